This design comes from an exercise in tuning for small area on the open sky130 flow, not from production work. At most, simulation tests tie the RTL to the original design; equivalence was not proved. Runs are listed by start time; runs that overlapped did not see each other's results, and the first one shown may already differ from the original design. The series may have gaps, and a smaller design here may also do less where the tests do not look. For run 1, only the layout was checked, not whether the RTL still works.

$ cat flow/run.sh
#!/bin/bash
# synth_recipe.tcl (not shown) runs the flow's synth.tcl, then flattens the netlist and writes it again
# the make line also repeats each setting of config.mk as NAME=value (left out here)
make -C /OpenROAD-flow-scripts/flow DESIGN_CONFIG=/design/flow/config.mk WORK_HOME=/design/flow/orfs CLKGATE_MAP_FILE= SYNTH_SCRIPT=/design/flow/synth_recipe.tcl finish
$ cat flow/config.mk
export PLATFORM = sky130hd
export DESIGN_NAME = y_huff
export DESIGN_NICKNAME = y_huff
export VERILOG_FILES = /design/flow/design.v
export SDC_FILE = /design/flow/constraint.sdc
export NUM_CORES = 4
export LEC_CHECK = 0
export CAP_MARGIN = 20
export CORE_MARGIN = 2
export CORE_UTILIZATION = 40
export SLEW_MARGIN = 20
$ cat flow/constraint.sdc
create_clock -name core_clock -period 10.0 [get_ports {clk}]
set_input_delay 2.0000 -clock core_clock [delete_from_list [all_inputs] [get_ports {clk}]]
set_output_delay 2.0000 -clock core_clock [all_outputs]
set_load 0.01 [all_outputs]
$ cat flow/design.v
module y_huff(clk, rst, enable,
Y11, Y12, Y13, Y14, Y15, Y16, Y17, Y18, Y21, Y22, Y23, Y24, Y25, Y26, Y27, Y28,
Y31, Y32, Y33, Y34, Y35, Y36, Y37, Y38, Y41, Y42, Y43, Y44, Y45, Y46, Y47, Y48,
Y51, Y52, Y53, Y54, Y55, Y56, Y57, Y58, Y61, Y62, Y63, Y64, Y65, Y66, Y67, Y68,
Y71, Y72, Y73, Y74, Y75, Y76, Y77, Y78, Y81, Y82, Y83, Y84, Y85, Y86, Y87, Y88,
JPEG_bitstream, data_ready, output_reg_count, end_of_block_output,
 end_of_block_empty);
input		clk;
input		rst;
input		enable;
input  [10:0]  Y11, Y12, Y13, Y14, Y15, Y16, Y17, Y18, Y21, Y22, Y23, Y24;
input  [10:0]  Y25, Y26, Y27, Y28, Y31, Y32, Y33, Y34, Y35, Y36, Y37, Y38;
input  [10:0]  Y41, Y42, Y43, Y44, Y45, Y46, Y47, Y48, Y51, Y52, Y53, Y54;
input  [10:0]  Y55, Y56, Y57, Y58, Y61, Y62, Y63, Y64, Y65, Y66, Y67, Y68;
input  [10:0]  Y71, Y72, Y73, Y74, Y75, Y76, Y77, Y78, Y81, Y82, Y83, Y84;
input  [10:0]  Y85, Y86, Y87, Y88;
output	[31:0]	JPEG_bitstream;
output	data_ready;
output	[4:0] output_reg_count;
output	end_of_block_output;
output		end_of_block_empty;
reg		[7:0] block_counter;
reg		[11:0]  Y11_amp, Y11_1_pos, Y11_1_neg, Y11_diff;
reg		[11:0]  Y11_previous, Y11_1;
reg		[10:0]  Y12_amp, Y12_pos, Y12_neg;
reg		[10:0]  Y21_pos, Y21_neg, Y31_pos, Y31_neg, Y22_pos, Y22_neg;
reg		[10:0]  Y13_pos, Y13_neg, Y14_pos, Y14_neg, Y15_pos, Y15_neg;
reg		[10:0]  Y16_pos, Y16_neg, Y17_pos, Y17_neg, Y18_pos, Y18_neg;
reg		[10:0]  Y23_pos, Y23_neg, Y24_pos, Y24_neg, Y25_pos, Y25_neg;
reg		[10:0]  Y26_pos, Y26_neg, Y27_pos, Y27_neg, Y28_pos, Y28_neg;
reg		[10:0]  Y32_pos, Y32_neg;
reg		[10:0]  Y33_pos, Y33_neg, Y34_pos, Y34_neg, Y35_pos, Y35_neg;
reg		[10:0]  Y36_pos, Y36_neg, Y37_pos, Y37_neg, Y38_pos, Y38_neg;
reg		[10:0]  Y41_pos, Y41_neg, Y42_pos, Y42_neg;
reg		[10:0]  Y43_pos, Y43_neg, Y44_pos, Y44_neg, Y45_pos, Y45_neg;
reg		[10:0]  Y46_pos, Y46_neg, Y47_pos, Y47_neg, Y48_pos, Y48_neg;
reg		[10:0]  Y51_pos, Y51_neg, Y52_pos, Y52_neg;
reg		[10:0]  Y53_pos, Y53_neg, Y54_pos, Y54_neg, Y55_pos, Y55_neg;
reg		[10:0]  Y56_pos, Y56_neg, Y57_pos, Y57_neg, Y58_pos, Y58_neg;
reg		[10:0]  Y61_pos, Y61_neg, Y62_pos, Y62_neg;
reg		[10:0]  Y63_pos, Y63_neg, Y64_pos, Y64_neg, Y65_pos, Y65_neg;
reg		[10:0]  Y66_pos, Y66_neg, Y67_pos, Y67_neg, Y68_pos, Y68_neg;
reg		[10:0]  Y71_pos, Y71_neg, Y72_pos, Y72_neg;
reg		[10:0]  Y73_pos, Y73_neg, Y74_pos, Y74_neg, Y75_pos, Y75_neg;
reg		[10:0]  Y76_pos, Y76_neg, Y77_pos, Y77_neg, Y78_pos, Y78_neg;
reg		[10:0]  Y81_pos, Y81_neg, Y82_pos, Y82_neg;
reg		[10:0]  Y83_pos, Y83_neg, Y84_pos, Y84_neg, Y85_pos, Y85_neg;
reg		[10:0]  Y86_pos, Y86_neg, Y87_pos, Y87_neg, Y88_pos, Y88_neg;
reg		[3:0]	Y11_bits_pos, Y11_bits_neg, Y11_bits, Y11_bits_1;
reg		[3:0]	Y12_bits_pos, Y12_bits_neg, Y12_bits, Y12_bits_1; 
reg		[3:0]	Y12_bits_2, Y12_bits_3;
reg		Y11_msb, Y12_msb, Y12_msb_1, data_ready;
reg		enable_1, enable_2, enable_3, enable_4, enable_5, enable_6;
reg		enable_7, enable_8, enable_9, enable_10, enable_11, enable_12;
reg		enable_13, enable_module, enable_latch_7, enable_latch_8;
reg		Y12_et_zero, rollover, rollover_1, rollover_2, rollover_3;
reg		rollover_4, rollover_5, rollover_6, rollover_7;
reg		Y21_et_zero, Y21_msb, Y31_et_zero, Y31_msb;
reg		Y22_et_zero, Y22_msb, Y13_et_zero, Y13_msb;
reg		Y14_et_zero, Y14_msb, Y15_et_zero, Y15_msb;
reg		Y16_et_zero, Y16_msb, Y17_et_zero, Y17_msb;
reg		Y18_et_zero, Y18_msb;
reg		Y23_et_zero, Y23_msb, Y24_et_zero, Y24_msb;
reg		Y25_et_zero, Y25_msb, Y26_et_zero, Y26_msb;
reg		Y27_et_zero, Y27_msb, Y28_et_zero, Y28_msb;
reg		Y32_et_zero, Y32_msb, Y33_et_zero, Y33_msb;
reg		Y34_et_zero, Y34_msb, Y35_et_zero, Y35_msb;
reg		Y36_et_zero, Y36_msb, Y37_et_zero, Y37_msb;
reg		Y38_et_zero, Y38_msb;
reg		Y41_et_zero, Y41_msb, Y42_et_zero, Y42_msb;
reg		Y43_et_zero, Y43_msb, Y44_et_zero, Y44_msb;
reg		Y45_et_zero, Y45_msb, Y46_et_zero, Y46_msb;
reg		Y47_et_zero, Y47_msb, Y48_et_zero, Y48_msb;
reg		Y51_et_zero, Y51_msb, Y52_et_zero, Y52_msb;
reg		Y53_et_zero, Y53_msb, Y54_et_zero, Y54_msb;
reg		Y55_et_zero, Y55_msb, Y56_et_zero, Y56_msb;
reg		Y57_et_zero, Y57_msb, Y58_et_zero, Y58_msb;
reg		Y61_et_zero, Y61_msb, Y62_et_zero, Y62_msb;
reg		Y63_et_zero, Y63_msb, Y64_et_zero, Y64_msb;
reg		Y65_et_zero, Y65_msb, Y66_et_zero, Y66_msb;
reg		Y67_et_zero, Y67_msb, Y68_et_zero, Y68_msb;
reg		Y71_et_zero, Y71_msb, Y72_et_zero, Y72_msb;
reg		Y73_et_zero, Y73_msb, Y74_et_zero, Y74_msb;
reg		Y75_et_zero, Y75_msb, Y76_et_zero, Y76_msb;
reg		Y77_et_zero, Y77_msb, Y78_et_zero, Y78_msb;
reg		Y81_et_zero, Y81_msb, Y82_et_zero, Y82_msb;
reg		Y83_et_zero, Y83_msb, Y84_et_zero, Y84_msb;
reg		Y85_et_zero, Y85_msb, Y86_et_zero, Y86_msb;
reg		Y87_et_zero, Y87_msb, Y88_et_zero, Y88_msb;
reg 	Y12_et_zero_1, Y12_et_zero_2, Y12_et_zero_3, Y12_et_zero_4, Y12_et_zero_5;
reg		[10:0] Y_DC [11:0];
reg 	[3:0] Y_DC_code_length [11:0];
reg		[15:0] Y_AC [161:0];
reg 	[4:0] Y_AC_code_length [161:0];
reg 	[7:0] Y_AC_run_code [250:0];
reg		[10:0] Y11_Huff, Y11_Huff_1, Y11_Huff_2;
reg		[15:0] Y12_Huff, Y12_Huff_1, Y12_Huff_2;
reg		[3:0] Y11_Huff_count, Y11_Huff_shift, Y11_Huff_shift_1, Y11_amp_shift, Y12_amp_shift;
reg		[3:0] Y12_Huff_shift, Y12_Huff_shift_1, zero_run_length, zrl_1, zrl_2, zrl_3;
reg		[4:0] Y12_Huff_count, Y12_Huff_count_1;
reg		[4:0] output_reg_count, Y11_output_count, old_orc_1, old_orc_2;
reg		[4:0] old_orc_3, old_orc_4, old_orc_5, old_orc_6, Y12_oc_1;
reg		[4:0] orc_3, orc_4, orc_5, orc_6, orc_7, orc_8;
reg		[4:0] Y12_output_count;
reg 	[4:0] Y12_edge, Y12_edge_1, Y12_edge_2, Y12_edge_3, Y12_edge_4;
reg		[31:0]	JPEG_bitstream, JPEG_bs, JPEG_bs_1, JPEG_bs_2, JPEG_bs_3, JPEG_bs_4, JPEG_bs_5;
reg		[31:0]	JPEG_Y12_bs, JPEG_Y12_bs_1, JPEG_Y12_bs_2, JPEG_Y12_bs_3, JPEG_Y12_bs_4;
reg		[31:0]	JPEG_ro_bs, JPEG_ro_bs_1, JPEG_ro_bs_2, JPEG_ro_bs_3, JPEG_ro_bs_4;
reg		[21:0]	Y11_JPEG_LSBs_3;
reg		[10:0]	Y11_JPEG_LSBs, Y11_JPEG_LSBs_1, Y11_JPEG_LSBs_2;
reg		[9:0]	Y12_JPEG_LSBs, Y12_JPEG_LSBs_1, Y12_JPEG_LSBs_2, Y12_JPEG_LSBs_3;
reg		[25:0]	Y11_JPEG_bits, Y11_JPEG_bits_1, Y12_JPEG_bits, Y12_JPEG_LSBs_4;	  
reg		[7:0]	Y12_code_entry;
reg		third_8_all_0s, fourth_8_all_0s, fifth_8_all_0s, sixth_8_all_0s, seventh_8_all_0s;
reg		eighth_8_all_0s, end_of_block, code_15_0, zrl_et_15, end_of_block_output;
reg		end_of_block_empty;
wire	[7:0]	code_index = { zrl_2, Y12_bits };
always @(posedge clk)
begin
	if (rst) begin
		third_8_all_0s <= 0; fourth_8_all_0s <= 0;
		fifth_8_all_0s <= 0; sixth_8_all_0s <= 0; seventh_8_all_0s <= 0;
		eighth_8_all_0s <= 0;
		end
	else if (enable_1) begin
		third_8_all_0s <= Y25_et_zero & Y34_et_zero & Y43_et_zero & Y52_et_zero
					  & Y61_et_zero & Y71_et_zero & Y62_et_zero & Y53_et_zero;
		fourth_8_all_0s <= Y44_et_zero & Y35_et_zero & Y26_et_zero & Y17_et_zero
					  & Y18_et_zero & Y27_et_zero & Y36_et_zero & Y45_et_zero;
		fifth_8_all_0s <= Y54_et_zero & Y63_et_zero & Y72_et_zero & Y81_et_zero
					  & Y82_et_zero & Y73_et_zero & Y64_et_zero & Y55_et_zero;
		sixth_8_all_0s <= Y46_et_zero & Y37_et_zero & Y28_et_zero & Y38_et_zero
					  & Y47_et_zero & Y56_et_zero & Y65_et_zero & Y74_et_zero;
		seventh_8_all_0s <= Y83_et_zero & Y84_et_zero & Y75_et_zero & Y66_et_zero
					  & Y57_et_zero & Y48_et_zero & Y58_et_zero & Y67_et_zero;
		eighth_8_all_0s <= Y76_et_zero & Y85_et_zero & Y86_et_zero & Y77_et_zero
					  & Y68_et_zero & Y78_et_zero & Y87_et_zero & Y88_et_zero;						  			  
		end
end	 
always @(posedge clk)
begin
	if (rst) 
		end_of_block <= 0;
	else if (enable)
		end_of_block <= 0;
	else if (enable_module & block_counter < 32)
		end_of_block <= third_8_all_0s & fourth_8_all_0s & fifth_8_all_0s
					& sixth_8_all_0s & seventh_8_all_0s & eighth_8_all_0s;
	else if (enable_module & block_counter < 48)
		end_of_block <= fifth_8_all_0s & sixth_8_all_0s & seventh_8_all_0s 
					& eighth_8_all_0s;
	else if (enable_module & block_counter <= 64)
		end_of_block <= seventh_8_all_0s & eighth_8_all_0s;
	else if (enable_module & block_counter > 64)
		end_of_block <= 1;
end	 
always @(posedge clk)
begin
	if (rst) begin
		block_counter <= 0;
		end
	else if (enable) begin
		block_counter <= 0;
		end	
	else if (enable_module && block_counter != 8'd255) begin
		block_counter <= block_counter + 1;
		end
end	 
always @(posedge clk)
begin
	if (rst) begin
		output_reg_count <= 0;
		end
	else if (end_of_block_output) begin
		output_reg_count <= 0;
		end
	else if (enable_6) begin
		output_reg_count <= output_reg_count + Y11_output_count;
		end	
	else if (enable_latch_7) begin
		output_reg_count <= output_reg_count + Y12_oc_1;
		end
end	 
always @(posedge clk)
begin
	if (rst) begin
		old_orc_1 <= 0;
		end
	else if (end_of_block_output) begin
		old_orc_1 <= 0;
		end
	else if (enable_module) begin
		old_orc_1 <= output_reg_count;
		end
end
always @(posedge clk)
begin
	if (rst) begin
		rollover <= 0; rollover_1 <= 0; rollover_2 <= 0;
		rollover_3 <= 0; rollover_4 <= 0; rollover_5 <= 0;
		rollover_6 <= 0; rollover_7 <= 0;
		old_orc_2 <= 0; 
		orc_3 <= 0; orc_4 <= 0; orc_5 <= 0; orc_6 <= 0; 
		orc_7 <= 0; orc_8 <= 0; data_ready <= 0;
		end_of_block_output <= 0; end_of_block_empty <= 0;
		end
	else if (enable_module) begin
		rollover <= (old_orc_1 > output_reg_count); 
		rollover_1 <= rollover;
		rollover_2 <= rollover_1;
		rollover_3 <= rollover_2;
		rollover_4 <= rollover_3;
		rollover_5 <= rollover_4;
		rollover_6 <= rollover_5;
		rollover_7 <= rollover_6;
		old_orc_2 <= old_orc_1;
		orc_3 <= old_orc_2;
		orc_4 <= orc_3; orc_5 <= orc_4;
		orc_6 <= orc_5; orc_7 <= orc_6;
		orc_8 <= orc_7;
		data_ready <= rollover_6 | block_counter == 77;
		end_of_block_output <= block_counter == 77;
		end_of_block_empty <= rollover_7 & block_counter == 77 & output_reg_count == 0;
		end
end	 
always @(posedge clk)
begin
	if (rst) begin
		JPEG_bs_5 <= 0; 
		end
	else if (enable_module) begin 
		JPEG_bs_5[31] <= (rollover_6 & orc_7 > 0) ? JPEG_ro_bs_4[31] : JPEG_bs_4[31];
		JPEG_bs_5[30] <= (rollover_6 & orc_7 > 1) ? JPEG_ro_bs_4[30] : JPEG_bs_4[30];
		JPEG_bs_5[29] <= (rollover_6 & orc_7 > 2) ? JPEG_ro_bs_4[29] : JPEG_bs_4[29];
		JPEG_bs_5[28] <= (rollover_6 & orc_7 > 3) ? JPEG_ro_bs_4[28] : JPEG_bs_4[28];
		JPEG_bs_5[27] <= (rollover_6 & orc_7 > 4) ? JPEG_ro_bs_4[27] : JPEG_bs_4[27];
		JPEG_bs_5[26] <= (rollover_6 & orc_7 > 5) ? JPEG_ro_bs_4[26] : JPEG_bs_4[26];
		JPEG_bs_5[25] <= (rollover_6 & orc_7 > 6) ? JPEG_ro_bs_4[25] : JPEG_bs_4[25];
		JPEG_bs_5[24] <= (rollover_6 & orc_7 > 7) ? JPEG_ro_bs_4[24] : JPEG_bs_4[24];
		JPEG_bs_5[23] <= (rollover_6 & orc_7 > 8) ? JPEG_ro_bs_4[23] : JPEG_bs_4[23];
		JPEG_bs_5[22] <= (rollover_6 & orc_7 > 9) ? JPEG_ro_bs_4[22] : JPEG_bs_4[22];
		JPEG_bs_5[21] <= (rollover_6 & orc_7 > 10) ? JPEG_ro_bs_4[21] : JPEG_bs_4[21];
		JPEG_bs_5[20] <= (rollover_6 & orc_7 > 11) ? JPEG_ro_bs_4[20] : JPEG_bs_4[20];
		JPEG_bs_5[19] <= (rollover_6 & orc_7 > 12) ? JPEG_ro_bs_4[19] : JPEG_bs_4[19];
		JPEG_bs_5[18] <= (rollover_6 & orc_7 > 13) ? JPEG_ro_bs_4[18] : JPEG_bs_4[18];
		JPEG_bs_5[17] <= (rollover_6 & orc_7 > 14) ? JPEG_ro_bs_4[17] : JPEG_bs_4[17];
		JPEG_bs_5[16] <= (rollover_6 & orc_7 > 15) ? JPEG_ro_bs_4[16] : JPEG_bs_4[16];
		JPEG_bs_5[15] <= (rollover_6 & orc_7 > 16) ? JPEG_ro_bs_4[15] : JPEG_bs_4[15];
		JPEG_bs_5[14] <= (rollover_6 & orc_7 > 17) ? JPEG_ro_bs_4[14] : JPEG_bs_4[14];
		JPEG_bs_5[13] <= (rollover_6 & orc_7 > 18) ? JPEG_ro_bs_4[13] : JPEG_bs_4[13];
		JPEG_bs_5[12] <= (rollover_6 & orc_7 > 19) ? JPEG_ro_bs_4[12] : JPEG_bs_4[12];
		JPEG_bs_5[11] <= (rollover_6 & orc_7 > 20) ? JPEG_ro_bs_4[11] : JPEG_bs_4[11];
		JPEG_bs_5[10] <= (rollover_6 & orc_7 > 21) ? JPEG_ro_bs_4[10] : JPEG_bs_4[10];
		JPEG_bs_5[9] <= (rollover_6 & orc_7 > 22) ? JPEG_ro_bs_4[9] : JPEG_bs_4[9];
		JPEG_bs_5[8] <= (rollover_6 & orc_7 > 23) ? JPEG_ro_bs_4[8] : JPEG_bs_4[8];
		JPEG_bs_5[7] <= (rollover_6 & orc_7 > 24) ? JPEG_ro_bs_4[7] : JPEG_bs_4[7];
		JPEG_bs_5[6] <= (rollover_6 & orc_7 > 25) ? JPEG_ro_bs_4[6] : JPEG_bs_4[6];
		JPEG_bs_5[5] <= (rollover_6 & orc_7 > 26) ? JPEG_ro_bs_4[5] : JPEG_bs_4[5];
		JPEG_bs_5[4] <= (rollover_6 & orc_7 > 27) ? JPEG_ro_bs_4[4] : JPEG_bs_4[4];
		JPEG_bs_5[3] <= (rollover_6 & orc_7 > 28) ? JPEG_ro_bs_4[3] : JPEG_bs_4[3];
		JPEG_bs_5[2] <= (rollover_6 & orc_7 > 29) ? JPEG_ro_bs_4[2] : JPEG_bs_4[2];
		JPEG_bs_5[1] <= (rollover_6 & orc_7 > 30) ? JPEG_ro_bs_4[1] : JPEG_bs_4[1];
		JPEG_bs_5[0] <= JPEG_bs_4[0];
		end
end	
always @(posedge clk)
begin
	if (rst) begin
		JPEG_bs_4 <= 0; JPEG_ro_bs_4 <= 0;
		end
	else if (enable_module) begin 
		JPEG_bs_4 <= (old_orc_6 == 1) ? JPEG_bs_3 >> 1 : JPEG_bs_3;
		JPEG_ro_bs_4 <= (Y12_edge_4 <= 1) ? JPEG_ro_bs_3 << 1 : JPEG_ro_bs_3;
		end
end	
always @(posedge clk)
begin
	if (rst) begin
		JPEG_bs_3 <= 0; old_orc_6 <= 0; JPEG_ro_bs_3 <= 0;
		Y12_edge_4 <= 0; 
		end
	else if (enable_module) begin 
		JPEG_bs_3 <= (old_orc_5 >= 2) ? JPEG_bs_2 >> 2 : JPEG_bs_2;
		old_orc_6 <= (old_orc_5 >= 2) ? old_orc_5 - 2 : old_orc_5;
		JPEG_ro_bs_3 <= (Y12_edge_3 <= 2) ? JPEG_ro_bs_2 << 2 : JPEG_ro_bs_2;
		Y12_edge_4 <= (Y12_edge_3 <= 2) ? Y12_edge_3 : Y12_edge_3 - 2;
		end
end	
always @(posedge clk)
begin
	if (rst) begin
		JPEG_bs_2 <= 0; old_orc_5 <= 0; JPEG_ro_bs_2 <= 0;
		Y12_edge_3 <= 0; 
		end
	else if (enable_module) begin 
		JPEG_bs_2 <= (old_orc_4 >= 4) ? JPEG_bs_1 >> 4 : JPEG_bs_1;
		old_orc_5 <= (old_orc_4 >= 4) ? old_orc_4 - 4 : old_orc_4;
		JPEG_ro_bs_2 <= (Y12_edge_2 <= 4) ? JPEG_ro_bs_1 << 4 : JPEG_ro_bs_1;
		Y12_edge_3 <= (Y12_edge_2 <= 4) ? Y12_edge_2 : Y12_edge_2 - 4;
		end
end	
always @(posedge clk)
begin
	if (rst) begin
		JPEG_bs_1 <= 0; old_orc_4 <= 0; JPEG_ro_bs_1 <= 0; 
		Y12_edge_2 <= 0; 
		end
	else if (enable_module) begin 
		JPEG_bs_1 <= (old_orc_3 >= 8) ? JPEG_bs >> 8 : JPEG_bs;
		old_orc_4 <= (old_orc_3 >= 8) ? old_orc_3 - 8 : old_orc_3;
		JPEG_ro_bs_1 <= (Y12_edge_1 <= 8) ? JPEG_ro_bs << 8 : JPEG_ro_bs;
		Y12_edge_2 <= (Y12_edge_1 <= 8) ? Y12_edge_1 : Y12_edge_1 - 8;
		end
end	
always @(posedge clk)
begin
	if (rst) begin
		JPEG_bs <= 0; old_orc_3 <= 0; JPEG_ro_bs <= 0;
		Y12_edge_1 <= 0; Y11_JPEG_bits_1 <= 0;
		end
	else if (enable_module) begin 
		JPEG_bs <= (old_orc_2 >= 16) ? Y11_JPEG_bits >> 10 : Y11_JPEG_bits << 6;
		old_orc_3 <= (old_orc_2 >= 16) ? old_orc_2 - 16 : old_orc_2;
		JPEG_ro_bs <= (Y12_edge <= 16) ? Y11_JPEG_bits_1 << 16 : Y11_JPEG_bits_1;
		Y12_edge_1 <= (Y12_edge <= 16) ? Y12_edge : Y12_edge - 16;
		Y11_JPEG_bits_1 <= Y11_JPEG_bits;
		end
end	
always @(posedge clk)
begin
	if (rst) begin
		Y12_JPEG_bits <= 0; Y12_edge <= 0;
		end
	else if (enable_module) begin 
		Y12_JPEG_bits[25] <= (Y12_Huff_shift_1 >= 16) ? Y12_JPEG_LSBs_4[25] : Y12_Huff_2[15];
		Y12_JPEG_bits[24] <= (Y12_Huff_shift_1 >= 15) ? Y12_JPEG_LSBs_4[24] : Y12_Huff_2[14];
		Y12_JPEG_bits[23] <= (Y12_Huff_shift_1 >= 14) ? Y12_JPEG_LSBs_4[23] : Y12_Huff_2[13];
		Y12_JPEG_bits[22] <= (Y12_Huff_shift_1 >= 13) ? Y12_JPEG_LSBs_4[22] : Y12_Huff_2[12];
		Y12_JPEG_bits[21] <= (Y12_Huff_shift_1 >= 12) ? Y12_JPEG_LSBs_4[21] : Y12_Huff_2[11];
		Y12_JPEG_bits[20] <= (Y12_Huff_shift_1 >= 11) ? Y12_JPEG_LSBs_4[20] : Y12_Huff_2[10];
		Y12_JPEG_bits[19] <= (Y12_Huff_shift_1 >= 10) ? Y12_JPEG_LSBs_4[19] : Y12_Huff_2[9];
		Y12_JPEG_bits[18] <= (Y12_Huff_shift_1 >= 9) ? Y12_JPEG_LSBs_4[18] : Y12_Huff_2[8];
		Y12_JPEG_bits[17] <= (Y12_Huff_shift_1 >= 8) ? Y12_JPEG_LSBs_4[17] : Y12_Huff_2[7];
		Y12_JPEG_bits[16] <= (Y12_Huff_shift_1 >= 7) ? Y12_JPEG_LSBs_4[16] : Y12_Huff_2[6];
		Y12_JPEG_bits[15] <= (Y12_Huff_shift_1 >= 6) ? Y12_JPEG_LSBs_4[15] : Y12_Huff_2[5];
		Y12_JPEG_bits[14] <= (Y12_Huff_shift_1 >= 5) ? Y12_JPEG_LSBs_4[14] : Y12_Huff_2[4];
		Y12_JPEG_bits[13] <= (Y12_Huff_shift_1 >= 4) ? Y12_JPEG_LSBs_4[13] : Y12_Huff_2[3];
		Y12_JPEG_bits[12] <= (Y12_Huff_shift_1 >= 3) ? Y12_JPEG_LSBs_4[12] : Y12_Huff_2[2];
		Y12_JPEG_bits[11] <= (Y12_Huff_shift_1 >= 2) ? Y12_JPEG_LSBs_4[11] : Y12_Huff_2[1];
		Y12_JPEG_bits[10] <= (Y12_Huff_shift_1 >= 1) ? Y12_JPEG_LSBs_4[10] : Y12_Huff_2[0];
		Y12_JPEG_bits[9:0] <= Y12_JPEG_LSBs_4[9:0];
		Y12_edge <= old_orc_2 + 26;  
		end
end	
always @(posedge clk)
begin
	if (rst) begin
		Y11_JPEG_bits <= 0; 
		end
	else if (enable_7) begin 
		Y11_JPEG_bits[25] <= (Y11_Huff_shift_1 >= 11) ? Y11_JPEG_LSBs_3[21] : Y11_Huff_2[10];
		Y11_JPEG_bits[24] <= (Y11_Huff_shift_1 >= 10) ? Y11_JPEG_LSBs_3[20] : Y11_Huff_2[9];
		Y11_JPEG_bits[23] <= (Y11_Huff_shift_1 >= 9) ? Y11_JPEG_LSBs_3[19] : Y11_Huff_2[8];
		Y11_JPEG_bits[22] <= (Y11_Huff_shift_1 >= 8) ? Y11_JPEG_LSBs_3[18] : Y11_Huff_2[7];
		Y11_JPEG_bits[21] <= (Y11_Huff_shift_1 >= 7) ? Y11_JPEG_LSBs_3[17] : Y11_Huff_2[6];
		Y11_JPEG_bits[20] <= (Y11_Huff_shift_1 >= 6) ? Y11_JPEG_LSBs_3[16] : Y11_Huff_2[5];
		Y11_JPEG_bits[19] <= (Y11_Huff_shift_1 >= 5) ? Y11_JPEG_LSBs_3[15] : Y11_Huff_2[4];
		Y11_JPEG_bits[18] <= (Y11_Huff_shift_1 >= 4) ? Y11_JPEG_LSBs_3[14] : Y11_Huff_2[3];
		Y11_JPEG_bits[17] <= (Y11_Huff_shift_1 >= 3) ? Y11_JPEG_LSBs_3[13] : Y11_Huff_2[2];
		Y11_JPEG_bits[16] <= (Y11_Huff_shift_1 >= 2) ? Y11_JPEG_LSBs_3[12] : Y11_Huff_2[1];
		Y11_JPEG_bits[15] <= (Y11_Huff_shift_1 >= 1) ? Y11_JPEG_LSBs_3[11] : Y11_Huff_2[0];
		Y11_JPEG_bits[14:4] <= Y11_JPEG_LSBs_3[10:0];
		end
	else if (enable_latch_8) begin
		Y11_JPEG_bits <= Y12_JPEG_bits;
		end
end	
always @(posedge clk)
begin
	if (rst) begin
		Y12_oc_1 <= 0; Y12_JPEG_LSBs_4 <= 0;
		Y12_Huff_2 <= 0; Y12_Huff_shift_1 <= 0;
		end
	else if (enable_module) begin 
		Y12_oc_1 <= (Y12_et_zero_5 & !code_15_0 & block_counter != 67) ? 0 : 
			Y12_bits_3 + Y12_Huff_count_1;
		Y12_JPEG_LSBs_4 <= Y12_JPEG_LSBs_3 << Y12_Huff_shift;
		Y12_Huff_2 <= Y12_Huff_1;
		Y12_Huff_shift_1 <= Y12_Huff_shift;
		end
end
always @(posedge clk)
begin
	if (rst) begin
		Y11_JPEG_LSBs_3 <= 0; Y11_Huff_2 <= 0; 
		Y11_Huff_shift_1 <= 0; 
		end
	else if (enable_6) begin 
		Y11_JPEG_LSBs_3 <= Y11_JPEG_LSBs_2 << Y11_Huff_shift;
		Y11_Huff_2 <= Y11_Huff_1;
		Y11_Huff_shift_1 <= Y11_Huff_shift;
		end
end	
always @(posedge clk)
begin
	if (rst) begin
		Y12_Huff_shift <= 0;
		Y12_Huff_1 <= 0; Y12_JPEG_LSBs_3 <= 0; Y12_bits_3 <= 0;
		Y12_Huff_count_1 <= 0; Y12_et_zero_5 <= 0; code_15_0 <= 0;
		end
	else if (enable_module) begin 
		Y12_Huff_shift <= 16 - Y12_Huff_count;
		Y12_Huff_1 <= Y12_Huff;
		Y12_JPEG_LSBs_3 <= Y12_JPEG_LSBs_2;
		Y12_bits_3 <= Y12_bits_2;
		Y12_Huff_count_1 <= Y12_Huff_count;
		Y12_et_zero_5 <= Y12_et_zero_4;
		code_15_0 <= zrl_et_15 & !end_of_block;
		end
end	
always @(posedge clk)
begin
	if (rst) begin
		Y11_output_count <= 0; Y11_JPEG_LSBs_2 <= 0; Y11_Huff_shift <= 0;
		Y11_Huff_1 <= 0;
		end
	else if (enable_5) begin 
		Y11_output_count <= Y11_bits_1 + Y11_Huff_count;
		Y11_JPEG_LSBs_2 <= Y11_JPEG_LSBs_1 << Y11_amp_shift;
		Y11_Huff_shift <= 11 - Y11_Huff_count;
		Y11_Huff_1 <= Y11_Huff;
		end
end	
always @(posedge clk)
begin
	if (rst) begin
		Y12_JPEG_LSBs_2 <= 0;
		Y12_Huff <= 0; Y12_Huff_count <= 0; Y12_bits_2 <= 0;
		Y12_et_zero_4 <= 0; zrl_et_15 <= 0; zrl_3 <= 0;
		end
	else if (enable_module) begin
		Y12_JPEG_LSBs_2 <= Y12_JPEG_LSBs_1 << Y12_amp_shift;
		Y12_Huff <= Y_AC[Y12_code_entry];
		Y12_Huff_count <= Y_AC_code_length[Y12_code_entry];
		Y12_bits_2 <= Y12_bits_1;
		Y12_et_zero_4 <= Y12_et_zero_3;
		zrl_et_15 <= zrl_3 == 15;
		zrl_3 <= zrl_2;
		end
end	
always @(posedge clk)
begin
	if (rst) begin
		Y11_Huff <= 0; Y11_Huff_count <= 0; Y11_amp_shift <= 0;
		Y11_JPEG_LSBs_1 <= 0; Y11_bits_1 <= 0; 
		end
	else if (enable_4) begin
		Y11_Huff[10:0] <= Y_DC[Y11_bits];
		Y11_Huff_count <= Y_DC_code_length[Y11_bits];
		Y11_amp_shift <= 11 - Y11_bits;
		Y11_JPEG_LSBs_1 <= Y11_JPEG_LSBs;
		Y11_bits_1 <= Y11_bits;
		end
end	
always @(posedge clk)
begin
	if (rst) begin
		Y12_code_entry <= 0; Y12_JPEG_LSBs_1 <= 0; Y12_amp_shift <= 0; 
		Y12_bits_1 <= 0; Y12_et_zero_3 <= 0; zrl_2 <= 0;
		end
	else if (enable_module) begin
		Y12_code_entry <= Y_AC_run_code[code_index];
		Y12_JPEG_LSBs_1 <= Y12_JPEG_LSBs;
		Y12_amp_shift <= 10 - Y12_bits;
		Y12_bits_1 <= Y12_bits;
		Y12_et_zero_3 <= Y12_et_zero_2;
		zrl_2 <= zrl_1;
		end
end	
always @(posedge clk)
begin
	if (rst) begin
		Y11_bits <= 0; Y11_JPEG_LSBs <= 0; 
		end
	else if (enable_3) begin
		Y11_bits <= Y11_msb ? Y11_bits_neg : Y11_bits_pos;
		Y11_JPEG_LSBs <= Y11_amp[10:0];  
		end
end	
always @(posedge clk)
begin
	if (rst) begin
		Y12_bits <= 0; Y12_JPEG_LSBs <= 0; zrl_1 <= 0;
		Y12_et_zero_2 <= 0;
		end
	else if (enable_module) begin 
		Y12_bits <= Y12_msb_1 ? Y12_bits_neg : Y12_bits_pos;
		Y12_JPEG_LSBs <= Y12_amp[9:0];  
		zrl_1 <= block_counter == 62 & Y12_et_zero ? 0 : zero_run_length;
		Y12_et_zero_2 <= Y12_et_zero_1;
		end
end	
always @(posedge clk)
begin
	if (rst) begin
		Y11_amp <= 0;
		end
	else if (enable_2) begin 
		Y11_amp <= Y11_msb ? Y11_1_neg : Y11_1_pos;
		end
end	
always @(posedge clk)
begin
	if (rst) 
		zero_run_length <= 0; 
	else if (enable)
		zero_run_length <= 0; 
	else if (enable_module) 
		zero_run_length <= Y12_et_zero ? zero_run_length + 1: 0;
end	 
always @(posedge clk)
begin
	if (rst) begin
		Y12_amp <= 0;  
		Y12_et_zero_1 <= 0; Y12_msb_1 <= 0;
		end
	else if (enable_module) begin
		Y12_amp <= Y12_msb ? Y12_neg : Y12_pos;
		Y12_et_zero_1 <= Y12_et_zero;
		Y12_msb_1 <= Y12_msb;
		end
end	 
always @(posedge clk)
begin
	if (rst) begin
		Y11_1_pos <= 0; Y11_1_neg <= 0; Y11_msb <= 0;
		Y11_previous <= 0; 
		end
	else if (enable_1) begin
		Y11_1_pos <= Y11_diff;
		Y11_1_neg <= Y11_diff - 1;
		Y11_msb <= Y11_diff[11];
		Y11_previous <= Y11_1;
		end
end	 
always @(posedge clk)
begin
	if (rst) begin 
		Y12_pos <= 0; Y12_neg <= 0; Y12_msb <= 0; Y12_et_zero <= 0; 
		Y13_pos <= 0; Y13_neg <= 0; Y13_msb <= 0; Y13_et_zero <= 0;
		Y14_pos <= 0; Y14_neg <= 0; Y14_msb <= 0; Y14_et_zero <= 0; 
		Y15_pos <= 0; Y15_neg <= 0; Y15_msb <= 0; Y15_et_zero <= 0;
		Y16_pos <= 0; Y16_neg <= 0; Y16_msb <= 0; Y16_et_zero <= 0; 
		Y17_pos <= 0; Y17_neg <= 0; Y17_msb <= 0; Y17_et_zero <= 0;
		Y18_pos <= 0; Y18_neg <= 0; Y18_msb <= 0; Y18_et_zero <= 0; 
		Y21_pos <= 0; Y21_neg <= 0; Y21_msb <= 0; Y21_et_zero <= 0;
		Y22_pos <= 0; Y22_neg <= 0; Y22_msb <= 0; Y22_et_zero <= 0; 
		Y23_pos <= 0; Y23_neg <= 0; Y23_msb <= 0; Y23_et_zero <= 0;
		Y24_pos <= 0; Y24_neg <= 0; Y24_msb <= 0; Y24_et_zero <= 0; 
		Y25_pos <= 0; Y25_neg <= 0; Y25_msb <= 0; Y25_et_zero <= 0;
		Y26_pos <= 0; Y26_neg <= 0; Y26_msb <= 0; Y26_et_zero <= 0; 
		Y27_pos <= 0; Y27_neg <= 0; Y27_msb <= 0; Y27_et_zero <= 0;
		Y28_pos <= 0; Y28_neg <= 0; Y28_msb <= 0; Y28_et_zero <= 0; 
		Y31_pos <= 0; Y31_neg <= 0; Y31_msb <= 0; Y31_et_zero <= 0;  
		Y32_pos <= 0; Y32_neg <= 0; Y32_msb <= 0; Y32_et_zero <= 0; 
		Y33_pos <= 0; Y33_neg <= 0; Y33_msb <= 0; Y33_et_zero <= 0;
		Y34_pos <= 0; Y34_neg <= 0; Y34_msb <= 0; Y34_et_zero <= 0; 
		Y35_pos <= 0; Y35_neg <= 0; Y35_msb <= 0; Y35_et_zero <= 0;
		Y36_pos <= 0; Y36_neg <= 0; Y36_msb <= 0; Y36_et_zero <= 0; 
		Y37_pos <= 0; Y37_neg <= 0; Y37_msb <= 0; Y37_et_zero <= 0;
		Y38_pos <= 0; Y38_neg <= 0; Y38_msb <= 0; Y38_et_zero <= 0;
		Y41_pos <= 0; Y41_neg <= 0; Y41_msb <= 0; Y41_et_zero <= 0;  
		Y42_pos <= 0; Y42_neg <= 0; Y42_msb <= 0; Y42_et_zero <= 0; 
		Y43_pos <= 0; Y43_neg <= 0; Y43_msb <= 0; Y43_et_zero <= 0;
		Y44_pos <= 0; Y44_neg <= 0; Y44_msb <= 0; Y44_et_zero <= 0; 
		Y45_pos <= 0; Y45_neg <= 0; Y45_msb <= 0; Y45_et_zero <= 0;
		Y46_pos <= 0; Y46_neg <= 0; Y46_msb <= 0; Y46_et_zero <= 0; 
		Y47_pos <= 0; Y47_neg <= 0; Y47_msb <= 0; Y47_et_zero <= 0;
		Y48_pos <= 0; Y48_neg <= 0; Y48_msb <= 0; Y48_et_zero <= 0;
		Y51_pos <= 0; Y51_neg <= 0; Y51_msb <= 0; Y51_et_zero <= 0;  
		Y52_pos <= 0; Y52_neg <= 0; Y52_msb <= 0; Y52_et_zero <= 0; 
		Y53_pos <= 0; Y53_neg <= 0; Y53_msb <= 0; Y53_et_zero <= 0;
		Y54_pos <= 0; Y54_neg <= 0; Y54_msb <= 0; Y54_et_zero <= 0; 
		Y55_pos <= 0; Y55_neg <= 0; Y55_msb <= 0; Y55_et_zero <= 0;
		Y56_pos <= 0; Y56_neg <= 0; Y56_msb <= 0; Y56_et_zero <= 0; 
		Y57_pos <= 0; Y57_neg <= 0; Y57_msb <= 0; Y57_et_zero <= 0;
		Y58_pos <= 0; Y58_neg <= 0; Y58_msb <= 0; Y58_et_zero <= 0;
		Y61_pos <= 0; Y61_neg <= 0; Y61_msb <= 0; Y61_et_zero <= 0;  
		Y62_pos <= 0; Y62_neg <= 0; Y62_msb <= 0; Y62_et_zero <= 0; 
		Y63_pos <= 0; Y63_neg <= 0; Y63_msb <= 0; Y63_et_zero <= 0;
		Y64_pos <= 0; Y64_neg <= 0; Y64_msb <= 0; Y64_et_zero <= 0; 
		Y65_pos <= 0; Y65_neg <= 0; Y65_msb <= 0; Y65_et_zero <= 0;
		Y66_pos <= 0; Y66_neg <= 0; Y66_msb <= 0; Y66_et_zero <= 0; 
		Y67_pos <= 0; Y67_neg <= 0; Y67_msb <= 0; Y67_et_zero <= 0;
		Y68_pos <= 0; Y68_neg <= 0; Y68_msb <= 0; Y68_et_zero <= 0;
		Y71_pos <= 0; Y71_neg <= 0; Y71_msb <= 0; Y71_et_zero <= 0;  
		Y72_pos <= 0; Y72_neg <= 0; Y72_msb <= 0; Y72_et_zero <= 0; 
		Y73_pos <= 0; Y73_neg <= 0; Y73_msb <= 0; Y73_et_zero <= 0;
		Y74_pos <= 0; Y74_neg <= 0; Y74_msb <= 0; Y74_et_zero <= 0; 
		Y75_pos <= 0; Y75_neg <= 0; Y75_msb <= 0; Y75_et_zero <= 0;
		Y76_pos <= 0; Y76_neg <= 0; Y76_msb <= 0; Y76_et_zero <= 0; 
		Y77_pos <= 0; Y77_neg <= 0; Y77_msb <= 0; Y77_et_zero <= 0;
		Y78_pos <= 0; Y78_neg <= 0; Y78_msb <= 0; Y78_et_zero <= 0;
		Y81_pos <= 0; Y81_neg <= 0; Y81_msb <= 0; Y81_et_zero <= 0;  
		Y82_pos <= 0; Y82_neg <= 0; Y82_msb <= 0; Y82_et_zero <= 0; 
		Y83_pos <= 0; Y83_neg <= 0; Y83_msb <= 0; Y83_et_zero <= 0;
		Y84_pos <= 0; Y84_neg <= 0; Y84_msb <= 0; Y84_et_zero <= 0; 
		Y85_pos <= 0; Y85_neg <= 0; Y85_msb <= 0; Y85_et_zero <= 0;
		Y86_pos <= 0; Y86_neg <= 0; Y86_msb <= 0; Y86_et_zero <= 0; 
		Y87_pos <= 0; Y87_neg <= 0; Y87_msb <= 0; Y87_et_zero <= 0;
		Y88_pos <= 0; Y88_neg <= 0; Y88_msb <= 0; Y88_et_zero <= 0; 
		end
	else if (enable) begin 
		Y12_pos <= Y12;	   
		Y12_neg <= Y12 - 1;
		Y12_msb <= Y12[10];
		Y12_et_zero <= !(|Y12);
		Y13_pos <= Y13;	   
		Y13_neg <= Y13 - 1;
		Y13_msb <= Y13[10];
		Y13_et_zero <= !(|Y13);
		Y14_pos <= Y14;	   
		Y14_neg <= Y14 - 1;
		Y14_msb <= Y14[10];
		Y14_et_zero <= !(|Y14);
		Y15_pos <= Y15;	   
		Y15_neg <= Y15 - 1;
		Y15_msb <= Y15[10];
		Y15_et_zero <= !(|Y15);
		Y16_pos <= Y16;	   
		Y16_neg <= Y16 - 1;
		Y16_msb <= Y16[10];
		Y16_et_zero <= !(|Y16);
		Y17_pos <= Y17;	   
		Y17_neg <= Y17 - 1;
		Y17_msb <= Y17[10];
		Y17_et_zero <= !(|Y17);
		Y18_pos <= Y18;	   
		Y18_neg <= Y18 - 1;
		Y18_msb <= Y18[10];
		Y18_et_zero <= !(|Y18);
		Y21_pos <= Y21;	   
		Y21_neg <= Y21 - 1;
		Y21_msb <= Y21[10];
		Y21_et_zero <= !(|Y21);
		Y22_pos <= Y22;	   
		Y22_neg <= Y22 - 1;
		Y22_msb <= Y22[10];
		Y22_et_zero <= !(|Y22);
		Y23_pos <= Y23;	   
		Y23_neg <= Y23 - 1;
		Y23_msb <= Y23[10];
		Y23_et_zero <= !(|Y23);
		Y24_pos <= Y24;	   
		Y24_neg <= Y24 - 1;
		Y24_msb <= Y24[10];
		Y24_et_zero <= !(|Y24);
		Y25_pos <= Y25;	   
		Y25_neg <= Y25 - 1;
		Y25_msb <= Y25[10];
		Y25_et_zero <= !(|Y25);
		Y26_pos <= Y26;	   
		Y26_neg <= Y26 - 1;
		Y26_msb <= Y26[10];
		Y26_et_zero <= !(|Y26);
		Y27_pos <= Y27;	   
		Y27_neg <= Y27 - 1;
		Y27_msb <= Y27[10];
		Y27_et_zero <= !(|Y27);
		Y28_pos <= Y28;	   
		Y28_neg <= Y28 - 1;
		Y28_msb <= Y28[10];
		Y28_et_zero <= !(|Y28);
		Y31_pos <= Y31;	   
		Y31_neg <= Y31 - 1;
		Y31_msb <= Y31[10];
		Y31_et_zero <= !(|Y31);
		Y32_pos <= Y32;	   
		Y32_neg <= Y32 - 1;
		Y32_msb <= Y32[10];
		Y32_et_zero <= !(|Y32);
		Y33_pos <= Y33;	   
		Y33_neg <= Y33 - 1;
		Y33_msb <= Y33[10];
		Y33_et_zero <= !(|Y33);
		Y34_pos <= Y34;	   
		Y34_neg <= Y34 - 1;
		Y34_msb <= Y34[10];
		Y34_et_zero <= !(|Y34);
		Y35_pos <= Y35;	   
		Y35_neg <= Y35 - 1;
		Y35_msb <= Y35[10];
		Y35_et_zero <= !(|Y35);
		Y36_pos <= Y36;	   
		Y36_neg <= Y36 - 1;
		Y36_msb <= Y36[10];
		Y36_et_zero <= !(|Y36);
		Y37_pos <= Y37;	   
		Y37_neg <= Y37 - 1;
		Y37_msb <= Y37[10];
		Y37_et_zero <= !(|Y37);
		Y38_pos <= Y38;	   
		Y38_neg <= Y38 - 1;
		Y38_msb <= Y38[10];
		Y38_et_zero <= !(|Y38);
		Y41_pos <= Y41;	   
		Y41_neg <= Y41 - 1;
		Y41_msb <= Y41[10];
		Y41_et_zero <= !(|Y41);
		Y42_pos <= Y42;	   
		Y42_neg <= Y42 - 1;
		Y42_msb <= Y42[10];
		Y42_et_zero <= !(|Y42);
		Y43_pos <= Y43;	   
		Y43_neg <= Y43 - 1;
		Y43_msb <= Y43[10];
		Y43_et_zero <= !(|Y43);
		Y44_pos <= Y44;	   
		Y44_neg <= Y44 - 1;
		Y44_msb <= Y44[10];
		Y44_et_zero <= !(|Y44);
		Y45_pos <= Y45;	   
		Y45_neg <= Y45 - 1;
		Y45_msb <= Y45[10];
		Y45_et_zero <= !(|Y45);
		Y46_pos <= Y46;	   
		Y46_neg <= Y46 - 1;
		Y46_msb <= Y46[10];
		Y46_et_zero <= !(|Y46);
		Y47_pos <= Y47;	   
		Y47_neg <= Y47 - 1;
		Y47_msb <= Y47[10];
		Y47_et_zero <= !(|Y47);
		Y48_pos <= Y48;	   
		Y48_neg <= Y48 - 1;
		Y48_msb <= Y48[10];
		Y48_et_zero <= !(|Y48);
		Y51_pos <= Y51;	   
		Y51_neg <= Y51 - 1;
		Y51_msb <= Y51[10];
		Y51_et_zero <= !(|Y51);
		Y52_pos <= Y52;	   
		Y52_neg <= Y52 - 1;
		Y52_msb <= Y52[10];
		Y52_et_zero <= !(|Y52);
		Y53_pos <= Y53;	   
		Y53_neg <= Y53 - 1;
		Y53_msb <= Y53[10];
		Y53_et_zero <= !(|Y53);
		Y54_pos <= Y54;	   
		Y54_neg <= Y54 - 1;
		Y54_msb <= Y54[10];
		Y54_et_zero <= !(|Y54);
		Y55_pos <= Y55;	   
		Y55_neg <= Y55 - 1;
		Y55_msb <= Y55[10];
		Y55_et_zero <= !(|Y55);
		Y56_pos <= Y56;	   
		Y56_neg <= Y56 - 1;
		Y56_msb <= Y56[10];
		Y56_et_zero <= !(|Y56);
		Y57_pos <= Y57;	   
		Y57_neg <= Y57 - 1;
		Y57_msb <= Y57[10];
		Y57_et_zero <= !(|Y57);
		Y58_pos <= Y58;	   
		Y58_neg <= Y58 - 1;
		Y58_msb <= Y58[10];
		Y58_et_zero <= !(|Y58);
		Y61_pos <= Y61;	   
		Y61_neg <= Y61 - 1;
		Y61_msb <= Y61[10];
		Y61_et_zero <= !(|Y61);
		Y62_pos <= Y62;	   
		Y62_neg <= Y62 - 1;
		Y62_msb <= Y62[10];
		Y62_et_zero <= !(|Y62);
		Y63_pos <= Y63;	   
		Y63_neg <= Y63 - 1;
		Y63_msb <= Y63[10];
		Y63_et_zero <= !(|Y63);
		Y64_pos <= Y64;	   
		Y64_neg <= Y64 - 1;
		Y64_msb <= Y64[10];
		Y64_et_zero <= !(|Y64);
		Y65_pos <= Y65;	   
		Y65_neg <= Y65 - 1;
		Y65_msb <= Y65[10];
		Y65_et_zero <= !(|Y65);
		Y66_pos <= Y66;	   
		Y66_neg <= Y66 - 1;
		Y66_msb <= Y66[10];
		Y66_et_zero <= !(|Y66);
		Y67_pos <= Y67;	   
		Y67_neg <= Y67 - 1;
		Y67_msb <= Y67[10];
		Y67_et_zero <= !(|Y67);
		Y68_pos <= Y68;	   
		Y68_neg <= Y68 - 1;
		Y68_msb <= Y68[10];
		Y68_et_zero <= !(|Y68);
		Y71_pos <= Y71;	   
		Y71_neg <= Y71 - 1;
		Y71_msb <= Y71[10];
		Y71_et_zero <= !(|Y71);
		Y72_pos <= Y72;	   
		Y72_neg <= Y72 - 1;
		Y72_msb <= Y72[10];
		Y72_et_zero <= !(|Y72);
		Y73_pos <= Y73;	   
		Y73_neg <= Y73 - 1;
		Y73_msb <= Y73[10];
		Y73_et_zero <= !(|Y73);
		Y74_pos <= Y74;	   
		Y74_neg <= Y74 - 1;
		Y74_msb <= Y74[10];
		Y74_et_zero <= !(|Y74);
		Y75_pos <= Y75;	   
		Y75_neg <= Y75 - 1;
		Y75_msb <= Y75[10];
		Y75_et_zero <= !(|Y75);
		Y76_pos <= Y76;	   
		Y76_neg <= Y76 - 1;
		Y76_msb <= Y76[10];
		Y76_et_zero <= !(|Y76);
		Y77_pos <= Y77;	   
		Y77_neg <= Y77 - 1;
		Y77_msb <= Y77[10];
		Y77_et_zero <= !(|Y77);
		Y78_pos <= Y78;	   
		Y78_neg <= Y78 - 1;
		Y78_msb <= Y78[10];
		Y78_et_zero <= !(|Y78);
		Y81_pos <= Y81;	   
		Y81_neg <= Y81 - 1;
		Y81_msb <= Y81[10];
		Y81_et_zero <= !(|Y81);
		Y82_pos <= Y82;	   
		Y82_neg <= Y82 - 1;
		Y82_msb <= Y82[10];
		Y82_et_zero <= !(|Y82);
		Y83_pos <= Y83;	   
		Y83_neg <= Y83 - 1;
		Y83_msb <= Y83[10];
		Y83_et_zero <= !(|Y83);
		Y84_pos <= Y84;	   
		Y84_neg <= Y84 - 1;
		Y84_msb <= Y84[10];
		Y84_et_zero <= !(|Y84);
		Y85_pos <= Y85;	   
		Y85_neg <= Y85 - 1;
		Y85_msb <= Y85[10];
		Y85_et_zero <= !(|Y85);
		Y86_pos <= Y86;	   
		Y86_neg <= Y86 - 1;
		Y86_msb <= Y86[10];
		Y86_et_zero <= !(|Y86);
		Y87_pos <= Y87;	   
		Y87_neg <= Y87 - 1;
		Y87_msb <= Y87[10];
		Y87_et_zero <= !(|Y87);
		Y88_pos <= Y88;	   
		Y88_neg <= Y88 - 1;
		Y88_msb <= Y88[10];
		Y88_et_zero <= !(|Y88);
		end
	else if (enable_module) begin 
		Y12_pos <= Y21_pos;	   
		Y12_neg <= Y21_neg;
		Y12_msb <= Y21_msb;
		Y12_et_zero <= Y21_et_zero;
		Y21_pos <= Y31_pos;	   
		Y21_neg <= Y31_neg;
		Y21_msb <= Y31_msb;
		Y21_et_zero <= Y31_et_zero;
		Y31_pos <= Y22_pos;	   
		Y31_neg <= Y22_neg;
		Y31_msb <= Y22_msb;
		Y31_et_zero <= Y22_et_zero;
		Y22_pos <= Y13_pos;	   
		Y22_neg <= Y13_neg;
		Y22_msb <= Y13_msb;
		Y22_et_zero <= Y13_et_zero;
		Y13_pos <= Y14_pos;	   
		Y13_neg <= Y14_neg;
		Y13_msb <= Y14_msb;
		Y13_et_zero <= Y14_et_zero;
		Y14_pos <= Y23_pos;	   
		Y14_neg <= Y23_neg;
		Y14_msb <= Y23_msb;
		Y14_et_zero <= Y23_et_zero;
		Y23_pos <= Y32_pos;	   
		Y23_neg <= Y32_neg;
		Y23_msb <= Y32_msb;
		Y23_et_zero <= Y32_et_zero;
		Y32_pos <= Y41_pos;	   
		Y32_neg <= Y41_neg;
		Y32_msb <= Y41_msb;
		Y32_et_zero <= Y41_et_zero;
		Y41_pos <= Y51_pos;	   
		Y41_neg <= Y51_neg;
		Y41_msb <= Y51_msb;
		Y41_et_zero <= Y51_et_zero;
		Y51_pos <= Y42_pos;	   
		Y51_neg <= Y42_neg;
		Y51_msb <= Y42_msb;
		Y51_et_zero <= Y42_et_zero;
		Y42_pos <= Y33_pos;	   
		Y42_neg <= Y33_neg;
		Y42_msb <= Y33_msb;
		Y42_et_zero <= Y33_et_zero;
		Y33_pos <= Y24_pos;	   
		Y33_neg <= Y24_neg;
		Y33_msb <= Y24_msb;
		Y33_et_zero <= Y24_et_zero;
		Y24_pos <= Y15_pos;	   
		Y24_neg <= Y15_neg;
		Y24_msb <= Y15_msb;
		Y24_et_zero <= Y15_et_zero;
		Y15_pos <= Y16_pos;	   
		Y15_neg <= Y16_neg;
		Y15_msb <= Y16_msb;
		Y15_et_zero <= Y16_et_zero;
		Y16_pos <= Y25_pos;	   
		Y16_neg <= Y25_neg;
		Y16_msb <= Y25_msb;
		Y16_et_zero <= Y25_et_zero;
		Y25_pos <= Y34_pos;	   
		Y25_neg <= Y34_neg;
		Y25_msb <= Y34_msb;
		Y25_et_zero <= Y34_et_zero;
		Y34_pos <= Y43_pos;	   
		Y34_neg <= Y43_neg;
		Y34_msb <= Y43_msb;
		Y34_et_zero <= Y43_et_zero;
		Y43_pos <= Y52_pos;	   
		Y43_neg <= Y52_neg;
		Y43_msb <= Y52_msb;
		Y43_et_zero <= Y52_et_zero;
		Y52_pos <= Y61_pos;	   
		Y52_neg <= Y61_neg;
		Y52_msb <= Y61_msb;
		Y52_et_zero <= Y61_et_zero;
		Y61_pos <= Y71_pos;	   
		Y61_neg <= Y71_neg;
		Y61_msb <= Y71_msb;
		Y61_et_zero <= Y71_et_zero;
		Y71_pos <= Y62_pos;	   
		Y71_neg <= Y62_neg;
		Y71_msb <= Y62_msb;
		Y71_et_zero <= Y62_et_zero;
		Y62_pos <= Y53_pos;	   
		Y62_neg <= Y53_neg;
		Y62_msb <= Y53_msb;
		Y62_et_zero <= Y53_et_zero;
		Y53_pos <= Y44_pos;	   
		Y53_neg <= Y44_neg;
		Y53_msb <= Y44_msb;
		Y53_et_zero <= Y44_et_zero;
		Y44_pos <= Y35_pos;	   
		Y44_neg <= Y35_neg;
		Y44_msb <= Y35_msb;
		Y44_et_zero <= Y35_et_zero;
		Y35_pos <= Y26_pos;	   
		Y35_neg <= Y26_neg;
		Y35_msb <= Y26_msb;
		Y35_et_zero <= Y26_et_zero;
		Y26_pos <= Y17_pos;	   
		Y26_neg <= Y17_neg;
		Y26_msb <= Y17_msb;
		Y26_et_zero <= Y17_et_zero;
		Y17_pos <= Y18_pos;	   
		Y17_neg <= Y18_neg;
		Y17_msb <= Y18_msb;
		Y17_et_zero <= Y18_et_zero;
		Y18_pos <= Y27_pos;	   
		Y18_neg <= Y27_neg;
		Y18_msb <= Y27_msb;
		Y18_et_zero <= Y27_et_zero;
		Y27_pos <= Y36_pos;	   
		Y27_neg <= Y36_neg;
		Y27_msb <= Y36_msb;
		Y27_et_zero <= Y36_et_zero;
		Y36_pos <= Y45_pos;	   
		Y36_neg <= Y45_neg;
		Y36_msb <= Y45_msb;
		Y36_et_zero <= Y45_et_zero;
		Y45_pos <= Y54_pos;	   
		Y45_neg <= Y54_neg;
		Y45_msb <= Y54_msb;
		Y45_et_zero <= Y54_et_zero;
		Y54_pos <= Y63_pos;	   
		Y54_neg <= Y63_neg;
		Y54_msb <= Y63_msb;
		Y54_et_zero <= Y63_et_zero;
		Y63_pos <= Y72_pos;	   
		Y63_neg <= Y72_neg;
		Y63_msb <= Y72_msb;
		Y63_et_zero <= Y72_et_zero;
		Y72_pos <= Y81_pos;	   
		Y72_neg <= Y81_neg;
		Y72_msb <= Y81_msb;
		Y72_et_zero <= Y81_et_zero;
		Y81_pos <= Y82_pos;	   
		Y81_neg <= Y82_neg;
		Y81_msb <= Y82_msb;
		Y81_et_zero <= Y82_et_zero;
		Y82_pos <= Y73_pos;	   
		Y82_neg <= Y73_neg;
		Y82_msb <= Y73_msb;
		Y82_et_zero <= Y73_et_zero;
		Y73_pos <= Y64_pos;	   
		Y73_neg <= Y64_neg;
		Y73_msb <= Y64_msb;
		Y73_et_zero <= Y64_et_zero;
		Y64_pos <= Y55_pos;	   
		Y64_neg <= Y55_neg;
		Y64_msb <= Y55_msb;
		Y64_et_zero <= Y55_et_zero;
		Y55_pos <= Y46_pos;	   
		Y55_neg <= Y46_neg;
		Y55_msb <= Y46_msb;
		Y55_et_zero <= Y46_et_zero;
		Y46_pos <= Y37_pos;	   
		Y46_neg <= Y37_neg;
		Y46_msb <= Y37_msb;
		Y46_et_zero <= Y37_et_zero;
		Y37_pos <= Y28_pos;	   
		Y37_neg <= Y28_neg;
		Y37_msb <= Y28_msb;
		Y37_et_zero <= Y28_et_zero;
		Y28_pos <= Y38_pos;	   
		Y28_neg <= Y38_neg;
		Y28_msb <= Y38_msb;
		Y28_et_zero <= Y38_et_zero;
		Y38_pos <= Y47_pos;	   
		Y38_neg <= Y47_neg;
		Y38_msb <= Y47_msb;
		Y38_et_zero <= Y47_et_zero;
		Y47_pos <= Y56_pos;	   
		Y47_neg <= Y56_neg;
		Y47_msb <= Y56_msb;
		Y47_et_zero <= Y56_et_zero;
		Y56_pos <= Y65_pos;	   
		Y56_neg <= Y65_neg;
		Y56_msb <= Y65_msb;
		Y56_et_zero <= Y65_et_zero;
		Y65_pos <= Y74_pos;	   
		Y65_neg <= Y74_neg;
		Y65_msb <= Y74_msb;
		Y65_et_zero <= Y74_et_zero;
		Y74_pos <= Y83_pos;	   
		Y74_neg <= Y83_neg;
		Y74_msb <= Y83_msb;
		Y74_et_zero <= Y83_et_zero;
		Y83_pos <= Y84_pos;	   
		Y83_neg <= Y84_neg;
		Y83_msb <= Y84_msb;
		Y83_et_zero <= Y84_et_zero;
		Y84_pos <= Y75_pos;	   
		Y84_neg <= Y75_neg;
		Y84_msb <= Y75_msb;
		Y84_et_zero <= Y75_et_zero;
		Y75_pos <= Y66_pos;	   
		Y75_neg <= Y66_neg;
		Y75_msb <= Y66_msb;
		Y75_et_zero <= Y66_et_zero;
		Y66_pos <= Y57_pos;	   
		Y66_neg <= Y57_neg;
		Y66_msb <= Y57_msb;
		Y66_et_zero <= Y57_et_zero;
		Y57_pos <= Y48_pos;	   
		Y57_neg <= Y48_neg;
		Y57_msb <= Y48_msb;
		Y57_et_zero <= Y48_et_zero;
		Y48_pos <= Y58_pos;	   
		Y48_neg <= Y58_neg;
		Y48_msb <= Y58_msb;
		Y48_et_zero <= Y58_et_zero;
		Y58_pos <= Y67_pos;	   
		Y58_neg <= Y67_neg;
		Y58_msb <= Y67_msb;
		Y58_et_zero <= Y67_et_zero;
		Y67_pos <= Y76_pos;	   
		Y67_neg <= Y76_neg;
		Y67_msb <= Y76_msb;
		Y67_et_zero <= Y76_et_zero;
		Y76_pos <= Y85_pos;	   
		Y76_neg <= Y85_neg;
		Y76_msb <= Y85_msb;
		Y76_et_zero <= Y85_et_zero;
		Y85_pos <= Y86_pos;	   
		Y85_neg <= Y86_neg;
		Y85_msb <= Y86_msb;
		Y85_et_zero <= Y86_et_zero;
		Y86_pos <= Y77_pos;	   
		Y86_neg <= Y77_neg;
		Y86_msb <= Y77_msb;
		Y86_et_zero <= Y77_et_zero;
		Y77_pos <= Y68_pos;	   
		Y77_neg <= Y68_neg;
		Y77_msb <= Y68_msb;
		Y77_et_zero <= Y68_et_zero;
		Y68_pos <= Y78_pos;	   
		Y68_neg <= Y78_neg;
		Y68_msb <= Y78_msb;
		Y68_et_zero <= Y78_et_zero;
		Y78_pos <= Y87_pos;	   
		Y78_neg <= Y87_neg;
		Y78_msb <= Y87_msb;
		Y78_et_zero <= Y87_et_zero;
		Y87_pos <= Y88_pos;	   
		Y87_neg <= Y88_neg;
		Y87_msb <= Y88_msb;
		Y87_et_zero <= Y88_et_zero;
		Y88_pos <= 0;	   
		Y88_neg <= 0;
		Y88_msb <= 0;
		Y88_et_zero <= 1;
		end
end	 
always @(posedge clk)
begin
	if (rst) begin 
		Y11_diff <= 0; Y11_1 <= 0; 
		end
	else if (enable) begin  
		Y11_diff <= {Y11[10], Y11} - Y11_previous;
		Y11_1 <= Y11[10] ? { 1'b1, Y11 } : { 1'b0, Y11 };
		end
end	 
always @(posedge clk)
begin
	if (rst) 
		Y11_bits_pos <= 0;
	else if (Y11_1_pos[10] == 1) 
		Y11_bits_pos <= 11;	
	else if (Y11_1_pos[9] == 1) 
		Y11_bits_pos <= 10;
	else if (Y11_1_pos[8] == 1) 
		Y11_bits_pos <= 9;
	else if (Y11_1_pos[7] == 1) 
		Y11_bits_pos <= 8;
	else if (Y11_1_pos[6] == 1) 
		Y11_bits_pos <= 7;
	else if (Y11_1_pos[5] == 1) 
		Y11_bits_pos <= 6;
	else if (Y11_1_pos[4] == 1) 
		Y11_bits_pos <= 5;
	else if (Y11_1_pos[3] == 1) 
		Y11_bits_pos <= 4;
	else if (Y11_1_pos[2] == 1) 
		Y11_bits_pos <= 3;
	else if (Y11_1_pos[1] == 1) 
		Y11_bits_pos <= 2;
	else if (Y11_1_pos[0] == 1) 
		Y11_bits_pos <= 1;
	else 
	 	Y11_bits_pos <= 0;
end
always @(posedge clk)
begin
	if (rst) 
		Y11_bits_neg <= 0;
	else if (Y11_1_neg[10] == 0) 
		Y11_bits_neg <= 11;	
	else if (Y11_1_neg[9] == 0) 
		Y11_bits_neg <= 10;  
	else if (Y11_1_neg[8] == 0) 
		Y11_bits_neg <= 9;   
	else if (Y11_1_neg[7] == 0) 
		Y11_bits_neg <= 8;   
	else if (Y11_1_neg[6] == 0) 
		Y11_bits_neg <= 7;   
	else if (Y11_1_neg[5] == 0) 
		Y11_bits_neg <= 6;   
	else if (Y11_1_neg[4] == 0) 
		Y11_bits_neg <= 5;   
	else if (Y11_1_neg[3] == 0) 
		Y11_bits_neg <= 4;   
	else if (Y11_1_neg[2] == 0) 
		Y11_bits_neg <= 3;   
	else if (Y11_1_neg[1] == 0) 
		Y11_bits_neg <= 2;   
	else if (Y11_1_neg[0] == 0) 
		Y11_bits_neg <= 1;
	else 
	 	Y11_bits_neg <= 0;
end
always @(posedge clk)
begin
	if (rst) 
		Y12_bits_pos <= 0;
	else if (Y12_pos[9] == 1) 
		Y12_bits_pos <= 10;
	else if (Y12_pos[8] == 1) 
		Y12_bits_pos <= 9;
	else if (Y12_pos[7] == 1) 
		Y12_bits_pos <= 8;
	else if (Y12_pos[6] == 1) 
		Y12_bits_pos <= 7;
	else if (Y12_pos[5] == 1) 
		Y12_bits_pos <= 6;
	else if (Y12_pos[4] == 1) 
		Y12_bits_pos <= 5;
	else if (Y12_pos[3] == 1) 
		Y12_bits_pos <= 4;
	else if (Y12_pos[2] == 1) 
		Y12_bits_pos <= 3;
	else if (Y12_pos[1] == 1) 
		Y12_bits_pos <= 2;
	else if (Y12_pos[0] == 1) 
		Y12_bits_pos <= 1;
	else 
	 	Y12_bits_pos <= 0;
end
always @(posedge clk)
begin
	if (rst) 
		Y12_bits_neg <= 0;
	else if (Y12_neg[9] == 0) 
		Y12_bits_neg <= 10;  
	else if (Y12_neg[8] == 0) 
		Y12_bits_neg <= 9;   
	else if (Y12_neg[7] == 0) 
		Y12_bits_neg <= 8;   
	else if (Y12_neg[6] == 0) 
		Y12_bits_neg <= 7;   
	else if (Y12_neg[5] == 0) 
		Y12_bits_neg <= 6;   
	else if (Y12_neg[4] == 0) 
		Y12_bits_neg <= 5;   
	else if (Y12_neg[3] == 0) 
		Y12_bits_neg <= 4;   
	else if (Y12_neg[2] == 0) 
		Y12_bits_neg <= 3;   
	else if (Y12_neg[1] == 0) 
		Y12_bits_neg <= 2;   
	else if (Y12_neg[0] == 0) 
		Y12_bits_neg <= 1;
	else 
	 	Y12_bits_neg <= 0;
end
always @(posedge clk)
begin
	if (rst) begin
		enable_module <= 0; 
		end
	else if (enable) begin
		enable_module <= 1; 
		end
end	 
always @(posedge clk)
begin
	if (rst) begin
		enable_latch_7 <= 0; 
		end
	else if (block_counter == 68)  begin
		enable_latch_7 <= 0; 
		end
	else if (enable_6) begin
		enable_latch_7 <= 1; 
		end
end	
always @(posedge clk)
begin
	if (rst) begin
		enable_latch_8 <= 0; 
		end
	else if (enable_7) begin
		enable_latch_8 <= 1; 
		end
end	
always @(posedge clk)
begin
	if (rst) begin
		enable_1 <= 0; enable_2 <= 0; enable_3 <= 0;
		enable_4 <= 0; enable_5 <= 0; enable_6 <= 0;
		enable_7 <= 0; enable_8 <= 0; enable_9 <= 0;
		enable_10 <= 0; enable_11 <= 0; enable_12 <= 0;
		enable_13 <= 0;
		end
	else begin
		enable_1 <= enable; enable_2 <= enable_1; enable_3 <= enable_2;
		enable_4 <= enable_3; enable_5 <= enable_4; enable_6 <= enable_5;
		enable_7 <= enable_6; enable_8 <= enable_7; enable_9 <= enable_8;
		enable_10 <= enable_9; enable_11 <= enable_10; enable_12 <= enable_11;
		enable_13 <= enable_12;
		end
end	 
always @(posedge clk)
begin
	Y_DC_code_length[0] <= 2;
Y_DC_code_length[1] <= 2;
Y_DC_code_length[2] <= 2;
Y_DC_code_length[3] <= 3;
Y_DC_code_length[4] <= 4;
Y_DC_code_length[5] <= 5;
Y_DC_code_length[6] <= 6;
Y_DC_code_length[7] <= 7;
Y_DC_code_length[8] <= 8;
Y_DC_code_length[9] <= 9;
Y_DC_code_length[10] <= 10;
Y_DC_code_length[11] <= 11;
Y_DC[0] <= 11'b00000000000;
Y_DC[1] <= 11'b01000000000;
Y_DC[2] <= 11'b10000000000;
Y_DC[3] <= 11'b11000000000;
Y_DC[4] <= 11'b11100000000;
Y_DC[5] <= 11'b11110000000;
Y_DC[6] <= 11'b11111000000;
Y_DC[7] <= 11'b11111100000;
Y_DC[8] <= 11'b11111110000;
Y_DC[9] <= 11'b11111111000;
Y_DC[10] <= 11'b11111111100;
Y_DC[11] <= 11'b11111111110;
Y_AC_code_length[0] <= 2;
Y_AC_code_length[1] <= 2;
Y_AC_code_length[2] <= 3;
Y_AC_code_length[3] <= 4;
Y_AC_code_length[4] <= 4;
Y_AC_code_length[5] <= 4;
Y_AC_code_length[6] <= 5;
Y_AC_code_length[7] <= 5;
Y_AC_code_length[8] <= 5;
Y_AC_code_length[9] <= 6;
Y_AC_code_length[10] <= 6;
Y_AC_code_length[11] <= 7;
Y_AC_code_length[12] <= 7;
Y_AC_code_length[13] <= 7;
Y_AC_code_length[14] <= 7;
Y_AC_code_length[15] <= 8;
Y_AC_code_length[16] <= 8;
Y_AC_code_length[17] <= 8;
Y_AC_code_length[18] <= 9;
Y_AC_code_length[19] <= 9;
Y_AC_code_length[20] <= 9;
Y_AC_code_length[21] <= 9;
Y_AC_code_length[22] <= 9;
Y_AC_code_length[23] <= 10;
Y_AC_code_length[24] <= 10;
Y_AC_code_length[25] <= 10;
Y_AC_code_length[26] <= 10;
Y_AC_code_length[27] <= 10;
Y_AC_code_length[28] <= 11;
Y_AC_code_length[29] <= 11;
Y_AC_code_length[30] <= 11;
Y_AC_code_length[31] <= 11;
Y_AC_code_length[32] <= 12;
Y_AC_code_length[33] <= 12;
Y_AC_code_length[34] <= 12;
Y_AC_code_length[35] <= 12;
Y_AC_code_length[36] <= 15;
Y_AC_code_length[37] <= 16;
Y_AC_code_length[38] <= 16;
Y_AC_code_length[39] <= 16;
Y_AC_code_length[40] <= 16;
Y_AC_code_length[41] <= 16;
Y_AC_code_length[42] <= 16;
Y_AC_code_length[43] <= 16;
Y_AC_code_length[44] <= 16;
Y_AC_code_length[45] <= 16;
Y_AC_code_length[46] <= 16;
Y_AC_code_length[47] <= 16;
Y_AC_code_length[48] <= 16;
Y_AC_code_length[49] <= 16;
Y_AC_code_length[50] <= 16;
Y_AC_code_length[51] <= 16;
Y_AC_code_length[52] <= 16;
Y_AC_code_length[53] <= 16;
Y_AC_code_length[54] <= 16;
Y_AC_code_length[55] <= 16;
Y_AC_code_length[56] <= 16;
Y_AC_code_length[57] <= 16;
Y_AC_code_length[58] <= 16;
Y_AC_code_length[59] <= 16;
Y_AC_code_length[60] <= 16;
Y_AC_code_length[61] <= 16;
Y_AC_code_length[62] <= 16;
Y_AC_code_length[63] <= 16;
Y_AC_code_length[64] <= 16;
Y_AC_code_length[65] <= 16;
Y_AC_code_length[66] <= 16;
Y_AC_code_length[67] <= 16;
Y_AC_code_length[68] <= 16;
Y_AC_code_length[69] <= 16;
Y_AC_code_length[70] <= 16;
Y_AC_code_length[71] <= 16;
Y_AC_code_length[72] <= 16;
Y_AC_code_length[73] <= 16;
Y_AC_code_length[74] <= 16;
Y_AC_code_length[75] <= 16;
Y_AC_code_length[76] <= 16;
Y_AC_code_length[77] <= 16;
Y_AC_code_length[78] <= 16;
Y_AC_code_length[79] <= 16;
Y_AC_code_length[80] <= 16;
Y_AC_code_length[81] <= 16;
Y_AC_code_length[82] <= 16;
Y_AC_code_length[83] <= 16;
Y_AC_code_length[84] <= 16;
Y_AC_code_length[85] <= 16;
Y_AC_code_length[86] <= 16;
Y_AC_code_length[87] <= 16;
Y_AC_code_length[88] <= 16;
Y_AC_code_length[89] <= 16;
Y_AC_code_length[90] <= 16;
Y_AC_code_length[91] <= 16;
Y_AC_code_length[92] <= 16;
Y_AC_code_length[93] <= 16;
Y_AC_code_length[94] <= 16;
Y_AC_code_length[95] <= 16;
Y_AC_code_length[96] <= 16;
Y_AC_code_length[97] <= 16;
Y_AC_code_length[98] <= 16;
Y_AC_code_length[99] <= 16;
Y_AC_code_length[100] <= 16;
Y_AC_code_length[101] <= 16;
Y_AC_code_length[102] <= 16;
Y_AC_code_length[103] <= 16;
Y_AC_code_length[104] <= 16;
Y_AC_code_length[105] <= 16;
Y_AC_code_length[106] <= 16;
Y_AC_code_length[107] <= 16;
Y_AC_code_length[108] <= 16;
Y_AC_code_length[109] <= 16;
Y_AC_code_length[110] <= 16;
Y_AC_code_length[111] <= 16;
Y_AC_code_length[112] <= 16;
Y_AC_code_length[113] <= 16;
Y_AC_code_length[114] <= 16;
Y_AC_code_length[115] <= 16;
Y_AC_code_length[116] <= 16;
Y_AC_code_length[117] <= 16;
Y_AC_code_length[118] <= 16;
Y_AC_code_length[119] <= 16;
Y_AC_code_length[120] <= 16;
Y_AC_code_length[121] <= 16;
Y_AC_code_length[122] <= 16;
Y_AC_code_length[123] <= 16;
Y_AC_code_length[124] <= 16;
Y_AC_code_length[125] <= 16;
Y_AC_code_length[126] <= 16;
Y_AC_code_length[127] <= 16;
Y_AC_code_length[128] <= 16;
Y_AC_code_length[129] <= 16;
Y_AC_code_length[130] <= 16;
Y_AC_code_length[131] <= 16;
Y_AC_code_length[132] <= 16;
Y_AC_code_length[133] <= 16;
Y_AC_code_length[134] <= 16;
Y_AC_code_length[135] <= 16;
Y_AC_code_length[136] <= 16;
Y_AC_code_length[137] <= 16;
Y_AC_code_length[138] <= 16;
Y_AC_code_length[139] <= 16;
Y_AC_code_length[140] <= 16;
Y_AC_code_length[141] <= 16;
Y_AC_code_length[142] <= 16;
Y_AC_code_length[143] <= 16;
Y_AC_code_length[144] <= 16;
Y_AC_code_length[145] <= 16;
Y_AC_code_length[146] <= 16;
Y_AC_code_length[147] <= 16;
Y_AC_code_length[148] <= 16;
Y_AC_code_length[149] <= 16;
Y_AC_code_length[150] <= 16;
Y_AC_code_length[151] <= 16;
Y_AC_code_length[152] <= 16;
Y_AC_code_length[153] <= 16;
Y_AC_code_length[154] <= 16;
Y_AC_code_length[155] <= 16;
Y_AC_code_length[156] <= 16;
Y_AC_code_length[157] <= 16;
Y_AC_code_length[158] <= 16;
Y_AC_code_length[159] <= 16;
Y_AC_code_length[160] <= 16;
Y_AC_code_length[161] <= 16;
Y_AC[0] <= 16'b0000000000000000;
Y_AC[1] <= 16'b0100000000000000;
Y_AC[2] <= 16'b1000000000000000;
Y_AC[3] <= 16'b1010000000000000;
Y_AC[4] <= 16'b1011000000000000;
Y_AC[5] <= 16'b1100000000000000;
Y_AC[6] <= 16'b1101000000000000;
Y_AC[7] <= 16'b1101100000000000;
Y_AC[8] <= 16'b1110000000000000;
Y_AC[9] <= 16'b1110100000000000;
Y_AC[10] <= 16'b1110110000000000;
Y_AC[11] <= 16'b1111000000000000;
Y_AC[12] <= 16'b1111001000000000;
Y_AC[13] <= 16'b1111010000000000;
Y_AC[14] <= 16'b1111011000000000;
Y_AC[15] <= 16'b1111100000000000;
Y_AC[16] <= 16'b1111100100000000;
Y_AC[17] <= 16'b1111101000000000;
Y_AC[18] <= 16'b1111101100000000;
Y_AC[19] <= 16'b1111101110000000;
Y_AC[20] <= 16'b1111110000000000;
Y_AC[21] <= 16'b1111110010000000;
Y_AC[22] <= 16'b1111110100000000;
Y_AC[23] <= 16'b1111110110000000;
Y_AC[24] <= 16'b1111110111000000;
Y_AC[25] <= 16'b1111111000000000;
Y_AC[26] <= 16'b1111111001000000;
Y_AC[27] <= 16'b1111111010000000;
Y_AC[28] <= 16'b1111111011000000;
Y_AC[29] <= 16'b1111111011100000;
Y_AC[30] <= 16'b1111111100000000;
Y_AC[31] <= 16'b1111111100100000;
Y_AC[32] <= 16'b1111111101000000;
Y_AC[33] <= 16'b1111111101010000;
Y_AC[34] <= 16'b1111111101100000;
Y_AC[35] <= 16'b1111111101110000;
Y_AC[36] <= 16'b1111111110000000;
Y_AC[37] <= 16'b1111111110000010;
Y_AC[38] <= 16'b1111111110000011;
Y_AC[39] <= 16'b1111111110000100;
Y_AC[40] <= 16'b1111111110000101;
Y_AC[41] <= 16'b1111111110000110;
Y_AC[42] <= 16'b1111111110000111;
Y_AC[43] <= 16'b1111111110001000;
Y_AC[44] <= 16'b1111111110001001;
Y_AC[45] <= 16'b1111111110001010;
Y_AC[46] <= 16'b1111111110001011;
Y_AC[47] <= 16'b1111111110001100;
Y_AC[48] <= 16'b1111111110001101;
Y_AC[49] <= 16'b1111111110001110;
Y_AC[50] <= 16'b1111111110001111;
Y_AC[51] <= 16'b1111111110010000;
Y_AC[52] <= 16'b1111111110010001;
Y_AC[53] <= 16'b1111111110010010;
Y_AC[54] <= 16'b1111111110010011;
Y_AC[55] <= 16'b1111111110010100;
Y_AC[56] <= 16'b1111111110010101;
Y_AC[57] <= 16'b1111111110010110;
Y_AC[58] <= 16'b1111111110010111;
Y_AC[59] <= 16'b1111111110011000;
Y_AC[60] <= 16'b1111111110011001;
Y_AC[61] <= 16'b1111111110011010;
Y_AC[62] <= 16'b1111111110011011;
Y_AC[63] <= 16'b1111111110011100;
Y_AC[64] <= 16'b1111111110011101;
Y_AC[65] <= 16'b1111111110011110;
Y_AC[66] <= 16'b1111111110011111;
Y_AC[67] <= 16'b1111111110100000;
Y_AC[68] <= 16'b1111111110100001;
Y_AC[69] <= 16'b1111111110100010;
Y_AC[70] <= 16'b1111111110100011;
Y_AC[71] <= 16'b1111111110100100;
Y_AC[72] <= 16'b1111111110100101;
Y_AC[73] <= 16'b1111111110100110;
Y_AC[74] <= 16'b1111111110100111;
Y_AC[75] <= 16'b1111111110101000;
Y_AC[76] <= 16'b1111111110101001;
Y_AC[77] <= 16'b1111111110101010;
Y_AC[78] <= 16'b1111111110101011;
Y_AC[79] <= 16'b1111111110101100;
Y_AC[80] <= 16'b1111111110101101;
Y_AC[81] <= 16'b1111111110101110;
Y_AC[82] <= 16'b1111111110101111;
Y_AC[83] <= 16'b1111111110110000;
Y_AC[84] <= 16'b1111111110110001;
Y_AC[85] <= 16'b1111111110110010;
Y_AC[86] <= 16'b1111111110110011;
Y_AC[87] <= 16'b1111111110110100;
Y_AC[88] <= 16'b1111111110110101;
Y_AC[89] <= 16'b1111111110110110;
Y_AC[90] <= 16'b1111111110110111;
Y_AC[91] <= 16'b1111111110111000;
Y_AC[92] <= 16'b1111111110111001;
Y_AC[93] <= 16'b1111111110111010;
Y_AC[94] <= 16'b1111111110111011;
Y_AC[95] <= 16'b1111111110111100;
Y_AC[96] <= 16'b1111111110111101;
Y_AC[97] <= 16'b1111111110111110;
Y_AC[98] <= 16'b1111111110111111;
Y_AC[99] <= 16'b1111111111000000;
Y_AC[100] <= 16'b1111111111000001;
Y_AC[101] <= 16'b1111111111000010;
Y_AC[102] <= 16'b1111111111000011;
Y_AC[103] <= 16'b1111111111000100;
Y_AC[104] <= 16'b1111111111000101;
Y_AC[105] <= 16'b1111111111000110;
Y_AC[106] <= 16'b1111111111000111;
Y_AC[107] <= 16'b1111111111001000;
Y_AC[108] <= 16'b1111111111001001;
Y_AC[109] <= 16'b1111111111001010;
Y_AC[110] <= 16'b1111111111001011;
Y_AC[111] <= 16'b1111111111001100;
Y_AC[112] <= 16'b1111111111001101;
Y_AC[113] <= 16'b1111111111001110;
Y_AC[114] <= 16'b1111111111001111;
Y_AC[115] <= 16'b1111111111010000;
Y_AC[116] <= 16'b1111111111010001;
Y_AC[117] <= 16'b1111111111010010;
Y_AC[118] <= 16'b1111111111010011;
Y_AC[119] <= 16'b1111111111010100;
Y_AC[120] <= 16'b1111111111010101;
Y_AC[121] <= 16'b1111111111010110;
Y_AC[122] <= 16'b1111111111010111;
Y_AC[123] <= 16'b1111111111011000;
Y_AC[124] <= 16'b1111111111011001;
Y_AC[125] <= 16'b1111111111011010;
Y_AC[126] <= 16'b1111111111011011;
Y_AC[127] <= 16'b1111111111011100;
Y_AC[128] <= 16'b1111111111011101;
Y_AC[129] <= 16'b1111111111011110;
Y_AC[130] <= 16'b1111111111011111;
Y_AC[131] <= 16'b1111111111100000;
Y_AC[132] <= 16'b1111111111100001;
Y_AC[133] <= 16'b1111111111100010;
Y_AC[134] <= 16'b1111111111100011;
Y_AC[135] <= 16'b1111111111100100;
Y_AC[136] <= 16'b1111111111100101;
Y_AC[137] <= 16'b1111111111100110;
Y_AC[138] <= 16'b1111111111100111;
Y_AC[139] <= 16'b1111111111101000;
Y_AC[140] <= 16'b1111111111101001;
Y_AC[141] <= 16'b1111111111101010;
Y_AC[142] <= 16'b1111111111101011;
Y_AC[143] <= 16'b1111111111101100;
Y_AC[144] <= 16'b1111111111101101;
Y_AC[145] <= 16'b1111111111101110;
Y_AC[146] <= 16'b1111111111101111;
Y_AC[147] <= 16'b1111111111110000;
Y_AC[148] <= 16'b1111111111110001;
Y_AC[149] <= 16'b1111111111110010;
Y_AC[150] <= 16'b1111111111110011;
Y_AC[151] <= 16'b1111111111110100;
Y_AC[152] <= 16'b1111111111110101;
Y_AC[153] <= 16'b1111111111110110;
Y_AC[154] <= 16'b1111111111110111;
Y_AC[155] <= 16'b1111111111111000;
Y_AC[156] <= 16'b1111111111111001;
Y_AC[157] <= 16'b1111111111111010;
Y_AC[158] <= 16'b1111111111111011;
Y_AC[159] <= 16'b1111111111111100;
Y_AC[160] <= 16'b1111111111111101;
Y_AC[161] <= 16'b1111111111111110;
Y_AC_run_code[1] <= 0;
Y_AC_run_code[2] <= 1;
Y_AC_run_code[3] <= 2;
Y_AC_run_code[0] <= 3;
Y_AC_run_code[4] <= 4;
Y_AC_run_code[17] <= 5;
Y_AC_run_code[5] <= 6;
Y_AC_run_code[18] <= 7;
Y_AC_run_code[33] <= 8;
Y_AC_run_code[49] <= 9;
Y_AC_run_code[65] <= 10;
Y_AC_run_code[6] <= 11;
Y_AC_run_code[19] <= 12;
Y_AC_run_code[81] <= 13;
Y_AC_run_code[97] <= 14;
Y_AC_run_code[7] <= 15;
Y_AC_run_code[34] <= 16;
Y_AC_run_code[113] <= 17;
Y_AC_run_code[20] <= 18;
Y_AC_run_code[50] <= 19;
Y_AC_run_code[129] <= 20;
Y_AC_run_code[145] <= 21;
Y_AC_run_code[161] <= 22;
Y_AC_run_code[8] <= 23;
Y_AC_run_code[35] <= 24;
Y_AC_run_code[66] <= 25;
Y_AC_run_code[177] <= 26;
Y_AC_run_code[193] <= 27;
Y_AC_run_code[21] <= 28;
Y_AC_run_code[82] <= 29;
Y_AC_run_code[209] <= 30;
Y_AC_run_code[240] <= 31;
Y_AC_run_code[36] <= 32;
Y_AC_run_code[51] <= 33;
Y_AC_run_code[98] <= 34;
Y_AC_run_code[114] <= 35;
Y_AC_run_code[130] <= 36;
Y_AC_run_code[9] <= 37;
Y_AC_run_code[10] <= 38;
Y_AC_run_code[22] <= 39;
Y_AC_run_code[23] <= 40;
Y_AC_run_code[24] <= 41;
Y_AC_run_code[25] <= 42;
Y_AC_run_code[26] <= 43;
Y_AC_run_code[37] <= 44;
Y_AC_run_code[38] <= 45;
Y_AC_run_code[39] <= 46;
Y_AC_run_code[40] <= 47;
Y_AC_run_code[41] <= 48;
Y_AC_run_code[42] <= 49;
Y_AC_run_code[52] <= 50;
Y_AC_run_code[53] <= 51;
Y_AC_run_code[54] <= 52;
Y_AC_run_code[55] <= 53;
Y_AC_run_code[56] <= 54;
Y_AC_run_code[57] <= 55;
Y_AC_run_code[58] <= 56;
Y_AC_run_code[67] <= 57;
Y_AC_run_code[68] <= 58;
Y_AC_run_code[69] <= 59;
Y_AC_run_code[70] <= 60;
Y_AC_run_code[71] <= 61;
Y_AC_run_code[72] <= 62;
Y_AC_run_code[73] <= 63;
Y_AC_run_code[74] <= 64;
Y_AC_run_code[83] <= 65;
Y_AC_run_code[84] <= 66;
Y_AC_run_code[85] <= 67;
Y_AC_run_code[86] <= 68;
Y_AC_run_code[87] <= 69;
Y_AC_run_code[88] <= 70;
Y_AC_run_code[89] <= 71;
Y_AC_run_code[90] <= 72;
Y_AC_run_code[99] <= 73;
Y_AC_run_code[100] <= 74;
Y_AC_run_code[101] <= 75;
Y_AC_run_code[102] <= 76;
Y_AC_run_code[103] <= 77;
Y_AC_run_code[104] <= 78;
Y_AC_run_code[105] <= 79;
Y_AC_run_code[106] <= 80;
Y_AC_run_code[115] <= 81;
Y_AC_run_code[116] <= 82;
Y_AC_run_code[117] <= 83;
Y_AC_run_code[118] <= 84;
Y_AC_run_code[119] <= 85;
Y_AC_run_code[120] <= 86;
Y_AC_run_code[121] <= 87;
Y_AC_run_code[122] <= 88;
Y_AC_run_code[131] <= 89;
Y_AC_run_code[132] <= 90;
Y_AC_run_code[133] <= 91;
Y_AC_run_code[134] <= 92;
Y_AC_run_code[135] <= 93;
Y_AC_run_code[136] <= 94;
Y_AC_run_code[137] <= 95;
Y_AC_run_code[138] <= 96;
Y_AC_run_code[146] <= 97;
Y_AC_run_code[147] <= 98;
Y_AC_run_code[148] <= 99;
Y_AC_run_code[149] <= 100;
Y_AC_run_code[150] <= 101;
Y_AC_run_code[151] <= 102;
Y_AC_run_code[152] <= 103;
Y_AC_run_code[153] <= 104;
Y_AC_run_code[154] <= 105;
Y_AC_run_code[162] <= 106;
Y_AC_run_code[163] <= 107;
Y_AC_run_code[164] <= 108;
Y_AC_run_code[165] <= 109;
Y_AC_run_code[166] <= 110;
Y_AC_run_code[167] <= 111;
Y_AC_run_code[168] <= 112;
Y_AC_run_code[169] <= 113;
Y_AC_run_code[170] <= 114;
Y_AC_run_code[178] <= 115;
Y_AC_run_code[179] <= 116;
Y_AC_run_code[180] <= 117;
Y_AC_run_code[181] <= 118;
Y_AC_run_code[182] <= 119;
Y_AC_run_code[183] <= 120;
Y_AC_run_code[184] <= 121;
Y_AC_run_code[185] <= 122;
Y_AC_run_code[186] <= 123;
Y_AC_run_code[194] <= 124;
Y_AC_run_code[195] <= 125;
Y_AC_run_code[196] <= 126;
Y_AC_run_code[197] <= 127;
Y_AC_run_code[198] <= 128;
Y_AC_run_code[199] <= 129;
Y_AC_run_code[200] <= 130;
Y_AC_run_code[201] <= 131;
Y_AC_run_code[202] <= 132;
Y_AC_run_code[210] <= 133;
Y_AC_run_code[211] <= 134;
Y_AC_run_code[212] <= 135;
Y_AC_run_code[213] <= 136;
Y_AC_run_code[214] <= 137;
Y_AC_run_code[215] <= 138;
Y_AC_run_code[216] <= 139;
Y_AC_run_code[217] <= 140;
Y_AC_run_code[218] <= 141;
Y_AC_run_code[225] <= 142;
Y_AC_run_code[226] <= 143;
Y_AC_run_code[227] <= 144;
Y_AC_run_code[228] <= 145;
Y_AC_run_code[229] <= 146;
Y_AC_run_code[230] <= 147;
Y_AC_run_code[231] <= 148;
Y_AC_run_code[232] <= 149;
Y_AC_run_code[233] <= 150;
Y_AC_run_code[234] <= 151;
Y_AC_run_code[241] <= 152;
Y_AC_run_code[242] <= 153;
Y_AC_run_code[243] <= 154;
Y_AC_run_code[244] <= 155;
Y_AC_run_code[245] <= 156;
Y_AC_run_code[246] <= 157;
Y_AC_run_code[247] <= 158;
Y_AC_run_code[248] <= 159;
Y_AC_run_code[249] <= 160;
Y_AC_run_code[250] <= 161;
	Y_AC_run_code[16] <= 0;
	Y_AC_run_code[32] <= 0;
	Y_AC_run_code[48] <= 0;
	Y_AC_run_code[64] <= 0;
	Y_AC_run_code[80] <= 0;
	Y_AC_run_code[96] <= 0;
	Y_AC_run_code[112] <= 0;
	Y_AC_run_code[128] <= 0;
	Y_AC_run_code[144] <= 0;
	Y_AC_run_code[160] <= 0;
	Y_AC_run_code[176] <= 0;
	Y_AC_run_code[192] <= 0;
	Y_AC_run_code[208] <= 0;
	Y_AC_run_code[224] <= 0;
end	
always @(posedge clk)
begin
	if (rst) 
		JPEG_bitstream[31] <= 0;
	else if (enable_module && rollover_7) 
		JPEG_bitstream[31] <= JPEG_bs_5[31];
	else if (enable_module && orc_8 == 0) 
		JPEG_bitstream[31] <= JPEG_bs_5[31];
end
always @(posedge clk)
begin
	if (rst) 
		JPEG_bitstream[30] <= 0;
	else if (enable_module && rollover_7) 
		JPEG_bitstream[30] <= JPEG_bs_5[30];
	else if (enable_module && orc_8 <= 1) 
		JPEG_bitstream[30] <= JPEG_bs_5[30];
end
always @(posedge clk)
begin
	if (rst) 
		JPEG_bitstream[29] <= 0;
	else if (enable_module && rollover_7)
		JPEG_bitstream[29] <= JPEG_bs_5[29];
	else if (enable_module && orc_8 <= 2) 
		JPEG_bitstream[29] <= JPEG_bs_5[29];
end
always @(posedge clk)
begin
	if (rst) 
		JPEG_bitstream[28] <= 0;
	else if (enable_module && rollover_7)
		JPEG_bitstream[28] <= JPEG_bs_5[28];
	else if (enable_module && orc_8 <= 3) 
		JPEG_bitstream[28] <= JPEG_bs_5[28];
end
always @(posedge clk)
begin
	if (rst) 
		JPEG_bitstream[27] <= 0;
	else if (enable_module && rollover_7)
		JPEG_bitstream[27] <= JPEG_bs_5[27];
	else if (enable_module && orc_8 <= 4) 
		JPEG_bitstream[27] <= JPEG_bs_5[27];
end
always @(posedge clk)
begin
	if (rst) 
		JPEG_bitstream[26] <= 0;
	else if (enable_module && rollover_7)
		JPEG_bitstream[26] <= JPEG_bs_5[26];
	else if (enable_module && orc_8 <= 5) 
		JPEG_bitstream[26] <= JPEG_bs_5[26];
end
always @(posedge clk)
begin
	if (rst) 
		JPEG_bitstream[25] <= 0;
	else if (enable_module && rollover_7)
		JPEG_bitstream[25] <= JPEG_bs_5[25];
	else if (enable_module && orc_8 <= 6) 
		JPEG_bitstream[25] <= JPEG_bs_5[25];
end
always @(posedge clk)
begin
	if (rst) 
		JPEG_bitstream[24] <= 0;
	else if (enable_module && rollover_7)
		JPEG_bitstream[24] <= JPEG_bs_5[24];
	else if (enable_module && orc_8 <= 7) 
		JPEG_bitstream[24] <= JPEG_bs_5[24];
end
always @(posedge clk)
begin
	if (rst) 
		JPEG_bitstream[23] <= 0;
	else if (enable_module && rollover_7)
		JPEG_bitstream[23] <= JPEG_bs_5[23];
	else if (enable_module && orc_8 <= 8) 
		JPEG_bitstream[23] <= JPEG_bs_5[23];
end
always @(posedge clk)
begin
	if (rst) 
		JPEG_bitstream[22] <= 0;
	else if (enable_module && rollover_7)
		JPEG_bitstream[22] <= JPEG_bs_5[22];
	else if (enable_module && orc_8 <= 9) 
		JPEG_bitstream[22] <= JPEG_bs_5[22];
end
always @(posedge clk)
begin
	if (rst) 
		JPEG_bitstream[21] <= 0;
	else if (enable_module && rollover_7)
		JPEG_bitstream[21] <= JPEG_bs_5[21];
	else if (enable_module && orc_8 <= 10) 
		JPEG_bitstream[21] <= JPEG_bs_5[21];
end
always @(posedge clk)
begin
	if (rst) 
		JPEG_bitstream[20] <= 0;
	else if (enable_module && rollover_7)
		JPEG_bitstream[20] <= JPEG_bs_5[20];
	else if (enable_module && orc_8 <= 11) 
		JPEG_bitstream[20] <= JPEG_bs_5[20];
end
always @(posedge clk)
begin
	if (rst) 
		JPEG_bitstream[19] <= 0;
	else if (enable_module && rollover_7)
		JPEG_bitstream[19] <= JPEG_bs_5[19];
	else if (enable_module && orc_8 <= 12) 
		JPEG_bitstream[19] <= JPEG_bs_5[19];
end
always @(posedge clk)
begin
	if (rst) 
		JPEG_bitstream[18] <= 0;
	else if (enable_module && rollover_7)
		JPEG_bitstream[18] <= JPEG_bs_5[18];
	else if (enable_module && orc_8 <= 13) 
		JPEG_bitstream[18] <= JPEG_bs_5[18];
end
always @(posedge clk)
begin
	if (rst) 
		JPEG_bitstream[17] <= 0;
	else if (enable_module && rollover_7)
		JPEG_bitstream[17] <= JPEG_bs_5[17];
	else if (enable_module && orc_8 <= 14) 
		JPEG_bitstream[17] <= JPEG_bs_5[17];
end
always @(posedge clk)
begin
	if (rst) 
		JPEG_bitstream[16] <= 0;
	else if (enable_module && rollover_7)
		JPEG_bitstream[16] <= JPEG_bs_5[16];
	else if (enable_module && orc_8 <= 15) 
		JPEG_bitstream[16] <= JPEG_bs_5[16];
end
always @(posedge clk)
begin
	if (rst) 
		JPEG_bitstream[15] <= 0;
	else if (enable_module && rollover_7)
		JPEG_bitstream[15] <= JPEG_bs_5[15];
	else if (enable_module && orc_8 <= 16) 
		JPEG_bitstream[15] <= JPEG_bs_5[15];
end
always @(posedge clk)
begin
	if (rst) 
		JPEG_bitstream[14] <= 0;
	else if (enable_module && rollover_7)
		JPEG_bitstream[14] <= JPEG_bs_5[14];
	else if (enable_module && orc_8 <= 17) 
		JPEG_bitstream[14] <= JPEG_bs_5[14];
end
always @(posedge clk)
begin
	if (rst) 
		JPEG_bitstream[13] <= 0;
	else if (enable_module && rollover_7)
		JPEG_bitstream[13] <= JPEG_bs_5[13];
	else if (enable_module && orc_8 <= 18) 
		JPEG_bitstream[13] <= JPEG_bs_5[13];
end
always @(posedge clk)
begin
	if (rst) 
		JPEG_bitstream[12] <= 0;
	else if (enable_module && rollover_7)
		JPEG_bitstream[12] <= JPEG_bs_5[12];
	else if (enable_module && orc_8 <= 19) 
		JPEG_bitstream[12] <= JPEG_bs_5[12];
end
always @(posedge clk)
begin
	if (rst) 
		JPEG_bitstream[11] <= 0;
	else if (enable_module && rollover_7)
		JPEG_bitstream[11] <= JPEG_bs_5[11];
	else if (enable_module && orc_8 <= 20) 
		JPEG_bitstream[11] <= JPEG_bs_5[11];
end
always @(posedge clk)
begin
	if (rst) 
		JPEG_bitstream[10] <= 0;
	else if (enable_module && rollover_7)
		JPEG_bitstream[10] <= JPEG_bs_5[10];
	else if (enable_module && orc_8 <= 21) 
		JPEG_bitstream[10] <= JPEG_bs_5[10];
end
always @(posedge clk)
begin
	if (rst) 
		JPEG_bitstream[9] <= 0;
	else if (enable_module && rollover_7)
		JPEG_bitstream[9] <= JPEG_bs_5[9];
	else if (enable_module && orc_8 <= 22) 
		JPEG_bitstream[9] <= JPEG_bs_5[9];
end
always @(posedge clk)
begin
	if (rst) 
		JPEG_bitstream[8] <= 0;
	else if (enable_module && rollover_7)
		JPEG_bitstream[8] <= JPEG_bs_5[8];
	else if (enable_module && orc_8 <= 23) 
		JPEG_bitstream[8] <= JPEG_bs_5[8];
end
always @(posedge clk)
begin
	if (rst) 
		JPEG_bitstream[7] <= 0;
	else if (enable_module && rollover_7)
		JPEG_bitstream[7] <= JPEG_bs_5[7];
	else if (enable_module && orc_8 <= 24) 
		JPEG_bitstream[7] <= JPEG_bs_5[7];
end
always @(posedge clk)
begin
	if (rst) 
		JPEG_bitstream[6] <= 0;
	else if (enable_module && rollover_7)
		JPEG_bitstream[6] <= JPEG_bs_5[6];
	else if (enable_module && orc_8 <= 25) 
		JPEG_bitstream[6] <= JPEG_bs_5[6];
end
always @(posedge clk)
begin
	if (rst) 
		JPEG_bitstream[5] <= 0;
	else if (enable_module && rollover_7)
		JPEG_bitstream[5] <= JPEG_bs_5[5];
	else if (enable_module && orc_8 <= 26) 
		JPEG_bitstream[5] <= JPEG_bs_5[5];
end
always @(posedge clk)
begin
	if (rst) 
		JPEG_bitstream[4] <= 0;
	else if (enable_module && rollover_7)
		JPEG_bitstream[4] <= JPEG_bs_5[4];
	else if (enable_module && orc_8 <= 27) 
		JPEG_bitstream[4] <= JPEG_bs_5[4];
end
always @(posedge clk)
begin
	if (rst) 
		JPEG_bitstream[3] <= 0;
	else if (enable_module && rollover_7)
		JPEG_bitstream[3] <= JPEG_bs_5[3];
	else if (enable_module && orc_8 <= 28) 
		JPEG_bitstream[3] <= JPEG_bs_5[3];
end
always @(posedge clk)
begin
	if (rst) 
		JPEG_bitstream[2] <= 0;
	else if (enable_module && rollover_7)
		JPEG_bitstream[2] <= JPEG_bs_5[2];
	else if (enable_module && orc_8 <= 29) 
		JPEG_bitstream[2] <= JPEG_bs_5[2];
end
always @(posedge clk)
begin
	if (rst) 
		JPEG_bitstream[1] <= 0;
	else if (enable_module && rollover_7)
		JPEG_bitstream[1] <= JPEG_bs_5[1];
	else if (enable_module && orc_8 <= 30) 
		JPEG_bitstream[1] <= JPEG_bs_5[1];
end
always @(posedge clk)
begin
	if (rst) 
		JPEG_bitstream[0] <= 0;
	else if (enable_module && rollover_7)
		JPEG_bitstream[0] <= JPEG_bs_5[0];
	else if (enable_module && orc_8 <= 31) 
		JPEG_bitstream[0] <= JPEG_bs_5[0];
end
endmodule
==> out/qor.csv, run 1 <==
stage,metric,value,unit
cells_and_area,"commonest non-fill, non-tap cells in the layout","nor2_1, dfxtp_1, a211oi_1",
floorplan,starting density of the core,40.1,%
timing,fmax,0.220,GHz
cells_and_area,Syn-to-layout area delta,16.0,%
routing,Vias,97510,
clock_tree,clk slew on worst S/H paths,0.06,ns
placed_design,post-DP HPWL,287000,µm
setup_path,WP data arrival,5.27,ns
logic_synthesis,Ys Warns,606,
logic_synthesis,syn_area_per_cell,8.58,µm²
routing,routed len/inst,23.1,µm
setup_path,crit path max-delay cell type,buf_4,
logic_synthesis,syn nets,14122,
timing,final worst slack,5.46,ns
grt,vias in the first global route,89907,
routing,"antenna viol nets, final",0,
timing,final hold violations,0,
routing,DR iter-0 viols,9754,
placed_design,GPL Wtd Cong,1.01,
flow_run,Max Cap Viol,0,
clock_tree,clk root buf,clkbuf_16,
clock_tree,Max Buffers Root-to-Sink,4,
timing,relative slew slack,10.6,%
setup_path,"Req. time, crit path",10.73,ns
logic_synthesis,cells after synthesis,13296,
routing,Vias/cell,5.60,
setup_path,Setup CP Type,input port to flop,
logic_synthesis,Cell variety after synth,95,
logic_synthesis,Synth area leaders,"dfxtp_1, mux2i_1, a211oi_1, nor2_1, nor2b_1",
floorplan,total die area,290000,µm²
setup_path,critical path peak fanout,239,
placed_design,Port Buf Inserts,746,
timing,share of the clock period used by the worst path,45.4,%
logic_synthesis,#FFs+latches synth,2350,
logic_synthesis,post-synth top area share,41.2,%
placed_design,Setup WS pre-CTS,4.75,ns
floorplan,core box area,284000,µm²
floorplan,io pins,747,
clock_tree,Num CTS Buffers,273,
clock_tree,Skew-Pair Late Insertion Delay,0.93,ns
routing,# DRC,0,
cells_and_area,storage element area,47100,µm²
cells_and_area,nets,14152,
routing,DRT Wirelength,402000,µm
timing,clock skew,0.101,ns
routing,Detailed Routing Iterations Pass 1,8,
setup_path,Worst setup EP type,flop,
cells_and_area,layout cell share with drive strength beyond 1,4.65,%
grt,initial antenna violation count,167,
worst_hold_path,worst min-delay path class,flop to flop,
floorplan,DIE WIDTH,538,µm
clock_tree,"Hold-fix buffers, CTS",0,
timing,post-layout min period,4.54,ns
timing,Total Neg Setup Slack,0,ns
status,status,timing/DRC/antenna clean,
timing,Worst Tran Pin Value,1.32,ns
grt,largest net degree at the start of global routing,267,
floorplan,chip height,538,µm
setup_path,Startpoint Class,input port,
setup_path,CP Cell Sequence,buf_16 > buf_4 > buf_12 > buf_12 > nor2_1 > a21oi_1 > nor2_1,
timing,final slew viol count,0,
setup_path,CP max stage delay,0.77,ns
logic_synthesis,number of enable flip-flop cells after synthesis,0,
logic_synthesis,Post-synth ARST share,0,%
clock_tree,CTS H-tree lvls,5,
logic_synthesis,post-synthesis cell area,114000,µm²
clock_tree,TritonCTS clock tree,done,
cells_and_area,Filler cells,27755,
clock_tree,clock tree sinks,2350,
logic_synthesis,largest area contributor in the netlist,dfxtp_1,
cells_and_area,"commonest non-fill, non-tap cell in the layout",nor2_1,
cells_and_area,Final Core Density,46.5,%
timing,RSZ-0062 raised after global routing,false,
setup_path,largest delay contributor family on the critical path,buffers and inverters,
timing,final setup fails,0,
grt,"Remaining Overflow, GRT",0,
clock_tree,CTS resizes,0,
floorplan,# rows,196,
clock_tree,Post-CTS Setup Bufs,0,
cells_and_area,Multi-input gate area,61800,µm²
grt,global-route wire length before repair,592000,µm
logic_synthesis,register area share after synthesis,41.2,%
setup_path,Buf/Inv on CP,4,
grt,Tot GR Track Use,26.6,%
logic_synthesis,"Primary FF master, synth",dfxtp_1,
-- final cells by class --
class / count / share of cell area (%)
antenna: 107 / 0.202
sequential: 2350 / 35.5
tap: 3762 / 3.56
multi-input combinational: 9587 / 46.7
inverter: 262 / 0.750
timing repair buffer: 852 / 6.50
clock inverter: 62 / 0.513
clock buffer: 425 / 6.25
-- path summary, 6_finish.rpt --
kind | start | to | slack [ns] | cells after the start
max reg2reg | enable_module | Y15_et_zero | 5.78 | 7
min reg2reg | Y11_JPEG_LSBs_3[8] | Y11_JPEG_bits[12] | 0.41 | 2
max | enable | Y16_pos[4] | 5.46 | 7
min | Y11_JPEG_LSBs_3[8] | Y11_JPEG_bits[12] | 0.41 | 2
-- per-layer routing --
| metal | global-route usage (%) | up-vias | part of all wire [%] |
|---|---|---|---|
| li1 | - | 47674 | - |
| met1 | 35.0 | 46183 | 43 |
| met2 | 42.3 | 2884 | 46 |
| met3 | 4.10 | 721 | 6.0 |
| met4 | 13.2 | 48 | 4.7 |
| met5 | 0 | - | 0.086 |
-- per-stage QoR --
stage | std cells | area (µm²) | hold WS (ns)
global placement | 16811 | 123000 | 0.447
floorplan | 13296 | 114000 | 0.425
detailed placement | 16812 | 123000 | 0.449
global route | 17388 | 132000 | 0.470
CTS | 17299 | 132000 | 0.416
finish | 17407 | 132000 | 0.414
-- tightest hold or removal path, cell delays in order, from the launching register on --
cell and delay, ns:
dfxtp_1 0.34, a21oi_1 0.06, nor2_1 0.07
-- synth_stat cells, types with 9 or more instances --
library cell,n
o211ai_1,13
clkbuf_1,882
ha_1,115
nor2_1,2357
nor2b_1,685
o22a_1,9
a22o_1,51
a31oi_1,35
or4_1,78
a311oi_1,132
o221ai_1,10
o31ai_1,12
nand2b_1,32
mux2_2,39
xnor2_1,289
a21o_1,16
or3_1,33
a41oi_1,31
and2_1,15
buf_1,45
and3_1,12
nand4_1,20
xor2_1,219
nand3b_1,23
o21ai_0,231
nand3_1,117
a211oi_1,1677
inv_1,258
nand2_1,569
o22ai_1,43
dfxtp_1,2350
nor3_1,261
nor4_1,96
nor3b_1,15
buf_2,166
a221oi_1,15
a22oi_1,39
nor4b_1,53
a21oi_1,775
or2_2,19
mux2i_1,1335
-- registers in the layout (all words and copies together) (netlist names), 32 cells and up --
register        count
JPEG_bs_1          32
JPEG_ro_bs         32
JPEG_bitstream     32
JPEG_bs_2          32
JPEG_bs            32
JPEG_bs_5          32
JPEG_bs_4          32
JPEG_ro_bs_1       32
JPEG_ro_bs_2       32
JPEG_ro_bs_3       32
JPEG_bs_3          32
-- cell families (layout without fill, tap and decap cells) --
family | count (synthesis) | count (layout) | synth area share (%)
compound gates | 3171 | 3171 | 19.0
mux | 1380 | 1380 | 12.2
buf+inv | 1359 | 1601 | 4.68
xor+xnor | 508 | 508 | 3.90
other cells | 0 | 107 | 0
flops | 2350 | 2350 | 41.2
simple gates | 4409 | 4409 | 17.7
fa+ha+maj | 119 | 119 | 1.33
Power of run 1 is not shown: the default activity estimate is doubtful for this run.
==> inputs of run 2 (changes only) <==
==> flow/design.v (replaced) <==
module y_huff(clk, rst, enable,
Y11, Y12, Y13, Y14, Y15, Y16, Y17, Y18, Y21, Y22, Y23, Y24, Y25, Y26, Y27, Y28,
Y31, Y32, Y33, Y34, Y35, Y36, Y37, Y38, Y41, Y42, Y43, Y44, Y45, Y46, Y47, Y48,
Y51, Y52, Y53, Y54, Y55, Y56, Y57, Y58, Y61, Y62, Y63, Y64, Y65, Y66, Y67, Y68,
Y71, Y72, Y73, Y74, Y75, Y76, Y77, Y78, Y81, Y82, Y83, Y84, Y85, Y86, Y87, Y88,
JPEG_bitstream, data_ready, output_reg_count, end_of_block_output,
 end_of_block_empty);
input		clk;
input		rst;
input		enable;
input  [10:0]  Y11, Y12, Y13, Y14, Y15, Y16, Y17, Y18, Y21, Y22, Y23, Y24;
input  [10:0]  Y25, Y26, Y27, Y28, Y31, Y32, Y33, Y34, Y35, Y36, Y37, Y38;
input  [10:0]  Y41, Y42, Y43, Y44, Y45, Y46, Y47, Y48, Y51, Y52, Y53, Y54;
input  [10:0]  Y55, Y56, Y57, Y58, Y61, Y62, Y63, Y64, Y65, Y66, Y67, Y68;
input  [10:0]  Y71, Y72, Y73, Y74, Y75, Y76, Y77, Y78, Y81, Y82, Y83, Y84;
input  [10:0]  Y85, Y86, Y87, Y88;
output	[31:0]	JPEG_bitstream;
output	data_ready;
output	[4:0] output_reg_count;
output	end_of_block_output;
output		end_of_block_empty;
wire ld = enable & ~rst;
wire [11*64-1:0] yin = {Y88, Y87, Y78, Y68, Y77, Y86, Y85, Y76, Y67, Y58, Y48, Y57, Y66, Y75, Y84, Y83, Y74, Y65, Y56, Y47, Y38, Y28, Y37, Y46, Y55, Y64, Y73, Y82, Y81, Y72, Y63, Y54, Y45, Y36, Y27, Y18, Y17, Y26, Y35, Y44, Y53, Y62, Y71, Y61, Y52, Y43, Y34, Y25, Y16, Y15, Y24, Y33, Y42, Y51, Y41, Y32, Y23, Y14, Y13, Y22, Y31, Y21, Y12, Y11};
reg  [11*77-1:0] ch;
always @(posedge clk) begin
	ch[11*13-1:0] <= ch[11*14-1:11];
	ch[11*77-1:11*13] <= (yin & {704{ld}}) | ({11'd0, ch[11*77-1:11*14]} & {704{~rst}});
end
wire [10:0] head = ch[10:0];
reg [6:0] bc;
always @(posedge clk) begin
	if (rst) bc <= 7'd127;
	else if (enable) bc <= 7'd0;
	else if (bc != 7'd127) bc <= bc + 7'd1;
end
wire is_dc  = bc == 7'd13;                  
wire is_ac  = bc >= 7'd14 && bc <= 7'd76;   
wire is_63  = bc == 7'd76;
wire is_64  = bc == 7'd77;
wire det1 = |ch[11*29 +: 11];
wire det2 = |ch[11*48 +: 11];
reg nz_a, nz_b, nz_c;
always @(posedge clk) begin
	if (ld) begin
		nz_a <= 1'b0; nz_b <= 1'b0; nz_c <= 1'b0;
	end else if (bc <= 7'd28) begin
		nz_a <= nz_a | det1 | det2;
		nz_b <= nz_b | det2 | (det1 & (bc >= 7'd16));
		nz_c <= nz_c | (det2 & (bc >= 7'd13));
	end
end
wire eobf = (bc <= 7'd42) ? ~nz_a : (bc <= 7'd58) ? ~nz_b : (bc <= 7'd75) ? ~nz_c : 1'b1;
reg [10:0] prev;    
always @(posedge clk) begin
	if (rst) prev <= 11'd0;
	else if (is_dc) prev <= head;
end
wire [11:0] val  = {head[10], head} - ({prev[10], prev} & {12{is_dc}});
wire        neg  = val[11];
wire [11:0] amp  = val - {11'd0, neg};
wire [10:0] mag  = amp[10:0] ^ {11{neg}};
reg  [3:0]  size;
integer k;
always @* begin
	size = 4'd0;
	for (k = 0; k < 11; k = k + 1)
		if (mag[k]) size = k + 1;
end
wire ez = head == 11'd0;
reg [3:0] zr;       
always @(posedge clk) zr <= (is_dc | ~ez) ? 4'd0 : zr + 4'd1;
wire [3:0] run = (is_63 & ez) ? 4'd0 : zr;
reg [20:0] hc;      
always @* begin
	casez ({is_dc, run, size})
      9'b0_0000_0000: hc = {5'd4, 16'b1010000000000000};
      9'b0_0000_0001: hc = {5'd2, 16'b0000000000000000};
      9'b0_0000_0010: hc = {5'd2, 16'b0100000000000000};
      9'b0_0000_0011: hc = {5'd3, 16'b1000000000000000};
      9'b0_0000_0100: hc = {5'd4, 16'b1011000000000000};
      9'b0_0000_0101: hc = {5'd5, 16'b1101000000000000};
      9'b0_0000_0110: hc = {5'd7, 16'b1111000000000000};
      9'b0_0000_0111: hc = {5'd8, 16'b1111100000000000};
      9'b0_0000_1000: hc = {5'd10, 16'b1111110110000000};
      9'b0_0000_1001: hc = {5'd16, 16'b1111111110000010};
      9'b0_0000_1010: hc = {5'd16, 16'b1111111110000011};
      9'b0_0001_0000: hc = {5'd2, 16'b0000000000000000};
      9'b0_0001_0001: hc = {5'd4, 16'b1100000000000000};
      9'b0_0001_0010: hc = {5'd5, 16'b1101100000000000};
      9'b0_0001_0011: hc = {5'd7, 16'b1111001000000000};
      9'b0_0001_0100: hc = {5'd9, 16'b1111101100000000};
      9'b0_0001_0101: hc = {5'd11, 16'b1111111011000000};
      9'b0_0001_0110: hc = {5'd16, 16'b1111111110000100};
      9'b0_0001_0111: hc = {5'd16, 16'b1111111110000101};
      9'b0_0001_1000: hc = {5'd16, 16'b1111111110000110};
      9'b0_0001_1001: hc = {5'd16, 16'b1111111110000111};
      9'b0_0001_1010: hc = {5'd16, 16'b1111111110001000};
      9'b0_0010_0000: hc = {5'd2, 16'b0000000000000000};
      9'b0_0010_0001: hc = {5'd5, 16'b1110000000000000};
      9'b0_0010_0010: hc = {5'd8, 16'b1111100100000000};
      9'b0_0010_0011: hc = {5'd10, 16'b1111110111000000};
      9'b0_0010_0100: hc = {5'd12, 16'b1111111101000000};
      9'b0_0010_0101: hc = {5'd16, 16'b1111111110001001};
      9'b0_0010_0110: hc = {5'd16, 16'b1111111110001010};
      9'b0_0010_0111: hc = {5'd16, 16'b1111111110001011};
      9'b0_0010_1000: hc = {5'd16, 16'b1111111110001100};
      9'b0_0010_1001: hc = {5'd16, 16'b1111111110001101};
      9'b0_0010_1010: hc = {5'd16, 16'b1111111110001110};
      9'b0_0011_0000: hc = {5'd2, 16'b0000000000000000};
      9'b0_0011_0001: hc = {5'd6, 16'b1110100000000000};
      9'b0_0011_0010: hc = {5'd9, 16'b1111101110000000};
      9'b0_0011_0011: hc = {5'd12, 16'b1111111101010000};
      9'b0_0011_0100: hc = {5'd16, 16'b1111111110001111};
      9'b0_0011_0101: hc = {5'd16, 16'b1111111110010000};
      9'b0_0011_0110: hc = {5'd16, 16'b1111111110010001};
      9'b0_0011_0111: hc = {5'd16, 16'b1111111110010010};
      9'b0_0011_1000: hc = {5'd16, 16'b1111111110010011};
      9'b0_0011_1001: hc = {5'd16, 16'b1111111110010100};
      9'b0_0011_1010: hc = {5'd16, 16'b1111111110010101};
      9'b0_0100_0000: hc = {5'd2, 16'b0000000000000000};
      9'b0_0100_0001: hc = {5'd6, 16'b1110110000000000};
      9'b0_0100_0010: hc = {5'd10, 16'b1111111000000000};
      9'b0_0100_0011: hc = {5'd16, 16'b1111111110010110};
      9'b0_0100_0100: hc = {5'd16, 16'b1111111110010111};
      9'b0_0100_0101: hc = {5'd16, 16'b1111111110011000};
      9'b0_0100_0110: hc = {5'd16, 16'b1111111110011001};
      9'b0_0100_0111: hc = {5'd16, 16'b1111111110011010};
      9'b0_0100_1000: hc = {5'd16, 16'b1111111110011011};
      9'b0_0100_1001: hc = {5'd16, 16'b1111111110011100};
      9'b0_0100_1010: hc = {5'd16, 16'b1111111110011101};
      9'b0_0101_0000: hc = {5'd2, 16'b0000000000000000};
      9'b0_0101_0001: hc = {5'd7, 16'b1111010000000000};
      9'b0_0101_0010: hc = {5'd11, 16'b1111111011100000};
      9'b0_0101_0011: hc = {5'd16, 16'b1111111110011110};
      9'b0_0101_0100: hc = {5'd16, 16'b1111111110011111};
      9'b0_0101_0101: hc = {5'd16, 16'b1111111110100000};
      9'b0_0101_0110: hc = {5'd16, 16'b1111111110100001};
      9'b0_0101_0111: hc = {5'd16, 16'b1111111110100010};
      9'b0_0101_1000: hc = {5'd16, 16'b1111111110100011};
      9'b0_0101_1001: hc = {5'd16, 16'b1111111110100100};
      9'b0_0101_1010: hc = {5'd16, 16'b1111111110100101};
      9'b0_0110_0000: hc = {5'd2, 16'b0000000000000000};
      9'b0_0110_0001: hc = {5'd7, 16'b1111011000000000};
      9'b0_0110_0010: hc = {5'd12, 16'b1111111101100000};
      9'b0_0110_0011: hc = {5'd16, 16'b1111111110100110};
      9'b0_0110_0100: hc = {5'd16, 16'b1111111110100111};
      9'b0_0110_0101: hc = {5'd16, 16'b1111111110101000};
      9'b0_0110_0110: hc = {5'd16, 16'b1111111110101001};
      9'b0_0110_0111: hc = {5'd16, 16'b1111111110101010};
      9'b0_0110_1000: hc = {5'd16, 16'b1111111110101011};
      9'b0_0110_1001: hc = {5'd16, 16'b1111111110101100};
      9'b0_0110_1010: hc = {5'd16, 16'b1111111110101101};
      9'b0_0111_0000: hc = {5'd2, 16'b0000000000000000};
      9'b0_0111_0001: hc = {5'd8, 16'b1111101000000000};
      9'b0_0111_0010: hc = {5'd12, 16'b1111111101110000};
      9'b0_0111_0011: hc = {5'd16, 16'b1111111110101110};
      9'b0_0111_0100: hc = {5'd16, 16'b1111111110101111};
      9'b0_0111_0101: hc = {5'd16, 16'b1111111110110000};
      9'b0_0111_0110: hc = {5'd16, 16'b1111111110110001};
      9'b0_0111_0111: hc = {5'd16, 16'b1111111110110010};
      9'b0_0111_1000: hc = {5'd16, 16'b1111111110110011};
      9'b0_0111_1001: hc = {5'd16, 16'b1111111110110100};
      9'b0_0111_1010: hc = {5'd16, 16'b1111111110110101};
      9'b0_1000_0000: hc = {5'd2, 16'b0000000000000000};
      9'b0_1000_0001: hc = {5'd9, 16'b1111110000000000};
      9'b0_1000_0010: hc = {5'd15, 16'b1111111110000000};
      9'b0_1000_0011: hc = {5'd16, 16'b1111111110110110};
      9'b0_1000_0100: hc = {5'd16, 16'b1111111110110111};
      9'b0_1000_0101: hc = {5'd16, 16'b1111111110111000};
      9'b0_1000_0110: hc = {5'd16, 16'b1111111110111001};
      9'b0_1000_0111: hc = {5'd16, 16'b1111111110111010};
      9'b0_1000_1000: hc = {5'd16, 16'b1111111110111011};
      9'b0_1000_1001: hc = {5'd16, 16'b1111111110111100};
      9'b0_1000_1010: hc = {5'd16, 16'b1111111110111101};
      9'b0_1001_0000: hc = {5'd2, 16'b0000000000000000};
      9'b0_1001_0001: hc = {5'd9, 16'b1111110010000000};
      9'b0_1001_0010: hc = {5'd16, 16'b1111111110111110};
      9'b0_1001_0011: hc = {5'd16, 16'b1111111110111111};
      9'b0_1001_0100: hc = {5'd16, 16'b1111111111000000};
      9'b0_1001_0101: hc = {5'd16, 16'b1111111111000001};
      9'b0_1001_0110: hc = {5'd16, 16'b1111111111000010};
      9'b0_1001_0111: hc = {5'd16, 16'b1111111111000011};
      9'b0_1001_1000: hc = {5'd16, 16'b1111111111000100};
      9'b0_1001_1001: hc = {5'd16, 16'b1111111111000101};
      9'b0_1001_1010: hc = {5'd16, 16'b1111111111000110};
      9'b0_1010_0000: hc = {5'd2, 16'b0000000000000000};
      9'b0_1010_0001: hc = {5'd9, 16'b1111110100000000};
      9'b0_1010_0010: hc = {5'd16, 16'b1111111111000111};
      9'b0_1010_0011: hc = {5'd16, 16'b1111111111001000};
      9'b0_1010_0100: hc = {5'd16, 16'b1111111111001001};
      9'b0_1010_0101: hc = {5'd16, 16'b1111111111001010};
      9'b0_1010_0110: hc = {5'd16, 16'b1111111111001011};
      9'b0_1010_0111: hc = {5'd16, 16'b1111111111001100};
      9'b0_1010_1000: hc = {5'd16, 16'b1111111111001101};
      9'b0_1010_1001: hc = {5'd16, 16'b1111111111001110};
      9'b0_1010_1010: hc = {5'd16, 16'b1111111111001111};
      9'b0_1011_0000: hc = {5'd2, 16'b0000000000000000};
      9'b0_1011_0001: hc = {5'd10, 16'b1111111001000000};
      9'b0_1011_0010: hc = {5'd16, 16'b1111111111010000};
      9'b0_1011_0011: hc = {5'd16, 16'b1111111111010001};
      9'b0_1011_0100: hc = {5'd16, 16'b1111111111010010};
      9'b0_1011_0101: hc = {5'd16, 16'b1111111111010011};
      9'b0_1011_0110: hc = {5'd16, 16'b1111111111010100};
      9'b0_1011_0111: hc = {5'd16, 16'b1111111111010101};
      9'b0_1011_1000: hc = {5'd16, 16'b1111111111010110};
      9'b0_1011_1001: hc = {5'd16, 16'b1111111111010111};
      9'b0_1011_1010: hc = {5'd16, 16'b1111111111011000};
      9'b0_1100_0000: hc = {5'd2, 16'b0000000000000000};
      9'b0_1100_0001: hc = {5'd10, 16'b1111111010000000};
      9'b0_1100_0010: hc = {5'd16, 16'b1111111111011001};
      9'b0_1100_0011: hc = {5'd16, 16'b1111111111011010};
      9'b0_1100_0100: hc = {5'd16, 16'b1111111111011011};
      9'b0_1100_0101: hc = {5'd16, 16'b1111111111011100};
      9'b0_1100_0110: hc = {5'd16, 16'b1111111111011101};
      9'b0_1100_0111: hc = {5'd16, 16'b1111111111011110};
      9'b0_1100_1000: hc = {5'd16, 16'b1111111111011111};
      9'b0_1100_1001: hc = {5'd16, 16'b1111111111100000};
      9'b0_1100_1010: hc = {5'd16, 16'b1111111111100001};
      9'b0_1101_0000: hc = {5'd2, 16'b0000000000000000};
      9'b0_1101_0001: hc = {5'd11, 16'b1111111100000000};
      9'b0_1101_0010: hc = {5'd16, 16'b1111111111100010};
      9'b0_1101_0011: hc = {5'd16, 16'b1111111111100011};
      9'b0_1101_0100: hc = {5'd16, 16'b1111111111100100};
      9'b0_1101_0101: hc = {5'd16, 16'b1111111111100101};
      9'b0_1101_0110: hc = {5'd16, 16'b1111111111100110};
      9'b0_1101_0111: hc = {5'd16, 16'b1111111111100111};
      9'b0_1101_1000: hc = {5'd16, 16'b1111111111101000};
      9'b0_1101_1001: hc = {5'd16, 16'b1111111111101001};
      9'b0_1101_1010: hc = {5'd16, 16'b1111111111101010};
      9'b0_1110_0000: hc = {5'd2, 16'b0000000000000000};
      9'b0_1110_0001: hc = {5'd16, 16'b1111111111101011};
      9'b0_1110_0010: hc = {5'd16, 16'b1111111111101100};
      9'b0_1110_0011: hc = {5'd16, 16'b1111111111101101};
      9'b0_1110_0100: hc = {5'd16, 16'b1111111111101110};
      9'b0_1110_0101: hc = {5'd16, 16'b1111111111101111};
      9'b0_1110_0110: hc = {5'd16, 16'b1111111111110000};
      9'b0_1110_0111: hc = {5'd16, 16'b1111111111110001};
      9'b0_1110_1000: hc = {5'd16, 16'b1111111111110010};
      9'b0_1110_1001: hc = {5'd16, 16'b1111111111110011};
      9'b0_1110_1010: hc = {5'd16, 16'b1111111111110100};
      9'b0_1111_0000: hc = {5'd11, 16'b1111111100100000};
      9'b0_1111_0001: hc = {5'd16, 16'b1111111111110101};
      9'b0_1111_0010: hc = {5'd16, 16'b1111111111110110};
      9'b0_1111_0011: hc = {5'd16, 16'b1111111111110111};
      9'b0_1111_0100: hc = {5'd16, 16'b1111111111111000};
      9'b0_1111_0101: hc = {5'd16, 16'b1111111111111001};
      9'b0_1111_0110: hc = {5'd16, 16'b1111111111111010};
      9'b0_1111_0111: hc = {5'd16, 16'b1111111111111011};
      9'b0_1111_1000: hc = {5'd16, 16'b1111111111111100};
      9'b0_1111_1001: hc = {5'd16, 16'b1111111111111101};
      9'b0_1111_1010: hc = {5'd16, 16'b1111111111111110};
      9'b1_????_0000: hc = {5'd2, 16'b0000000000000000};
      9'b1_????_0001: hc = {5'd2, 16'b0100000000000000};
      9'b1_????_0010: hc = {5'd2, 16'b1000000000000000};
      9'b1_????_0011: hc = {5'd3, 16'b1100000000000000};
      9'b1_????_0100: hc = {5'd4, 16'b1110000000000000};
      9'b1_????_0101: hc = {5'd5, 16'b1111000000000000};
      9'b1_????_0110: hc = {5'd6, 16'b1111100000000000};
      9'b1_????_0111: hc = {5'd7, 16'b1111110000000000};
      9'b1_????_1000: hc = {5'd8, 16'b1111111000000000};
      9'b1_????_1001: hc = {5'd9, 16'b1111111100000000};
      9'b1_????_1010: hc = {5'd10, 16'b1111111110000000};
      9'b1_????_1011: hc = {5'd11, 16'b1111111111000000};
      default: hc = 21'd0;
	endcase
end
wire [4:0]  hlen = hc[20:16];
wire [15:0] code = hc[15:0];
wire emit = is_dc | (is_ac & (~ez | ((zr == 4'd15) & ~eobf) | is_63));
wire [4:0] nbits = emit ? ({1'b0, size} + hlen) : 5'd0;
wire [10:0] ampl  = amp[10:0] << (4'd11 - size);
wire [25:0] field = {code, 10'd0} | ({ampl, 15'd0} >> hlen);
reg  [4:0]  pos;        
reg  [31:0] word;       
reg  [31:7] ovf;        
reg         wrapped;    
reg         eob_out;
wire [4:0]  p    = is_dc ? 5'd0 : pos;
wire [5:0]  sum  = {1'b0, p} + {1'b0, nbits};
wire [63:0] rot2 = {field, 6'd0, field, 6'd0} >> p;
wire [31:0] rot  = rot2[31:0];
wire [31:0] keep = 32'hffffffff << (6'd32 - {1'b0, p});
wire [31:0] old  = {wrapped ? ovf : word[31:7], word[6:0]};
always @(posedge clk) begin
	pos  <= sum[4:0];
	word <= (old & keep) | (rot & ~keep);
	ovf  <= rot[31:7];
	wrapped <= ~rst & (is_dc | is_ac) & sum[5];
	eob_out <= ~rst & is_64;
end
assign JPEG_bitstream = word;
assign data_ready = wrapped | eob_out;
assign output_reg_count = pos;
assign end_of_block_output = eob_out;
assign end_of_block_empty = eob_out & (pos == 5'd0);
endmodule
==> run 2 against run 1 <==
Compared with the run above: area after synthesis fell by 68%; critical path depth grew 28; largest cell class is now flip-flops and latches; die area is 68% lower; final cell count down 65%; global-route usage increased by 4.4 points; sequential cell count decreased by 1414; first-iteration DRC count decreased by 65%; via count decreased by 65%; final area down 63%.
==> out/qor.csv, run 2 <==
stage,metric,value,unit
logic_synthesis,"top cells by count, synth","dfxtp_1, nor2_1, a21oi_1, clkbuf_1, nand2_1",
flow_run,Max Cap Viol,0,
logic_synthesis,#FFs+latches synth,936,
setup_path,CP max stage delay,0.50,ns
cells_and_area,Largest Register,ch,
timing,final slew viol count,0,
grt,"Remaining Overflow, GRT",0,
floorplan,DIE WIDTH,305,µm
setup_path,critical path peak fanout,25,
logic_synthesis,largest area contributor in the netlist,dfxtp_1,
cells_and_area,storage element area,19100,µm²
logic_synthesis,number of enable flip-flop cells after synthesis,32,
setup_path,Reg2Reg Setup Slack,0.59,ns
cells_and_area,Largest register FFs,847,
routing,DR iter-0 viols,3462,
floorplan,chip height,305,µm
floorplan,starting density of the core,40.3,%
placed_design,GPL Wtd Cong,0.980,
logic_synthesis,"Primary FF master, synth",dfxtp_1,
routing,Detailed Routing Iterations Pass 1,5,
logic_synthesis,Post-synth ARST share,0,%
timing,Total Neg Setup Slack,0,ns
cells_and_area,Multi-input gate area,16100,µm²
cells_and_area,"commonest non-fill, non-tap cell in the layout",dfxtp_1,
logic_synthesis,syn_area_per_cell,8.73,µm²
logic_synthesis,post-synth top area share,49.8,%
logic_synthesis,register area share after synthesis,52.5,%
logic_synthesis,Ys Warns,1,
setup_path,Setup CP Type,flop to flop,
grt,initial antenna violation count,53,
grt,Tot GR Track Use,31.0,%
clock_tree,clk root buf,clkbuf_16,
logic_synthesis,post-synthesis cell area,36300,µm²
routing,# DRC,0,
logic_synthesis,"count leader, synth",dfxtp_1,
clock_tree,"Hold-fix buffers, CTS",0,
timing,worst hold margin,0.301,ns
routing,Vias/cell,5.55,
cells_and_area,Syn-to-layout area delta,33.8,%
setup_path,Worst setup EP type,flop,
routing,Vias,33927,
grt,vias in the first global route,32491,
timing,final hold violations,0,
floorplan,total die area,93200,µm²
status,status,timing/DRC/antenna clean,
cells_and_area,Largest regs,"ch: 847 flops, ovf: 25 flops, prev: 11 flops",
floorplan,# rows,110,
cells_and_area,"commonest non-fill, non-tap cells in the layout","dfxtp_1, nor2_1, a21oi_1",
setup_path,WP data arrival,9.88,ns
cells_and_area,nets,5576,
placed_design,post-DP HPWL,113000,µm
timing,Worst Tran Pin Value,1.17,ns
setup_path,Startpoint Class,flop,
grt,largest net degree at the start of global routing,177,
clock_tree,Max Buffers Root-to-Sink,3,
clock_tree,clock tree sinks,936,
grt,global-route wire length before repair,217000,µm
placed_design,Port Buf Inserts,746,
floorplan,io pins,747,
routing,DRT Wirelength,149000,µm
timing,share of the clock period used by the worst path,94.1,%
worst_hold_path,worst min-delay path class,flop to flop,
clock_tree,Num CTS Buffers,98,
routing,routed len/inst,24.5,µm
timing,RSZ-0062 raised after global routing,false,
cells_and_area,layout cell share with drive strength beyond 1,7.70,%
timing,fmax,0.106,GHz
timing,final setup fails,0,
timing,post-layout min period,9.41,ns
clock_tree,clk slew on worst S/H paths,0.06,ns
setup_path,"Req. time, crit path",10.47,ns
clock_tree,Skew-Pair Late Insertion Delay,0.68,ns
floorplan,core box area,90000,µm²
routing,"antenna viol nets, final",0,
logic_synthesis,Cell variety after synth,123,
timing,relative slew slack,21.4,%
clock_tree,CTS H-tree lvls,3,
setup_path,crit path max-delay cell type,or3_4,
logic_synthesis,cells after synthesis,4159,
cells_and_area,Filler cells,8386,
logic_synthesis,Synth area leaders,"dfxtp_1, a21oi_1, nor2_1, edfxtp_1, clkbuf_1",
timing,clock skew,0.0483,ns
clock_tree,TritonCTS clock tree,done,
logic_synthesis,syn nets,4902,
run 2: cell count changes in the layout (fill, tap and decap cells not counted), sizes merged, moves of 210 or more:
cell    change
nand2     -360
dfxtp    -1446
mux2i    -1298
nor2     -1502
nor2b     -679
xor2      -210
xnor2     -272
inv       -233
a211oi   -1615
clkbuf    -287
run 2: layer usage:
layer | track usage [%] | vias up | wire length [µm]
li1 | - | 16080 | -
met1 | 40.7 | 16113 | 64000
met2 | 49.9 | 1399 | 68500
met3 | 8.57 | 275 | 12800
met4 | 8.61 | 60 | 3800
met5 | 0 | - | 391
run 2: worst max-delay path: cells and delay by family, from the launching register on:
| family | cells | cell delay (ns) |
|---|---|---|
| compound gates | 10 | 2.06 |
| fa+ha+maj | 3 | 0.74 |
| buf+inv | 4 | 0.76 |
| flops | 1 | 0.43 |
| mux | 2 | 0.74 |
| simple gates | 16 | 4.41 |
run 2: path summary, 6_finish.rpt:
path,startpoint,cells after the start,end
min reg2reg,ch[85],0,ch[74]
max,bc[4],35,flop
min,ch[85],0,ch[74]
max reg2reg,bc[4],35,flop
run 2: cell type report:
cell class	instances	area share [%]
antenna	23	0.118
clock buffer	138	5.79
clock inverter	38	1.25
inverter	38	0.294
multi-input combinational	2912	33.2
sequential	936	39.2
tap	1176	3.03
timing repair buffer	847	17.1
run 2: cells by family after synthesis:
logic type / Yosys count / share of synthesized area [%]
simple gates: 1443 / 17.6
compound gates: 1346 / 22.6
flops: 936 / 52.5
buf+inv: 311 / 3.45
mux: 59 / 1.79
fa+ha+maj: 37 / 1.33
xor+xnor: 27 / 0.710
run 2: what timing repair did:
action                                  CTS  global route
hold endpoints to repair                  0             0
endpoints found under the setup margin    0            57
gates resized for setup                   0            21
buffers inserted                          0             3
run 2: stage by stage:
stage | util (%) | worst slack, ns | std cells | area, µm²
5_1_grt | 53.9 | 0.00293 | 6098 | 48600
3_3_place_gp | 50.0 | 0.348 | 5905 | 45000
6_report | 54.0 | 0.593 | 6108 | 48600
4_1_cts | 53.8 | 0.143 | 6081 | 48400
3_5_place_dp | 50.0 | 0.248 | 5905 | 45000
2_1_floorplan | - | 0.625 | 4159 | 36300
Power of run 2 is not shown: the default activity estimate is doubtful for this run.
==> inputs of run 3 (changes only) <==
==> flow/flow/run.sh (new file) <==
#!/bin/bash
# Own layout flow: the standard flow (standard.sh, unchanged synthesis,
# floorplan, power grid, placement and routing) with two knobs changed:
#  - port buffers are sky130_fd_sc_hd__buf_1 instead of the default pick,
#  - the clock tree is built from clkbuf_4 cells without dummy loads.
# The full make output goes to standard_flow.log in this folder; ORFS's
# per-step logs stay under orfs/logs/.
set -euo pipefail
bash standard.sh \
  "BUFFER_PORTS_ARGS=-buffer_cell sky130_fd_sc_hd__buf_1" \
  "CTS_ARGS=-sink_clustering_enable -repair_clock_nets -dont_use_dummy_load -buf_list sky130_fd_sc_hd__clkbuf_4" \
  finish > standard_flow.log 2>&1
==> flow/standard.sh (new file) <==
#!/bin/bash
# synth_recipe.tcl (not shown) runs the flow's synth.tcl, then flattens the netlist and writes it again
# the make line also repeats each setting of config.mk as NAME=value (left out here)
make -C /OpenROAD-flow-scripts/flow DESIGN_CONFIG=/design/flow/config.mk WORK_HOME=/design/flow/orfs CLKGATE_MAP_FILE= SYNTH_SCRIPT=/design/flow/synth_recipe.tcl "${@:-finish}"
removed: flow/run.sh
==> run 3 against run 2 <==
Compared with the run above: final area fell by 13%; clock skew rose by 0.071 ns; still clean on timing, DRC and antenna; maximum frequency up 0.95%; clock-buffer cell count increased by 90; area after synthesis unchanged; final cell count rose by 1.0%.
==> out/qor.csv, run 3 <==
stage,metric,value,unit
status,status,timing/DRC/antenna clean,
timing,final slew viol count,0,
timing,post-layout min period,9.32,ns
flow_run,Max Cap Viol,0,
clock_tree,Max Buffers Root-to-Sink,3,
setup_path,Worst setup EP type,flop,
floorplan,starting density of the core,40.3,%
timing,clock skew,0.119,ns
logic_synthesis,post-synth top area share,49.8,%
clock_tree,Num CTS Buffers,228,
floorplan,DIE WIDTH,305,µm
timing,final setup fails,0,
routing,Vias/cell,5.60,
cells_and_area,Largest register FFs,847,
setup_path,Startpoint Class,flop,
cells_and_area,layout cell share with drive strength beyond 1,8.87,%
timing,share of the clock period used by the worst path,93.2,%
setup_path,crit path max-delay cell type,nor2_1,
logic_synthesis,#FFs+latches synth,936,
logic_synthesis,Synth Area in Adders,1.33,%
clock_tree,clock tree sinks,936,
clock_tree,clk slew on worst S/H paths,0.07,ns
logic_synthesis,post-synthesis compound-gate area fraction,22.6,%
grt,"Remaining Overflow, GRT",0,
floorplan,total die area,93200,µm²
worst_hold_path,worst min-delay path class,flop to flop,
routing,DRT Wirelength,145000,µm
floorplan,chip height,305,µm
setup_path,CP dominant cell by count,ha_1,
routing,Detailed Routing Iterations Pass 1,6,
timing,fmax,0.107,GHz
placed_design,Port Buf Inserts,746,
cells_and_area,"commonest non-fill, non-tap cell in the layout",dfxtp_1,
logic_synthesis,register area share after synthesis,52.5,%
logic_synthesis,syn nets,4902,
logic_synthesis,Cell variety after synth,123,
grt,initial antenna violation count,42,
setup_path,Setup CP Type,flop to flop,
cells_and_area,Multi-input gate area,16000,µm²
floorplan,core box area,90000,µm²
logic_synthesis,largest area contributor in the netlist,dfxtp_1,
timing,final hold violations,0,
clock_tree,TritonCTS clock tree,done,
grt,Tot GR Track Use,30.0,%
cells_and_area,Syn-to-layout area delta,16.0,%
grt,largest net degree at the start of global routing,191,
floorplan,# rows,110,
routing,DR iter-0 viols,3841,
setup_path,CP max stage delay,0.47,ns
logic_synthesis,post-synthesis cell area,36300,µm²
logic_synthesis,"Primary FF master, synth",dfxtp_1,
logic_synthesis,"count leader, synth",dfxtp_1,
placed_design,GPL Wtd Cong,0.969,
cells_and_area,"commonest non-fill, non-tap cells in the layout","dfxtp_1, nor2_1, a21oi_1",
cells_and_area,nets,5706,
logic_synthesis,cells after synthesis,4159,
cells_and_area,Filler cells,9162,
logic_synthesis,syn_area_per_cell,8.73,µm²
setup_path,largest delay contributor family on the critical path,simple AND/OR/NAND/NOR gates,
cells_and_area,Largest Register,ch,
logic_synthesis,largest family of logic cells by synthesized area,compound AO/OA/AOI/OAI gates,
logic_synthesis,"area fraction in and, or, nand and nor cells after synthesis",17.6,%
routing,Vias,34541,
logic_synthesis,number of enable flip-flop cells after synthesis,32,
cells_and_area,storage element area,19100,µm²
setup_path,critical path peak fanout,24,
logic_synthesis,Ys Warns,1,
routing,"antenna viol nets, final",0,
routing,# DRC,0,
logic_synthesis,mux cell area share after synthesis,1.79,%
floorplan,io pins,747,
clock_tree,Skew-Pair Late Insertion Delay,1.11,ns
routing,routed len/inst,23.5,µm
grt,vias in the first global route,33230,
logic_synthesis,Synth area leaders,"dfxtp_1, a21oi_1, nor2_1, edfxtp_1, clkbuf_1",
cells_and_area,Largest regs,"ch: 847 flops, ovf: 25 flops, prev: 11 flops",
clock_tree,clk root buf,clkbuf_4,
logic_synthesis,Post-synth ARST share,0,%
timing,Total Neg Setup Slack,0,ns
timing,RSZ-0062 raised after global routing,false,
clock_tree,CTS H-tree lvls,4,
grt,global-route wire length before repair,211000,µm
logic_synthesis,XOR/XNOR Fraction of Synth Area,0.710,%
placed_design,post-DP HPWL,108000,µm
setup_path,Buf/Inv on CP,2,
logic_synthesis,"top cells by count, synth","dfxtp_1, nor2_1, a21oi_1, clkbuf_1, nand2_1",
timing,relative slew slack,21.3,%
setup_path,WP data arrival,10.16,ns
setup_path,"Req. time, crit path",10.84,ns
timing,Worst Tran Pin Value,1.18,ns
[run 3: cell types whose count changed in the layout (fill, tap and decap cells not counted), sizes merged]
cell / delta
inv: -1
bufinv: -13
diode: +11
clkinv: -20
clkbuf: +92
clkdlybuf4s50: -744
buf: +742
clkinvlp: -4
[run 3: kinds of logic after synthesis]
group           Yosys count
compound gates         1346
xor+xnor                 27
fa+ha+maj                37
buf+inv                 311
flops                   936
mux                      59
simple gates           1443
[run 3: final timing paths]
kind / to / from / slack [ns] / cells after the start
setup / recovery: flop / bc[4] / 0.68 / 32
hold / removal: ch[80] / ch[91] / 0.25 / 0
setup reg to reg: flop / bc[4] / 0.68 / 32
hold reg to reg: ch[80] / ch[91] / 0.25 / 0
[run 3: cell type report]
| cell class | instances | area share (%) |
|---|---|---|
| Multi-Input combinational cell | 2912 | 38.1 |
| Tap cell | 1176 | 3.49 |
| Inverter | 38 | 0.339 |
| Clock buffer | 228 | 4.06 |
| Sequential cell | 936 | 45.2 |
| Antenna cell | 34 | 0.202 |
| Timing Repair Buffer | 847 | 8.58 |
[run 3: metrics by stage]
stage | hold slack, ns | cell area [µm²] | instances | utilization (%) | setup WS (ns)
global route | 0.246 | 42100 | 6161 | 46.8 | 0.0312
detailed placement | 0.312 | 40300 | 5906 | 44.8 | 0.483
finish | 0.250 | 42100 | 6171 | 46.8 | 0.682
global placement | 0.310 | 40300 | 5906 | 44.8 | 0.435
floorplan | 0.310 | 36300 | 4159 | - | 0.625
CTS | 0.248 | 42000 | 6134 | 46.7 | 0.396
[run 3: timing repair]
item,in CTS,in global routing
setup buffers,0,3
setup endpoints to repair,0,57
endpoints found under the hold margin,0,0
hold buffers,0,0
resized for setup,0,8
[run 3: metal layers]
layer / track usage (%) / vias up / wire (µm)
met5: 0 / - / 200
met4: 11.3 / 32 / 4590
met3: 9.39 / 316 / 13400
met2: 47.3 / 1593 / 65800
met1: 38.6 / 16233 / 61000
li1: - / 16367 / -
Power of run 3 is not shown: the default activity estimate is doubtful for this run.
==> inputs of run 4 (changes only) <==
==> flow/design.v (replaced) <==
module y_huff(clk, rst, enable,
Y11, Y12, Y13, Y14, Y15, Y16, Y17, Y18, Y21, Y22, Y23, Y24, Y25, Y26, Y27, Y28,
Y31, Y32, Y33, Y34, Y35, Y36, Y37, Y38, Y41, Y42, Y43, Y44, Y45, Y46, Y47, Y48,
Y51, Y52, Y53, Y54, Y55, Y56, Y57, Y58, Y61, Y62, Y63, Y64, Y65, Y66, Y67, Y68,
Y71, Y72, Y73, Y74, Y75, Y76, Y77, Y78, Y81, Y82, Y83, Y84, Y85, Y86, Y87, Y88,
JPEG_bitstream, data_ready, output_reg_count, end_of_block_output,
 end_of_block_empty);
input		clk;
input		rst;
input		enable;
input  [10:0]  Y11, Y12, Y13, Y14, Y15, Y16, Y17, Y18, Y21, Y22, Y23, Y24;
input  [10:0]  Y25, Y26, Y27, Y28, Y31, Y32, Y33, Y34, Y35, Y36, Y37, Y38;
input  [10:0]  Y41, Y42, Y43, Y44, Y45, Y46, Y47, Y48, Y51, Y52, Y53, Y54;
input  [10:0]  Y55, Y56, Y57, Y58, Y61, Y62, Y63, Y64, Y65, Y66, Y67, Y68;
input  [10:0]  Y71, Y72, Y73, Y74, Y75, Y76, Y77, Y78, Y81, Y82, Y83, Y84;
input  [10:0]  Y85, Y86, Y87, Y88;
output	[31:0]	JPEG_bitstream;
output	data_ready;
output	[4:0] output_reg_count;
output	end_of_block_output;
output		end_of_block_empty;
wire ld = enable & ~rst;
wire [11*64-1:0] yin = {Y88, Y87, Y78, Y68, Y77, Y86, Y85, Y76, Y67, Y58, Y48, Y57, Y66, Y75, Y84, Y83, Y74, Y65, Y56, Y47, Y38, Y28, Y37, Y46, Y55, Y64, Y73, Y82, Y81, Y72, Y63, Y54, Y45, Y36, Y27, Y18, Y17, Y26, Y35, Y44, Y53, Y62, Y71, Y61, Y52, Y43, Y34, Y25, Y16, Y15, Y24, Y33, Y42, Y51, Y41, Y32, Y23, Y14, Y13, Y22, Y31, Y21, Y12, Y11};
reg  [11*77-1:0] ch;
always @(posedge clk) begin
	ch[11*13-1:0] <= ch[11*14-1:11];
	ch[11*77-1:11*13] <= (yin & {704{ld}}) | ({11'd0, ch[11*77-1:11*14]} & {704{~rst}});
end
wire [10:0] head = ch[10:0];
reg [6:0] bc;
always @(posedge clk) begin
	if (rst) bc <= 7'd127;
	else if (enable) bc <= 7'd0;
	else if (bc != 7'd127) bc <= bc + 7'd1;
end
wire is_dc  = bc == 7'd13;                  
wire is_ac  = bc >= 7'd14 && bc <= 7'd76;   
wire is_63  = bc == 7'd76;
wire is_64  = bc == 7'd77;
wire det1 = |ch[11*29 +: 11];
wire det2 = |ch[11*48 +: 11];
reg nz_a, nz_b, nz_c;
always @(posedge clk) begin
	if (ld) begin
		nz_a <= 1'b0; nz_b <= 1'b0; nz_c <= 1'b0;
	end else if (bc <= 7'd28) begin
		nz_a <= nz_a | det1 | det2;
		nz_b <= nz_b | det2 | (det1 & (bc >= 7'd16));
		nz_c <= nz_c | (det2 & (bc >= 7'd13));
	end
end
wire eobf = (bc <= 7'd42) ? ~nz_a : (bc <= 7'd58) ? ~nz_b : (bc <= 7'd75) ? ~nz_c : 1'b1;
reg [10:0] prev;    
always @(posedge clk) begin
	if (rst) prev <= 11'd0;
	else if (is_dc) prev <= head;
end
wire [11:0] val  = {head[10], head} - ({prev[10], prev} & {12{is_dc}});
wire        neg  = val[11];
wire [11:0] amp  = val - {11'd0, neg};
wire [10:0] mag  = amp[10:0] ^ {11{neg}};
reg  [3:0]  size;
integer k;
always @* begin
	size = 4'd0;
	for (k = 0; k < 11; k = k + 1)
		if (mag[k]) size = k + 1;
end
wire ez = head == 11'd0;
reg [3:0] zr;       
always @(posedge clk) zr <= (is_dc | ~ez) ? 4'd0 : zr + 4'd1;
wire [3:0] run = (is_63 & ez) ? 4'd0 : zr;
reg [20:0] hc;      
always @* begin
	casez ({is_dc, run, size})
      9'b0_0000_0000: hc = {5'd4, 16'b1010000000000000};
      9'b0_0000_0001: hc = {5'd2, 16'b0000000000000000};
      9'b0_0000_0010: hc = {5'd2, 16'b0100000000000000};
      9'b0_0000_0011: hc = {5'd3, 16'b1000000000000000};
      9'b0_0000_0100: hc = {5'd4, 16'b1011000000000000};
      9'b0_0000_0101: hc = {5'd5, 16'b1101000000000000};
      9'b0_0000_0110: hc = {5'd7, 16'b1111000000000000};
      9'b0_0000_0111: hc = {5'd8, 16'b1111100000000000};
      9'b0_0000_1000: hc = {5'd10, 16'b1111110110000000};
      9'b0_0001_0000: hc = {5'd2, 16'b0000000000000000};
      9'b0_0001_0001: hc = {5'd4, 16'b1100000000000000};
      9'b0_0001_0010: hc = {5'd5, 16'b1101100000000000};
      9'b0_0001_0011: hc = {5'd7, 16'b1111001000000000};
      9'b0_0001_0100: hc = {5'd9, 16'b1111101100000000};
      9'b0_0001_0101: hc = {5'd11, 16'b1111111011000000};
      9'b0_0010_0000: hc = {5'd2, 16'b0000000000000000};
      9'b0_0010_0001: hc = {5'd5, 16'b1110000000000000};
      9'b0_0010_0010: hc = {5'd8, 16'b1111100100000000};
      9'b0_0010_0011: hc = {5'd10, 16'b1111110111000000};
      9'b0_0010_0100: hc = {5'd12, 16'b1111111101000000};
      9'b0_0011_0000: hc = {5'd2, 16'b0000000000000000};
      9'b0_0011_0001: hc = {5'd6, 16'b1110100000000000};
      9'b0_0011_0010: hc = {5'd9, 16'b1111101110000000};
      9'b0_0011_0011: hc = {5'd12, 16'b1111111101010000};
      9'b0_0100_0000: hc = {5'd2, 16'b0000000000000000};
      9'b0_0100_0001: hc = {5'd6, 16'b1110110000000000};
      9'b0_0100_0010: hc = {5'd10, 16'b1111111000000000};
      9'b0_0101_0000: hc = {5'd2, 16'b0000000000000000};
      9'b0_0101_0001: hc = {5'd7, 16'b1111010000000000};
      9'b0_0101_0010: hc = {5'd11, 16'b1111111011100000};
      9'b0_0110_0000: hc = {5'd2, 16'b0000000000000000};
      9'b0_0110_0001: hc = {5'd7, 16'b1111011000000000};
      9'b0_0110_0010: hc = {5'd12, 16'b1111111101100000};
      9'b0_0111_0000: hc = {5'd2, 16'b0000000000000000};
      9'b0_0111_0001: hc = {5'd8, 16'b1111101000000000};
      9'b0_0111_0010: hc = {5'd12, 16'b1111111101110000};
      9'b0_1000_0000: hc = {5'd2, 16'b0000000000000000};
      9'b0_1000_0001: hc = {5'd9, 16'b1111110000000000};
      9'b0_1000_0010: hc = {5'd15, 16'b1111111110000000};
      9'b0_1001_0000: hc = {5'd2, 16'b0000000000000000};
      9'b0_1001_0001: hc = {5'd9, 16'b1111110010000000};
      9'b0_1010_0000: hc = {5'd2, 16'b0000000000000000};
      9'b0_1010_0001: hc = {5'd9, 16'b1111110100000000};
      9'b0_1011_0000: hc = {5'd2, 16'b0000000000000000};
      9'b0_1011_0001: hc = {5'd10, 16'b1111111001000000};
      9'b0_1100_0000: hc = {5'd2, 16'b0000000000000000};
      9'b0_1100_0001: hc = {5'd10, 16'b1111111010000000};
      9'b0_1101_0000: hc = {5'd2, 16'b0000000000000000};
      9'b0_1101_0001: hc = {5'd11, 16'b1111111100000000};
      9'b0_1110_0000: hc = {5'd2, 16'b0000000000000000};
      9'b0_1111_0000: hc = {5'd11, 16'b1111111100100000};
      9'b1_????_0000: hc = {5'd2, 16'b0000000000000000};
      9'b1_????_0001: hc = {5'd2, 16'b0100000000000000};
      9'b1_????_0010: hc = {5'd2, 16'b1000000000000000};
      9'b1_????_0011: hc = {5'd3, 16'b1100000000000000};
      9'b1_????_0100: hc = {5'd4, 16'b1110000000000000};
      9'b1_????_0101: hc = {5'd5, 16'b1111000000000000};
      9'b1_????_0110: hc = {5'd6, 16'b1111100000000000};
      9'b1_????_0111: hc = {5'd7, 16'b1111110000000000};
      9'b1_????_1000: hc = {5'd8, 16'b1111111000000000};
      9'b1_????_1001: hc = {5'd9, 16'b1111111100000000};
      9'b1_????_1010: hc = {5'd10, 16'b1111111110000000};
      9'b1_????_1011: hc = {5'd11, 16'b1111111111000000};
      default: hc = 21'd0;
	endcase
end
reg [6:0] tb;
reg [3:0] fl;
always @* begin
	case (run)
      4'd0: begin tb = 7'd121; fl = 4'd9; end
      4'd1: begin tb = 7'd126; fl = 4'd6; end
      4'd2: begin tb = 7'd4; fl = 4'd5; end
      4'd3: begin tb = 7'd11; fl = 4'd4; end
      4'd4: begin tb = 7'd19; fl = 4'd3; end
      4'd5: begin tb = 7'd27; fl = 4'd3; end
      4'd6: begin tb = 7'd35; fl = 4'd3; end
      4'd7: begin tb = 7'd43; fl = 4'd3; end
      4'd8: begin tb = 7'd51; fl = 4'd3; end
      4'd9: begin tb = 7'd60; fl = 4'd2; end
      4'd10: begin tb = 7'd69; fl = 4'd2; end
      4'd11: begin tb = 7'd78; fl = 4'd2; end
      4'd12: begin tb = 7'd87; fl = 4'd2; end
      4'd13: begin tb = 7'd96; fl = 4'd2; end
      4'd14: begin tb = 7'd106; fl = 4'd1; end
      4'd15: begin tb = 7'd116; fl = 4'd1; end
	endcase
end
wire        aclong = ~is_dc & (size >= fl);
wire [6:0]  lcode  = tb + {3'd0, size};
wire [20:0] hcx    = aclong ? {5'd16, 9'h1ff, lcode} : hc;
wire [4:0]  hlen = hcx[20:16];
wire [15:0] code = hcx[15:0];
wire emit = is_dc | (is_ac & (~ez | ((zr == 4'd15) & ~eobf) | is_63));
reg  [4:0]  pos;        
reg  [31:0] word;       
reg  [31:7] ovf;        
reg         wrapped;    
reg         eob_out;
wire [4:0]  p    = is_dc ? 5'd0 : pos;
wire [5:0]  sum  = {1'b0, p} + {1'b0, hlen} + {2'b0, size};    
wire [10:0] ampm = amp[10:0] & ~(11'h7ff << size);
wire [63:0] rc2  = {code, 16'd0, code, 16'd0} >> p;
wire [63:0] ra2  = {21'd0, ampm, 21'd0, ampm} >> sum[4:0];
wire [31:0] rot  = rc2[31:0] | ra2[31:0];
wire [31:0] keep = 32'hffffffff << (6'd32 - {1'b0, p});
wire [31:0] old  = {wrapped ? ovf : word[31:7], word[6:0]};
always @(posedge clk) begin
	if (emit) pos <= sum[4:0];
	word <= (old & keep) | (rot & ~keep);
	ovf  <= rot[31:7];
	wrapped <= ~rst & emit & sum[5];
	eob_out <= ~rst & is_64;
end
assign JPEG_bitstream = word;
assign data_ready = wrapped | eob_out;
assign output_reg_count = pos;
assign end_of_block_output = eob_out;
assign end_of_block_empty = eob_out & (pos == 5'd0);
endmodule
--- a/flow/config.mk
+++ b/flow/config.mk
@@ -7,5 +7,6 @@
 export LEC_CHECK = 0
+export ABC_AREA = 1
 export CAP_MARGIN = 20
 export CORE_MARGIN = 2
-export CORE_UTILIZATION = 40
+export CORE_UTILIZATION = 55
 export SLEW_MARGIN = 20
==> run 4 against run 3 <==
Compared with the run above: non-clock buffer count down 76; synthesized cell count fell by 2.4%; final cell count shrank 8.4%; sequential share of layout area up 4.4 points; die area is 32% lower; first-iteration DRC count shrank 18%; maximum frequency increased by 2.8%; clock-buffer cell count down 7; clock skew grew 0.0013 ns; area after synthesis down 7.7%; sequential cell count is the same; critical path type unchanged.
==> out/qor.csv, run 4 <==
stage,metric,value,unit
routing,"antenna viol nets, final",0,
logic_synthesis,Ys Warns,1,
clock_tree,Num CTS Buffers,221,
clock_tree,clk slew on worst S/H paths,0.07,ns
cells_and_area,Largest Register,ch,
floorplan,DIE WIDTH,251,µm
floorplan,# rows,90,
setup_path,RR Startpoint,bc[1],
cells_and_area,Largest regs,"ch: 847 flops, ovf: 25 flops, prev: 11 flops",
routing,DR iter-0 viols,3164,
setup_path,Buf/Inv on CP,8,
timing,final worst slack,0.937,ns
cells_and_area,Filler cells,5574,
placed_design,Post-Place Cells,5404,
logic_synthesis,largest area contributor in the netlist,dfxtp_1,
timing,clock skew,0.121,ns
flow_run,Max Cap Viol,0,
clock_tree,CTS resizes,0,
floorplan,total die area,62900,µm²
setup_path,worst setup path startpoint,bc[1],
clock_tree,Post-CTS Setup Bufs,0,
placed_design,Setup WS pre-CTS,1.13,ns
cells_and_area,"commonest non-fill, non-tap cell in the layout",dfxtp_1,
logic_synthesis,post-synthesis cell area,33500,µm²
grt,largest net degree at the start of global routing,224,
placed_design,GPL Wtd Cong,0.972,
timing,final hold violations,0,
floorplan,chip height,251,µm
worst_hold_path,worst hold stages,0,
setup_path,CP dominant cell by count,nand2_1,
clock_tree,TritonCTS clock tree,done,
grt,"Remaining Overflow, GRT",0,
routing,DRT Wirelength,118000,µm
setup_path,CP max stage delay,0.62,ns
logic_synthesis,Cell variety after synth,57,
timing,share of the clock period used by the worst path,90.6,%
worst_hold_path,worst min-delay path class,flop to flop,
setup_path,WP data arrival,9.74,ns
cells_and_area,Largest register FFs,847,
setup_path,Worst setup EP type,flop,
cells_and_area,layout cell share with drive strength beyond 1,7.02,%
routing,routed len/inst,20.8,µm
timing,final slew viol count,0,
setup_path,crit path max-delay cell type,fa_1,
grt,vias in the first global route,28780,
logic_synthesis,syn_area_per_cell,8.25,µm²
clock_tree,Max Buffers Root-to-Sink,3,
logic_synthesis,Post-synth ARST share,0,%
worst_hold_path,startpoint of the worst hold path,ch[45],
logic_synthesis,post-synth top area share,53.7,%
cells_and_area,"commonest non-fill, non-tap cells in the layout","dfxtp_1, nor2_1, buf_1",
clock_tree,"Hold-fix buffers, CTS",0,
timing,relative slew slack,26.1,%
logic_synthesis,#FFs+latches synth,936,
logic_synthesis,"Primary FF master, synth",dfxtp_1,
setup_path,Reg2Reg Setup Slack,0.94,ns
routing,Vias,30547,
logic_synthesis,number of enable flip-flop cells after synthesis,37,
logic_synthesis,"top cells by count, synth","dfxtp_1, nor2_1, a21oi_1, nand2_1, nand3_1",
timing,Worst Tran Pin Value,1.11,ns
cells_and_area,Final Core Density,63.8,%
floorplan,core box area,60200,µm²
routing,# DRC,0,
timing,post-layout min period,9.06,ns
floorplan,io pins,747,
logic_synthesis,register area share after synthesis,57.0,%
grt,Tot GR Track Use,36.5,%
logic_synthesis,cells after synthesis,4060,
routing,Detailed Routing Iterations Pass 1,6,
placed_design,Port Buf Inserts,746,
setup_path,Startpoint Class,flop,
setup_path,critical path peak fanout,35,
clock_tree,Skew-Pair Late Insertion Delay,1.02,ns
logic_synthesis,syn nets,4818,
cells_and_area,non-filler instance count after layout,5653,
clock_tree,CTS H-tree lvls,4,
placed_design,post-DP HPWL,88900,µm
timing,RSZ-0062 raised after global routing,false,
timing,Total Neg Setup Slack,0,ns
grt,initial antenna violation count,30,
setup_path,"Req. time, crit path",10.67,ns
status,status,timing/DRC/antenna clean,
cells_and_area,Syn-to-layout area delta,14.8,%
setup_path,largest delay contributor family on the critical path,simple AND/OR/NAND/NOR gates,
floorplan,starting density of the core,55.6,%
setup_path,reg2reg path depth,50,
setup_path,Setup CP Type,flop to flop,
cells_and_area,nets,5603,
routing,Vias/cell,5.40,
clock_tree,clk root buf,clkbuf_4,
setup_path,Levels on crit path,50,
clock_tree,clock tree sinks,936,
grt,global-route wire length before repair,172000,µm
timing,fmax,0.110,GHz
logic_synthesis,"count leader, synth",dfxtp_1,
timing,final setup fails,0,
logic_synthesis,Synth area leaders,"dfxtp_1, a21oi_1, nor2_1, nand2_1, nand3_1",
run 4: cell count changes in the layout (fill, tap and decap cells not counted), sizes merged, moves of 63 or more:
cell    change
nor3       -67
a211oi     -63
nand2     +317
buf        -76
nand3     +157
a21oi     -106
inv       +183
run 4: kinds of logic (layout without fill, tap and decap cells):
kind of cell / count (synthesis) / count (layout) / synth area share, %
buffers and inverters: 431 / 1214 / 4.96
XOR/XNOR: 6 / 6 / 0.157
AO/OA/AOI/OAI: 878 / 878 / 13.5
multiplexers: 3 / 3 / 0.0896
AND/OR/NAND/NOR: 1755 / 1755 / 22.2
other: 0 / 28 / 0
flip-flops: 936 / 936 / 57.0
adder cells (fa/ha/maj): 51 / 51 / 2.06
run 4: layer usage:
layer | wire length, µm | vias up | track usage (%)
li1 | - | 14879 | -
met1 | 49200 | 13986 | 48.0
met2 | 52900 | 1450 | 56.2
met3 | 11800 | 218 | 11.0
met4 | 3660 | 14 | 15.1
met5 | 92 | - | 0
run 4: final timing paths:
| check | end |
|---|---|
| hold / removal | ch[34] |
| setup reg to reg | flop |
| hold reg to reg | ch[34] |
| setup / recovery | flop |
run 4: through the flow:
stage,area (µm²),hold slack [ns]
finish,38500,0.237
global route,38400,0.221
CTS,38400,0.198
detailed placement,36700,0.312
global placement,36700,0.310
floorplan,33500,0.310
run 4: layout make-up:
| cell class | instances | area [µm²] | share of cell area (%) |
|---|---|---|---|
| diodes | 28 | 70.1 | 0.182 |
| clock buffers | 221 | 1660 | 4.31 |
| inverters | 222 | 836 | 2.17 |
| multi-input cells | 2693 | 12700 | 33.2 |
| flip-flops and latches | 936 | 19100 | 49.7 |
| well taps | 782 | 978 | 2.54 |
| repair buffers | 771 | 3060 | 7.95 |
Power of run 4 is not shown: the default activity estimate is doubtful for this run.
==> run 5: too many edits to list; what changed since run 4 <==
flow/design.v: 195 -> 7891 lines; modules unchanged: 0
  y_huff: edited, 195 -> 7891 lines, shown in part
==> module y_huff as of run 5, first 75 of 7891 lines <==
module y_huff(clk, rst, enable, Y11, Y12, Y13, Y14, Y15, Y16, Y17, Y18, Y21, Y22, Y23, Y24, Y25, Y26, Y27, Y28, Y31, Y32
, Y33, Y34, Y35, Y36, Y37, Y38, Y41, Y42, Y43, Y44, Y45, Y46, Y47, Y48, Y51, Y52, Y53, Y54, Y55, Y56, Y57
, Y58, Y61, Y62, Y63, Y64, Y65, Y66, Y67, Y68, Y71, Y72, Y73, Y74, Y75, Y76, Y77, Y78, Y81, Y82, Y83, Y84
, Y85, Y86, Y87, Y88, JPEG_bitstream, data_ready, output_reg_count, end_of_block_output, end_of_block_empty);
  input clk;
  wire clk;
  input rst;
  wire rst;
  input enable;
  wire enable;
  input [10:0] Y11;
  wire [10:0] Y11;
  input [10:0] Y12;
  wire [10:0] Y12;
  input [10:0] Y13;
  wire [10:0] Y13;
  input [10:0] Y14;
  wire [10:0] Y14;
  input [10:0] Y15;
  wire [10:0] Y15;
  input [10:0] Y16;
  wire [10:0] Y16;
  input [10:0] Y17;
  wire [10:0] Y17;
  input [10:0] Y18;
  wire [10:0] Y18;
  input [10:0] Y21;
  wire [10:0] Y21;
  input [10:0] Y22;
  wire [10:0] Y22;
  input [10:0] Y23;
  wire [10:0] Y23;
  input [10:0] Y24;
  wire [10:0] Y24;
  input [10:0] Y25;
  wire [10:0] Y25;
  input [10:0] Y26;
  wire [10:0] Y26;
  input [10:0] Y27;
  wire [10:0] Y27;
  input [10:0] Y28;
  wire [10:0] Y28;
  input [10:0] Y31;
  wire [10:0] Y31;
  input [10:0] Y32;
  wire [10:0] Y32;
  input [10:0] Y33;
  wire [10:0] Y33;
  input [10:0] Y34;
  wire [10:0] Y34;
  input [10:0] Y35;
  wire [10:0] Y35;
  input [10:0] Y36;
  wire [10:0] Y36;
  input [10:0] Y37;
  wire [10:0] Y37;
  input [10:0] Y38;
  wire [10:0] Y38;
  input [10:0] Y41;
  wire [10:0] Y41;
  input [10:0] Y42;
  wire [10:0] Y42;
  input [10:0] Y43;
  wire [10:0] Y43;
  input [10:0] Y44;
  wire [10:0] Y44;
  input [10:0] Y45;
  wire [10:0] Y45;
  input [10:0] Y46;
  wire [10:0] Y46;
  input [10:0] Y47;
  wire [10:0] Y47;
  input [10:0] Y48;
  wire [10:0] Y48;
  input [10:0] Y51;
==> run 5 against run 4 <==
Compared with the run above: die area decreased by 9.0%; non-clock buffer count decreased by 1; final cell count decreased by 19%; via count decreased by 12%; area after synthesis decreased by 9.1%; hold slack improved by 0.0061 ns; critical path depth decreased by 3; critical path type unchanged.
==> out/qor.csv, run 5 <==
stage,metric,value,unit
status,status,timing/DRC/antenna clean,
routing,Vias/cell,5.92,
timing,RSZ-0062 raised after global routing,false,
placed_design,Port Buf Inserts,746,
timing,fmax,0.117,GHz
logic_synthesis,Synth area leaders,"dfxtp_1, o22ai_1, nand2_1, edfxtp_1, nand3_1",
routing,routed len/inst,24.5,µm
timing,share of the clock period used by the worst path,85.2,%
floorplan,DIE WIDTH,239,µm
routing,DRT Wirelength,112000,µm
floorplan,starting density of the core,55.5,%
setup_path,Worst setup EP type,flop,
clock_tree,Post-CTS Setup Bufs,0,
clock_tree,Num CTS Buffers,215,
timing,final setup fails,0,
timing,relative slew slack,17.7,%
logic_synthesis,"top cells by count, synth","dfxtp_1, o22ai_1, nand2_1, inv_1, clkbuf_1",
logic_synthesis,Ys Warns,1,
clock_tree,Max Buffers Root-to-Sink,3,
logic_synthesis,post-synth top area share,60.0,%
grt,"Remaining Overflow, GRT",0,
clock_tree,Skew-Pair Late Insertion Delay,1.08,ns
clock_tree,CTS H-tree lvls,4,
clock_tree,clock tree sinks,941,
floorplan,total die area,57300,µm²
timing,Total Neg Setup Slack,0,ns
floorplan,core box area,54900,µm²
timing,post-layout min period,8.52,ns
routing,"antenna viol nets, final",0,
cells_and_area,layout cell share with drive strength beyond 1,8.10,%
logic_synthesis,largest area contributor in the netlist,dfxtp_1,
placed_design,GPL Wtd Cong,1.00,
worst_hold_path,worst min-delay path class,flop to flop,
logic_synthesis,Cell variety after synth,59,
routing,Detailed Routing Iterations Pass 1,6,
clock_tree,CTS resizes,0,
clock_tree,clk slew on worst S/H paths,0.06,ns
cells_and_area,Largest register FFs,847,
grt,largest net degree at the start of global routing,235,
cells_and_area,Largest regs,"ch: 847 flops, word: 32 flops, ovf: 25 flops",
logic_synthesis,post-synthesis cell area,30400,µm²
cells_and_area,Multi-input gate area,9830,µm²
grt,Tot GR Track Use,38.0,%
floorplan,chip height,239,µm
setup_path,CP max stage delay,0.47,ns
cells_and_area,Largest Register,ch,
logic_synthesis,Post-synth ARST share,0,%
routing,Vias,27029,
grt,global-route wire length before repair,158000,µm
cells_and_area,Filler cells,4679,
logic_synthesis,syn_area_per_cell,9.96,µm²
logic_synthesis,cells after synthesis,3057,
timing,clock skew,0.110,ns
logic_synthesis,#FFs+latches synth,941,
flow_run,Max Cap Viol,0,
cells_and_area,storage element area,19100,µm²
setup_path,CP dominant cell by count,nand2_1,
logic_synthesis,"Primary FF master, synth",dfxtp_1,
timing,final slew viol count,0,
timing,final hold violations,0,
routing,DR iter-0 viols,3091,
logic_synthesis,number of enable flip-flop cells after synthesis,29,
clock_tree,clk root buf,clkbuf_4,
grt,vias in the first global route,25781,
cells_and_area,Final Core Density,64.2,%
routing,# DRC,0,
clock_tree,"Hold-fix buffers, CTS",0,
setup_path,Startpoint Class,flop,
cells_and_area,Syn-to-layout area delta,15.8,%
cells_and_area,"commonest non-fill, non-tap cell in the layout",dfxtp_1,
timing,Worst Tran Pin Value,1.24,ns
placed_design,post-DP HPWL,84300,µm
logic_synthesis,"count leader, synth",dfxtp_1,
clock_tree,TritonCTS clock tree,done,
setup_path,WP data arrival,9.43,ns
setup_path,crit path max-delay cell type,fa_1,
logic_synthesis,register area share after synthesis,62.8,%
cells_and_area,"commonest non-fill, non-tap cells in the layout","dfxtp_1, buf_1, o22ai_1",
setup_path,critical path peak fanout,11,
floorplan,# rows,86,
cells_and_area,nets,4611,
grt,initial antenna violation count,31,
setup_path,Setup CP Type,flop to flop,
setup_path,"Req. time, crit path",10.91,ns
floorplan,io pins,747,
logic_synthesis,syn nets,3815,
[run 5: cell count changes in the layout (fill, tap and decap cells not counted), moves of 8 or more]
cell,before,now
diode_2,28,12
dfxtp_1,899,912
nand3_1,229,147
clkbuf_4,223,215
xor2_1,3,16
o22ai_1,3,699
o21ai_0,84,96
nor2_1,880,142
edfxtp_1,37,29
a21oi_1,726,40
nand3_2,13,5
nand4_1,39,26
nand2_1,497,342
inv_1,204,182
[run 5: logic make-up after synthesis]
group | Yosys count | synth area share [%]
adders and majority gates | 51 | 2.17
xor gates and xnor gates | 21 | 0.649
buffers and inverters | 389 | 4.88
DFF | 941 | 62.8
and+or+nand+nor | 751 | 11.1
muxes | 2 | 0.0658
AOI/OAI and AO/OA | 902 | 18.3
[run 5: worst max-delay path, delay by kind of cell (launching register included)]
family | cells | cell delay [ns]
AOI/OAI and AO/OA | 8 | 1.25
buffers and inverters | 9 | 1.47
DFF | 1 | 0.38
xor gates and xnor gates | 1 | 0.28
and+or+nand+nor | 21 | 2.88
adders and majority gates | 8 | 2.18
[run 5: worst paths after layout]
| path | cells after the start | to | from | slack, ns |
|---|---|---|---|---|
| setup / recovery | 47 | word[6] | bc[0] | 1.48 |
| hold / removal | 0 | ch[71] | ch[82] | 0.24 |
| setup reg to reg | 47 | word[6] | bc[0] | 1.48 |
| hold reg to reg | 0 | ch[71] | ch[82] | 0.24 |
[run 5: per-stage QoR]
step	std cells	cell area [µm²]	hold slack [ns]	worst slack, ns
after floorplan	3057	30400	0.310	2.91
after global placement	4340	33600	0.310	1.84
after detailed placement	4340	33600	0.312	1.70
after CTS	4555	35200	0.229	1.70
after global routing	4564	35200	0.230	0.913
final	4567	35300	0.243	1.48
[run 5: area by class of cell]
cell class / instances / area share (%)
Sequential cell: 941 / 54.3
Multi-Input combinational cell: 1727 / 27.9
Timing Repair Buffer: 770 / 8.53
Clock buffer: 215 / 4.58
Tap cell: 704 / 2.50
Inverter: 198 / 2.16
Antenna cell: 12 / 0.0852
[run 5: routing by layer]
metal  vias to the layer above  GRT usage, %  routed length [µm]
met5                         -             0                  69
met2                      1581          54.4               47600
met1                     12714          54.2               47700
met4                        10          15.1                3590
li1                      12492             -                   -
met3                       232          10.6               13000
Power of run 5 is not shown: the default activity estimate is doubtful for this run.
==> inputs of run 6 (changes only) <==
==> flow/flow/run.sh (replaced) <==
#!/bin/bash
# Own layout flow: the standard flow (standard.sh, unchanged synthesis,
# floorplan, power grid, placement and routing) with two knobs changed:
#  - port buffers are sky130_fd_sc_hd__buf_1 instead of the default pick,
#  - the clock tree is built from clkbuf_4 cells without dummy loads, with
#    sink clusters of up to 8 flip-flops within 40 um.
# The full make output goes to standard_flow.log in this folder; ORFS's
# per-step logs stay under orfs/logs/.
set -euo pipefail
bash standard.sh \
  "BUFFER_PORTS_ARGS=-buffer_cell sky130_fd_sc_hd__buf_1" \
  "CTS_ARGS=-sink_clustering_enable -repair_clock_nets -dont_use_dummy_load -buf_list sky130_fd_sc_hd__clkbuf_4 -sink_clustering_size 8 -sink_clustering_max_diameter 40 -sink_buffer_max_cap_derate 1.0" \
  finish > standard_flow.log 2>&1
==> run 6 against run 5 <==
Compared with the run above: still clean on timing, DRC and antenna; hold slack improved by 0.014 ns; worst setup slack better by 0.0016 ns; final area shrank 1.6%; sequential cell count is the same; area after synthesis stayed put; synthesized cell count unchanged; die area stayed put; critical path type unchanged; largest cell class unchanged; highest routed layer unchanged.
==> out/qor.csv, run 6 <==
stage,metric,value,unit
timing,relative slew slack,11.5,%
clock_tree,CTS resizes,0,
clock_tree,"Hold-fix buffers, CTS",0,
cells_and_area,Syn-to-layout area delta,14.0,%
placed_design,GPL Wtd Cong,1.00,
grt,global-route wire length before repair,157000,µm
setup_path,reg2reg path depth,48,
clock_tree,clk root buf,clkbuf_4,
floorplan,starting density of the core,55.5,%
grt,initial antenna violation count,26,
timing,final slew viol count,0,
setup_path,largest delay contributor family on the critical path,simple AND/OR/NAND/NOR gates,
cells_and_area,Filler cells,4744,
setup_path,WP data arrival,9.31,ns
routing,DR iter-0 viols,3120,
routing,routed len/inst,24.8,µm
floorplan,io pins,747,
logic_synthesis,cells after synthesis,3057,
timing,post-layout min period,8.52,ns
clock_tree,Skew-Pair Late Insertion Delay,1.00,ns
flow_run,Max Cap Viol,0,
cells_and_area,non-filler instance count after layout,4492,
setup_path,critical path peak fanout,11,
setup_path,"Req. time, crit path",10.79,ns
clock_tree,Max Buffers Root-to-Sink,3,
logic_synthesis,"top cells by count, synth","dfxtp_1, o22ai_1, nand2_1, inv_1, clkbuf_1",
grt,Tot GR Track Use,37.7,%
clock_tree,Num CTS Buffers,141,
placed_design,Post-Place Cells,4340,
logic_synthesis,Ys Warns,1,
grt,largest net degree at the start of global routing,235,
status,status,timing/DRC/antenna clean,
logic_synthesis,"count leader, synth",dfxtp_1,
logic_synthesis,#FFs+latches synth,941,
timing,Total Neg Setup Slack,0,ns
timing,share of the clock period used by the worst path,85.2,%
grt,"Remaining Overflow, GRT",0,
grt,vias in the first global route,25212,
floorplan,core box area,54900,µm²
logic_synthesis,syn_area_per_cell,9.96,µm²
floorplan,chip height,239,µm
cells_and_area,layout cell share with drive strength beyond 1,6.30,%
cells_and_area,Largest Register,ch,
setup_path,Setup CP Type,flop to flop,
setup_path,Buf/Inv on CP,9,
worst_hold_path,worst min-delay path class,flop to flop,
timing,worst hold margin,0.257,ns
timing,final setup fails,0,
cells_and_area,"commonest non-fill, non-tap cells in the layout","dfxtp_1, buf_1, o22ai_1",
routing,Detailed Routing Iterations Pass 1,8,
routing,DRT Wirelength,111000,µm
placed_design,Port Buf Inserts,746,
worst_hold_path,worst hold stages,0,
clock_tree,CTS H-tree lvls,4,
cells_and_area,"commonest non-fill, non-tap cell in the layout",dfxtp_1,
timing,clock skew,0.0948,ns
logic_synthesis,syn nets,3815,
floorplan,# rows,86,
logic_synthesis,register area share after synthesis,62.8,%
cells_and_area,Largest regs,"ch: 847 flops, word: 32 flops, ovf: 25 flops",
setup_path,crit path max-delay cell type,fa_1,
routing,Vias/cell,5.90,
timing,fmax,0.117,GHz
cells_and_area,Largest register FFs,847,
setup_path,Levels on crit path,48,
logic_synthesis,"Primary FF master, synth",dfxtp_1,
clock_tree,TritonCTS clock tree,done,
routing,# DRC,0,
setup_path,Startpoint Class,flop,
routing,"antenna viol nets, final",0,
placed_design,post-DP HPWL,84300,µm
timing,Worst Tran Pin Value,1.33,ns
cells_and_area,nets,4537,
setup_path,CP max stage delay,0.47,ns
logic_synthesis,Post-synth ARST share,0,%
logic_synthesis,post-synthesis cell area,30400,µm²
logic_synthesis,Synth area leaders,"dfxtp_1, o22ai_1, nand2_1, edfxtp_1, nand3_1",
routing,Vias,26525,
timing,RSZ-0062 raised after global routing,false,
setup_path,CP dominant cell by count,nand2_1,
setup_path,Worst setup EP type,flop,
timing,final hold violations,0,
clock_tree,clk slew on worst S/H paths,0.09,ns
clock_tree,Post-CTS Setup Bufs,0,
floorplan,DIE WIDTH,239,µm
logic_synthesis,post-synth top area share,60.0,%
clock_tree,clock tree sinks,941,
floorplan,total die area,57300,µm²
logic_synthesis,number of enable flip-flop cells after synthesis,29,
logic_synthesis,largest area contributor in the netlist,dfxtp_1,
logic_synthesis,Cell variety after synth,59,
run 6: cell counts after synthesis:
Identical to the previous run, type by type.
run 6: cell families (layout without fill, tap and decap cells):
logic type / Yosys count / in the layout / share of synthesized area [%]
compound gates: 902 / 902 / 18.3
xor+xnor: 21 / 21 / 0.649
fa+ha+maj: 51 / 51 / 2.17
buf+inv: 389 / 1109 / 4.88
flops: 941 / 941 / 62.8
mux: 2 / 2 / 0.0658
other cells: 0 / 11 / 0
simple gates: 751 / 751 / 11.1
run 6: layout make-up:
| type | count | area [µm²] | area share, % |
|---|---|---|---|
| Timing Repair Buffer | 770 | 3010 | 8.66 |
| Antenna cell | 11 | 27.5 | 0.0793 |
| Inverter | 198 | 761 | 2.19 |
| Multi-Input combinational cell | 1727 | 9830 | 28.3 |
| Sequential cell | 941 | 19100 | 55.1 |
| Clock buffer | 141 | 1060 | 3.05 |
| Tap cell | 704 | 881 | 2.54 |
run 6: path summary, 6_finish.rpt:
kind | start | end | slack [ns]
min | ch[120] | ch[109] | 0.26
min reg2reg | ch[120] | ch[109] | 0.26
max | bc[0] | word[23] | 1.48
max reg2reg | bc[0] | word[23] | 1.48
run 6: per-stage QoR:
stage                     worst slack (ns)  cell area, µm²  util, %
after global placement                1.84           33600     61.2
after detailed placement              1.70           33600     61.2
after CTS                             1.64           34700     63.2
final                                 1.48           34700     63.2
after floorplan                       2.91           30400        -
after global routing                 0.865           34700     63.2
run 6: layer usage:
metal / routed length [µm] / global-route usage, % / vias up / share of wire [%]
met5: 62 / 0 / - / 0.056
li1: - / - / 12306 / -
met2: 47400 / 53.8 / 1443 / 43
met1: 48000 / 53.5 / 12541 / 43
met4: 3280 / 13.7 / 10 / 2.9
met3: 12600 / 12.1 / 225 / 11
Power of run 6 is not shown: the default activity estimate is doubtful for this run.
==> inputs of run 7 (changes only) <==
--- a/flow/config.mk
+++ b/flow/config.mk
@@ -10,3 +10,3 @@
 export CORE_MARGIN = 2
-export CORE_UTILIZATION = 55
+export CORE_UTILIZATION = 68
 export SLEW_MARGIN = 20
==> run 7 against run 6 <==
Compared with the run above: die area decreased by 19%; via count is 5.0% higher; utilization increased by 15 points; first-iteration DRC count increased by 36%; area after synthesis is the same; synthesized cell count unchanged; worst setup slack worse by 0.55 ns; maximum frequency fell by 6.0%; register-to-register slack lost 0.55 ns; sequential cell count stayed put; final cell count fell by 2.4%.
==> out/qor.csv, run 7 <==
stage,metric,value,unit
floorplan,DIE WIDTH,216,µm
grt,global-route wire length before repair,160000,µm
clock_tree,Num CTS Buffers,140,
cells_and_area,Syn-to-layout area delta,13.5,%
floorplan,io pins,747,
setup_path,RR Endpoint,word[23],
timing,final hold violations,0,
cells_and_area,"commonest non-fill, non-tap cell in the layout",dfxtp_1,
worst_hold_path,worst hold stages,0,
timing,relative slew slack,25.9,%
setup_path,CP max stage delay,0.54,ns
routing,DR iter-0 viols,4250,
flow_run,Max Cap Viol,0,
placed_design,GPL Wtd Cong,1.08,
cells_and_area,layout cell share with drive strength beyond 1,6.13,%
setup_path,crit path max-delay cell type,nor2_1,
logic_synthesis,"Primary FF master, synth",dfxtp_1,
routing,routed len/inst,25.6,µm
routing,highest metal used,met5,
setup_path,largest delay contributor family on the critical path,simple AND/OR/NAND/NOR gates,
grt,largest net degree at the start of global routing,219,
clock_tree,Max Buffers Root-to-Sink,3,
cells_and_area,nets,4530,
setup_path,Setup CP Type,flop to flop,
logic_synthesis,"top cells by count, synth","dfxtp_1, o22ai_1, nand2_1, inv_1, clkbuf_1",
setup_path,reg2reg path depth,48,
logic_synthesis,Synth area leaders,"dfxtp_1, o22ai_1, nand2_1, edfxtp_1, nand3_1",
setup_path,Reg2Reg Setup Slack,0.94,ns
logic_synthesis,syn_area_per_cell,9.96,µm²
logic_synthesis,"count leader, synth",dfxtp_1,
status,status,timing/DRC/antenna clean,
cells_and_area,Largest register FFs,847,
logic_synthesis,register area share after synthesis,62.8,%
logic_synthesis,XOR/XNOR Fraction of Synth Area,0.649,%
cells_and_area,Largest Register,ch,
logic_synthesis,Synth Area in Adders,2.17,%
timing,Total Neg Setup Slack,0,ns
floorplan,chip height,216,µm
logic_synthesis,post-synthesis cell area,30400,µm²
timing,post-layout min period,9.06,ns
logic_synthesis,post-synthesis compound-gate area fraction,18.3,%
grt,Tot GR Track Use,46.6,%
grt,"Remaining Overflow, GRT",0,
clock_tree,clk root buf,clkbuf_4,
routing,Vias/cell,6.35,
placed_design,post-DP HPWL,82600,µm
clock_tree,Post-CTS Setup Bufs,0,
clock_tree,CTS resizes,0,
logic_synthesis,largest area contributor in the netlist,dfxtp_1,
routing,# DRC,0,
logic_synthesis,number of enable flip-flop cells after synthesis,29,
cells_and_area,"commonest non-fill, non-tap cells in the layout","dfxtp_1, buf_1, o22ai_1",
clock_tree,clock tree sinks,941,
grt,vias in the first global route,26412,
clock_tree,clk slew on worst S/H paths,0.09,ns
setup_path,worst setup path startpoint,is_dc,
logic_synthesis,largest family of logic cells by synthesized area,compound AO/OA/AOI/OAI gates,
logic_synthesis,mux cell area share after synthesis,0.0658,%
logic_synthesis,#FFs+latches synth,941,
clock_tree,CTS H-tree lvls,4,
cells_and_area,Largest regs,"ch: 847 flops, word: 32 flops, ovf: 25 flops",
floorplan,total die area,46500,µm²
setup_path,critical path peak fanout,14,
placed_design,Setup WS pre-CTS,1.08,ns
logic_synthesis,"area fraction in and, or, nand and nor cells after synthesis",11.1,%
floorplan,# rows,77,
setup_path,"Req. time, crit path",10.86,ns
routing,Detailed Routing Iterations Pass 1,8,
setup_path,CP dominant cell by count,nand2_1,
setup_path,Worst setup EP type,flop,
grt,initial antenna violation count,22,
floorplan,core box area,44200,µm²
logic_synthesis,syn nets,3815,
logic_synthesis,Post-synth ARST share,0,%
logic_synthesis,Ys Warns,1,
routing,"antenna viol nets, final",0,
logic_synthesis,Cell variety after synth,59,
clock_tree,TritonCTS clock tree,done,
routing,DRT Wirelength,112000,µm
logic_synthesis,post-synth top area share,60.0,%
worst_hold_path,worst min-delay path class,flop to flop,
timing,final slew viol count,0,
floorplan,starting density of the core,68.8,%
timing,clock skew,0.113,ns
routing,met3 wire len,16800,µm
setup_path,Buf/Inv on CP,7,
timing,share of the clock period used by the worst path,90.6,%
logic_synthesis,cells after synthesis,3057,
clock_tree,Skew-Pair Late Insertion Delay,1.04,ns
timing,final setup fails,0,
timing,Worst Tran Pin Value,1.11,ns
routing,Met1 Wirelength,42100,µm
routing,Vias,27852,
placed_design,Port Buf Inserts,746,
setup_path,Startpoint Class,flop,
setup_path,RR Startpoint,is_dc,
timing,RSZ-0062 raised after global routing,false,
worst_hold_path,startpoint of the worst hold path,ch[108],
worst_hold_path,Hold Path Sink,ch[97],
routing,metal2 WL,47300,µm
timing,final worst slack,0.939,ns
setup_path,WP data arrival,9.92,ns
timing,fmax,0.110,GHz
clock_tree,"Hold-fix buffers, CTS",0,
-- run 7: cell counts after synthesis --
No cell type changed its count.
-- run 7: cell type report --
type | instances | area (µm²)
Sequential cell | 941 | 19100
Multi-Input combinational cell | 1727 | 9830
Fill cell | 2806 | 9670
Timing Repair Buffer | 764 | 2990
Clock buffer | 140 | 1050
Inverter | 198 | 761
Tap cell | 592 | 741
Antenna cell | 22 | 55.1
-- run 7: metal layers --
layer / track usage (%) / vias up
li1: - / 12316
met1: 60.8 / 12883
met2: 67.3 / 2197
met3: 19.2 / 442
met4: 22.6 / 14
met5: 0 / -
-- run 7: through the flow --
step	utilization [%]	instances	instance area [µm²]	hold slack [ns]
global placement	75.6	4222	33400	0.311
detailed placement	75.6	4222	33400	0.312
global route	78.1	4377	34500	0.281
floorplan	-	3057	30400	0.310
CTS	78.0	4362	34500	0.278
finish	78.1	4384	34600	0.270
-- run 7: logic make-up (layout without fill, tap and decap cells) --
family / after synthesis / in the layout
buffers and inverters: 389 / 1102
adder cells (fa/ha/maj): 51 / 51
AO/OA/AOI/OAI: 902 / 902
other: 0 / 22
AND/OR/NAND/NOR: 751 / 751
multiplexers: 2 / 2
XOR/XNOR: 21 / 21
flip-flops: 941 / 941
-- run 7: how the worst max path moves through the flow --
stage / endpoint / slack, ns / cells past startpoint
final: word[23] / 0.94 / 48
after global routing: word[23] / 0.28 / 47
after CTS: word[23] / 1.10 / 48
after detailed placement: word[23] / 1.08 / 48
after global placement: word[23] / 1.42 / 43
after floorplan: word[23] / 2.91 / 47
Power of run 7 is not shown: the default activity estimate is doubtful for this run.
==> inputs of run 8 (changes only) <==
--- a/flow/config.mk
+++ b/flow/config.mk
@@ -10,3 +10,3 @@
 export CORE_MARGIN = 2
-export CORE_UTILIZATION = 68
+export CORE_UTILIZATION = 78
 export SLEW_MARGIN = 20
==> run 8 against run 7 <==
Compared with the run above: synthesized cell count stayed put; area after synthesis unchanged; the flow now stops in I/O pin placement.
==> out/qor.csv, run 8 <==
stage,metric,value,unit
status,status,stopped before the end,
status,Failed at,I/O pin placement,
status,Err,[ERROR PPL-0024] Number of IO pins (747) exceeds maximum number of available positions (722). Increase the die perimeter from 806.24um to 1015.92um.,
logic_synthesis,Synth Area in Adders,2.17,%
logic_synthesis,Cell variety after synth,59,
floorplan,chip height,202,µm
logic_synthesis,"Primary FF master, synth",dfxtp_1,
logic_synthesis,post-synthesis compound-gate area fraction,18.3,%
floorplan,# rows,72,
logic_synthesis,"area fraction in and, or, nand and nor cells after synthesis",11.1,%
logic_synthesis,XOR/XNOR Fraction of Synth Area,0.649,%
logic_synthesis,"top cells by count, synth","dfxtp_1, o22ai_1, nand2_1, inv_1, clkbuf_1",
logic_synthesis,largest family of logic cells by synthesized area,compound AO/OA/AOI/OAI gates,
logic_synthesis,Post-synth ARST share,0,%
logic_synthesis,syn_area_per_cell,9.96,µm²
logic_synthesis,number of enable flip-flop cells after synthesis,29,
logic_synthesis,syn nets,3815,
logic_synthesis,largest area contributor in the netlist,dfxtp_1,
logic_synthesis,Ys Warns,1,
logic_synthesis,mux cell area share after synthesis,0.0658,%
logic_synthesis,cells after synthesis,3057,
logic_synthesis,"count leader, synth",dfxtp_1,
floorplan,starting density of the core,79.0,%
logic_synthesis,Synth area leaders,"dfxtp_1, o22ai_1, nand2_1, edfxtp_1, nand3_1",
floorplan,DIE WIDTH,202,µm
logic_synthesis,post-synthesis cell area,30400,µm²
logic_synthesis,#FFs+latches synth,941,
logic_synthesis,register area share after synthesis,62.8,%
logic_synthesis,post-synth top area share,60.0,%
==> run 8: cell counts after synthesis <==
Identical to the previous run, type by type.
==> run 8: cell families after synthesis <==
family,after synthesis
compound gates,902
mux,2
simple gates,751
fa+ha+maj,51
buf+inv,389
xor+xnor,21
flops,941

[separate check: timing with driven ports]
No port has a modelled driver above. Below, the same layouts with a new extraction and two added sets of constraints.
Step 1 assumes that a clkbuf_16 drives the clock port and a buf_2 every other input.
Step 2 adds t to the input delays and takes it off the output delays; t is the mean of the earliest and latest rising clock arrival at the registers after step 1. Input paths then give back, and output paths get back, about the clock's delay inside the block.
Slacks: ideal / step 1 / step 2; pairs: ideal / step 1.
run	t (ns)	slack for setup (ns)	worst hold slack (ns)
run 1	0.987	5.458 / 5.481 / 4.494	0.414 / 0.414 / 0.414
run 2	0.732	0.593 / 0.593 / 0.593	0.301 / 0.301 / 0.301
run 3	1.117	0.682 / 0.682 / 0.682	0.250 / 0.250 / 0.250
run 4	1.019	0.937 / 0.937 / 0.937	0.237 / 0.237 / 0.237
run 5	1.096	1.482 / 1.482 / 1.482	0.243 / 0.243 / 0.243
run 6	1.039	1.484 / 1.484 / 1.484	0.257 / 0.257 / 0.257
run 7	1.046	0.939 / 0.939 / 0.939	0.270 / 0.270 / 0.270
After both steps every run listed still meets setup and hold. For run 1, which loses most, drivers alone change the setup slack by +0.023 ns; drivers and shift together by -0.964 ns.
